From an optimization exercise on the open Yosys and OpenROAD flow, aimed at small area, a short achievable clock period and few clock cycles; shortcuts taken in it are not production practice. Only simulation tests tie the RTL to the original design; equivalence was not proved. Runs are listed by start time; runs that overlapped did not see each other's results, and the first one shown may already differ from the original design. Some runs may be left out. An edit can pass the tests and still lose a function that they never use. Power and IR drop assume default switching activity.

===== design/flow/config.mk =====
export PLATFORM = sky130hd
export DESIGN_NAME = pipe_noDataHazards_cpu
export DESIGN_NICKNAME = pipe_noDataHazards_cpu
export VERILOG_FILES = /design/flow/design.v
export SDC_FILE = /design/flow/constraint.sdc
export NUM_CORES = 4
export LEC_CHECK = 0
export CAP_MARGIN = 20
export CORE_MARGIN = 2
export CORE_UTILIZATION = 40
export PLACE_DENSITY = 0.6
export SLEW_MARGIN = 20

===== design/flow/design.v =====
`timescale 1ns / 1ps
module pipe_noDataHazards_cpu(clrn,clk,pc,inst,dmem_addr,dmem_wdata,dmem_we,dmem_rdata);
	input clrn,clk;
	output [31:0] pc;
	input [31:0] inst;
	output [31:0] dmem_addr,dmem_wdata;
	output dmem_we;
	input [31:0] dmem_rdata;
	reg [31:2] pcr;             
	reg pend;                   
	reg [31:2] ptgt;            
	reg id_v;                   
	reg [31:0] ir;              
	reg ex_we, ex_ld, ex_st, ex_beq, ex_bne, ex_j, ex_br;
	reg [4:0] ex_wn;
	reg [31:0] ex_a, ex_b, ex_c;
	reg ex_fa_r, ex_fa_m, ex_fa_w;
	reg ex_fb_r, ex_fb_m, ex_fb_w;
	reg ex_fc_r, ex_fc_m, ex_fc_w;
	reg ex_add, ex_and, ex_or, ex_xor, ex_sh, ex_shl, ex_shr, ex_ari;
	reg m_we, m_ld, m_st;
	reg [4:0] m_wn;
	reg [31:0] m_res, m_sd;
	reg w_we;
	reg [4:0] w_wn;
	reg [31:0] w_val;
	wire stall;
	assign pc = {pcr, 2'b00};
	wire [31:2] pc_inc = pcr + 30'd1;
	always @(posedge clk or negedge clrn)
		if (!clrn) pcr <= 30'd0;
		else if (!stall) pcr <= pend ? ptgt : pc_inc;
	always @(posedge clk or negedge clrn)
		if (!clrn) id_v <= 1'b0;
		else if (!stall) id_v <= 1'b1;
	always @(posedge clk)
		if (!stall) ir <= inst;
	wire [11:0] op12 = ir[31:20];
	wire [5:0]  op6  = ir[31:26];
	wire [4:0]  rs = ir[9:5], rt = ir[4:0], rd = ir[14:10];
	wire [15:0] imm = ir[25:10];
	wire d_add  = op12 == 12'h001;
	wire d_and  = op12 == 12'h041;
	wire d_or   = op12 == 12'h042;
	wire d_xor  = op12 == 12'h044;
	wire d_sra  = op12 == 12'h081;
	wire d_srl  = op12 == 12'h082;
	wire d_sll  = op12 == 12'h083;
	wire d_addi = op6 == 6'b000101;
	wire d_andi = op6 == 6'b001001;
	wire d_ori  = op6 == 6'b001010;
	wire d_xori = op6 == 6'b001100;
	wire d_ld   = op6 == 6'b001101;
	wire d_st   = op6 == 6'b001110;
	wire d_beq  = op6 == 6'b001111;
	wire d_bne  = op6 == 6'b010000;
	wire d_j    = op6 == 6'b010010;
	wire d_rr   = d_add | d_and | d_or | d_xor;
	wire d_shf  = d_sra | d_srl | d_sll;
	wire d_imm  = d_addi | d_andi | d_ori | d_xori | d_ld;
	wire d_bb   = d_beq | d_bne;
	wire use_rs = d_rr | d_imm | d_st | d_bb;
	wire use_rt = d_rr | d_shf | d_st | d_bb;
	wire [4:0] wn = (d_rr | d_shf) ? rd : rt;
	wire d_we   = (d_rr | d_shf | d_imm) & (wn != 5'd0);
	assign stall = ex_ld & ((use_rs & (ex_wn == rs)) | (use_rt & (ex_wn == rt)));
	wire go = id_v & ~stall;
	reg [31:1] rv;
	always @(posedge clk or negedge clrn)
		if (!clrn) rv <= 31'd0;
		else if (w_we) rv <= rv | (31'd1 << (w_wn - 5'd1));
	wire [31:0] rf [1:31];
	genvar g;
	generate
		for (g = 1; g < 32; g = g + 1) begin : R
			reg [31:0] q;
			always @(posedge clk)
				if (w_we & (w_wn == g)) q <= w_val;
			assign rf[g] = q;
		end
	endgenerate
	reg [31:0] rfa, rfb;
	integer k;
	always @(*) begin
		rfa = 32'd0;
		rfb = 32'd0;
		for (k = 1; k < 32; k = k + 1) begin
			rfa = rfa | ({32{(rs == k) & rv[k]}} & rf[k]);
			rfb = rfb | ({32{(rt == k) & rv[k]}} & rf[k]);
		end
	end
	wire byp_a = w_we & (w_wn == rs);
	wire byp_b = w_we & (w_wn == rt);
	wire [31:0] qa = byp_a ? w_val : rfa;
	wire [31:0] qb = byp_b ? w_val : rfb;
	wire [31:0] immx = {{16{imm[15] & (d_addi | d_ld | d_st)}}, imm};
	wire [31:2] btgt = pcr + {{14{imm[15]}}, imm};
	wire [31:2] jtgt = {pcr[31:28], ir[25:0]};
	wire b_imm = d_imm | d_st;
	wire em_a = ex_we & (ex_wn == rs);
	wire em_b = ex_we & (ex_wn == rt);
	wire mw_a = m_we & (m_wn == rs);
	wire mw_b = m_we & (m_wn == rt);
	always @(posedge clk or negedge clrn)
		if (!clrn) begin
			ex_we <= 1'b0; ex_ld <= 1'b0; ex_st <= 1'b0;
			ex_beq <= 1'b0; ex_bne <= 1'b0; ex_j <= 1'b0; ex_br <= 1'b0;
		end else begin
			ex_we  <= go & d_we;
			ex_ld  <= go & d_ld & (wn != 5'd0);
			ex_st  <= go & d_st;
			ex_beq <= go & d_beq;
			ex_bne <= go & d_bne;
			ex_j   <= go & d_j;
			ex_br  <= go & (d_bb | d_j);
		end
	always @(posedge clk) begin
		ex_wn <= wn;
		ex_a  <= qa;
		ex_b  <= b_imm ? immx : qb;
		ex_c  <= d_st ? qb : d_bb ? {btgt, 2'b00} : d_j ? {jtgt, 2'b00} : {27'd0, ir[19:15]};
		ex_fa_m <= em_a;
		ex_fa_w <= ~em_a & mw_a;
		ex_fa_r <= ~em_a & ~mw_a;
		ex_fb_m <= ~b_imm & em_b;
		ex_fb_w <= ~b_imm & ~em_b & mw_b;
		ex_fb_r <= b_imm | (~em_b & ~mw_b);
		ex_fc_m <= em_b;
		ex_fc_w <= ~em_b & mw_b;
		ex_fc_r <= ~em_b & ~mw_b;
		ex_add <= d_add | d_addi | d_ld | d_st;
		ex_and <= d_and | d_andi;
		ex_or  <= d_or | d_ori;
		ex_xor <= d_xor | d_xori;
		ex_sh  <= d_shf;
		ex_shl <= d_sll;
		ex_shr <= d_sra | d_srl;
		ex_ari <= d_sra;
	end
	wire [31:0] opa = ({32{ex_fa_r}} & ex_a) | ({32{ex_fa_m}} & m_res) | ({32{ex_fa_w}} & w_val);
	wire [31:0] opb = ({32{ex_fb_r}} & ex_b) | ({32{ex_fb_m}} & m_res) | ({32{ex_fb_w}} & w_val);
	wire [31:0] sdat = ({32{ex_fc_r}} & ex_c) | ({32{ex_fc_m}} & m_res) | ({32{ex_fc_w}} & w_val);
	wire [31:0] sum = opa + opb;
	wire [4:0] sa = ex_c[4:0];
	wire fill = ex_ari & opb[31];
	wire [31:0] s0 = opb;
	wire [31:0] s1, s2, s3, s4, s5;
	function [31:0] shstep;
		input [31:0] x;
		input h, l, r, f;
		input integer n;
		integer j;
		begin
			for (j = 0; j < 32; j = j + 1)
				shstep[j] = (h & x[j]) | (l & ((j >= n) ? x[j-n] : 1'b0))
				          | (r & ((j + n < 32) ? x[j+n] : f));
		end
	endfunction
	assign s1 = shstep(s0, ~sa[0], ex_shl & sa[0], ex_shr & sa[0], fill, 1);
	assign s2 = shstep(s1, ~sa[1], ex_shl & sa[1], ex_shr & sa[1], fill, 2);
	assign s3 = shstep(s2, ~sa[2], ex_shl & sa[2], ex_shr & sa[2], fill, 4);
	assign s4 = shstep(s3, ~sa[3], ex_shl & sa[3], ex_shr & sa[3], fill, 8);
	assign s5 = shstep(s4, ~sa[4], ex_shl & sa[4], ex_shr & sa[4], fill, 16);
	wire [31:0] res = ({32{ex_add}} & sum) | ({32{ex_and}} & (opa & opb)) |
	                  ({32{ex_or}} & (opa | opb)) | ({32{ex_xor}} & (opa ^ opb)) |
	                  ({32{ex_sh}} & s5);
	wire eq = opa == opb;
	wire taken = ex_j | (ex_beq & eq) | (ex_bne & ~eq);
	always @(posedge clk or negedge clrn)
		if (!clrn) pend <= 1'b0;
		else if (taken) pend <= 1'b1;
		else if (!stall) pend <= 1'b0;
	always @(posedge clk)
		if (ex_br) ptgt <= ex_c[31:2];
	always @(posedge clk or negedge clrn)
		if (!clrn) begin
			m_we <= 1'b0; m_ld <= 1'b0; m_st <= 1'b0;
		end else begin
			m_we <= ex_we; m_ld <= ex_ld; m_st <= ex_st;
		end
	always @(posedge clk) begin
		m_wn  <= ex_wn;
		m_res <= res;
		m_sd  <= sdat;
	end
	assign dmem_addr  = m_res;
	assign dmem_wdata = m_sd;
	assign dmem_we    = m_st;
	always @(posedge clk or negedge clrn)
		if (!clrn) w_we <= 1'b0;
		else w_we <= m_we;
	always @(posedge clk) begin
		w_wn  <= m_wn;
		w_val <= m_ld ? dmem_rdata : m_res;
	end
endmodule

===== design/flow/run.sh =====
#!/bin/bash
# synth_recipe.tcl (not shown) runs the flow's synth.tcl, then flattens the netlist and writes it again
# the make line also repeats each setting of config.mk as NAME=value (left out here)
make -C /OpenROAD-flow-scripts/flow DESIGN_CONFIG=/design/flow/config.mk WORK_HOME=/design/flow/orfs CLKGATE_MAP_FILE= SYNTH_SCRIPT=/design/flow/synth_recipe.tcl finish

===== design/flow/constraint.sdc =====
create_clock -name core_clock -period 8.0 [get_ports {clk}]
set_input_delay 1.6000 -clock core_clock [delete_from_list [all_inputs] [get_ports {clk}]]
set_output_delay 1.6000 -clock core_clock [all_outputs]
set_load 0.01 [all_outputs]

==> metrics list, run 1 <==
* Horizontal die dimension: roughly 400 um
* Final cell count without fillers: between 7000 and 8000
* Clock period minus final worst setup slack: around 5.4 ns
- The worst setup path is captured at a register.
* Maximum number of pins on one net before global-route repair: 75
* Adder-cell area share of the yosys netlist: roughly 1.9%
* Post-synth top area cell: edfxtp_1
- Number of I/O port buffers: 160
- Post-synth EDFFs: approximately 1100
- For this design, the sink count on the clock tree is between 1000 and 1500.
- Ranked by total cell area, the synthesized netlist is headed by edfxtp_1, dfxtp_1, a22oi_1.
- The initial antenna violation count is 17.
- Data arrives at the worst endpoint at between 6 and 7 ns.
* Instance area at placement: between 0.06 and 0.07 mm^2
- The first TritonRoute pass finished after 12 iterations.
- For this run, the number of Yosys warnings is 1.
* Worst Path Required: 8.65 ns
- In this run the remaining antenna-violating nets after routing total 0.
- Clock tree synthesis inserted a total of 142 buffers.
- The clock arrives with a little under 0.08 ns of skew.
* Final wirelength: roughly 310000 um
- Average via count per standard cell: 7.512
- Global routing used 37.62% of the available tracks.
- Of all nets on the critical path, the largest fanout is 32.
- Total number of placement rows: about 150
* First-pass GRT wire length: approximately 420000 um
- Counting cells, the worst reg-to-reg path comes to 14.
* Boundary pin count: 163
- Dividing the final minimum period by the clock period gives about two thirds.
- Setup violations remaining at the end of the flow were counted as 0.
* Worst-path clk slew: ~0.060 ns
* Post-Synth Simple-Gate Area: around 9%
- Number of DRC markers after the initial detailed-route iteration: 13226
- Overall die area: 0.1602 mm^2
* CTS Buffer Depth: 3
- Measured along the y axis, the die boundary spans around 400 um.
- Sorting the synthesized cells by how often they occur yields edfxtp_1, clkbuf_1, a22oi_1.
* Worst-margin pin slew: around 1.3 ns
- In this run the clock root is driven by a clkbuf_16.
- Total power density per cell area: 228.2 mW/mm^2
- Of the post-synthesis cell area, the part taken by muxes is less than 1%.
- In the synthesized netlist the dominant register cell turns out to be edfxtp_1.
* R2r setup slk: ~2.6 ns
- The analysis attributes to cell leakage a power of 25.00 nW.
- Highest Clock Rate: 0.1858 GHz
- Dividing the detail-routed wire length by the instance count gives around 42 um.
- Count of unresolved DRC violations after routing: 0
- Compound-Gate Fraction of Synth Area: between 20% and 30%
* Min-Delay Startpoint: ex_ld
* Unrepaired setup endpoints after global routing: no
- VDD sags by at most about 0.24 mV.
- The worst setup path is launched from a register.
- Top-area cell type share of the netlist area: ~50%
* Xor and xnor area share after synthesis: 0.8365%
- Measured on the finished design, the core utilization comes to a little under half.
- Core area: around 0.16 mm^2
* DP Wirelength: about 190000 um
- Mean cell area of the mapped netlist: roughly 12 um^2
* Type of the worst setup path: register to register
- After routing the design area is a little over 0.07 mm^2.
* Maximum level of the CTS H-tree: 4
* Post-layout net count: between 5000 and 6000
* Critical register-to-register path endpoint: m_res[28]
- At the later pin of the worst-skew pair, clock insertion delay measures 0.85 ns.
- The initial utilization of the core area, before any placement, comes to between 40% and 50%.
- Synthesized cell area: between 0.06 and 0.07 mm^2
- Post-cts sizing count: 0
- Final setup TNS: 0 ns
* Cell with the most instances after synthesis: edfxtp_1
- The tool flagged a number of max-cap violations equal to 0.
- Slew margin rel.: 9.813%
- Beginning of the critical path: ex_fb_m
* Post-synthesis cell type count: 91
* Proportion of synthesized chip area in sequential cells: 60.46%
- The startpoint identified for the worst register-to-register timing path is ex_fb_m.
* Fraction of final layout cells with drive strength greater than 1: 12.21%
- Share of synthesized registers carrying an async set or reset: about 5.5%
* Vias in the first global route: slightly above 50000
- Post-CTS timing repair inserted 0 buffers for setup.
- Register bit total from synthesis: about 1400
- The number of pins exceeding their max-slew limit in the final report was 0.
- From synthesis to final layout, the design area changed by 14.36%.
* Largest family of logic cells by synthesized area: compound AO/OA/AOI/OAI gates
- Worst setup path end: m_res[28]
- Path type of the worst min-delay path: register to register
- Gr ovfl total: 0
- The number of failing hold endpoints at the final stage was 0.
- Number of vias after detailed routing: between 50000 and 60000
- TritonCTS built the clock tree.
- Gate Count Post-Synth: between 5000 and 6000
* Number of buffers inserted by hold repair at cts: 0
- Routability-driven placement finished with a final weighted congestion of ~1.
- The flow ran to the end and the layout has no timing, DRC or antenna violations.
* Cell total after placement: 7176
==> cells by family (layout without fill, tap and decap cells) <==
group                      Yosys count  after routing
adders and majority gates           96             96
muxes                               49             49
AOI/OAI and AO/OA                 1899           1899
DFF                               1352           1352
xor gates and xnor gates            60             60
buffers and inverters              605            771
other                                1             12
and+or+nand+nor                   1150           1150
==> how the worst min path moves through the flow <==
stage / cells after the start / endpoint / slack, ns
floorplan: 0 / m_st / 0.33
global placement: 0 / m_ld / 0.36
detailed placement: 0 / m_ld / 0.37
CTS: 0 / m_ld / 0.39
global route: 0 / m_wn[3] / 0.40
finish: 0 / m_ld / 0.39
==> registers in the layout (all words and copies together) (netlist names), 30 cells and up <==
register,count
ptgt,30
rv,31
ex_b,32
ir,32
ex_a,32
w_val,32
m_res,32
pcr,30
R.q,992
m_sd,32
ex_c,32
==> critical path, cell delays in order, from the launching register on <==
cell	delay (ns)
dfxtp_1	0.30
buf_4	0.25
a222oi_1	0.93
inv_1	0.12
ha_1	0.32
fa_1	0.50
a211oi_1	0.25
o21ai_0	0.21
o31ai_1	0.64
o311ai_1	0.30
a31oi_1	0.43
o21ai_1	0.19
a221o_1	0.37
mux2_2	0.25
o2111ai_1	0.11
==> stage by stage <==
step / hold slack, ns / power, W / worst slack, ns
3_3_place_gp: 0.3598 / 0.009816 / 2.603
5_1_grt: 0.4001 / 0.01677 / 2.412
6_report: 0.3874 / 0.01640 / 2.617
3_5_place_dp: 0.3683 / 0.009826 / 2.565
2_1_floorplan: 0.3312 / 0.008986 / 3.263
4_1_cts: 0.3861 / 0.01630 / 2.582
==> placed cells by master, fill, tap and decap left out, types with 42 or more instances in the layout <==
cell type,synthesis,final
a221oi_1,308,308
clkdlybuf4s50_1,0,159
a22o_1,284,284
mux2_2,42,42
and3_2,0,55
a22oi_1,361,361
nand3_1,186,184
o211ai_1,83,83
a21oi_1,235,234
inv_1,131,131
dfxtp_1,224,214
ha_1,94,94
nor3_1,106,83
nand2_1,264,264
o21ai_0,158,158
clkbuf_16,0,145
edfxtp_1,1054,1054
dfrtp_1,74,73
buf_4,3,210
nor2_1,242,224
a222oi_1,163,163
nand4_1,112,112
==> report_power, final <==
part           leakage, nW  switching (W)  total (W)  internal, W
sequential            12.1       0.000280    0.00799      0.00771
combinational         10.7        0.00112    0.00177     0.000649
clock                 2.24        0.00298    0.00663      0.00365
total                 25.0        0.00438     0.0164       0.0120
==> layer usage <==
layer	up-vias	share of wire (%)	track usage (%)
li1	21360	-	-
met1	26974	34	45.90
met2	5906	41	54.64
met3	1673	16	15.55
met4	31	8.6	24.51
met5	-	0.14	0.4163
==> layout make-up <==
| cell class | instances | area, um^2 |
|---|---|---|
| Fill cell | 14023 | 84180 |
| Sequential cell | 1352 | 38000 |
| Multi-Input combinational cell | 3256 | 22920 |
| Clock buffer | 184 | 3866 |
| Timing Repair Buffer | 373 | 3209 |
| Tap cell | 2058 | 2575 |
| Clock inverter | 75 | 719.4 |
| Inverter | 139 | 524.3 |
| Antenna cell | 10 | 25.02 |
Testbench counts, summed over its fixed seeds: cycles 49,672.
==> inputs of run 2 (changes only) <==
==> design/flow/design.v (replaced) <==
`timescale 1ns / 1ps
module pipe_noDataHazards_cpu(clrn,clk,pc,inst,dmem_addr,dmem_wdata,dmem_we,dmem_rdata);
	input clrn,clk;
	output [31:0] pc;
	input [31:0] inst;
	output [31:0] dmem_addr,dmem_wdata;
	output dmem_we;
	input [31:0] dmem_rdata;
	reg [31:2] pcr;             
	reg pend;                   
	reg [31:2] ptgt;            
	reg id_v;                   
	reg [31:0] ir;              
	reg ex_we, ex_ld, ex_st, ex_beq, ex_bne, ex_j;
	reg [4:0] ex_wn;
	reg [31:0] ex_an;           
	reg [31:0] ex_b;            
	reg [31:0] ex_cn;           
	reg [4:0] ex_sa;
	reg ex_fa_r, ex_fa_s, ex_fa_o;   
	reg ex_fb_r, ex_fb_s, ex_fb_o;   
	reg ex_fc_r, ex_fc_s, ex_fc_o;   
	reg ex_add, ex_and, ex_or, ex_xor, ex_sh, ex_shl, ex_shr, ex_ari;
	reg m_we, m_ld, m_st, m_add;
	reg [4:0] m_wn;
	reg [31:0] m_sum;           
	reg [31:0] m_oth;           
	reg [31:0] m_sd;
	wire stall;
	assign pc = {pcr, 2'b00};
	wire [31:2] pc_inc = pcr + 30'd1;
	always @(posedge clk or negedge clrn)
		if (!clrn) pcr <= 30'd0;
		else if (!stall) pcr <= pend ? ptgt : pc_inc;
	always @(posedge clk or negedge clrn)
		if (!clrn) id_v <= 1'b0;
		else if (!stall) id_v <= 1'b1;
	always @(posedge clk)
		if (!stall) ir <= inst;
	wire [11:0] op12 = ir[31:20];
	wire [5:0]  op6  = ir[31:26];
	wire [4:0]  rs = ir[9:5], rt = ir[4:0], rd = ir[14:10];
	wire [15:0] imm = ir[25:10];
	wire d_add  = op12 == 12'h001;
	wire d_and  = op12 == 12'h041;
	wire d_or   = op12 == 12'h042;
	wire d_xor  = op12 == 12'h044;
	wire d_sra  = op12 == 12'h081;
	wire d_srl  = op12 == 12'h082;
	wire d_sll  = op12 == 12'h083;
	wire d_addi = op6 == 6'b000101;
	wire d_andi = op6 == 6'b001001;
	wire d_ori  = op6 == 6'b001010;
	wire d_xori = op6 == 6'b001100;
	wire d_ld   = op6 == 6'b001101;
	wire d_st   = op6 == 6'b001110;
	wire d_beq  = op6 == 6'b001111;
	wire d_bne  = op6 == 6'b010000;
	wire d_j    = op6 == 6'b010010;
	wire d_rr   = d_add | d_and | d_or | d_xor;
	wire d_shf  = d_sra | d_srl | d_sll;
	wire d_imm  = d_addi | d_andi | d_ori | d_xori | d_ld;
	wire d_bb   = d_beq | d_bne;
	wire use_rs = d_rr | d_imm | d_st | d_bb;
	wire use_rt = d_rr | d_shf | d_st | d_bb;
	wire [4:0] wn = (d_rr | d_shf) ? rd : rt;
	wire d_we   = (d_rr | d_shf | d_imm) & (wn != 5'd0);
	assign stall = ex_ld & ((use_rs & (ex_wn == rs)) | (use_rt & (ex_wn == rt)));
	wire go = id_v & ~stall;
	wire [31:0] wdata = m_ld ? dmem_rdata : m_add ? m_sum : m_oth;
	reg [31:1] rv;
	always @(posedge clk or negedge clrn)
		if (!clrn) rv <= 31'd0;
		else if (m_we) rv <= rv | (31'd1 << (m_wn - 5'd1));
	reg byp_a, byp_b;
	wire [4:0] rs_nx = stall ? rs : inst[9:5];
	wire [4:0] rt_nx = stall ? rt : inst[4:0];
	always @(posedge clk) begin
		byp_a <= ex_we & (ex_wn == rs_nx);
		byp_b <= ex_we & (ex_wn == rt_nx);
	end
	wire [31:0] sel_a, sel_b;
	wire [31:0] qa_n, qb_n;
	assign sel_a[0] = byp_a;
	assign sel_b[0] = byp_b;
	wire [31:0] rfx [0:31];
	assign rfx[0] = wdata;
	genvar g, b;
	generate
		for (g = 1; g < 32; g = g + 1) begin : R
			reg [31:0] q;
			wire e = m_we & (m_wn == g);
			wire en = ~e;
			wire [31:0] nx;
			for (b = 0; b < 32; b = b + 1) begin : H
				rf_hold h(.e(e), .en(en), .d(wdata[b]), .q(q[b]), .y(nx[b]));
			end
			always @(posedge clk) q <= nx;
			assign rfx[g] = q;
			assign sel_a[g] = (rs == g) & rv[g] & ~byp_a;
			assign sel_b[g] = (rt == g) & rv[g] & ~byp_b;
		end
		for (b = 0; b < 32; b = b + 1) begin : C
			wire [31:0] x;
			for (g = 0; g < 32; g = g + 1) begin : X
				assign x[g] = rfx[g][b];
			end
			rf_read32 ra(.x(x), .s(sel_a), .y(qa_n[b]));
			rf_read32 rb(.x(x), .s(sel_b), .y(qb_n[b]));
		end
	endgenerate
	wire [31:2] btgt = pcr + {{14{imm[15]}}, imm};
	wire [31:2] jtgt = {pcr[31:28], ir[25:0]};
	wire b_imm = d_imm | d_st;
	wire [31:0] immx = {{16{imm[15] & (d_addi | d_ld | d_st)}}, imm};
	wire em_a = ex_we & (ex_wn == rs);
	wire em_b = ex_we & (ex_wn == rt);
	wire ex_isadd = ex_add;
	always @(posedge clk or negedge clrn)
		if (!clrn) begin
			ex_we <= 1'b0; ex_ld <= 1'b0; ex_st <= 1'b0;
			ex_beq <= 1'b0; ex_bne <= 1'b0; ex_j <= 1'b0;
		end else begin
			ex_we  <= go & d_we;
			ex_ld  <= go & d_ld & (wn != 5'd0);
			ex_st  <= go & d_st;
			ex_beq <= go & d_beq;
			ex_bne <= go & d_bne;
			ex_j   <= go & d_j;
		end
	always @(posedge clk)
		if (go & (d_bb | d_j)) ptgt <= d_j ? jtgt : btgt;
	always @(posedge clk) begin
		ex_wn  <= wn;
		ex_an  <= qa_n;
		ex_b   <= b_imm ? immx : ~qb_n;
		ex_cn  <= qb_n;
		ex_sa  <= ir[19:15];
		ex_fa_s <= em_a & ex_isadd;
		ex_fa_o <= em_a & ~ex_isadd;
		ex_fa_r <= ~em_a;
		ex_fb_s <= ~b_imm & em_b & ex_isadd;
		ex_fb_o <= ~b_imm & em_b & ~ex_isadd;
		ex_fb_r <= b_imm | ~em_b;
		ex_fc_s <= em_b & ex_isadd;
		ex_fc_o <= em_b & ~ex_isadd;
		ex_fc_r <= ~em_b;
		ex_add <= d_add | d_addi | d_ld | d_st;
		ex_and <= d_and | d_andi;
		ex_or  <= d_or | d_ori;
		ex_xor <= d_xor | d_xori;
		ex_sh  <= d_shf;
		ex_shl <= d_sll;
		ex_shr <= d_sra | d_srl;
		ex_ari <= d_sra;
	end
	wire [31:0] opa  = ({32{ex_fa_r}} & ~ex_an) | ({32{ex_fa_s}} & m_sum) | ({32{ex_fa_o}} & m_oth);
	wire [31:0] opb  = ({32{ex_fb_r}} & ex_b) | ({32{ex_fb_s}} & m_sum) | ({32{ex_fb_o}} & m_oth);
	wire [31:0] sdat = ({32{ex_fc_r}} & ~ex_cn) | ({32{ex_fc_s}} & m_sum) | ({32{ex_fc_o}} & m_oth);
	wire [31:0] sum = opa + opb;
	wire [4:0] sa = ex_sa;
	wire fill = ex_ari & opb[31];
	function [31:0] shstep;
		input [31:0] x;
		input h, l, r, f;
		input integer n;
		integer j;
		begin
			for (j = 0; j < 32; j = j + 1)
				shstep[j] = (h & x[j]) | (l & ((j >= n) ? x[j-n] : 1'b0))
				          | (r & ((j + n < 32) ? x[j+n] : f));
		end
	endfunction
	wire [31:0] s1 = shstep(opb, ~sa[0], ex_shl & sa[0], ex_shr & sa[0], fill, 1);
	wire [31:0] s2 = shstep(s1,  ~sa[1], ex_shl & sa[1], ex_shr & sa[1], fill, 2);
	wire [31:0] s3 = shstep(s2,  ~sa[2], ex_shl & sa[2], ex_shr & sa[2], fill, 4);
	wire [31:0] s4 = shstep(s3,  ~sa[3], ex_shl & sa[3], ex_shr & sa[3], fill, 8);
	wire [31:0] s5 = shstep(s4,  ~sa[4], ex_shl & sa[4], ex_shr & sa[4], fill, 16);
	wire [31:0] oth = ({32{ex_and}} & (opa & opb)) |
	                  ({32{ex_or}} & (opa | opb)) | ({32{ex_xor}} & (opa ^ opb)) |
	                  ({32{ex_sh}} & s5);
	wire eq = opa == opb;
	wire taken = ex_j | (ex_beq & eq) | (ex_bne & ~eq);
	always @(posedge clk or negedge clrn)
		if (!clrn) pend <= 1'b0;
		else if (taken) pend <= 1'b1;
		else if (!stall) pend <= 1'b0;
	always @(posedge clk or negedge clrn)
		if (!clrn) begin
			m_we <= 1'b0; m_ld <= 1'b0; m_st <= 1'b0;
		end else begin
			m_we <= ex_we; m_ld <= ex_ld; m_st <= ex_st;
		end
	always @(posedge clk) begin
		m_wn  <= ex_wn;
		m_add <= ex_add;
		m_sum <= sum;
		m_oth <= oth;
		m_sd  <= sdat;
	end
	assign dmem_addr  = m_sum;
	assign dmem_wdata = m_sd;
	assign dmem_we    = m_st;
endmodule
module rf_hold(input e, input en, input d, input q, output y);
	assign y = (e & d) | (en & q);
endmodule
module rf_read32(input [31:0] x, input [31:0] s, output y);
	wire [10:0] t;
	wire n0, n1, n2;
	genvar i;
	generate
		for (i = 0; i < 10; i = i + 1) begin : A
			rf_ao222n u(.a0(x[3*i]), .s0(s[3*i]), .a1(x[3*i+1]), .s1(s[3*i+1]), .a2(x[3*i+2]), .s2(s[3*i+2]), .y(t[i]));
		end
	endgenerate
	rf_ao22n u10(.a0(x[30]), .s0(s[30]), .a1(x[31]), .s1(s[31]), .y(t[10]));
	rf_nand4 v0(.a(t[0]), .b(t[1]), .c(t[2]), .d(t[3]), .y(n0));
	rf_nand4 v1(.a(t[4]), .b(t[5]), .c(t[6]), .d(t[7]), .y(n1));
	rf_nand3 v2(.a(t[8]), .b(t[9]), .c(t[10]), .y(n2));
	rf_nor3 w(.a(n0), .b(n1), .c(n2), .y(y));
endmodule
module rf_ao222n(input a0, input s0, input a1, input s1, input a2, input s2, output y);
	assign y = ~((a0 & s0) | (a1 & s1) | (a2 & s2));
endmodule
module rf_ao22n(input a0, input s0, input a1, input s1, output y);
	assign y = ~((a0 & s0) | (a1 & s1));
endmodule
module rf_nand4(input a, input b, input c, input d, output y);
	assign y = ~(a & b & c & d);
endmodule
module rf_nand3(input a, input b, input c, output y);
	assign y = ~(a & b & c);
endmodule
module rf_nor3(input a, input b, input c, output y);
	assign y = ~(a | b | c);
endmodule
--- a/design/flow/config.mk
+++ b/design/flow/config.mk
@@ -11,2 +11,4 @@
 export PLACE_DENSITY = 0.6
+export SETUP_SLACK_MARGIN = 5
 export SLEW_MARGIN = 20
+export SYNTH_HIERARCHICAL = 1
==> run 2 against run 1 <==
  * Critical path depth unchanged
  * Synthesized area is 5.6% lower
  * Cell count is 12% higher
  * Clock power grew 7.8%
  * Sequential power shrank 11%
  * Critical endpoint is now m_sum[27]
  * Cell area increased by 4.8%
  * Clock skew fell by 0.049 ns
  * Via count rose by 11%
  * Routed wire length down 2.3%
  * Register-to-register slack improved by 2.1 ns
  * Utilization is 5.0 points higher
==> metrics list, run 2 <==
* Outcome: complete, no violations
* Count of unresolved DRC violations after routing: 0 (unchanged)
- Final cell count without fillers: 8325 (+12%)
- CTS Buffer Depth: 3 (unchanged)
- The commonest cells after synthesis are dfxtp_1, a22o_1, a222oi_1.
* Overall die area: 0.1514 mm^2 (-5.5%)
* Total count of max-transition violations in the final report: 0 (unchanged)
- Gr ovfl total: 0 (unchanged)
- Fillers: 13064 (-6.8%)
- Type of the worst setup path: register to register
* Number of failing setup endpoints in the final timing report: 0 (unchanged)
- Setup repair after global routing could not meet its margin everywhere.
- The area taken by multi-input logic gates came to 0.03277 mm^2 (+43%).
- Horizontal die dimension: 389.1 um (-2.8%)
- Storage cell area: 0.02826 mm^2 (-26%)
* Largest cells by area after synthesis: dfxtp_1, a22o_1, a222oi_1
- The relative slew slack came to 22.49% (+13 points).
- Mean cell area of the mapped netlist: 10.56 um^2 (-12%)
* Worst EP arrival: 4.06 ns (-1.97 ns)
* Top-area cell type share of the netlist area: 41.14% (-9.2 points)
- Warning count from the yosys run: 7 (+6)
- The total routing usage reported by global routing came to 37.36% (-0.26 points).
* Number of DRC markers after the initial detailed-route iteration: 13634 (+3.1%)
- In this run the worst hold path is classified as register to register.
- Final setup TNS: 0 ns (unchanged)
- dfxtp_1 takes more of the synthesized area than any other cell.
* Boundary pin count: 163 (unchanged)
- The global routing usage on met2 came to 53.75% (-0.89 points).
* Worst Path Required: 8.76 ns (+0.11 ns)
* Placer's final routability congestion estimate: 1.002 (-0.79%)
* Leading cell types in the layout, fill and taps excluded: dfxtp_1, a22o_1, a222oi_1, buf_4, nand2_1
* Count of endpoints failing hold in the final timing report: 0 (unchanged)
- Fraction of final layout cells with drive strength greater than 1: 23.45% (+11 points)
- Critical Path Fanout Max: 9 (-72%)
- The number of vias after detailed routing is 62219 (+11%).
- The most used flip-flop cell after synthesis is dfxtp_1.
- The post-synthesis instance area was 0.05932 mm^2 (-5.6%).
- The area of the placeable core came to 0.1475 mm^2 (-5.5%).
- Busiest grt layer: met2
- Number of antenna violations at the first check in global routing: 9 (-8)
- Worst-case vdd ir drop: 0.2463 mV (+2.7%)
- The power density of the placed cells was 210.6 mW/mm^2 (-7.7%).
- The number of clock buffers inserted by TritonCTS was 147 (+3.5%).
- Wire per inst: 36.84 um (-13%)
* Clock tree from TritonCTS: done
- The number of clock sinks is 1353 (+0.074%).
- The row count is 141 (-2.8%).
- The latest clock arrival within the worst-skew pair came to 0.84 ns (about the same).
- Period Utilization, post-route: 41.31% (-26 points)
* Die height: 389.1 um (-2.8%)
* Post-synth EDFFs: 62 (-94%)
* Routing usage on met1: 46.97% (+1.1 points)
- Register bit total from synthesis: 1353 (+0.074%)
- The maximum number of pins on one net before global-route repair is 69 (-8.0%).
- The wire length reported by the detailed router came to 306700 um (-2.3%).
- Pre-Repair DR Iteration Count: 14 (+2)
- The number of global-route vias before repair was 57154 (+11%).
* R2r setup slk: 4.70 ns (+2.08 ns)
- The count of cell types in the netlist came to 86 (-5.5%).
- The number of instances in the synthesized netlist is 5615 (+7.7%).
- Clock tree synthesis selected as its root buffer the cell clkbuf_16.
* Share of synthesized registers carrying an async set or reset: 5.322% (-0.15 points)
- The clock transition time at the flip-flop clock pins of the worst setup and hold paths was 0.06 ns (about the same).
- The library cell used most frequently in the layout, excluding fill and tap cells, is dfxtp_1.
- Number of maximum-capacitance violations: 0 (unchanged)
- The leakage power total came to 27.97 nW (+12%).
* Cell with the most instances after synthesis: dfxtp_1
- The number of hold buffers added after CTS was 0 (unchanged).
* Met3 Track Usage GR: 13.08% (-2.5 points)
* Crit path capture type: register
- Compared with the post-synthesis result, the final layout area differs by 26.90%.
- Worst-margin pin slew: 1.158 ns (-0.1842 ns)
- Proportion of synthesized chip area in sequential cells: 47.32% (-13 points)
- DP Wirelength: 172500 um (-7.4%)
- Initial core utilization: 40.22% (-0.047 points)
* Post-layout net count: 6432 (+19%)
- The depth of the CTS H-tree is 4 (unchanged).
* Cell total after placement: 7684 (+7.1%)
* DRT antenna net count: 0 (unchanged)
- Number of I/O port buffers: 160 (unchanged)
- Highest Clock Rate: 0.3026 GHz (+63%)
- The flip-flop count of the largest register after layout was 992 (unchanged).
- Register name with the most flops: R.q
- First-pass GRT wire length: 417600 um (-1.3%)
* Final worst clock skew: 0.03010 ns (-0.04877 ns)
* Average via count per standard cell: 7.474 (-0.51%)
- Startpoint type of the worst setup path: register
* Clock period minus final worst setup slack: 3.305 ns (-2.079 ns)
==> run 2: per-stage QoR <==
stage	total power, W	area [um^2]	setup WS [ns]	utilization, %	hold WS, ns
after floorplan	0.007956	59550	4.771	-	0.3290
after global placement	0.008412	64240	3.499	43.55	0.3347
after detailed placement	0.008425	64250	3.668	43.56	0.3418
after CTS	0.01561	72650	4.757	49.26	0.3556
after global routing	0.01625	75260	4.590	51.03	0.3641
final	0.01585	75270	4.695	51.04	0.3525
==> run 2: logic make-up after synthesis <==
kind of cell             Yosys count  synth area share, %
AND/OR/NAND/NOR                 1181                10.48
multiplexers                      52               0.8901
XOR/XNOR                          63               0.9302
other                              1             0.006322
flip-flops                      1353                47.32
buffers and inverters            323                2.090
AO/OA/AOI/OAI                   2546                36.24
adder cells (fa/ha/maj)           96                2.050
==> run 2: worst paths after layout <==
kind,startpoint,cells after the start,endpoint
max,ex_fb_r,14,m_sum[27]
min,ex_st,0,m_st
max reg2reg,ex_fb_r,14,m_sum[27]
min reg2reg,ex_st,0,m_st
max in group asynchronous,clrn,2,rv[28]
min in group asynchronous,clrn,1,pcr[12]
==> run 2: final cells by class <==
class / instances / share of cell area, %
timing repair buffer: 678 / 8.286
multi-input combinational: 3955 / 43.53
clock inverter: 58 / 0.8860
inverter: 133 / 0.7064
clock buffer: 210 / 5.798
tap: 1930 / 3.208
antenna: 6 / 0.01995
sequential: 1353 / 37.54
timing repair inverter: 2 / 0.01662
==> run 2: worst max-delay path: stages, from the launching register on <==
cell	delay [ns]
dfxtp_4	0.39
buf_12	0.16
a222oi_1	0.44
inv_1	0.15
ha_4	0.28
buf_4	0.15
a21oi_1	0.24
nor3_2	0.09
a21oi_2	0.23
nand2_2	0.18
a211oi_4	0.37
o31ai_4	0.11
a21o_1	0.20
a21oi_2	0.13
xnor2_1	0.12
==> run 2: what timing repair did <==
item | 4_1_cts | 5_1_grt
gates cloned | 17 | 17
endpoints found under the setup margin | 338 | 335
pin swaps | 147 | 243
buffers inserted | 216 | 117
gates resized for setup | 761 | 347
==> run 2: where the power goes <==
group	internal (W)	switching, W
Clock	0.00406	0.00309
Sequential	0.00694	0.000141
Combinational	0.000708	0.000909
==> run 2: modules after synthesis, one instance, submodules excluded, a selection <==
module	cells inside	cell area, um^2	flops+latches
rf_nand3	1	5.005	0
pipe_noDataHazards_cpu	3663	41660	1353
rf_hold	1	8.758	0
rf_nor3	1	10.01	0
rf_ao22n	1	12.51	0
rf_nand4	1	6.256	0
rf_ao222n	1	10.01	0
==> run 2: metal layers <==
metal	up-vias	share of wire [%]
li1	25243	-
met1	30106	36
met2	5478	41
met3	1384	15
met4	8	8.7
met5	-	0.032
Testbench counts for the RTL of run 2, summed over its fixed seeds: cycles 49,672.
==> inputs of run 3 (changes only) <==
--- a/design/flow/design.v
+++ b/design/flow/design.v
@@ -1 +1,603 @@
+module ks_add32(input [31:0] a, input [31:0] b, output [31:0] s, output [31:0] ng, output [31:0] np);
+	wire w65;
+	wire w67;
+	wire w69;
+	wire w71;
+	wire w73;
+	wire w75;
+	wire w77;
+	wire w79;
+	wire w81;
+	wire w83;
+	wire w85;
+	wire w87;
+	wire w89;
+	wire w91;
+	wire w93;
+	wire w95;
+	wire w97;
+	wire w99;
+	wire w101;
+	wire w103;
+	wire w105;
+	wire w107;
+	wire w109;
+	wire w111;
+	wire w113;
+	wire w115;
+	wire w117;
+	wire w119;
+	wire w121;
+	wire w123;
+	wire w125;
+	wire w127;
+	wire w129;
+	wire w131;
+	wire w133;
+	wire w135;
+	wire w137;
+	wire w139;
+	wire w141;
+	wire w143;
+	wire w145;
+	wire w147;
+	wire w149;
+	wire w151;
+	wire w153;
+	wire w155;
+	wire w157;
+	wire w159;
+	wire w161;
+	wire w163;
+	wire w165;
+	wire w167;
+	wire w169;
+	wire w171;
+	wire w173;
+	wire w175;
+	wire w177;
+	wire w179;
+	wire w181;
+	wire w183;
+	wire w185;
+	wire w187;
+	wire w189;
+	wire w191;
+	wire w193;
+	wire w195;
+	wire w197;
+	wire w199;
+	wire w201;
+	wire w203;
+	wire w205;
+	wire w207;
+	wire w209;
+	wire w211;
+	wire w213;
+	wire w215;
+	wire w217;
+	wire w219;
+	wire w221;
+	wire w223;
+	wire w225;
+	wire w227;
+	wire w229;
+	wire w231;
+	wire w233;
+	wire w235;
+	wire w237;
+	wire w239;
+	wire w241;
+	wire w243;
+	wire w245;
+	wire w247;
+	wire w249;
+	wire w251;
+	wire w253;
+	wire w255;
+	wire w257;
+	wire w259;
+	wire w261;
+	wire w263;
+	wire w265;
+	wire w267;
+	wire w269;
+	wire w271;
+	wire w273;
+	wire w275;
+	wire w277;
+	wire w279;
+	wire w281;
+	wire w283;
+	wire w285;
+	wire w287;
+	wire w289;
+	wire w291;
+	wire w293;
+	wire w295;
+	wire w297;
+	wire w299;
+	wire w301;
+	wire w303;
+	wire w305;
+	wire w307;
+	wire w309;
+	wire w311;
+	wire w313;
+	wire w315;
+	wire w317;
+	wire w319;
+	wire w321;
+	wire w323;
+	wire w325;
+	wire w327;
+	wire w329;
+	wire w331;
+	wire w333;
+	wire w335;
+	wire w337;
+	wire w339;
+	wire w341;
+	wire w343;
+	wire w345;
+	wire w347;
+	wire w349;
+	wire w351;
+	wire w353;
+	wire w355;
+	wire w357;
+	wire w359;
+	wire w361;
+	wire w363;
+	wire w365;
+	wire w367;
+	wire w369;
+	wire w371;
+	wire w373;
+	wire w375;
+	wire w377;
+	wire w379;
+	wire w381;
+	wire w383;
+	wire w385;
+	wire w387;
+	wire w389;
+	wire w391;
+	wire w393;
+	wire w395;
+	wire w397;
+	wire w399;
+	wire w401;
+	wire w403;
+	wire w405;
+	wire w407;
+	wire w409;
+	wire w411;
+	wire w413;
+	wire w415;
+	wire w417;
+	wire w419;
+	wire w421;
+	wire w423;
+	wire w425;
+	wire w427;
+	wire w429;
+	wire w431;
+	wire w433;
+	wire w435;
+	wire w437;
+	wire w439;
+	wire w441;
+	wire w443;
+	wire w445;
+	wire w447;
+	wire w449;
+	wire w451;
+	wire w453;
+	wire w455;
+	wire w457;
+	wire w459;
+	wire w461;
+	wire w463;
+	wire w465;
+	wire w467;
+	wire w469;
+	wire w471;
+	wire w473;
+	wire w475;
+	wire w477;
+	wire w479;
+	wire w481;
+	wire w483;
+	wire w485;
+	wire w487;
+	wire w489;
+	wire w491;
+	wire w493;
+	wire w495;
+	wire w497;
+	wire w499;
+	wire w501;
+	wire w503;
+	wire w505;
+	wire w507;
+	wire w509;
+	wire w511;
+	wire w513;
+	wire w515;
+	wire w517;
+	wire w519;
+	wire w521;
+	wire w523;
+	wire w525;
+	wire w527;
+	wire w529;
+	wire w531;
+	wire w533;
+	wire w535;
+	wire w537;
+	ks_nand2 u1(.a(a[0]), .b(b[0]), .y(ng[0]));
+	ks_xnor2 u2(.a(a[0]), .b(b[0]), .y(np[0]));
+	ks_nand2 u3(.a(a[1]), .b(b[1]), .y(ng[1]));
+	ks_xnor2 u4(.a(a[1]), .b(b[1]), .y(np[1]));
+	ks_nand2 u5(.a(a[2]), .b(b[2]), .y(ng[2]));
+	ks_xnor2 u6(.a(a[2]), .b(b[2]), .y(np[2]));
+	ks_nand2 u7(.a(a[3]), .b(b[3]), .y(ng[3]));
+	ks_xnor2 u8(.a(a[3]), .b(b[3]), .y(np[3]));
+	ks_nand2 u9(.a(a[4]), .b(b[4]), .y(ng[4]));
+	ks_xnor2 u10(.a(a[4]), .b(b[4]), .y(np[4]));
+	ks_nand2 u11(.a(a[5]), .b(b[5]), .y(ng[5]));
+	ks_xnor2 u12(.a(a[5]), .b(b[5]), .y(np[5]));
+	ks_nand2 u13(.a(a[6]), .b(b[6]), .y(ng[6]));
+	ks_xnor2 u14(.a(a[6]), .b(b[6]), .y(np[6]));
+	ks_nand2 u15(.a(a[7]), .b(b[7]), .y(ng[7]));
+	ks_xnor2 u16(.a(a[7]), .b(b[7]), .y(np[7]));
+	ks_nand2 u17(.a(a[8]), .b(b[8]), .y(ng[8]));
+	ks_xnor2 u18(.a(a[8]), .b(b[8]), .y(np[8]));
+	ks_nand2 u19(.a(a[9]), .b(b[9]), .y(ng[9]));
+	ks_xnor2 u20(.a(a[9]), .b(b[9]), .y(np[9]));
+	ks_nand2 u21(.a(a[10]), .b(b[10]), .y(ng[10]));
+	ks_xnor2 u22(.a(a[10]), .b(b[10]), .y(np[10]));
+	ks_nand2 u23(.a(a[11]), .b(b[11]), .y(ng[11]));
+	ks_xnor2 u24(.a(a[11]), .b(b[11]), .y(np[11]));
+	ks_nand2 u25(.a(a[12]), .b(b[12]), .y(ng[12]));
+	ks_xnor2 u26(.a(a[12]), .b(b[12]), .y(np[12]));
+	ks_nand2 u27(.a(a[13]), .b(b[13]), .y(ng[13]));
+	ks_xnor2 u28(.a(a[13]), .b(b[13]), .y(np[13]));
+	ks_nand2 u29(.a(a[14]), .b(b[14]), .y(ng[14]));
+	ks_xnor2 u30(.a(a[14]), .b(b[14]), .y(np[14]));
+	ks_nand2 u31(.a(a[15]), .b(b[15]), .y(ng[15]));
+	ks_xnor2 u32(.a(a[15]), .b(b[15]), .y(np[15]));
+	ks_nand2 u33(.a(a[16]), .b(b[16]), .y(ng[16]));
+	ks_xnor2 u34(.a(a[16]), .b(b[16]), .y(np[16]));
+	ks_nand2 u35(.a(a[17]), .b(b[17]), .y(ng[17]));
+	ks_xnor2 u36(.a(a[17]), .b(b[17]), .y(np[17]));
+	ks_nand2 u37(.a(a[18]), .b(b[18]), .y(ng[18]));
+	ks_xnor2 u38(.a(a[18]), .b(b[18]), .y(np[18]));
+	ks_nand2 u39(.a(a[19]), .b(b[19]), .y(ng[19]));
+	ks_xnor2 u40(.a(a[19]), .b(b[19]), .y(np[19]));
+	ks_nand2 u41(.a(a[20]), .b(b[20]), .y(ng[20]));
+	ks_xnor2 u42(.a(a[20]), .b(b[20]), .y(np[20]));
+	ks_nand2 u43(.a(a[21]), .b(b[21]), .y(ng[21]));
+	ks_xnor2 u44(.a(a[21]), .b(b[21]), .y(np[21]));
+	ks_nand2 u45(.a(a[22]), .b(b[22]), .y(ng[22]));
+	ks_xnor2 u46(.a(a[22]), .b(b[22]), .y(np[22]));
+	ks_nand2 u47(.a(a[23]), .b(b[23]), .y(ng[23]));
+	ks_xnor2 u48(.a(a[23]), .b(b[23]), .y(np[23]));
+	ks_nand2 u49(.a(a[24]), .b(b[24]), .y(ng[24]));
+	ks_xnor2 u50(.a(a[24]), .b(b[24]), .y(np[24]));
+	ks_nand2 u51(.a(a[25]), .b(b[25]), .y(ng[25]));
+	ks_xnor2 u52(.a(a[25]), .b(b[25]), .y(np[25]));
+	ks_nand2 u53(.a(a[26]), .b(b[26]), .y(ng[26]));
+	ks_xnor2 u54(.a(a[26]), .b(b[26]), .y(np[26]));
+	ks_nand2 u55(.a(a[27]), .b(b[27]), .y(ng[27]));
+	ks_xnor2 u56(.a(a[27]), .b(b[27]), .y(np[27]));
+	ks_nand2 u57(.a(a[28]), .b(b[28]), .y(ng[28]));
+	ks_xnor2 u58(.a(a[28]), .b(b[28]), .y(np[28]));
+	ks_nand2 u59(.a(a[29]), .b(b[29]), .y(ng[29]));
+	ks_xnor2 u60(.a(a[29]), .b(b[29]), .y(np[29]));
+	ks_nand2 u61(.a(a[30]), .b(b[30]), .y(ng[30]));
+	ks_xnor2 u62(.a(a[30]), .b(b[30]), .y(np[30]));
+	ks_nand2 u63(.a(a[31]), .b(b[31]), .y(ng[31]));
+	ks_xnor2 u64(.a(a[31]), .b(b[31]), .y(np[31]));
+	ks_oai21 u66(.a1(np[31]), .a2(ng[30]), .b1(ng[31]), .y(w65));
+	ks_nor2 u68(.a(np[31]), .b(np[30]), .y(w67));
+	ks_oai21 u70(.a1(np[30]), .a2(ng[29]), .b1(ng[30]), .y(w69));
+	ks_nor2 u72(.a(np[30]), .b(np[29]), .y(w71));
+	ks_oai21 u74(.a1(np[29]), .a2(ng[28]), .b1(ng[29]), .y(w73));
+	ks_nor2 u76(.a(np[29]), .b(np[28]), .y(w75));
+	ks_oai21 u78(.a1(np[28]), .a2(ng[27]), .b1(ng[28]), .y(w77));
+	ks_nor2 u80(.a(np[28]), .b(np[27]), .y(w79));
+	ks_oai21 u82(.a1(np[27]), .a2(ng[26]), .b1(ng[27]), .y(w81));
+	ks_nor2 u84(.a(np[27]), .b(np[26]), .y(w83));
+	ks_oai21 u86(.a1(np[26]), .a2(ng[25]), .b1(ng[26]), .y(w85));
+	ks_nor2 u88(.a(np[26]), .b(np[25]), .y(w87));
+	ks_oai21 u90(.a1(np[25]), .a2(ng[24]), .b1(ng[25]), .y(w89));
+	ks_nor2 u92(.a(np[25]), .b(np[24]), .y(w91));
+	ks_oai21 u94(.a1(np[24]), .a2(ng[23]), .b1(ng[24]), .y(w93));
+	ks_nor2 u96(.a(np[24]), .b(np[23]), .y(w95));
+	ks_oai21 u98(.a1(np[23]), .a2(ng[22]), .b1(ng[23]), .y(w97));
+	ks_nor2 u100(.a(np[23]), .b(np[22]), .y(w99));
+	ks_oai21 u102(.a1(np[22]), .a2(ng[21]), .b1(ng[22]), .y(w101));
+	ks_nor2 u104(.a(np[22]), .b(np[21]), .y(w103));
+	ks_oai21 u106(.a1(np[21]), .a2(ng[20]), .b1(ng[21]), .y(w105));
+	ks_nor2 u108(.a(np[21]), .b(np[20]), .y(w107));
+	ks_oai21 u110(.a1(np[20]), .a2(ng[19]), .b1(ng[20]), .y(w109));
+	ks_nor2 u112(.a(np[20]), .b(np[19]), .y(w111));
+	ks_oai21 u114(.a1(np[19]), .a2(ng[18]), .b1(ng[19]), .y(w113));
+	ks_nor2 u116(.a(np[19]), .b(np[18]), .y(w115));
+	ks_oai21 u118(.a1(np[18]), .a2(ng[17]), .b1(ng[18]), .y(w117));
+	ks_nor2 u120(.a(np[18]), .b(np[17]), .y(w119));
+	ks_oai21 u122(.a1(np[17]), .a2(ng[16]), .b1(ng[17]), .y(w121));
+	ks_nor2 u124(.a(np[17]), .b(np[16]), .y(w123));
+	ks_oai21 u126(.a1(np[16]), .a2(ng[15]), .b1(ng[16]), .y(w125));
+	ks_nor2 u128(.a(np[16]), .b(np[15]), .y(w127));
+	ks_oai21 u130(.a1(np[15]), .a2(ng[14]), .b1(ng[15]), .y(w129));
+	ks_nor2 u132(.a(np[15]), .b(np[14]), .y(w131));
+	ks_oai21 u134(.a1(np[14]), .a2(ng[13]), .b1(ng[14]), .y(w133));
+	ks_nor2 u136(.a(np[14]), .b(np[13]), .y(w135));
+	ks_oai21 u138(.a1(np[13]), .a2(ng[12]), .b1(ng[13]), .y(w137));
+	ks_nor2 u140(.a(np[13]), .b(np[12]), .y(w139));
+	ks_oai21 u142(.a1(np[12]), .a2(ng[11]), .b1(ng[12]), .y(w141));
+	ks_nor2 u144(.a(np[12]), .b(np[11]), .y(w143));
+	ks_oai21 u146(.a1(np[11]), .a2(ng[10]), .b1(ng[11]), .y(w145));
+	ks_nor2 u148(.a(np[11]), .b(np[10]), .y(w147));
+	ks_oai21 u150(.a1(np[10]), .a2(ng[9]), .b1(ng[10]), .y(w149));
+	ks_nor2 u152(.a(np[10]), .b(np[9]), .y(w151));
+	ks_oai21 u154(.a1(np[9]), .a2(ng[8]), .b1(ng[9]), .y(w153));
+	ks_nor2 u156(.a(np[9]), .b(np[8]), .y(w155));
+	ks_oai21 u158(.a1(np[8]), .a2(ng[7]), .b1(ng[8]), .y(w157));
+	ks_nor2 u160(.a(np[8]), .b(np[7]), .y(w159));
+	ks_oai21 u162(.a1(np[7]), .a2(ng[6]), .b1(ng[7]), .y(w161));
+	ks_nor2 u164(.a(np[7]), .b(np[6]), .y(w163));
+	ks_oai21 u166(.a1(np[6]), .a2(ng[5]), .b1(ng[6]), .y(w165));
+	ks_nor2 u168(.a(np[6]), .b(np[5]), .y(w167));
+	ks_oai21 u170(.a1(np[5]), .a2(ng[4]), .b1(ng[5]), .y(w169));
+	ks_nor2 u172(.a(np[5]), .b(np[4]), .y(w171));
+	ks_oai21 u174(.a1(np[4]), .a2(ng[3]), .b1(ng[4]), .y(w173));
+	ks_nor2 u176(.a(np[4]), .b(np[3]), .y(w175));
+	ks_oai21 u178(.a1(np[3]), .a2(ng[2]), .b1(ng[3]), .y(w177));
+	ks_nor2 u180(.a(np[3]), .b(np[2]), .y(w179));
+	ks_oai21 u182(.a1(np[2]), .a2(ng[1]), .b1(ng[2]), .y(w181));
+	ks_nor2 u184(.a(np[2]), .b(np[1]), .y(w183));
+	ks_oai21 u186(.a1(np[1]), .a2(ng[0]), .b1(ng[1]), .y(w185));
+	ks_aoi21 u188(.a1(w67), .a2(w73), .b1(w65), .y(w187));
+	ks_nand2 u190(.a(w67), .b(w75), .y(w189));
+	ks_aoi21 u192(.a1(w71), .a2(w77), .b1(w69), .y(w191));
+	ks_nand2 u194(.a(w71), .b(w79), .y(w193));
+	ks_aoi21 u196(.a1(w75), .a2(w81), .b1(w73), .y(w195));
+	ks_nand2 u198(.a(w75), .b(w83), .y(w197));
+	ks_aoi21 u200(.a1(w79), .a2(w85), .b1(w77), .y(w199));
+	ks_nand2 u202(.a(w79), .b(w87), .y(w201));
+	ks_aoi21 u204(.a1(w83), .a2(w89), .b1(w81), .y(w203));
+	ks_nand2 u206(.a(w83), .b(w91), .y(w205));
+	ks_aoi21 u208(.a1(w87), .a2(w93), .b1(w85), .y(w207));
+	ks_nand2 u210(.a(w87), .b(w95), .y(w209));
+	ks_aoi21 u212(.a1(w91), .a2(w97), .b1(w89), .y(w211));
+	ks_nand2 u214(.a(w91), .b(w99), .y(w213));
+	ks_aoi21 u216(.a1(w95), .a2(w101), .b1(w93), .y(w215));
+	ks_nand2 u218(.a(w95), .b(w103), .y(w217));
+	ks_aoi21 u220(.a1(w99), .a2(w105), .b1(w97), .y(w219));
+	ks_nand2 u222(.a(w99), .b(w107), .y(w221));
+	ks_aoi21 u224(.a1(w103), .a2(w109), .b1(w101), .y(w223));
+	ks_nand2 u226(.a(w103), .b(w111), .y(w225));
+	ks_aoi21 u228(.a1(w107), .a2(w113), .b1(w105), .y(w227));
+	ks_nand2 u230(.a(w107), .b(w115), .y(w229));
+	ks_aoi21 u232(.a1(w111), .a2(w117), .b1(w109), .y(w231));
+	ks_nand2 u234(.a(w111), .b(w119), .y(w233));
+	ks_aoi21 u236(.a1(w115), .a2(w121), .b1(w113), .y(w235));
+	ks_nand2 u238(.a(w115), .b(w123), .y(w237));
+	ks_aoi21 u240(.a1(w119), .a2(w125), .b1(w117), .y(w239));
+	ks_nand2 u242(.a(w119), .b(w127), .y(w241));
+	ks_aoi21 u244(.a1(w123), .a2(w129), .b1(w121), .y(w243));
+	ks_nand2 u246(.a(w123), .b(w131), .y(w245));
+	ks_aoi21 u248(.a1(w127), .a2(w133), .b1(w125), .y(w247));
+	ks_nand2 u250(.a(w127), .b(w135), .y(w249));
+	ks_aoi21 u252(.a1(w131), .a2(w137), .b1(w129), .y(w251));
+	ks_nand2 u254(.a(w131), .b(w139), .y(w253));
+	ks_aoi21 u256(.a1(w135), .a2(w141), .b1(w133), .y(w255));
+	ks_nand2 u258(.a(w135), .b(w143), .y(w257));
+	ks_aoi21 u260(.a1(w139), .a2(w145), .b1(w137), .y(w259));
+	ks_nand2 u262(.a(w139), .b(w147), .y(w261));
+	ks_aoi21 u264(.a1(w143), .a2(w149), .b1(w141), .y(w263));
+	ks_nand2 u266(.a(w143), .b(w151), .y(w265));
+	ks_aoi21 u268(.a1(w147), .a2(w153), .b1(w145), .y(w267));
+	ks_nand2 u270(.a(w147), .b(w155), .y(w269));
+	ks_aoi21 u272(.a1(w151), .a2(w157), .b1(w149), .y(w271));
+	ks_nand2 u274(.a(w151), .b(w159), .y(w273));
+	ks_aoi21 u276(.a1(w155), .a2(w161), .b1(w153), .y(w275));
+	ks_nand2 u278(.a(w155), .b(w163), .y(w277));
+	ks_aoi21 u280(.a1(w159), .a2(w165), .b1(w157), .y(w279));
+	ks_nand2 u282(.a(w159), .b(w167), .y(w281));
+	ks_aoi21 u284(.a1(w163), .a2(w169), .b1(w161), .y(w283));
+	ks_nand2 u286(.a(w163), .b(w171), .y(w285));
+	ks_aoi21 u288(.a1(w167), .a2(w173), .b1(w165), .y(w287));
+	ks_nand2 u290(.a(w167), .b(w175), .y(w289));
+	ks_aoi21 u292(.a1(w171), .a2(w177), .b1(w169), .y(w291));
+	ks_nand2 u294(.a(w171), .b(w179), .y(w293));
+	ks_aoi21 u296(.a1(w175), .a2(w181), .b1(w173), .y(w295));
+	ks_nand2 u298(.a(w175), .b(w183), .y(w297));
+	ks_aoi21 u300(.a1(w179), .a2(w185), .b1(w177), .y(w299));
+	ks_inv u302(.a(ng[0]), .y(w301));
+	ks_aoi21 u304(.a1(w183), .a2(w301), .b1(w181), .y(w303));
+	ks_oai21 u306(.a1(w189), .a2(w203), .b1(w187), .y(w305));
+	ks_nor2 u308(.a(w189), .b(w205), .y(w307));
+	ks_oai21 u310(.a1(w193), .a2(w207), .b1(w191), .y(w309));
+	ks_nor2 u312(.a(w193), .b(w209), .y(w311));
+	ks_oai21 u314(.a1(w197), .a2(w211), .b1(w195), .y(w313));
+	ks_nor2 u316(.a(w197), .b(w213), .y(w315));
+	ks_oai21 u318(.a1(w201), .a2(w215), .b1(w199), .y(w317));
+	ks_nor2 u320(.a(w201), .b(w217), .y(w319));
+	ks_oai21 u322(.a1(w205), .a2(w219), .b1(w203), .y(w321));
+	ks_nor2 u324(.a(w205), .b(w221), .y(w323));
+	ks_oai21 u326(.a1(w209), .a2(w223), .b1(w207), .y(w325));
+	ks_nor2 u328(.a(w209), .b(w225), .y(w327));
+	ks_oai21 u330(.a1(w213), .a2(w227), .b1(w211), .y(w329));
+	ks_nor2 u332(.a(w213), .b(w229), .y(w331));
+	ks_oai21 u334(.a1(w217), .a2(w231), .b1(w215), .y(w333));
+	ks_nor2 u336(.a(w217), .b(w233), .y(w335));
+	ks_oai21 u338(.a1(w221), .a2(w235), .b1(w219), .y(w337));
+	ks_nor2 u340(.a(w221), .b(w237), .y(w339));
+	ks_oai21 u342(.a1(w225), .a2(w239), .b1(w223), .y(w341));
+	ks_nor2 u344(.a(w225), .b(w241), .y(w343));
+	ks_oai21 u346(.a1(w229), .a2(w243), .b1(w227), .y(w345));
+	ks_nor2 u348(.a(w229), .b(w245), .y(w347));
+	ks_oai21 u350(.a1(w233), .a2(w247), .b1(w231), .y(w349));
+	ks_nor2 u352(.a(w233), .b(w249), .y(w351));
+	ks_oai21 u354(.a1(w237), .a2(w251), .b1(w235), .y(w353));
+	ks_nor2 u356(.a(w237), .b(w253), .y(w355));
+	ks_oai21 u358(.a1(w241), .a2(w255), .b1(w239), .y(w357));
+	ks_nor2 u360(.a(w241), .b(w257), .y(w359));
+	ks_oai21 u362(.a1(w245), .a2(w259), .b1(w243), .y(w361));
+	ks_nor2 u364(.a(w245), .b(w261), .y(w363));
+	ks_oai21 u366(.a1(w249), .a2(w263), .b1(w247), .y(w365));
+	ks_nor2 u368(.a(w249), .b(w265), .y(w367));
+	ks_oai21 u370(.a1(w253), .a2(w267), .b1(w251), .y(w369));
+	ks_nor2 u372(.a(w253), .b(w269), .y(w371));
+	ks_oai21 u374(.a1(w257), .a2(w271), .b1(w255), .y(w373));
+	ks_nor2 u376(.a(w257), .b(w273), .y(w375));
+	ks_oai21 u378(.a1(w261), .a2(w275), .b1(w259), .y(w377));
+	ks_nor2 u380(.a(w261), .b(w277), .y(w379));
+	ks_oai21 u382(.a1(w265), .a2(w279), .b1(w263), .y(w381));
+	ks_nor2 u384(.a(w265), .b(w281), .y(w383));
+	ks_oai21 u386(.a1(w269), .a2(w283), .b1(w267), .y(w385));
+	ks_nor2 u388(.a(w269), .b(w285), .y(w387));
+	ks_oai21 u390(.a1(w273), .a2(w287), .b1(w271), .y(w389));
+	ks_nor2 u392(.a(w273), .b(w289), .y(w391));
+	ks_oai21 u394(.a1(w277), .a2(w291), .b1(w275), .y(w393));
+	ks_nor2 u396(.a(w277), .b(w293), .y(w395));
+	ks_oai21 u398(.a1(w281), .a2(w295), .b1(w279), .y(w397));
+	ks_nor2 u400(.a(w281), .b(w297), .y(w399));
+	ks_oai21 u402(.a1(w285), .a2(w299), .b1(w283), .y(w401));
+	ks_oai21 u404(.a1(w289), .a2(w303), .b1(w287), .y(w403));
+	ks_inv u406(.a(w185), .y(w405));
+	ks_oai21 u408(.a1(w293), .a2(w405), .b1(w291), .y(w407));
+	ks_oai21 u410(.a1(w297), .a2(ng[0]), .b1(w295), .y(w409));
+	ks_aoi21 u412(.a1(w307), .a2(w337), .b1(w305), .y(w411));
+	ks_nand2 u414(.a(w307), .b(w339), .y(w413));
+	ks_aoi21 u416(.a1(w311), .a2(w341), .b1(w309), .y(w415));
+	ks_nand2 u418(.a(w311), .b(w343), .y(w417));
+	ks_aoi21 u420(.a1(w315), .a2(w345), .b1(w313), .y(w419));
+	ks_nand2 u422(.a(w315), .b(w347), .y(w421));
+	ks_aoi21 u424(.a1(w319), .a2(w349), .b1(w317), .y(w423));
+	ks_nand2 u426(.a(w319), .b(w351), .y(w425));
+	ks_aoi21 u428(.a1(w323), .a2(w353), .b1(w321), .y(w427));
+	ks_nand2 u430(.a(w323), .b(w355), .y(w429));
+	ks_aoi21 u432(.a1(w327), .a2(w357), .b1(w325), .y(w431));
+	ks_nand2 u434(.a(w327), .b(w359), .y(w433));
+	ks_aoi21 u436(.a1(w331), .a2(w361), .b1(w329), .y(w435));
+	ks_nand2 u438(.a(w331), .b(w363), .y(w437));
+	ks_aoi21 u440(.a1(w335), .a2(w365), .b1(w333), .y(w439));
+	ks_nand2 u442(.a(w335), .b(w367), .y(w441));
+	ks_aoi21 u444(.a1(w339), .a2(w369), .b1(w337), .y(w443));
+	ks_nand2 u446(.a(w339), .b(w371), .y(w445));
+	ks_aoi21 u448(.a1(w343), .a2(w373), .b1(w341), .y(w447));
+	ks_nand2 u450(.a(w343), .b(w375), .y(w449));
+	ks_aoi21 u452(.a1(w347), .a2(w377), .b1(w345), .y(w451));
+	ks_nand2 u454(.a(w347), .b(w379), .y(w453));
+	ks_aoi21 u456(.a1(w351), .a2(w381), .b1(w349), .y(w455));
+	ks_nand2 u458(.a(w351), .b(w383), .y(w457));
+	ks_aoi21 u460(.a1(w355), .a2(w385), .b1(w353), .y(w459));
+	ks_nand2 u462(.a(w355), .b(w387), .y(w461));
+	ks_aoi21 u464(.a1(w359), .a2(w389), .b1(w357), .y(w463));
+	ks_nand2 u466(.a(w359), .b(w391), .y(w465));
+	ks_aoi21 u468(.a1(w363), .a2(w393), .b1(w361), .y(w467));
+	ks_nand2 u470(.a(w363), .b(w395), .y(w469));
+	ks_aoi21 u472(.a1(w367), .a2(w397), .b1(w365), .y(w471));
+	ks_nand2 u474(.a(w367), .b(w399), .y(w473));
+	ks_aoi21 u476(.a1(w371), .a2(w401), .b1(w369), .y(w475));
+	ks_aoi21 u478(.a1(w375), .a2(w403), .b1(w373), .y(w477));
+	ks_aoi21 u480(.a1(w379), .a2(w407), .b1(w377), .y(w479));
+	ks_aoi21 u482(.a1(w383), .a2(w409), .b1(w381), .y(w481));
+	ks_inv u484(.a(w299), .y(w483));
+	ks_aoi21 u486(.a1(w387), .a2(w483), .b1(w385), .y(w485));
+	ks_inv u488(.a(w303), .y(w487));
+	ks_aoi21 u490(.a1(w391), .a2(w487), .b1(w389), .y(w489));
+	ks_aoi21 u492(.a1(w395), .a2(w185), .b1(w393), .y(w491));
+	ks_inv u494(.a(ng[0]), .y(w493));
+	ks_aoi21 u496(.a1(w399), .a2(w493), .b1(w397), .y(w495));
+	ks_oai21 u498(.a1(w413), .a2(w475), .b1(w411), .y(w497));
+	ks_oai21 u500(.a1(w417), .a2(w477), .b1(w415), .y(w499));
+	ks_oai21 u502(.a1(w421), .a2(w479), .b1(w419), .y(w501));
+	ks_oai21 u504(.a1(w425), .a2(w481), .b1(w423), .y(w503));
+	ks_oai21 u506(.a1(w429), .a2(w485), .b1(w427), .y(w505));
+	ks_oai21 u508(.a1(w433), .a2(w489), .b1(w431), .y(w507));
+	ks_oai21 u510(.a1(w437), .a2(w491), .b1(w435), .y(w509));
+	ks_oai21 u512(.a1(w441), .a2(w495), .b1(w439), .y(w511));
+	ks_inv u514(.a(w401), .y(w513));
+	ks_oai21 u516(.a1(w445), .a2(w513), .b1(w443), .y(w515));
+	ks_inv u518(.a(w403), .y(w517));
+	ks_oai21 u520(.a1(w449), .a2(w517), .b1(w447), .y(w519));
+	ks_inv u522(.a(w407), .y(w521));
+	ks_oai21 u524(.a1(w453), .a2(w521), .b1(w451), .y(w523));
+	ks_inv u526(.a(w409), .y(w525));
+	ks_oai21 u528(.a1(w457), .a2(w525), .b1(w455), .y(w527));
+	ks_oai21 u530(.a1(w461), .a2(w299), .b1(w459), .y(w529));
+	ks_oai21 u532(.a1(w465), .a2(w303), .b1(w463), .y(w531));
+	ks_inv u534(.a(w185), .y(w533));
+	ks_oai21 u536(.a1(w469), .a2(w533), .b1(w467), .y(w535));
+	ks_oai21 u538(.a1(w473), .a2(ng[0]), .b1(w471), .y(w537));
+	ks_inv u539(.a(np[0]), .y(s[0]));
+	ks_xor2 u540(.a(np[1]), .b(ng[0]), .y(s[1]));
+	ks_xnor2 u541(.a(np[2]), .b(w185), .y(s[2]));
+	ks_xor2 u542(.a(np[3]), .b(w303), .y(s[3]));
+	ks_xor2 u543(.a(np[4]), .b(w299), .y(s[4]));
+	ks_xnor2 u544(.a(np[5]), .b(w409), .y(s[5]));
+	ks_xnor2 u545(.a(np[6]), .b(w407), .y(s[6]));
+	ks_xnor2 u546(.a(np[7]), .b(w403), .y(s[7]));
+	ks_xnor2 u547(.a(np[8]), .b(w401), .y(s[8]));
+	ks_xor2 u548(.a(np[9]), .b(w495), .y(s[9]));
+	ks_xor2 u549(.a(np[10]), .b(w491), .y(s[10]));
+	ks_xor2 u550(.a(np[11]), .b(w489), .y(s[11]));
+	ks_xor2 u551(.a(np[12]), .b(w485), .y(s[12]));
+	ks_xor2 u552(.a(np[13]), .b(w481), .y(s[13]));
+	ks_xor2 u553(.a(np[14]), .b(w479), .y(s[14]));
+	ks_xor2 u554(.a(np[15]), .b(w477), .y(s[15]));
+	ks_xor2 u555(.a(np[16]), .b(w475), .y(s[16]));
+	ks_xnor2 u556(.a(np[17]), .b(w537), .y(s[17]));
+	ks_xnor2 u557(.a(np[18]), .b(w535), .y(s[18]));
+	ks_xnor2 u558(.a(np[19]), .b(w531), .y(s[19]));
+	ks_xnor2 u559(.a(np[20]), .b(w529), .y(s[20]));
+	ks_xnor2 u560(.a(np[21]), .b(w527), .y(s[21]));
+	ks_xnor2 u561(.a(np[22]), .b(w523), .y(s[22]));
+	ks_xnor2 u562(.a(np[23]), .b(w519), .y(s[23]));
+	ks_xnor2 u563(.a(np[24]), .b(w515), .y(s[24]));
+	ks_xnor2 u564(.a(np[25]), .b(w511), .y(s[25]));
+	ks_xnor2 u565(.a(np[26]), .b(w509), .y(s[26]));
+	ks_xnor2 u566(.a(np[27]), .b(w507), .y(s[27]));
+	ks_xnor2 u567(.a(np[28]), .b(w505), .y(s[28]));
+	ks_xnor2 u568(.a(np[29]), .b(w503), .y(s[29]));
+	ks_xnor2 u569(.a(np[30]), .b(w501), .y(s[30]));
+	ks_xnor2 u570(.a(np[31]), .b(w499), .y(s[31]));
+endmodule
+module ks_nand2(input a, input b, output y);
+	assign y = ~(a & b);
+endmodule
+module ks_nor2(input a, input b, output y);
+	assign y = ~(a | b);
+endmodule
+module ks_xnor2(input a, input b, output y);
+	assign y = ~(a ^ b);
+endmodule
+module ks_xor2(input a, input b, output y);
+	assign y = a ^ b;
+endmodule
+module ks_inv(input a, output y);
+	assign y = ~a;
+endmodule
+module ks_aoi21(input a1, input a2, input b1, output y);
+	assign y = ~((a1 & a2) | b1);
+endmodule
+module ks_oai21(input a1, input a2, input b1, output y);
+	assign y = ~((a1 | a2) & b1);
+endmodule
+module ks_nand3(input a, input b, input c, output y);
+	assign y = ~(a & b & c);
+endmodule
+module ks_ornb(input a, input b, output y);
+	assign y = a | ~b;
+endmodule
+module ks_and2(input a, input b, output y);
+	assign y = a & b;
+endmodule
 `timescale 1ns / 1ps
@@ -86,2 +688,13 @@
 	wire [31:0] rfx [0:31];
+	wire [3:0] wlo;
+	wire [7:0] whi;
+	genvar wi;
+	generate
+		for (wi = 0; wi < 4; wi = wi + 1) begin : WL
+			assign wlo[wi] = m_we & (m_wn[1:0] == wi);
+		end
+		for (wi = 0; wi < 8; wi = wi + 1) begin : WH
+			assign whi[wi] = (m_wn[4:2] == wi);
+		end
+	endgenerate
 	assign rfx[0] = wdata;
@@ -91,4 +704,5 @@
 			reg [31:0] q;
-			wire e = m_we & (m_wn == g);
-			wire en = ~e;
+			wire e, en;
+			ks_and2  we_a(.a(wlo[g % 4]), .b(whi[g / 4]), .y(e));
+			ks_nand2 we_n(.a(wlo[g % 4]), .b(whi[g / 4]), .y(en));
 			wire [31:0] nx;
@@ -131,3 +745,3 @@
 	always @(posedge clk)
-		if (go & (d_bb | d_j)) ptgt <= d_j ? jtgt : btgt;
+		if (id_v & (d_bb | d_j)) ptgt <= d_j ? jtgt : btgt;
 	always @(posedge clk) begin
@@ -156,6 +770,20 @@
 	end
-	wire [31:0] opa  = ({32{ex_fa_r}} & ~ex_an) | ({32{ex_fa_s}} & m_sum) | ({32{ex_fa_o}} & m_oth);
-	wire [31:0] opb  = ({32{ex_fb_r}} & ex_b) | ({32{ex_fb_s}} & m_sum) | ({32{ex_fb_o}} & m_oth);
+	wire [31:0] opa, opb;
+	genvar fi;
+	generate
+		for (fi = 0; fi < 32; fi = fi + 1) begin : F
+			wire a0, a1, a2, b0, b1, b2;
+			ks_ornb   ua0(.a(ex_an[fi]), .b(ex_fa_r), .y(a0));
+			ks_nand2  ua1(.a(ex_fa_s), .b(m_sum[fi]), .y(a1));
+			ks_nand2  ua2(.a(ex_fa_o), .b(m_oth[fi]), .y(a2));
+			ks_nand3  ua3(.a(a0), .b(a1), .c(a2), .y(opa[fi]));
+			ks_nand2  ub0(.a(ex_fb_r), .b(ex_b[fi]), .y(b0));
+			ks_nand2  ub1(.a(ex_fb_s), .b(m_sum[fi]), .y(b1));
+			ks_nand2  ub2(.a(ex_fb_o), .b(m_oth[fi]), .y(b2));
+			ks_nand3  ub3(.a(b0), .b(b1), .c(b2), .y(opb[fi]));
+		end
+	endgenerate
 	wire [31:0] sdat = ({32{ex_fc_r}} & ~ex_cn) | ({32{ex_fc_s}} & m_sum) | ({32{ex_fc_o}} & m_oth);
-	wire [31:0] sum = opa + opb;
+	wire [31:0] sum, ng, np;
+	ks_add32 adder(.a(opa), .b(opb), .s(sum), .ng(ng), .np(np));
 	wire [4:0] sa = ex_sa;
@@ -178,6 +806,6 @@
 	wire [31:0] s5 = shstep(s4,  ~sa[4], ex_shl & sa[4], ex_shr & sa[4], fill, 16);
-	wire [31:0] oth = ({32{ex_and}} & (opa & opb)) |
-	                  ({32{ex_or}} & (opa | opb)) | ({32{ex_xor}} & (opa ^ opb)) |
+	wire [31:0] oth = ({32{ex_and}} & ~ng) |
+	                  ({32{ex_or}} & ~(ng & np)) | ({32{ex_xor}} & ~np) |
 	                  ({32{ex_sh}} & s5);
-	wire eq = opa == opb;
+	wire eq = &np;
 	wire taken = ex_j | (ex_beq & eq) | (ex_bne & ~eq);
--- a/design/flow/config.mk
+++ b/design/flow/config.mk
@@ -8,2 +8,3 @@
 export CAP_MARGIN = 20
+export CELL_PAD_IN_SITES_DETAIL_PLACEMENT = 1
 export CORE_MARGIN = 2
@@ -14 +15,2 @@
 export SYNTH_HIERARCHICAL = 1
+export TNS_END_PERCENT = 50
==> run 3 against run 2 <==
  * Routed wire length is 5.1% higher
  * Largest power group is now registers
  * Synthesized cell count increased by 2.3%
  * Maximum frequency is 3.9% higher
  * Critical path depth shrank 3
  * First-iteration DRC count shrank 13%
  * Synthesized area grew 0.47%
  * Global-route usage up 1.7 points
  * Die area grew 0.47%
  * Still clean
  * Non-clock buffer count down 186
==> metrics list, run 3 <==
- Routing usage on met1: 46.42% (-0.55 points)
- The number of clock buffers inserted by TritonCTS came to 145 (-1.4%).
- Mean cell area of the mapped netlist: 10.37 um^2 (-1.8%)
* Flip-flop count of the largest register after layout: 992 (unchanged)
- The fraction of layout instances using a drive strength above 1 is 18.72% (-4.7 points).
* Average via count per standard cell: 7.707 (+3.1%)
- Most frequent cell on the critical path: buf_12
- Total global routing track utilization: 39.10% (+1.7 points)
* Instance area at placement: 0.06453 mm^2 (+0.45%)
- The worst clock skew on the final layout was 0.03289 ns (+0.002791 ns).
- Worst-path clk slew: 0.06 ns (about the same)
* Length in cells of the worst reg-to-reg path: 11 (-3)
* Total number of placement rows: 141 (unchanged)
* Destination of the worst hold path: m_st
* Startpoint type of the worst setup path: register
- The number of violations reported at the end of detailed-routing iteration 0 was 11873 (-13%).
* Slew margin rel.: 16.51% (-6.0 points)
* Finished Cell Area: 0.07253 mm^2 (-3.6%)
- Number of I/O port buffers: 160 (unchanged)
* Placer's final routability congestion estimate: 1.031 (+2.9%)
- Fillers: 15895 (+22%)
- Number of maximum-capacitance violations: 0 (unchanged)
* Total count of max-transition violations in the final report: 0 (unchanged)
- Worst-case vdd ir drop: 0.2033 mV (-17%)
- In the layout the commonest cells are dfxtp_1, a22o_1, a222oi_1, nand2_1, buf_4.
- Clock period minus final worst setup slack: 3.180 ns (-0.1247 ns)
- The required time of the critical path came to 8.65 ns (-0.11 ns).
- The wire length reported by the detailed router was 322400 um (+5.1%).
- Count of endpoints failing hold in the final timing report: 0 (unchanged)
* Met3 Track Usage GR: 13.78% (+0.70 points)
- Crit path capture type: register
- Warning count from the yosys run: 7 (unchanged)
- Outcome: complete, no violations
* R2r setup slk: 4.82 ns (+0.12 ns)
- In the post-synthesis netlist, the biggest area contributors are dfxtp_1, a22o_1, a222oi_1.
* Period Utilization, post-route: 39.75% (-1.6 points)
* Maximum number of pins on one net before global-route repair: 110 (+59%)
* P_leak: 26.40 nW (-5.6%)
* Total power after layout: 0.01571 W (-0.88%)
- Post-layout net count: 6342 (-1.4%)
- Overall die area: 0.1521 mm^2 (+0.47%)
- Traced cell by cell, the critical path runs through buf_6 -> buf_6 -> nor3b_4 -> buf_12 -> buf_12 -> and3_4 -> buf_12 -> a222oi_1 -> nand4_1 -> nor3_2 -> o21ai_0.
* Number of antenna violations at the first check in global routing: 15 (+6)
- Slowest library cell on the worst path: edfxtp_1
- TritonCTS built the clock tree.
- met2 is the most crowded layer.
- The startpoint identified for the worst register-to-register timing path is ir[4].
* CP max stage delay: 0.59 ns (+0.15 ns)
- The data arrival at the endpoint of the critical path came to 3.83 ns (-0.23 ns).
- Die height: 390.0 um (+0.23%)
- The final setup violation count was 0 (unchanged).
* Top-area cell type share of the netlist area: 40.95% (-0.19 points)
* Core area: 0.1478 mm^2 (+0.24%)
* Register bit total from synthesis: 1353 (unchanged)
- The worst hold path begins at ex_st.
- Number of vias after detailed routing: 63918 (+2.7%)
- The count of cell types in the netlist is 90 (+4.7%).
* Share of synthesized registers carrying an async set or reset: 5.322% (unchanged)
- The sequential area share after synthesis was 47.10% (-0.22 points).
- The buffer depth of the longest clock path was 3 (unchanged).
- The number of DRC violations after detailed routing is 0 (unchanged).
- DP Wirelength: 182800 um (+5.9%)
- Among all cell types in the netlist, the one instantiated most often is dfxtp_1.
* Synthesized cell area: 0.05960 mm^2 (+0.47%)
* Source-to-sink clock delay at the later pin of the worst-skew pair: 0.82 ns (-0.02 ns)
* Initial core utilization: 40.31% (+0.093 points)
- Maximum level of the CTS H-tree: 4 (unchanged)
- Most common library cells after synthesis: dfxtp_1, a22o_1, a222oi_1
- The number of hold buffers added after CTS came to 0 (unchanged).
- In this run the critical register-to-register path is captured at ex_b[23].
- Most used DFF post-synth: dfxtp_1
- The global routing usage on met2 came to 58.67% (+4.9 points).
- Register name with the most flops: R.q
- The setup TNS is 0 ns (unchanged).
- Worst hold path depth: 0 (unchanged)
- The maximum fanout encountered on the critical timing path is 10 (+1).
* Highest Clock Rate: 0.3145 GHz (+3.9%)
- The minimum hold slack was 0.3485 ns (-0.003972 ns).
- The global-route wire length before repair is 441100 um (+5.6%).
- The number of synthesized flops with an enable pin was 62 (unchanged).
- Vias in the first global route: 62599 (+9.5%)
- Type of the worst setup path: register to register
* Gr ovfl total: 0 (unchanged)
- The power density of the placed cells came to 216.6 mW/mm^2 (+2.9%).
- DRT antenna net count: 0 (unchanged)
* Wire per inst: 38.87 um (+5.5%)
- The number of top-level design ports came to 163 (unchanged).
- Path type of the worst min-delay path: register to register
* Post-synth top area cell: dfxtp_1
- Gate Count Post-Synth: 5745 (+2.3%)
- The number of clock sinks came to 1353 (unchanged).
- The area growth from synthesis to layout is 21.71%.
- Setup repair after global routing could not meet its margin everywhere.
- CTS root buffer: clkbuf_16
- Leaving out fill and tap cells, the most frequent cell in the layout is dfxtp_1.
- The die outline width is 390.0 um (+0.23%).
- Worst-margin pin slew: 1.252 ns (+0.09415 ns)
- Pre-Repair DR Iteration Count: 13 (-1)
## run 3: what timing repair did
action	4_1_cts	5_1_grt
buffers inserted	87	69
cloned	4	14
setup endpoints to repair	316	235
pin swaps	15	99
resized for setup	525	240
## run 3: cell type report
type / instances / area, um^2 / area share [%]
antenna: 7 / 17.52 / 0.02415
timing repair inverter: 1 / 7.507 / 0.01035
clock buffer: 209 / 4225 / 5.825
timing repair buffer: 492 / 4395 / 6.060
sequential: 1353 / 28230 / 38.92
multi-input combinational: 4188 / 32400 / 44.67
inverter: 64 / 252.7 / 0.3484
tap: 1930 / 2415 / 3.329
clock inverter: 50 / 594.3 / 0.8194
## run 3: worst max-delay path by stage
stage,start,cells past startpoint,to,slack [ns]
final,ir[4],11,ex_b[23],4.82
after global routing,ir[4],9,ex_b[30],4.81
after CTS,m_sd[28],1,dmem_wdata[28],4.73
after detailed placement,dmem_rdata[29],8,ex_b[29],4.24
after global placement,dmem_rdata[29],8,ex_b[29],4.27
after floorplan,ir[25],8,byp_b,4.94
## run 3: per-stage QoR
step / worst slack, ns / instances / util, %
final: 4.820 / 8294 / 49.06
after global placement: 4.270 / 7852 / 43.64
after global routing: 4.812 / 8289 / 49.05
after detailed placement: 4.244 / 7853 / 43.65
after CTS: 4.731 / 8203 / 47.80
after floorplan: 4.939 / 5746 / -
## run 3: cells by family (layout without fill, tap and decap cells)
| kind of cell | count (synthesis) | count (layout) | synth area share [%] |
|---|---|---|---|
| AOI/OAI and AO/OA | 2567 | 2568 | 36.51 |
| xor gates and xnor gates | 96 | 96 | 1.411 |
| adders and majority gates | 31 | 31 | 0.6634 |
| buffers and inverters | 216 | 816 | 1.421 |
| DFF | 1353 | 1353 | 47.10 |
| muxes | 43 | 43 | 0.7243 |
| other | 1 | 9 | 0.006292 |
| and+or+nand+nor | 1438 | 1448 | 12.17 |
## run 3: critical path: cells and delay by family (launching register included)
| kind | cells | cell delay (ns) |
|---|---|---|
| AO/OA/AOI/OAI | 2 | 0.51 |
| buffers and inverters | 5 | 0.77 |
| flip-flops | 1 | 0.59 |
| AND/OR/NAND/NOR | 4 | 1.15 |
## run 3: report_power, final
part | switching [W] | total, W | internal, W
clock network | 0.00303 | 0.00701 | 0.00398
registers | 0.000135 | 0.00708 | 0.00694
logic | 0.000957 | 0.00162 | 0.000664
total | 0.00413 | 0.0157 | 0.0116
## run 3: routing by layer
layer | wire length (um) | part of all wire, %
met1 | 112400 | 35
met2 | 138000 | 43
met5 | 231 | 0.072
met4 | 27080 | 8.4
met3 | 44700 | 14
## run 3: per-module statistics from Yosys, one instance, submodules excluded, a selection
module,copies in the design,cell area (um^2),cells,flops+latches
ks_nor2,52,3.754,1,0
rf_nand3,64,5.005,1,0
ks_xnor2,52,8.758,1,0
ks_ornb,32,6.256,1,0
rf_nor3,64,10.01,1,0
ks_xor2,11,8.758,1,0
rf_ao222n,640,10.01,1,0
ks_aoi21,52,8.758,1,0
pipe_noDataHazards_cpu,1,38630,3151,1353
ks_inv,11,3.754,1,0
Testbench counts for the RTL of run 3, summed over its fixed seeds: cycles 49,672.
==> inputs of run 4 (changes only) <==
--- a/design/flow/design.v
+++ b/design/flow/design.v
@@ -677,7 +677,9 @@
 	reg byp_a, byp_b;
-	wire [4:0] rs_nx = stall ? rs : inst[9:5];
-	wire [4:0] rt_nx = stall ? rt : inst[4:0];
+	wire byp_a_id = ex_we & (ex_wn == rs);
+	wire byp_b_id = ex_we & (ex_wn == rt);
+	wire byp_a_if = ex_we & (ex_wn == inst[9:5]);
+	wire byp_b_if = ex_we & (ex_wn == inst[4:0]);
 	always @(posedge clk) begin
-		byp_a <= ex_we & (ex_wn == rs_nx);
-		byp_b <= ex_we & (ex_wn == rt_nx);
+		byp_a <= stall ? byp_a_id : byp_a_if;
+		byp_b <= stall ? byp_b_id : byp_b_if;
 	end
--- a/design/flow/config.mk
+++ b/design/flow/config.mk
@@ -11,2 +11,4 @@
 export CORE_UTILIZATION = 40
+export CTS_CLUSTER_DIAMETER = 100
+export CTS_CLUSTER_SIZE = 24
 export PLACE_DENSITY = 0.6
@@ -15,2 +17 @@
 export SYNTH_HIERARCHICAL = 1
-export TNS_END_PERCENT = 50
==> run 4 against run 3 <==
  * Still clean on timing, DRC and antenna
  * Die area grew 0.37%
  * Combinational power grew 21%
  * Worst hold slack gained 0.081 ns
  * Setup slack is essentially flat
  * Clock-buffer cell count shrank 131
  * Sequential share of layout area grew 1.5 points
  * Critical path type unchanged
==> metrics list, run 4 <==
* Total number of placement rows: 141 (unchanged)
- In the post-synthesis netlist, the biggest area contributors are dfxtp_1, a22o_1, a222oi_1.
- CTS root buffer: clkbuf_16
* Mean cell area of the mapped netlist: 10.37 um^2 (about the same)
* Worst EP arrival: 3.76 ns (-0.07 ns)
* Horizontal die dimension: 390.7 um (+0.19%)
* Clock tree from TritonCTS: done
- The total routing usage reported by global routing was 40.28% (+1.2 points).
- Synthesized cell area: 0.05982 mm^2 (+0.38%)
- Slew margin rel.: 20.57% (+4.1 points)
- Final wirelength: 328100 um (+1.8%)
* Number of maximum-capacitance violations: 0 (unchanged)
- The fraction of layout instances using a drive strength above 1 is 16.65% (-2.1 points).
- The depth of the CTS H-tree came to 3 (-1).
* Placer's final routability congestion estimate: 1.036 (+0.53%)
- Proportion of synthesized chip area in sequential cells: 46.92% (-0.18 points)
- The worst setup path is launched from a register.
* Total buffers and inverters traversed by the critical path: 1 (-4)
- Initial core utilization: 40.37% (+0.056 points)
- Top-area cell type share of the netlist area: 40.79% (-0.15 points)
- The maximum number of pins on one net before global-route repair was 115 (+4.5%).
* Count of endpoints failing hold in the final timing report: 0 (unchanged)
- First-pass GRT wire length: 451600 um (+2.4%)
- The worst hold path belongs to the class register to register.
- Leading cell type in the layout, fill and taps excluded: dfxtp_1
- The required time of the critical path was 8.58 ns (-0.07 ns).
- The proportion of synthesized flip-flops having asynchronous set or reset is 5.322% (unchanged).
- The buffer depth of the longest clock path was 3 (unchanged).
- Total count of max-transition violations in the final report: 0 (unchanged)
* Number of failing setup endpoints in the final timing report: 0 (unchanged)
* Number of DRC markers after the initial detailed-route iteration: 12169 (+2.5%)
* Boundary pin count: 163 (unchanged)
- The number of clock sinks was 1353 (unchanged).
- The leakage power total came to 24.87 nW (-5.8%).
- The pin slew with the least headroom to its limit is 1.191 ns (-0.06094 ns).
- The worst clock skew on the final layout is 0.05404 ns (+0.02115 ns).
- Total power density per cell area: 187.8 mW/mm^2 (-13%)
* CP max stage delay: 0.59 ns (about the same)
- The number of DRC violations after detailed routing is 0 (unchanged).
- The final critical delay including setup and external delays was 3.180 ns (+0.0002100 ns).
* Period Utilization, post-route: 39.75% (about the same)
- In this design, the largest share of critical-path delay is due to simple AND/OR/NAND/NOR gates.
- Most used DFF post-synth: dfxtp_1
- The number of hold buffers added after CTS was 0 (unchanged).
- Type of the worst setup path: register to register
* Warning count from the yosys run: 7 (unchanged)
- Source-to-sink clock delay at the later pin of the worst-skew pair: 0.75 ns (-0.07 ns)
- The slowest stage of the critical path belongs to the cell nand4_1.
* Register name with the most flops: R.q
- The number of nets at the end of the flow was 6275 (-1.1%).
* Post-synthesis cell type count: 102 (+13%)
- Flip-flop count of the largest register after layout: 992 (unchanged)
- Post-synth top area cell: dfxtp_1
- Setup repair after global routing could not meet its margin everywhere.
- The number of instances in the synthesized netlist is 5767 (+0.38%).
* Die height: 390.7 um (+0.19%)
- The sum of internal, switching and leakage power came to 0.01312 W (-16%).
- Highest Clock Rate: 0.3144 GHz (about the same)
* Leading cell types in the layout, fill and taps excluded: dfxtp_1, a22o_1, a222oi_1, nand2_1, buf_4
- The number of nets with antenna violations after routing was 0 (unchanged).
- By count the netlist is led by dfxtp_1, a22o_1, a222oi_1.
* Overall die area: 0.1527 mm^2 (+0.37%)
- Pre-Repair DR Iteration Count: 14 (+1)
- Final setup TNS: 0 ns (unchanged)
- Final cell count without fillers: 8141 (-1.8%)
- The flow ran to the end and the layout has no timing, DRC or antenna violations.
- The worst setup path is captured at a register.
- Series of cell instances along the critical path: nand2b_1 -> nor2_1 -> and3_2 -> buf_12 -> a222oi_1 -> nand4_1 -> nor3_4 -> o21ai_0
- Number of I/O port buffers: 160 (unchanged)
- The number of vias after detailed routing was 63805 (-0.18%).
* Critical Path Fanout Max: 32 (+22)
* Worst-path clk slew: 0.10 ns (+0.04 ns)
- The maximum resistive drop on vdd was 0.1750 mV (-14%).
* Fillers: 16121 (+1.4%)
* Final Hold Slack: 0.4290 ns (+0.08051 ns)
- The number of clock buffers inserted by TritonCTS was 68 (-53%).
- The area of the placeable core was 0.1482 mm^2 (+0.24%).
- The average detailed-routed wire length per instance is 40.30 um (+3.7%).
* Register bit total from synthesis: 1353 (unchanged)
- Average via count per standard cell: 7.837 (+1.7%)
- Dpl ws: 4.130 ns (-0.1136 ns)
- Post-synth EDFFs: 62 (unchanged)
- dfxtp_1 is the most common cell in the netlist.
- Vias in the first global route: 62132 (-0.75%)
- The worst setup slack after layout is 4.820 ns (-0.0002100 ns).
* Cell total after placement: 7895 (+0.53%)
* Layout-stage area growth over the synthesis result: 16.82%
- Number of antenna violations at the first check in global routing: 16 (+1)
* Gr ovfl total: 0 (unchanged)
* DP Wirelength: 190500 um (+4.2%)
[run 4: cell types whose count changed after synthesis, moves of 14 or more]
| cell | before | now |
|---|---|---|
| a21oi_1 | 121 | 138 |
| o21ai_0 | 200 | 185 |
| inv_1 | 62 | 44 |
| nor2_1 | 247 | 233 |
| nor3_1 | 60 | 38 |
| nand2_1 | 472 | 509 |
[run 4: repair_timing]
item | in CTS | in global routing
cloned | 2 | 10
pin swaps | 31 | 86
setup buffers | 59 | 72
setup endpoints to repair | 506 | 380
resized for setup | 450 | 263
[run 4: worst paths after layout]
| check | from | endpoint | slack [ns] | cells past startpoint |
|---|---|---|---|---|
| max | ir[3] | ex_b[9] | 4.82 | 8 |
| min | ex_st | m_st | 0.43 | 0 |
| max reg2reg | ir[3] | ex_b[9] | 4.82 | 8 |
| min reg2reg | ex_st | m_st | 0.43 | 0 |
| max in group asynchronous | clrn | m_ld | 6.23 | 1 |
| min in group asynchronous | clrn | pcr[30] | 1.00 | 1 |
[run 4: per-module statistics from Yosys (local to each module, per instance), excerpt]
module,area (um^2),flip-flops and latches,times used,cells inside
ks_xnor2,8.758,0,52,1
rf_nand3,5.005,0,64,1
rf_ao222n,10.01,0,640,1
ks_nand3,5.005,0,64,1
ks_and2,6.256,0,31,1
ks_inv,3.754,0,11,1
rf_nand4,6.256,0,128,1
rf_ao22n,12.51,0,64,1
rf_nor3,10.01,0,64,1
ks_oai21,5.005,0,72,1
pipe_noDataHazards_cpu,38850,1353,1,3173
ks_xor2,8.758,0,11,1
ks_nand2,3.754,0,265,1
ks_aoi21,8.758,0,52,1
[run 4: area by class of cell]
| class | count | area (um^2) | area share [%] |
|---|---|---|---|
| antenna | 12 | 30.03 | 0.04297 |
| timing repair buffer | 486 | 4543 | 6.501 |
| clock inverter | 13 | 173.9 | 0.2489 |
| clock buffer | 78 | 1760 | 2.519 |
| timing repair inverter | 1 | 7.507 | 0.01074 |
| sequential | 1353 | 28220 | 40.38 |
| multi-input combinational | 4219 | 32540 | 46.55 |
| tap | 1930 | 2415 | 3.455 |
| inverter | 49 | 200.2 | 0.2865 |
[run 4: worst register-to-register path: cells and delay by family, from the launching register on]
family / cells / cell delay [ns]
buffers and inverters: 1 / 0.18
DFF: 1 / 0.51
and+or+nand+nor: 5 / 1.70
AOI/OAI and AO/OA: 2 / 0.64
[run 4: layer usage]
metal | track usage (%) | share of wire (%) | vias to the layer above
li1 | - | - | 25043
met1 | 47.68 | 35 | 31490
met2 | 58.82 | 42 | 5552
met3 | 16.48 | 15 | 1698
met4 | 28.74 | 8.7 | 22
met5 | 0 | 0.045 | -
[run 4: per-stage QoR]
| stage | area [um^2] | utilization (%) |
|---|---|---|
| after floorplan | 59920 | - |
| after CTS | 68070 | 45.93 |
| after global routing | 69860 | 47.14 |
| after detailed placement | 64840 | 43.75 |
| after global placement | 64840 | 43.75 |
| final | 69890 | 47.16 |
[run 4: logic make-up after synthesis]
kind of cell | after synthesis | share of synthesized area [%]
AOI/OAI and AO/OA | 2581 | 36.48
and+or+nand+nor | 1450 | 12.14
DFF | 1353 | 46.92
buffers and inverters | 199 | 1.439
xor gates and xnor gates | 102 | 1.493
muxes | 50 | 0.8617
adders and majority gates | 31 | 0.6609
other | 1 | 0.006269
[run 4: report_power, final]
part           internal, W  switching, W  leakage [nW]
registers          0.00695      0.000130          11.3
clock network      0.00162       0.00245         0.949
logic             0.000824       0.00114          12.6
Testbench counts for the RTL of run 4, summed over its fixed seeds: cycles 49,672.
==> inputs of run 5 (changes only) <==
--- a/design/flow/design.v
+++ b/design/flow/design.v
@@ -625,4 +625,5 @@
 	reg ex_add, ex_and, ex_or, ex_xor, ex_sh, ex_shl, ex_shr, ex_ari;
-	reg m_we, m_ld, m_st, m_add;
-	reg [4:0] m_wn;
+	reg m_ld, m_st, m_add;
+	reg [3:0] m_wlo;            
+	reg [7:0] m_whi;            
 	reg [31:0] m_sum;           
@@ -639,4 +640,12 @@
 		else if (!stall) id_v <= 1'b1;
+	reg [3:0] id_alo, id_blo;
+	reg [7:0] id_ahi, id_bhi;
 	always @(posedge clk)
-		if (!stall) ir <= inst;
+		if (!stall) begin
+			ir <= inst;
+			id_alo <= 4'd1 << inst[6:5];
+			id_ahi <= 8'd1 << inst[9:7];
+			id_blo <= 4'd1 << inst[1:0];
+			id_bhi <= 8'd1 << inst[4:2];
+		end
 	wire [11:0] op12 = ir[31:20];
@@ -675,3 +684,3 @@
 		if (!clrn) rv <= 31'd0;
-		else if (m_we) rv <= rv | (31'd1 << (m_wn - 5'd1));
+		else rv <= rv | ewr;
 	reg byp_a, byp_b;
@@ -690,13 +699,5 @@
 	wire [31:0] rfx [0:31];
-	wire [3:0] wlo;
-	wire [7:0] whi;
-	genvar wi;
-	generate
-		for (wi = 0; wi < 4; wi = wi + 1) begin : WL
-			assign wlo[wi] = m_we & (m_wn[1:0] == wi);
-		end
-		for (wi = 0; wi < 8; wi = wi + 1) begin : WH
-			assign whi[wi] = (m_wn[4:2] == wi);
-		end
-	endgenerate
+	wire [3:0] wlo = m_wlo;
+	wire [7:0] whi = m_whi;
+	wire [31:1] ewr;
 	assign rfx[0] = wdata;
@@ -715,4 +716,5 @@
 			assign rfx[g] = q;
-			assign sel_a[g] = (rs == g) & rv[g] & ~byp_a;
-			assign sel_b[g] = (rt == g) & rv[g] & ~byp_b;
+			assign ewr[g] = e;
+			assign sel_a[g] = id_alo[g % 4] & id_ahi[g / 4] & rv[g] & ~byp_a;
+			assign sel_b[g] = id_blo[g % 4] & id_bhi[g / 4] & rv[g] & ~byp_b;
 		end
@@ -819,8 +821,9 @@
 		if (!clrn) begin
-			m_we <= 1'b0; m_ld <= 1'b0; m_st <= 1'b0;
+			m_wlo <= 4'd0; m_ld <= 1'b0; m_st <= 1'b0;
 		end else begin
-			m_we <= ex_we; m_ld <= ex_ld; m_st <= ex_st;
+			m_wlo <= {4{ex_we}} & (4'd1 << ex_wn[1:0]);
+			m_ld <= ex_ld; m_st <= ex_st;
 		end
 	always @(posedge clk) begin
-		m_wn  <= ex_wn;
+		m_whi <= 8'd1 << ex_wn[4:2];
 		m_add <= ex_add;
==> run 5 against run 4 <==
  * Setup slack gained 0.031 ns
  * Routed wire length fell by 4.7%
  * Cell area shrank 0.74%
  * Via count is 2.8% lower
  * Still clean on timing, DRC and antenna
  * Die area is 0.67% higher
  * Critical endpoint is now ex_an[20]
  * Sequential power up 2%
  * Flip-flop and latch count up 30
==> metrics list, run 5 <==
* Number of buffers inserted by hold repair at cts: 0 (unchanged)
- The placed wire-length estimate was 181900 um (-4.5%).
- The initial core utilization is 40.26% (-0.11 points).
* Average via count per standard cell: 7.643 (-2.5%)
- Largest cells by area after synthesis: dfxtp_1, a22o_1, a222oi_1
- The worst clock skew on the final layout was 0.03885 ns (-0.01519 ns).
- Critical Path Fanout Max: 36 (+13%)
- The number of instances in the synthesized netlist came to 5690 (-1.3%).
- Total count of max-transition violations in the final report: 0 (unchanged)
- The final core utilization was 46.37% (-0.79 points).
* Leading cell types in the layout, fill and taps excluded: dfxtp_1, a22o_1, a222oi_1, nand2_1, buf_4
* Share of synthesized registers carrying an async set or reset: 5.423% (+0.10 points)
- The wire length reported by the detailed router was 312600 um (-4.7%).
- Most used DFF post-synth: dfxtp_1
- Layout-stage area growth over the synthesis result: 15.18%
- The power density of the placed cells came to 186.8 mW/mm^2 (-0.51%).
* First-pass GRT wire length: 436700 um (-3.3%)
- The number of clock buffers inserted by TritonCTS is 71 (+4.4%).
* Worst-path clk slew: 0.10 ns (about the same)
- Setup repair after global routing could not meet its margin everywhere.
* Clock period minus final worst setup slack: 3.149 ns (-0.03125 ns)
* Final setup TNS: 0 ns (unchanged)
* Pre-Repair DR Iteration Count: 10 (-4)
- Instance area at placement: 0.06524 mm^2 (+0.62%)
- DRT antenna net count: 0 (unchanged)
- The post-synthesis instance area was 0.06023 mm^2 (+0.68%).
* Count of endpoints failing hold in the final timing report: 0 (unchanged)
- Count of unresolved DRC violations after routing: 0 (unchanged)
- The final clock period utilization by the worst path is 39.36% (-0.39 points).
- CTS root buffer: clkbuf_16
- Worst-margin pin slew: 1.250 ns (+0.05869 ns)
- The die outline width was 392.0 um (+0.34%).
* Number of I/O port buffers: 160 (unchanged)
- In the synthesized netlist, the cells that appear most often are dfxtp_1, a22o_1, a222oi_1.
* Boundary pin count: 163 (unchanged)
* Clk sink count: 1383 (+2.2%)
- Maximum level of the CTS H-tree: 3 (unchanged)
* Worst EP arrival: 3.76 ns (about the same)
* Number of failing setup endpoints in the final timing report: 0 (unchanged)
- The flip-flop count of the largest register after layout came to 992 (unchanged).
- Cell with the most instances after synthesis: dfxtp_1
- The portion of synthesized cell area occupied by the leading cell type came to 40.62% (-0.17 points).
- Finished Cell Area: 0.06937 mm^2 (-0.74%)
* Path type of the worst min-delay path: register to register
* Highest Clock Rate: 0.3176 GHz (+0.99%)
- The mean instance size in the synthesized netlist was 10.58 um^2 (+2.0%).
* Fraction of final layout cells with drive strength greater than 1: 16.27% (-0.38 points)
- Storage cell area: 0.02910 mm^2 (+3.1%)
- The initial antenna violation count is 7 (-9).
- The count of max-cap constraint violations came to 0 (unchanged).
- The maximum resistive drop on vdd is 0.1613 mV (-7.9%).
* Wire per inst: 38.52 um (-4.4%)
- Placer's final routability congestion estimate: 1.016 (-2.0%)
- The maximum number of pins on one net before global-route repair is 84 (-27%).
- Crit path capture type: register
- Leading cell type in the layout, fill and taps excluded: dfxtp_1
- Fillers: 16359 (+1.5%)
- Post-synthesis cell type count: 95 (-6.9%)
- Gr ovfl total: 0 (unchanged)
* Total number of placement rows: 142 (+0.71%)
* P_leak: 24.72 nW (-0.59%)
- Proportion of synthesized chip area in sequential cells: 48.02% (+1.1 points)
- The number of synthesis warnings was 7 (unchanged).
- The die outline area was 0.1537 mm^2 (+0.67%).
- The worst setup path is launched from a register.
- Core area: 0.1496 mm^2 (+0.95%)
* Outcome: complete, no violations
- Die height: 392.0 um (+0.34%)
- TritonCTS built the clock tree.
* Post-layout net count: 6171 (-1.7%)
* Register bit total from synthesis: 1383 (+2.2%)
- Type of the worst setup path: register to register
* Source-to-sink clock delay at the later pin of the worst-skew pair: 0.74 ns (about the same)
* Slew margin rel.: 16.66% (-3.9 points)
- The number of vias after detailed routing was 62025 (-2.8%).
* Area taken by multi-input logic gates: 0.03158 mm^2 (-2.9%)
* Number of DRC markers after the initial detailed-route iteration: 12133 (-0.30%)
* Worst Path Required: 8.62 ns (+0.04 ns)
- R.q holds more flip-flops than any other register.
* Post-synth top area cell: dfxtp_1
- Post-synth EDFFs: 86 (+39%)
- Total global routing track utilization: 38.72% (-1.6 points)
- CTS Buffer Depth: 3 (unchanged)
- Vias in the first global route: 60921 (-1.9%)
## run 5: layout make-up
cell class              count  area share (%)
clock inverters            14          0.2453
diodes                      2        0.007214
clock buffers              82           2.651
repair buffers            450           5.629
multi-input cells        4107           45.52
inverters                  60          0.3535
flip-flops and latches   1383           41.95
well taps                2016           3.636
repair inverters            1         0.01082
## run 5: cell families after synthesis
group                      after synthesis  synth area share (%)
AOI/OAI and AO/OA                     2528                 35.72
muxes                                   46                0.7977
and+or+nand+nor                       1398                 11.80
buffers and inverters                  201                 1.512
other                                    1              0.006226
adders and majority gates               31                0.6565
xor gates and xnor gates               102                 1.483
DFF                                   1383                 48.02
## run 5: per-stage QoR
step / hold slack [ns] / power, W / worst slack (ns) / std cells
detailed placement: 0.3550 / 0.008634 / 4.018 / 7910
floorplan: 0.3312 / 0.008120 / 4.881 / 5691
CTS: 0.3773 / 0.01277 / 4.971 / 8076
finish: 0.3701 / 0.01296 / 4.851 / 8115
global route: 0.3786 / 0.01329 / 4.836 / 8113
global placement: 0.3344 / 0.008579 / 4.076 / 7910
## run 5: where the power goes
group          switching, W  leakage [nW]  internal, W
clock network       0.00251         0.979      0.00169
registers          0.000128          11.7      0.00710
logic              0.000903          12.0     0.000626
total               0.00354          24.7      0.00942
## run 5: worst paths after layout
check	endpoint	slack (ns)	start	cells after the start
max	ex_an[20]	4.85	byp_a	7
max reg2reg	ex_an[20]	4.85	byp_a	7
min in group asynchronous	pcr[17]	0.74	clrn	1
min reg2reg	m_st	0.37	ex_st	0
min	m_st	0.37	ex_st	0
max in group asynchronous	m_ld	6.00	clrn	2
## run 5: per-module statistics from Yosys (local to each module, per instance), excerpt
module / copies in the design / cells inside / area [um^2]
rf_nand3: 64 / 1 / 5.005
ks_nand2: 265 / 1 / 3.754
ks_nand3: 64 / 1 / 5.005
ks_inv: 11 / 1 / 3.754
rf_nand4: 128 / 1 / 6.256
ks_xnor2: 52 / 1 / 8.758
ks_xor2: 11 / 1 / 8.758
rf_hold: 992 / 1 / 8.758
pipe_noDataHazards_cpu: 1 / 3096 / 39260
ks_and2: 31 / 1 / 6.256
rf_ao22n: 64 / 1 / 12.51
ks_oai21: 72 / 1 / 5.005
rf_nor3: 64 / 1 / 10.01
ks_nor2: 52 / 1 / 3.754
ks_ornb: 32 / 1 / 6.256
## run 5: repair_timing
action                                  in CTS  in global routing
gates cloned                                 1                  1
buffers inserted                            69                 36
pin swaps                                   13                 61
resized for setup                          431                204
endpoints found under the setup margin     319                196
## run 5: worst max-delay path, cell delays in order (launching register included)
cell and delay (ns):
dfxtp_2 0.34, buf_12 0.21, nor2b_2 0.61, and3_1 0.75, buf_4 0.60, a222oi_1 0.18
nand4_1 0.23, nor3_2 0.06
## run 5: per-layer routing
layer  up-vias  GRT usage, %  share of wire (%)
met3      1192         12.36                 14
met5         -             0              0.022
met2      5127         54.36                 41
li1      24700             -                  -
met4        12         23.81                7.3
met1     30994         51.27                 38
Testbench counts for the RTL of run 5, summed over its fixed seeds: cycles 49,672.
==> inputs of run 6 (changes only) <==
--- a/design/flow/design.v
+++ b/design/flow/design.v
@@ -729,3 +729,5 @@
 	endgenerate
-	wire [31:2] btgt = pcr + {{14{imm[15]}}, imm};
+	wire [31:0] bsum, bsum_ng, bsum_np;
+	ks_add32 badd(.a({2'b00, pcr}), .b({{16{imm[15]}}, imm}), .s(bsum), .ng(bsum_ng), .np(bsum_np));
+	wire [31:2] btgt = bsum[29:0];
 	wire [31:2] jtgt = {pcr[31:28], ir[25:0]};
==> run 6 against run 5 <==
  * Die area increased by 0.61%
  * Cell area increased by 0.43%
  * Clock skew increased by 0.0081 ns
  * First-iteration DRC count decreased by 1.6%
  * Utilization about the same
  * Maximum frequency increased by 2.5%
  * Non-clock buffer count decreased by 30
  * Critical path depth increased by 3
  * Global-route usage decreased by 0.52 points
  * Flip-flop and latch count unchanged
  * Largest cell class unchanged
  * Critical endpoint is now m_oth[9]
  * Sequential share of layout area decreased by 0.19 points
  * Via count increased by 0.78%
  * Still clean on timing, DRC and antenna
==> metrics list, run 6 <==
- Slew margin rel.: 16.69% (+0.033 points)
* Number of DRC markers after the initial detailed-route iteration: 11934 (-1.6%)
* Finished Cell Area: 0.06967 mm^2 (+0.43%)
- Relative contribution of sequential cells to total power: 55.3% (-0.5 points)
- Met3 wire len: 46700 um (+3.9%)
- Post-layout net count: 6241 (+1.1%)
- The number of nets with antenna violations after routing came to 0 (unchanged).
- The critical path depth in cells is 10 (+3).
- The die outline width was 393.2 um (+0.30%).
* Highest metal layer used by the detailed router: met5
* Highest Clock Rate: 0.3255 GHz (+2.5%)
- The average detailed-routed wire length per instance was 37.89 um (-1.7%).
- Leading cell type in the layout, fill and taps excluded: dfxtp_1
- The placed wire-length estimate came to 186900 um (+2.7%).
- By startpoint and endpoint, the worst setup path is classified as register to register.
- The met2 routed wirelength came to 123100 um (-3.2%).
- Leading cell types in the layout, fill and taps excluded: dfxtp_1, a22o_1, a222oi_1, nand2_1, nor2_1
- Gr ovfl total: 0 (unchanged)
- The number of failing hold endpoints at the final stage came to 0 (unchanged).
* Worst-case vdd ir drop: 0.1363 mV (-16%)
- Gate Count Post-Synth: 5808 (+2.1%)
- Final wirelength: 311400 um (-0.39%)
* P_leak: 24.49 nW (-0.93%)
- Final setup TNS: 0 ns (unchanged)
- Walking the worst path, the cells encountered are buf_6 -> inv_1 -> buf_6 -> o32ai_1 -> a211oi_1 -> a21oi_2 -> a221oi_1 -> o21ai_0 -> and3_2 -> or3_1.
- Number of I/O port buffers: 160 (unchanged)
* Period Utilization, post-route: 38.40% (-0.96 points)
* Layout-stage area growth over the synthesis result: 14.97%
* CTS Buffer Depth: 3 (unchanged)
- Boundary pin count: 163 (unchanged)
* Beginning of the worst register-to-register path: ex_shl
- The path class of the tightest hold or removal check is register to register.
* Total global routing track utilization: 38.20% (-0.52 points)
- Fraction of power consumed by combinational cells: 12.6% (+0.8 points)
- The number of vias after detailed routing is 62511 (+0.78%).
* Top cell family by delay on the critical path: compound AO/OA/AOI/OAI gates
- The clock transition time at the flip-flop clock pins of the worst setup and hold paths came to 0.11 ns (about the same).
* Average via count per standard cell: 7.605 (-0.50%)
* Most frequent cell on the critical path: buf_6
* Clock network fraction of design power: 32.1% (-0.3 points)
* Outcome: complete, no violations
- CP max stage delay: 0.39 ns (-0.36 ns)
- The number of stages on the worst hold path came to 1 (+1).
- Number of buffers inserted by hold repair at cts: 0 (unchanged)
- Register name with the most flops: R.q
- The area of the placeable core was 0.1501 mm^2 (+0.36%).
* Synthesized cell area: 0.06060 mm^2 (+0.62%)
- The pin slew with the least headroom to its limit is 1.250 ns (-0.0004964 ns).
- Vias in the first global route: 61342 (+0.69%)
* Worst Path Required: 8.63 ns (about the same)
- Instance area at placement: 0.06569 mm^2 (+0.70%)
- Detailed-routing wirelength on met1: 119200 um (+1.2%)
- The fraction of layout instances using a drive strength above 1 came to 16.01% (-0.26 points).
- Pre-Repair DR Iteration Count: 14 (+4)
* Clock period minus final worst setup slack: 3.072 ns (-0.07682 ns)
- Length in cells of the worst reg-to-reg path: 10 (+3)
* Overall die area: 0.1546 mm^2 (+0.61%)
* Worst Setup Slack, final: 4.928 ns (+0.07682 ns)
* First-pass GRT wire length: 435400 um (-0.31%)
- Worst EP arrival: 3.70 ns (-0.06 ns)
* Slowest library cell on the worst path: buf_6
- Number of antenna violations at the first check in global routing: 5 (-2)
* Source-to-sink clock delay at the later pin of the worst-skew pair: 0.75 ns (about the same)
- Maximum number of pins on one net before global-route repair: 87 (+3.6%)
- Startpoint type of the worst setup path: register
- The number of DRC violations after detailed routing came to 0 (unchanged).
- The depth of the CTS H-tree came to 3 (unchanged).
* Crit path capture type: register
* Num CTS Buffers: 70 (-1.4%)
- CTS placed an instance of clkbuf_16 at the clock tree root.
- The flip-flop count of the largest register after layout came to 992 (unchanged).
- Final worst clock skew: 0.04697 ns (+0.008126 ns)
* Critical Path Fanout Max: 47 (+31%)
* Number of maximum-capacitance violations: 0 (unchanged)
- The number of synthesis warnings is 7 (unchanged).
* Total number of placement rows: 142 (unchanged)
- The number of clock sinks is 1383 (unchanged).
- Dpl ws: 3.845 ns (-0.1725 ns)
- Die height: 393.2 um (+0.30%)
- Clock tree from TritonCTS: done
* Placer's final routability congestion estimate: 0.9960 (-1.9%)
- Initial core utilization: 40.36% (+0.11 points)
- Total power density per cell area: 188.2 mW/mm^2 (+0.76%)
* Switching power of the nets: 0.003655 W (+3.2%)
* Total count of max-transition violations in the final report: 0 (unchanged)
* Switching Fraction: 27.87% (+0.53 points)
* Unrepaired setup endpoints after global routing: yes
- Beginning of the critical path: ex_shl
- Mean cell area of the mapped netlist: 10.43 um^2 (-1.4%)
* Number of failing setup endpoints in the final timing report: 0 (unchanged)
- Min-Delay Startpoint: ex_cn[28]
- The cell internal power dissipation is 0.009458 W (+0.45%).
- The buffering stage count on the worst path with inverters included came to 3 (+1).
-- run 6: final cells by class --
class | instances | area (um^2)
Sequential cell | 1383 | 29100
Multi-Input combinational cell | 4241 | 32010
Inverter | 56 | 240.2
Clock inverter | 11 | 121.4
Timing Repair Buffer | 420 | 3726
Fill cell | 16351 | 80460
Tap cell | 2016 | 2522
Timing Repair inverter | 2 | 18.77
Clock buffer | 90 | 1932
Antenna cell | 1 | 2.502
-- run 6: routing by layer --
metal	up-vias	track usage, %
met5	-	0.1595
met4	4	22.56
met3	1102	12.50
met2	5348	52.32
met1	31062	51.85
li1	24995	-
-- run 6: what timing repair did --
action                     CTS  global route
resized for setup          431           162
buffers inserted            62            17
pin swaps                    8            34
setup endpoints to repair  304            92
cloned                       4             8
-- run 6: final timing paths --
check / to / slack, ns
max in group asynchronous: m_ld / 6.00
hold reg to reg: m_sd[28] / 0.42
min in group asynchronous: pcr[26] / 0.71
hold / removal: m_sd[28] / 0.42
setup / recovery: m_oth[9] / 4.93
setup reg to reg: m_oth[9] / 4.93
-- run 6: through the flow --
| stage | utilization (%) | instances | total power, W | hold WS [ns] |
|---|---|---|---|---|
| 2_1_floorplan | - | 5809 | 0.008303 | 0.3312 |
| 3_3_place_gp | 43.75 | 8026 | 0.008879 | 0.3966 |
| 3_5_place_dp | 43.76 | 8026 | 0.008913 | 0.4085 |
| 4_1_cts | 45.78 | 8193 | 0.01303 | 0.4218 |
| 5_1_grt | 46.40 | 8219 | 0.01344 | 0.4236 |
| 6_report | 46.41 | 8220 | 0.01311 | 0.4187 |
-- run 6: power by group through the flow --
stage | Sequential (W) | Clock [W] | Combinational [W]
3_3_place_gp | 0.00750 | 0 | 0.00138
4_1_cts | 0.00725 | 0.00420 | 0.00158
2_1_floorplan | 0.00742 | 0 | 0.000881
5_1_grt | 0.00726 | 0.00442 | 0.00176
6_report | 0.00726 | 0.00421 | 0.00165
3_5_place_dp | 0.00751 | 0 | 0.00140
Testbench counts for the RTL of run 6, summed over its fixed seeds: cycles 49,672.
==> inputs of run 7 (changes only) <==
--- a/design/flow/config.mk
+++ b/design/flow/config.mk
@@ -10,6 +10,6 @@
 export CORE_MARGIN = 2
-export CORE_UTILIZATION = 40
+export CORE_UTILIZATION = 45
 export CTS_CLUSTER_DIAMETER = 100
-export CTS_CLUSTER_SIZE = 24
-export PLACE_DENSITY = 0.6
+export CTS_CLUSTER_SIZE = 22
+export PLACE_DENSITY = 0.68
 export SETUP_SLACK_MARGIN = 5
==> run 7 against run 6 <==
  * Largest cell class unchanged
  * Critical path type unchanged
  * Die area decreased by 11%
  * Non-clock buffer count increased by 13
  * Synthesized cell count unchanged
  * Routed wire length increased by 4.4%
  * Cell count decreased by 2.7%
  * Largest power group unchanged
==> metrics list, run 7 <==
- The run finished with no timing, DRC or antenna violations.
* Clock tree from TritonCTS: done
- Warning count from the yosys run: 7 (unchanged)
* Synthesized cell area: 0.06060 mm^2 (unchanged)
* Total number of placement rows: 134 (-5.6%)
- STA classifies the critical path startpoint as a register.
* Total number of cells along the worst setup path: 7 (-3)
* Source-to-sink clock delay at the later pin of the worst-skew pair: 0.75 ns (about the same)
- Gate Count Post-Synth: 5808 (unchanged)
- Setup repair after global routing could not meet its margin everywhere.
- Layout-stage area growth over the synthesis result: 15.07% (about the same)
- Worst Path Required: 8.65 ns (+0.02 ns)
- Number of vias after detailed routing: 65072 (+4.1%)
- The final setup violation count is 0 (unchanged).
* Top cell family by delay on the critical path: simple AND/OR/NAND/NOR gates
- The die outline area came to 0.1376 mm^2 (-11%).
- The area of the placeable core came to 0.1336 mm^2 (-11%).
- Average via count per standard cell: 8.139 (+7.0%)
* Leading cell type in the layout, fill and taps excluded: dfxtp_1
- The global-route wire length before repair was 450400 um (+3.4%).
- Path type of the worst min-delay path: register to register
- The total routing usage reported by global routing is 44.41% (+6.2 points).
- Horizontal die dimension: 371.0 um (-5.7%)
- Critical Path Fanout Max: 36 (-23%)
* CTS Buffer Depth: 3 (unchanged)
- The sum of internal, switching and leakage power came to 0.01330 W (+1.4%).
- The count of max-cap constraint violations is 0 (unchanged).
* Final wirelength: 325100 um (+4.4%)
- Flip-flop count of the largest register after layout: 992 (unchanged)
- Total buffers and inverters traversed by the critical path: 2 (-1)
* Worst-margin pin slew: 1.404 ns (+0.1542 ns)
* Length in cells of the worst reg-to-reg path: 7 (-3)
* Final setup TNS: 0 ns (unchanged)
- The number of DRC violations after detailed routing was 0 (unchanged).
* Final worst clock skew: 0.05459 ns (+0.007612 ns)
- The final critical delay including setup and external delays is 3.134 ns (+0.06166 ns).
- Vias in the first global route: 63849 (+4.1%)
- Instance area at placement: 0.06540 mm^2 (-0.46%)
- DP Wirelength: 189600 um (+1.5%)
- The maximum number of pins on one net before global-route repair is 115 (+32%).
- The setup path with the least slack is of type register to register.
* Number of buffers inserted by hold repair at cts: 0 (unchanged)
* CTS root buffer: clkbuf_16
* Period Utilization, post-route: 39.17% (+0.77 points)
* Leading cell types in the layout, fill and taps excluded: dfxtp_1, a22o_1, a222oi_1, nand2_1, buf_4
* Worst EP arrival: 3.78 ns (+0.08 ns)
* Pre-Repair DR Iteration Count: 14 (unchanged)
- Worst-case vdd ir drop: 0.1454 mV (+6.7%)
- The remaining global-route overflow is 0 (unchanged).
* Finished Cell Area: 0.06973 mm^2 (about the same)
- Clk sink count: 1383 (unchanged)
- Fraction of final layout cells with drive strength greater than 1: 16.63% (+0.63 points)
- The number of nets with antenna violations after routing came to 0 (unchanged).
- Highest Clock Rate: 0.3191 GHz (-2.0%)
- The register with the most flip-flops in the final layout is R.q.
- Worst hold path depth: 0 (-1)
- The average detailed-routed wire length per instance is 40.66 um (+7.3%).
- The number of violations reported at the end of detailed-routing iteration 0 came to 13903 (+16%).
- P_leak: 24.60 nW (+0.45%)
* Number of I/O port buffers: 160 (unchanged)
- Total power density per cell area: 190.7 mW/mm^2 (+1.3%)
- The number of pins exceeding their max-slew limit in the final report was 0 (unchanged).
- The initial core utilization came to 45.35% (+5.0 points).
- Slew margin rel.: 6.410% (-10 points)
- Count of endpoints failing hold in the final timing report: 0 (unchanged)
* Slowest library cell on the worst path: a222oi_1
- Crit path capture type: register
- The number of nets at the end of the flow is 6261 (+0.32%).
- The clock transition time at the flip-flop clock pins of the worst setup and hold paths is 0.10 ns (about the same).
- Series of cell instances along the critical path: buf_12 -> nor2b_1 -> and3_1 -> buf_4 -> a222oi_1 -> nand4_1 -> nor3_2
- Maximum level of the CTS H-tree: 3 (unchanged)
- Die height: 371.0 um (-5.7%)
* Mean cell area of the mapped netlist: 10.43 um^2 (unchanged)
- The delay of the slowest cell on the worst path came to 0.57 ns (+0.18 ns).
- The initial antenna violation count was 14 (+9).
- The number of top-level design ports was 163 (unchanged).
- Placer's final routability congestion estimate: 1.041 (+4.5%)
- The number of clock buffers inserted by TritonCTS is 75 (+7.1%).
## run 7: report_power, final
group	leakage [nW]	switching [W]	internal, W
registers	11.7	0.000151	0.00711
clock network	1.04	0.00251	0.00181
logic	11.9	0.00111	0.000607
total	24.6	0.00377	0.00953
## run 7: through the flow
step / instances / utilization (%) / setup WS [ns] / hold WS (ns)
2_1_floorplan: 5809 / - / 4.881 / 0.3312
3_3_place_gp: 7776 / 48.94 / 4.054 / 0.3705
3_5_place_dp: 7776 / 48.94 / 4.007 / 0.3707
4_1_cts: 7939 / 51.36 / 4.917 / 0.3920
5_1_grt: 7990 / 52.18 / 4.907 / 0.3907
6_report: 7995 / 52.19 / 4.866 / 0.3874
## run 7: routing by layer
metal	track usage, %	vias up	wire [um]
met3	18.83	1588	54230
met1	56.49	32044	115400
li1	-	25049	-
met4	30.12	12	27780
met5	0.3846	-	112
met2	60.43	6379	127500
## run 7: what timing repair did
action	in CTS	in global routing
setup endpoints to repair	305	167
gates cloned	7	7
setup buffers	51	43
pin swaps	20	44
gates resized for setup	453	194
## run 7: worst paths after layout
kind / endpoint / slack, ns / startpoint
setup / recovery: ex_an[27] / 4.87 / byp_a
hold / removal: m_st / 0.39 / ex_st
setup reg to reg: ex_an[27] / 4.87 / byp_a
hold reg to reg: m_st / 0.39 / ex_st
max in group asynchronous: m_ld / 5.94 / clrn
min in group asynchronous: m_st / 0.74 / clrn
## run 7: layout make-up
class                      count  area [um^2]
multi-input combinational   4244        32220
clock buffer                  95         2016
timing repair inverter         1        7.507
antenna                        5        12.51
tap                         1768         2212
clock inverter                10        142.6
timing repair buffer         433         3802
inverter                      56        229.0
fill                       14354        63890
sequential                  1383        29090
## run 7: worst reg2reg max path, delay by kind of cell (launching register included)
family,cells,cell delay [ns]
flops,1,0.38
simple gates,4,1.43
buf+inv,2,0.60
compound gates,1,0.65
==> inputs of run 8 (changes only) <==
--- a/design/flow/design.v
+++ b/design/flow/design.v
@@ -695,5 +695,7 @@
 	wire [31:0] sel_a, sel_b;
-	wire [31:0] qa_n, qb_n;
-	assign sel_a[0] = byp_a;
-	assign sel_b[0] = byp_b;
+	wire [31:0] qa_t, qb_t;      
+	wire [31:0] qa_n = byp_a ? ~wdata : qa_t;
+	wire [31:0] qb_n = byp_b ? ~wdata : qb_t;
+	assign sel_a[0] = 1'b0;
+	assign sel_b[0] = 1'b0;
 	wire [31:0] rfx [0:31];
@@ -702,3 +704,3 @@
 	wire [31:1] ewr;
-	assign rfx[0] = wdata;
+	assign rfx[0] = 32'd0;
 	genvar g, b;
@@ -717,4 +719,4 @@
 			assign ewr[g] = e;
-			assign sel_a[g] = id_alo[g % 4] & id_ahi[g / 4] & rv[g] & ~byp_a;
-			assign sel_b[g] = id_blo[g % 4] & id_bhi[g / 4] & rv[g] & ~byp_b;
+			assign sel_a[g] = id_alo[g % 4] & id_ahi[g / 4] & rv[g];
+			assign sel_b[g] = id_blo[g % 4] & id_bhi[g / 4] & rv[g];
 		end
@@ -725,4 +727,4 @@
 			end
-			rf_read32 ra(.x(x), .s(sel_a), .y(qa_n[b]));
-			rf_read32 rb(.x(x), .s(sel_b), .y(qb_n[b]));
+			rf_read31 ra(.x(x[31:1]), .s(sel_a[31:1]), .y(qa_t[b]));
+			rf_read31 rb(.x(x[31:1]), .s(sel_b[31:1]), .y(qb_t[b]));
 		end
@@ -842,3 +844,3 @@
 endmodule
-module rf_read32(input [31:0] x, input [31:0] s, output y);
+module rf_read31(input [31:1] x, input [31:1] s, output y);
 	wire [10:0] t;
@@ -848,6 +850,6 @@
 		for (i = 0; i < 10; i = i + 1) begin : A
-			rf_ao222n u(.a0(x[3*i]), .s0(s[3*i]), .a1(x[3*i+1]), .s1(s[3*i+1]), .a2(x[3*i+2]), .s2(s[3*i+2]), .y(t[i]));
+			rf_ao222n u(.a0(x[3*i+1]), .s0(s[3*i+1]), .a1(x[3*i+2]), .s1(s[3*i+2]), .a2(x[3*i+3]), .s2(s[3*i+3]), .y(t[i]));
 		end
 	endgenerate
-	rf_ao22n u10(.a0(x[30]), .s0(s[30]), .a1(x[31]), .s1(s[31]), .y(t[10]));
+	rf_nand2 u10(.a(x[31]), .b(s[31]), .y(t[10]));
 	rf_nand4 v0(.a(t[0]), .b(t[1]), .c(t[2]), .d(t[3]), .y(n0));
@@ -860,4 +862,4 @@
 endmodule
-module rf_ao22n(input a0, input s0, input a1, input s1, output y);
-	assign y = ~((a0 & s0) | (a1 & s1));
+module rf_nand2(input a, input b, output y);
+	assign y = ~(a & b);
 endmodule
--- a/design/flow/config.mk
+++ b/design/flow/config.mk
@@ -10,6 +10,6 @@
 export CORE_MARGIN = 2
-export CORE_UTILIZATION = 45
+export CORE_UTILIZATION = 40
 export CTS_CLUSTER_DIAMETER = 100
-export CTS_CLUSTER_SIZE = 22
-export PLACE_DENSITY = 0.68
+export CTS_CLUSTER_SIZE = 24
+export PLACE_DENSITY = 0.6
 export SETUP_SLACK_MARGIN = 5
==> run 8 against run 7 <==
  * Global-route usage fell by 5.0 points
  * Worst hold slack worse by 0.017 ns
  * Utilization fell by 5.5 points
  * Sequential power about the same
  * Non-clock buffer count shrank 5
  * Critical path depth grew 2
  * Setup slack lost 0.098 ns
  * Total power is 0.16% higher
  * Via count shrank 3.1%
  * Clock-buffer cell count decreased by 11
==> metrics list, run 8 <==
- The run finished with no timing, DRC or antenna violations.
* Finished Cell Area: 0.07009 mm^2 (+0.51%)
- Worst EP arrival: 3.79 ns (about the same)
- The setup TNS came to 0 ns (unchanged).
- Mean cell area of the mapped netlist: 10.21 um^2 (-2.1%)
- Maximum level of the CTS H-tree: 3 (unchanged)
- R2r setup slk: 4.77 ns (-0.10 ns)
* Clock tree from TritonCTS: done
- Post-layout net count: 6352 (+1.5%)
* Dpl ws: 4.483 ns (+0.4760 ns)
- In this run the clock root is driven by a clkbuf_16.
- The number of pins exceeding their max-slew limit in the final report was 0 (unchanged).
- Initial core utilization: 40.35% (-5.0 points)
- The row count was 142 (+6.0%).
- Worst Path Required: 8.56 ns (-0.09 ns)
- The number of stages on the worst hold path came to 0 (unchanged).
- The register with the most flip-flops in the final layout is R.q.
- The wire length reported by the detailed router is 319400 um (-1.7%).
* Source-to-sink clock delay at the later pin of the worst-skew pair: 0.76 ns (about the same)
- The buffer depth of the longest clock path came to 3 (unchanged).
- Min-Delay Startpoint: ex_st
- The maximum resistive drop on vdd came to 0.1400 mV (-3.8%).
* Num CTS Buffers: 70 (-6.7%)
* Destination of the worst hold path: m_st
- The last weighted congestion value of the routability-driven placer was 0.9685 (-7.0%).
- The maximum fanout encountered on the critical timing path came to 13 (-64%).
* Worst Setup Slack, final: 4.768 ns (-0.09848 ns)
- The power density of the placed cells came to 190.1 mW/mm^2 (-0.34%).
* Number of buffers inserted by hold repair at cts: 0 (unchanged)
* Unrepaired setup endpoints after global routing: yes
* Flip-flop count of the largest register after layout: 992 (unchanged)
- The leakage power total is 24.89 nW (+1.2%).
- The area of the placeable core is 0.1501 mm^2 (+12%).
* Beginning of the worst register-to-register path: id_bhi[3]
- The initial antenna violation count is 10 (-4).
- The worst clock skew on the final layout was 0.05622 ns (+0.001632 ns).
- Layout-stage area growth over the synthesis result: 15.70%
- Gate Count Post-Synth: 5931 (+2.1%)
- Type of the worst setup path: register to register
- Clk sink count: 1383 (unchanged)
- Count of unresolved DRC violations after routing: 0 (unchanged)
* Final Hold Slack: 0.3699 ns (-0.01750 ns)
- Startpoint type of the worst setup path: register
* Number of vias after detailed routing: 63085 (-3.1%)
* DP Wirelength: 185500 um (-2.2%)
* Leading cell type in the layout, fill and taps excluded: dfxtp_1
- Leading cell types in the layout, fill and taps excluded: dfxtp_1, a22o_1, a222oi_1, nand2_1, nor2_1
- Horizontal die dimension: 393.1 um (+6.0%)
* Number of failing setup endpoints in the final timing report: 0 (unchanged)
* Fraction of final layout cells with drive strength greater than 1: 15.50% (-1.1 points)
* Synthesized cell area: 0.06057 mm^2 (about the same)
* First-pass GRT wire length: 444900 um (-1.2%)
- The average detailed-routed wire length per instance is 38.35 um (-5.7%).
* Count of endpoints failing hold in the final timing report: 0 (unchanged)
* Average via count per standard cell: 7.574 (-6.9%)
- Instance area at placement: 0.06587 mm^2 (+0.73%)
* Period Utilization, post-route: 40.40% (+1.2 points)
- Maximum number of pins on one net before global-route repair: 78 (-32%)
- The worst setup path is captured at a register.
- Path type of the worst min-delay path: register to register
- The number of buffers inserted by port buffering was 160 (unchanged).
- The number of synthesis warnings was 7 (unchanged).
- The final critical delay including setup and external delays came to 3.232 ns (+0.09848 ns).
- Length in cells of the worst reg-to-reg path: 9 (+2)
- The total routing usage reported by global routing came to 39.39% (-5.0 points).
- The clock transition time at the flip-flop clock pins of the worst setup and hold paths came to 0.10 ns (about the same).
* Vias in the first global route: 61875 (-3.1%)
- The timing-limited maximum frequency was 0.3094 GHz (-3.0%).
- Worst-margin pin slew: 1.189 ns (-0.2145 ns)
* Die height: 393.1 um (+6.0%)
- The count of max-cap constraint violations came to 0 (unchanged).
* Boundary pin count: 163 (unchanged)
- Number of DRC markers after the initial detailed-route iteration: 11578 (-17%)
- Slew margin rel.: 18.44% (+12 points)
- Overall die area: 0.1546 mm^2 (+12%)
* Pre-Repair DR Iteration Count: 14 (unchanged)
* Critical register-to-register path endpoint: ex_b[27]
- Gr ovfl total: 0 (unchanged)
- The number of nets with antenna violations after routing was 0 (unchanged).
run 8: worst max-delay path, stage by stage (launching register included):
cell and delay [ns]:
edfxtp_1 0.49, buf_4 0.18, and3_1 0.24, buf_6 0.19, a222oi_1 0.35, nand4_1 0.63
nor3_4 0.48, nor2_2 0.10, a21oi_2 0.26, o21ai_0 0.11
run 8: cell type report:
| type | count | area [um^2] |
|---|---|---|
| antenna | 4 | 10.01 |
| timing repair buffer | 428 | 3930 |
| clock inverter | 12 | 209.0 |
| fill | 16511 | 80050 |
| multi-input combinational | 4345 | 32260 |
| clock buffer | 84 | 1847 |
| inverter | 57 | 227.7 |
| tap | 2016 | 2522 |
| sequential | 1383 | 29080 |
run 8: routing by layer:
metal	global-route usage (%)	vias to the layer above	wire (um)
met1	49.79	31415	118400
met3	15.96	1333	48430
met4	23.49	16	22510
li1	-	25264	-
met2	55.78	5057	129600
met5	1.691	-	402
run 8: worst max-delay path by stage:
stage | from | endpoint | slack, ns
after floorplan | dmem_rdata[30] | ex_b[30] | 5.00
after global placement | dmem_rdata[29] | ex_b[29] | 4.50
after detailed placement | dmem_rdata[29] | ex_b[29] | 4.48
after CTS | m_sum[0] | dmem_addr[0] | 4.89
after global routing | id_bhi[3] | ex_b[21] | 4.84
final | id_bhi[3] | ex_b[27] | 4.77
run 8: what timing repair did:
action                                  4_1_cts  5_1_grt
endpoints found under the setup margin      312      199
gates resized for setup                     428      175
setup buffers                                55       25
pin swaps                                    23       55
cloned                                        1        4
run 8: through the flow:
| stage | utilization, % | cells | total power (W) |
|---|---|---|---|
| finish | 46.68 | 8329 | 0.01332 |
| global route | 46.68 | 8327 | 0.01368 |
| CTS | 45.89 | 8283 | 0.01322 |
| detailed placement | 43.88 | 8131 | 0.009055 |
| global placement | 43.79 | 8126 | 0.009007 |
| floorplan | - | 5932 | 0.008440 |
run 8: where the power goes:
group / switching (W) / internal [W]
logic: 0.00111 / 0.000686
clock network: 0.00252 / 0.00173
registers: 0.000144 / 0.00713
total: 0.00377 / 0.00955
Testbench counts for the RTL of run 8, summed over its fixed seeds: cycles 49,672.
==> inputs of run 9 (changes only) <==
--- a/design/flow/design.v
+++ b/design/flow/design.v
@@ -695,7 +695,5 @@
 	wire [31:0] sel_a, sel_b;
-	wire [31:0] qa_t, qb_t;      
-	wire [31:0] qa_n = byp_a ? ~wdata : qa_t;
-	wire [31:0] qb_n = byp_b ? ~wdata : qb_t;
-	assign sel_a[0] = 1'b0;
-	assign sel_b[0] = 1'b0;
+	wire [31:0] qa_n, qb_n;
+	assign sel_a[0] = byp_a;
+	assign sel_b[0] = byp_b;
 	wire [31:0] rfx [0:31];
@@ -704,3 +702,3 @@
 	wire [31:1] ewr;
-	assign rfx[0] = 32'd0;
+	assign rfx[0] = wdata;
 	genvar g, b;
@@ -719,4 +717,4 @@
 			assign ewr[g] = e;
-			assign sel_a[g] = id_alo[g % 4] & id_ahi[g / 4] & rv[g];
-			assign sel_b[g] = id_blo[g % 4] & id_bhi[g / 4] & rv[g];
+			assign sel_a[g] = id_alo[g % 4] & id_ahi[g / 4] & rv[g] & ~byp_a;
+			assign sel_b[g] = id_blo[g % 4] & id_bhi[g / 4] & rv[g] & ~byp_b;
 		end
@@ -727,4 +725,4 @@
 			end
-			rf_read31 ra(.x(x[31:1]), .s(sel_a[31:1]), .y(qa_t[b]));
-			rf_read31 rb(.x(x[31:1]), .s(sel_b[31:1]), .y(qb_t[b]));
+			rf_read32 ra(.x(x), .s(sel_a), .y(qa_n[b]));
+			rf_read32 rb(.x(x), .s(sel_b), .y(qb_n[b]));
 		end
@@ -844,3 +842,3 @@
 endmodule
-module rf_read31(input [31:1] x, input [31:1] s, output y);
+module rf_read32(input [31:0] x, input [31:0] s, output y);
 	wire [10:0] t;
@@ -850,6 +848,6 @@
 		for (i = 0; i < 10; i = i + 1) begin : A
-			rf_ao222n u(.a0(x[3*i+1]), .s0(s[3*i+1]), .a1(x[3*i+2]), .s1(s[3*i+2]), .a2(x[3*i+3]), .s2(s[3*i+3]), .y(t[i]));
+			rf_ao222n u(.a0(x[3*i]), .s0(s[3*i]), .a1(x[3*i+1]), .s1(s[3*i+1]), .a2(x[3*i+2]), .s2(s[3*i+2]), .y(t[i]));
 		end
 	endgenerate
-	rf_nand2 u10(.a(x[31]), .b(s[31]), .y(t[10]));
+	rf_ao22n u10(.a0(x[30]), .s0(s[30]), .a1(x[31]), .s1(s[31]), .y(t[10]));
 	rf_nand4 v0(.a(t[0]), .b(t[1]), .c(t[2]), .d(t[3]), .y(n0));
@@ -862,4 +860,4 @@
 endmodule
-module rf_nand2(input a, input b, output y);
-	assign y = ~(a & b);
+module rf_ao22n(input a0, input s0, input a1, input s1, output y);
+	assign y = ~((a0 & s0) | (a1 & s1));
 endmodule
==> design/flow/flow/run.sh (new file) <==
#!/bin/bash
set -e
sed -e 's/SETUP_SLACK_MARGIN=5 /SETUP_SLACK_MARGIN=5.25 /' standard.sh > standard_m.sh
grep -q 'SETUP_SLACK_MARGIN=5.25 ' standard_m.sh
bash standard_m.sh > standard.log 2>&1
==> design/flow/standard.sh (new file) <==
#!/bin/bash
# synth_recipe.tcl (not shown) runs the flow's synth.tcl, then flattens the netlist and writes it again
# the make line also repeats each setting of config.mk as NAME=value (left out here)
make -C /OpenROAD-flow-scripts/flow DESIGN_CONFIG=/design/flow/config.mk WORK_HOME=/design/flow/orfs CLKGATE_MAP_FILE= SYNTH_SCRIPT=/design/flow/synth_recipe.tcl "${@:-finish}"
removed: design/flow/run.sh
==> run 9 against run 8 <==
  * Sequential share of layout area down 2.4 points
  * First-iteration DRC count up 20%
  * Cell area up 6.4%
  * Flip-flop and latch count unchanged
  * Critical path depth up 4
  * Setup slack better by 0.20 ns
==> metrics list, run 9 <==
- Clock period minus final worst setup slack: 3.033 ns (-0.1997 ns)
- The last weighted congestion value of the routability-driven placer came to 1.021 (+5.4%).
- The average detailed-routed wire length per instance is 41.20 um (+7.4%).
* Layout-stage area growth over the synthesis result: 23.00%
- Final wirelength: 346900 um (+8.6%)
- The global-route wire length before repair is 467400 um (+5.1%).
- The number of failing hold endpoints at the final stage was 0 (unchanged).
* Maximum number of pins on one net before global-route repair: 65 (-17%)
* Period Utilization, post-route: 37.91% (-2.5 points)
- R.q holds more flip-flops than any other register.
- The power density of the placed cells came to 180.1 mW/mm^2 (-5.3%).
* Number of DRC markers after the initial detailed-route iteration: 13856 (+20%)
* Clock tree from TritonCTS: done
- Destination of the worst hold path: m_st
- Boundary pin count: 163 (unchanged)
- The final setup violation count is 0 (unchanged).
- Warning count from the yosys run: 7 (unchanged)
- The depth of the worst register-to-register path came to 13 (+4).
* Type of the worst setup path: register to register
- The number of buffers inserted by port buffering is 160 (unchanged).
* CTS root buffer: clkbuf_16
* Fraction of final layout cells with drive strength greater than 1: 23.83% (+8.3 points)
- Slew margin rel.: 12.64% (-5.8 points)
- Path type of the worst min-delay path: register to register
* DRT antenna net count: 0 (unchanged)
- Outcome: complete, no violations
* Share of the core filled with cells in the final layout: 49.65% (+3.0 points)
- The first-pass iteration count of the detailed router came to 14 (unchanged).
- The placed wire-length estimate is 190000 um (+2.4%).
* Die height: 393.2 um (about the same)
* Source-to-sink clock delay at the later pin of the worst-skew pair: 0.75 ns (about the same)
- The number of clock sinks came to 1383 (unchanged).
- Min-Delay Startpoint: ex_st
* Leading cell types in the layout, fill and taps excluded: dfxtp_1, a22o_1, a222oi_1, nand2_1, buf_4
- Leaving out fill and tap cells, the most frequent cell in the layout is dfxtp_1.
- Number of antenna violations at the first check in global routing: 11 (+1)
* Crit path capture type: register
* Startpoint type of the worst setup path: register
* Beginning of the worst register-to-register path: ex_fb_o
- The maximum fanout encountered on the critical timing path is 8 (-5).
* Horizontal die dimension: 393.2 um (about the same)
* Total global routing track utilization: 41.60% (+2.2 points)
* Worst Path Required: 8.62 ns (+0.06 ns)
- Overall die area: 0.1546 mm^2 (about the same)
- P_leak: 26.52 nW (+6.5%)
- Final setup TNS: 0 ns (unchanged)
- The number of pins exceeding their max-slew limit in the final report came to 0 (unchanged).
- Worst hold path depth: 0 (unchanged)
* Count of unresolved DRC violations after routing: 0 (unchanged)
- Worst-case vdd ir drop: 0.1609 mV (+15%)
- Gr ovfl total: 0 (unchanged)
* Synthesized cell area: 0.06060 mm^2 (about the same)
- Num CTS Buffers: 71 (+1.4%)
* Gate Count Post-Synth: 5808 (-2.1%)
- R2r setup slk: 4.97 ns (+0.20 ns)
- The buffer depth of the longest clock path came to 3 (unchanged).
* Worst-margin pin slew: 1.310 ns (+0.1210 ns)
* Vias in the first global route: 63585 (+2.8%)
- Critical register-to-register path endpoint: m_oth[15]
- The number of filler cells placed in the layout is 16057 (-2.7%).
- Average via count per standard cell: 7.811 (+3.1%)
- The area of the placeable core came to 0.1501 mm^2 (unchanged).
- The count of max-cap constraint violations is 0 (unchanged).
* Highest Clock Rate: 0.3298 GHz (+6.6%)
- Worst EP arrival: 3.65 ns (-0.14 ns)
- Mean cell area of the mapped netlist: 10.43 um^2 (+2.2%)
- The worst clock skew on the final layout is 0.03975 ns (-0.01647 ns).
- The number of vias after detailed routing was 65755 (+4.2%).
- The number of nets at the end of the flow was 6441 (+1.4%).
* Unrepaired setup endpoints after global routing: yes
- The initial core utilization is 40.36% (about the same).
* Maximum level of the CTS H-tree: 3 (unchanged)
* Flip-flop count of the largest register after layout: 992 (unchanged)
- The clock transition time at the flip-flop clock pins of the worst setup and hold paths came to 0.11 ns (about the same).
- The row count was 142 (unchanged).
-- run 9: cell count changes in the layout (fill, tap and decap cells not counted), moves of 26 or more --
cell,change
nand2_2,+33
nor2_1,-111
dlygate4sd2_1,-28
buf_6,+81
dfxtp_1,-30
nor2_2,+26
buf_4,+135
o21ai_2,+38
a21oi_1,-88
a22oi_2,+65
nand2_1,-79
-- run 9: final cells by class --
type	instances	area (um^2)	share of cell area [%]
repair buffers	605	6250	8.385
flip-flops and latches	1383	29140	39.09
multi-input cells	4257	34310	46.04
clock inverters	14	210.2	0.2820
well taps	2016	2522	3.384
clock buffers	85	1872	2.511
diodes	2	5.005	0.006714
inverters	56	226.5	0.3038
-- run 9: power by group --
part | total (W) | switching, W | internal, W
clock | 0.00429 | 0.00257 | 0.00172
combinational | 0.00186 | 0.00111 | 0.000746
sequential | 0.00727 | 0.000158 | 0.00711
total | 0.0134 | 0.00384 | 0.00958
-- run 9: what timing repair did --
action / CTS / global route
setup buffers: 130 / 113
cloned: 30 / 21
pin swaps: 79 / 150
hold buffers: 0 / 0
resized for setup: 1012 / 377
setup endpoints to repair: 338 / 248
endpoints found under the hold margin: 0 / 0
-- run 9: metal layers --
layer	up-vias	wire, um	global-route usage (%)
li1	25529	-	-
met1	32572	124500	54.06
met2	6100	134100	55.77
met3	1542	56890	16.30
met4	12	31310	29.03
met5	-	80	0
-- run 9: worst max path at each step --
stage,startpoint,end,slack [ns],cells past startpoint
floorplan,dmem_rdata[16],ex_b[16],5.17,6
global placement,dmem_rdata[4],ex_b[4],3.97,8
detailed placement,dmem_rdata[8],ex_b[8],3.94,8
CTS,pcr[3],pc[3],5.01,1
global route,ex_fb_o,m_oth[12],4.96,12
finish,ex_fb_o,m_oth[15],4.97,13
-- run 9: through the flow --
step | worst slack, ns | total power [W] | cell area (um^2) | std cells | hold slack (ns)
CTS | 5.014 | 0.01318 | 71500 | 8281 | 0.4129
finish | 4.967 | 0.01342 | 74540 | 8418 | 0.4237
floorplan | 5.166 | 0.008303 | 60780 | 5809 | 0.3312
detailed placement | 3.940 | 0.008888 | 65740 | 8022 | 0.3878
global route | 4.963 | 0.01372 | 74540 | 8417 | 0.4195
global placement | 3.973 | 0.008848 | 65740 | 8022 | 0.4107
-- run 9: critical path, stage by stage, from the launching register on --
cell and delay [ns]:
dfxtp_4 0.43, buf_6 0.15, buf_12 0.15, nand2_4 0.08, nand3_4 0.19, nor2_4 0.18
a311o_1 0.18, o31ai_1 0.09, a21o_2 0.32, buf_12 0.16, a21oi_2 0.19, nor3_1 0.08
a211o_1 0.33, a221o_1 0.37
Testbench counts for the RTL of run 9, summed over its fixed seeds: cycles 49,672.

[static timing again, ports no longer ideal]
The flow's constraints put no driver on any port. The routed layouts listed below were extracted and timed again, unchanged, in two steps.
Step 1: set_driving_cell puts a clkbuf_16 on clk and a buf_2 on each other input, an assumption about the parent block.
Step 2 adds t to the input delays and takes it off the output delays; t is the mean of the earliest and latest rising clock arrival at the registers after step 1. Input paths then give back, and output paths get back, about the clock's delay inside the block.
a / b / c = no drivers / after step 1 / after step 2; a / b = the first two.
| run | t (ns) | setup slack, ns | worst hold slack (ns) | clock arrival spread, ns | slew at the worst register clock pin (ns) |
|---|---|---|---|---|---|
| run 1 | 0.897 | 2.617 / 2.617 / 2.617 | 0.387 / 0.387 / 0.387 | 0.084 / 0.084 | 0.07 / 0.07 |
| run 2 | 0.906 | 4.695 / 4.695 / 4.060 | 0.352 / 0.352 / 0.352 | 0.038 / 0.038 | 0.07 / 0.07 |
| run 3 | 0.884 | 4.820 / 4.820 / 4.089 | 0.348 / 0.348 / 0.348 | 0.036 / 0.036 | 0.07 / 0.07 |
| run 4 | 0.813 | 4.820 / 4.792 / 4.248 | 0.429 / 0.429 / 0.429 | 0.055 / 0.054 | 0.12 / 0.12 |
| run 5 | 0.804 | 4.851 / 4.851 / 4.238 | 0.370 / 0.370 / 0.370 | 0.040 / 0.040 | 0.11 / 0.11 |
| run 6 | 0.818 | 4.928 / 4.925 / 4.244 | 0.419 / 0.419 / 0.419 | 0.055 / 0.055 | 0.11 / 0.11 |
| run 7 | 0.801 | 4.866 / 4.866 / 4.173 | 0.387 / 0.387 / 0.387 | 0.057 / 0.057 | 0.10 / 0.10 |
| run 8 | 0.809 | 4.768 / 4.768 / 4.560 | 0.370 / 0.370 / 0.370 | 0.062 / 0.062 | 0.11 / 0.11 |
| run 9 | 0.812 | 4.967 / 4.949 / 4.359 | 0.424 / 0.424 / 0.424 | 0.044 / 0.044 | 0.11 / 0.11 |
After both steps setup and hold are still met in every run listed. For run 3, which loses most, drivers alone change the setup slack by 0.000 ns; drivers and shift together by -0.731 ns.
